Context: an optimization exercise on an open-source flow, tuned for small area, a short achievable clock period and few clock cycles. The choices shown serve that exercise and are no tape-out recipe.
Where RTL was checked, it was by simulation tests only, not by an equivalence proof against the original.
Order is by start time. A run may have started before the one above it ended, and the first run may already hold edits.
Not every run is shown, and edits may drop behaviour that the tests do not exercise.
The RTL of runs 8 and 9 was laid out without a check of its function.
In runs 9 to 16 the design's own scripts or RTL, not TritonCTS, make the clock network.
The clock input has no modelled driver; a real chip could not lean on it and would need a root buffer or a full tree.

[config.mk]
export PLATFORM = sky130hd
export DESIGN_NAME = cache_top
export DESIGN_NICKNAME = cache_top
export VERILOG_FILES = /design/flow/design.v
export SDC_FILE = /design/flow/constraint.sdc
export NUM_CORES = 4
export LEC_CHECK = 0
export CAP_MARGIN = 20
export CORE_AREA = 3 3 61 61
export DIE_AREA = 0 0 64 64
export PLACE_DENSITY = 0.6
export SLEW_MARGIN = 20
[constraint.sdc]
create_clock -name core_clock -period 10.0 [get_ports {clk}]
set_input_delay 2.0000 -clock core_clock [delete_from_list [all_inputs] [get_ports {clk}]]
set_output_delay 2.0000 -clock core_clock [all_outputs]
set_load 0.01 [all_outputs]
[design.v]
module cache_controller (
    input clk,
    input rst,
    input cs_cpu,
    output reg rdy
);
reg [1:0] cs_counter;    
always @(posedge clk or posedge rst) begin
    if (rst) begin
        cs_counter <= 2'd0;
        rdy <= 1'b0;
    end else begin
        cs_counter <= cs_cpu ? cs_counter + 2'd1 : 2'd0;
        rdy <= cs_cpu && cs_counter == 2'd3;
    end
end
endmodule
module cache_top #(
    parameter ADDR_WIDTH = 16,
    parameter ADDR_WIDTH_SRAM = 8,
    parameter DATA_WIDTH = 8,
    parameter DEPTH = 2**ADDR_WIDTH_SRAM
)(
    input clk,
    input rst,
    input [ADDR_WIDTH-1:0] Address_cpu,
    input wr_rd_cpu,
    input cs_cpu,
    input [DATA_WIDTH-1:0] DOut_cpu,
    output wire [DATA_WIDTH-1:0] din_cpu,
    output wire rdy_cpu,
    input [DATA_WIDTH-1:0] DOut_sdram,
    output wire [ADDR_WIDTH-1:0] Address_sdram,
    output wire wr_rd_sdram,
    output wire mstrb_sdram,
    output wire [DATA_WIDTH-1:0] din_sdram
);
    wire rdy;
    cache_controller controller (
        .clk(clk),
        .rst(rst),
        .cs_cpu(cs_cpu),
        .rdy(rdy)
    );
    assign rdy_cpu       = rdy;
    assign mstrb_sdram   = rdy;
    assign Address_sdram = Address_cpu;
    assign wr_rd_sdram   = wr_rd_cpu;
    assign din_sdram     = DOut_cpu;
    assign din_cpu       = DOut_sdram;
endmodule
[run.sh]
#!/bin/bash
# synth_recipe.tcl (not shown) runs the flow's synth.tcl, then flattens the netlist and writes it again
# the make line also repeats each setting of config.mk as NAME=value (left out here)
make -C /OpenROAD-flow-scripts/flow DESIGN_CONFIG=/design/flow/config.mk WORK_HOME=/design/flow/orfs CLKGATE_MAP_FILE= SYNTH_SCRIPT=/design/flow/synth_recipe.tcl finish
==> results of run 1 <==
==> final cells by class <==
class	count	area share
flip-flops and latches	3	0.314
well taps	44	0.230
multi-input cells	4	0.162
repair buffers	4	0.168
inverters	1	0.0157
clock buffers	4	0.110
==> synthesized netlist by cell type <==
| cell type | instances |
|---|---|
| sky130_fd_sc_hd__buf_4 | 34 |
| sky130_fd_sc_hd__dfrtp_1 | 3 |
| sky130_fd_sc_hd__and2_1 | 2 |
| sky130_fd_sc_hd__ha_1 | 1 |
| sky130_fd_sc_hd__inv_1 | 1 |
| sky130_fd_sc_hd__nor2b_4 | 1 |
==> registers in the layout, summed over array words and instances (netlist names) <==
name,cells
controller.cs_counter,2
controller.rdy,1
==> metrics by stage <==
| step | instance area [um2] | setup WS (ns) | cells | hold WS, ns |
|---|---|---|---|---|
| 2_1_floorplan | 373 | 5.88 | 42 | 0.452 |
| 3_3_place_gp | 213 | 6.00 | 56 | 0.462 |
| 3_5_place_dp | 213 | 6.00 | 56 | 0.478 |
| 4_1_cts | 239 | 6.00 | 60 | 0.483 |
| 5_1_grt | 239 | 6.00 | 60 | 0.510 |
| 6_report | 239 | 6.00 | 60 | 0.481 |
==> cell families (layout without fill, tap and decap cells) <==
kind of cell | after synthesis | after routing | share of synthesized area
and+or+nand+nor | 3 | 3 | 0.0705
DFF | 3 | 3 | 0.201
adders and majority gates | 1 | 1 | 0.0336
buffers and inverters | 35 | 9 | 0.695
==> routing by layer <==
metal	wire, um	up-vias	track usage
met4	53	0	0.0620
li1	-	40	-
met5	0	-	0
met1	84	61	0.00953
met3	83	10	0.0264
met2	158	16	0.0232
==> worst paths after layout <==
path | startpoint | to | slack [ns] | depth (start not counted)
min in group asynchronous | rst | controller.rdy$_DFF_PP0_ | 1.94 | 2
hold / removal | controller.cs_counter[0]$_DFF_PP0_ | controller.cs_counter[0]$_DFF_PP0_ | 0.48 | 1
setup / recovery | Address_cpu[3] | Address_sdram[3] | 6.00 | 0
setup reg to reg | controller.cs_counter[0]$_DFF_PP0_ | controller.cs_counter[1]$_DFF_PP0_ | 9.04 | 2
max in group asynchronous | rst | controller.cs_counter[0]$_DFF_PP0_ | 7.93 | 2
hold reg to reg | controller.cs_counter[0]$_DFF_PP0_ | controller.cs_counter[0]$_DFF_PP0_ | 0.48 | 1
==> cell usage in the layout (no fill, tap or decap), drive strengths merged <==
cell type / Yosys / layout
dfrtp: 3 / 3
ha: 1 / 1
inv: 1 / 1
nor2b: 1 / 1
clkbuf: 0 / 4
clkdlybuf4s50: 0 / 4
and2: 2 / 2
==> summary.txt, run 1 <==
Floorplan:
- The total die area is 4100 um2.
- The die extent in x is 64 um.
- The number of placement rows is 20.
- Measured along the y axis, the die boundary spans 64 um.
- The starting density of the core is 0.119.
- In this run the standard cell core region covers 3130 um2.
- The number of I/O pins is 71.

STA:
- Setup repair after global routing left no endpoint under its margin.
- Timing would allow up to 250 MHz.
- In this run the tightest slew margin relative to its limit is 0.902.
- The worst clock skew is 0.00340 ns.
- Setup violations remaining at the end of the flow were counted as 0.
- Adding up every negative setup slack in the final design gives 0 ns.
- The max-slew violation count is 0.
- For the pin with the worst max-slew slack, the measured transition is 0.147 ns.
- Subtracting the final worst setup slack from the clock period gives 4.00 ns.
- The final count of hold timing violations is 0.
- Dividing the final minimum period by the clock period gives 0.400.

Clock network:
- At the later pin of the worst-skew pair, clock insertion delay measures 0.23 ns.
- The clock sink count is 3.
- The depth of the CTS H-tree is 1.
- Buffers added to address setup during post-CTS repair amount to 0.
- In this run the clock root is driven by a sky130_fd_sc_hd__clkbuf_4.
- In this run, post-CTS hold repair placed 0 buffers.
- TritonCTS built the clock tree.
- No sink is reached through more buffers than the 2 on the longest clock path.
- The number of clock buffers added by TritonCTS is 3.
- The number of gates resized after CTS is 0.
- Clock-pin slew was measured on the worst setup and hold paths at approximately 0.030 ns.

Route:
- For this block, the routed nets add up to 379 um of wire.
- The per-cell via count in the routed design is 2.12.
- The number of design-rule violations left by the first detailed-router iteration is 4.
- The residual DRC count is 0.
- The routed via count is 127.
- The length of the first detailed-routing pass in iterations is 2.
- The average wire length per cell after detail routing is 6.32 um.
- Once detail routing completed, the nets flagged for antenna violations numbered 0.

Final layout:
- The area growth from synthesis to final layout is -35.9%.
- The fraction of final layout cells sized beyond drive strength 1 is 0.250.
- The number of antenna cells inserted is 0.
- At the end of the flow the core is filled with cells to 0.0764.
- After the last flow step, the layout net total stands at 54.
- In the final layout, the multi-input gates occupy about 39 um2.
- The layout has 376 filler cells.
- Summing all flip-flop and latch instances after layout gives 75.1 um2.

GRT:
- The remaining global-route overflow is 0.
- The initial antenna violation count is 0.
- The wire length of the first global-routing pass is 634 um.
- For this run, the total global-route usage over all layers was measured as 0.0238.
- The maximum number of pins on one net before global-route repair is 4.
- The via count of the first global-routing pass is approximately 150.

Synthesis:
- After technology mapping, the gate count stands at 42.
- The post-synth design cell area is between 300 and 400 um2.
- The number of distinct library cells after synthesis is 6.
- The top-area cell type share of the netlist area is 0.685.
- The portion of the post-synthesis area used by sequential elements is 0.201.
- After synthesis, the mean cell area works out to 8.88 um2.
- For this run, the number of Yosys warnings is 1.
- In this run, synthesis produced a sequential element count of 3.
- Sorting the synthesized cells by area gives the leading types as sky130_fd_sc_hd__buf_4 68%, sky130_fd_sc_hd__dfrtp_1 20%, sky130_fd_sc_hd__nor2b_4 3.7%, sky130_fd_sc_hd__and2_1 3.4%, sky130_fd_sc_hd__ha_1 3.4%.
- Summed over all instances, the cell type with the most area after synthesis is sky130_fd_sc_hd__buf_4.
- Counting every net in the synthesized netlist gives between 70 and 80.

Setup path:
- The largest fanout on the critical path is 1.
- The critical path class is in -> out.
- The kind of start point of the critical path is an input port.
- The worst path arrival time is ~2.0 ns.
- The nature of the critical path endpoint is a primary output.
- For the worst setup path, the data required time is 8.00 ns.

Place:
- The global placement routability congestion is 0.533.
- The number of input and output port buffers inserted is 4.

Flow run:
- Max-cap violations in this run came to 0.

Min path:
- The type of the tightest min-delay check is reg -> reg.

Run status:
- The run finished with no timing, DRC or antenna violations.
Testbench counts, summed over its fixed seeds: cycles 16,000.
Power of run 1 is not shown: the default activity estimate is doubtful for this run.
==> run 2: changes to the inputs <==
--- a/design.v
+++ b/design.v
@@ -4,14 +4,15 @@
     input cs_cpu,
     output reg rdy
 );
-reg [1:0] cs_counter;    
+reg [1:0] cnt;
 always @(posedge clk or posedge rst) begin
     if (rst) begin
-        cs_counter <= 2'd0;
+        cnt <= 2'b00;
         rdy <= 1'b0;
     end else begin
-        cs_counter <= cs_cpu ? cs_counter + 2'd1 : 2'd0;
-        rdy <= cs_cpu && cs_counter == 2'd3;
+        cnt[0] <= cs_cpu && !cnt[1];
+        cnt[1] <= cnt[0];
+        rdy <= cnt[1] && !cnt[0];
     end
 end
 endmodule
==> run 2 against run 1 <==
  * Still clean on timing, DRC and antenna
  * Hold slack worse by 0.079 ns
  * Die area unchanged
  * First-iteration DRC count down 100%
  * Core utilization down 0.76 points
  * Global-route usage down 0.11 points
  * Setup slack about the same
  * Routed wire length up 13%
==> summary.txt, run 2 <==
STA:
- The worst hold margin is 0.402 ns (-0.0787 ns).
- The post-route fraction of the period consumed by the critical path is 0.400 (about the same).
- The final number of setup-violating endpoints was 0 (unchanged).
- Setup repair after global routing left no endpoint under its margin.
- The max-slew violation count is 0 (unchanged).
- The worst-case headroom to the max-slew limit is 0.920 (+0.0173).
- The top achievable clock speed was 250 MHz (about the same).
- The worst clock skew was 0.00232 ns (-0.00108 ns).
- The sum of negative setup slack is 0 ns (unchanged).
- The final count of hold timing violations is 0 (unchanged).
- The final critical path time including I/O delays and setup is 4.00 ns (+0.000330 ns).
- The actual transition at the worst max-transition pin is 0.120 ns (-0.0263 ns).
- The setup slack of the critical path after layout is 6.00 ns (-0.000330 ns).

Route:
- The number of design-rule violations left by the first detailed-router iteration is 0 (-4).
- The average wire length per cell after detail routing came to 7.38 um (+17%).
- The routed via count is 118 (-7.1%).
- The per-cell via count in the routed design came to 2.03 (-3.9%).
- The residual DRC count is 0 (unchanged).
- The final routed wirelength across all metal layers was 428 um (+13%).
- The length of the first detailed-routing pass in iterations is 1 (-1).
- The count of nets left with antenna violations after detail routing is 0 (unchanged).

Clock network:
- The clock transition time at the flip-flop clock pins of the worst setup and hold paths was 0.03 ns (about the same).
- The depth of the CTS H-tree was 1 (unchanged).
- Clock tree synthesis selected as its root buffer the cell sky130_fd_sc_hd__clkbuf_4.
- The clock sink count was 3 (unchanged).
- The post-cts hold buffer count was 0 (unchanged).
- The setup fix buffers added after clock tree synthesis is 0 (unchanged).
- The number of buffers on the longest clock path is 2 (unchanged).
- The later-pin clock latency in the skew report is 0.23 ns (about the same).
- The TritonCTS buffer count is 3 (unchanged).
- The number of gates resized after CTS is 0 (unchanged).
- TritonCTS built the clock tree.

Synthesis:
- The net count of the mapped netlist is 76 (-3.8%).
- The count of flip-flops with a built-in enable after synthesis is 0 (unchanged).
- The most used flip-flop cell after synthesis is sky130_fd_sc_hd__dfrtp_1.
- The synthesized design spends more area on one cell type than any other, namely sky130_fd_sc_hd__buf_4.
- The share of flip-flops with an asynchronous set or reset after synthesis came to 1.00 (unchanged).
- The top-area cell type share of the netlist area is 0.731 (+0.0466).
- The portion of the post-synthesis area used by sequential elements came to 0.215 (+0.0137).
- The per-instance average area after synthesis came to 8.73 um2 (-1.7%).
- The number of warning messages in the yosys log is 1 (unchanged).
- The cell with the most instances after synthesis is sky130_fd_sc_hd__buf_4.
- The synthesized flop and latch total is 3 (unchanged).
- The post-synth design cell area is 349 um2 (-6.4%).
- By count the netlist is led by 34 x sky130_fd_sc_hd__buf_4, 3 x sky130_fd_sc_hd__dfrtp_1, 1 x sky130_fd_sc_hd__inv_1, 1 x sky130_fd_sc_hd__nor2b_1, 1 x sky130_fd_sc_hd__nor2b_2.
- By area the synthesized netlist is led by sky130_fd_sc_hd__buf_4 73%, sky130_fd_sc_hd__dfrtp_1 22%, sky130_fd_sc_hd__nor2b_2 2.5%, sky130_fd_sc_hd__nor2b_1 1.8%, sky130_fd_sc_hd__inv_1 1.1%.
- The number of distinct library cells after synthesis is 5 (-1).
- The gate count of the mapped netlist was 40 (-4.8%).

Min path:
- The tightest min-delay check is of the reg -> reg type.

Floorplan:
- The number of I/O pins is 71 (unchanged).
- The area inside the core boundary is 3130 um2 (unchanged).
- The starting density of the core was 0.112 (-0.00760).
- The chip height was 64 um (unchanged).
- The number of placement rows is 20 (unchanged).
- The total die area came to 4100 um2 (unchanged).
- The die extent in x is 64 um (unchanged).

Place:
- The global placement routability congestion is 0.551 (+3.3%).
- The post-placement worst setup slack was 6.00 ns (-0.000330 ns).
- The number of input and output port buffers inserted came to 4 (unchanged).
- The cell area reported after detailed placement was 189 um2 (-11%).

GRT:
- The global routing usage summed across all routing layers is 0.0227 (-0.00110).
- The remaining global-route overflow came to 0 (unchanged).
- The maximum number of pins on one net before global-route repair is 4 (unchanged).
- The initial antenna violation count is 0 (unchanged).
- The wire length of the first global-routing pass is 621 um (-2.1%).
- The via count of the first global-routing pass is 152 (-1.3%).

Final layout:
- The number of fill cells in the layout is 365 (-2.9%).
- The number of antenna cells inserted came to 0 (unchanged).
- The register with the most flip-flops in the final layout is controller.cnt.
- The summed area of non-filler cells in the final layout is 215 um2 (-9.9%).
- The library cell used most frequently in the layout, excluding fill and tap cells, is sky130_fd_sc_hd__clkdlybuf4s50_1.
- The area of the multi-input gates is 15.0 um2 (-61%).
- The top cell types in the final layout, fill and taps aside, are 4 x sky130_fd_sc_hd__clkdlybuf4s50_1, 3 x sky130_fd_sc_hd__clkbuf_4, 3 x sky130_fd_sc_hd__dfrtp_1.
- The number of nets at the end of the flow is 51 (-5.6%).
- The number of flip-flops in the largest register is 2 (unchanged).
- The area of all sequential standard cells is 75.1 um2 (unchanged).
- In the final layout, the registers with the most flip-flops are controller.cnt x2, controller.rdy x1.
- Compared with the post-synthesis result, the final layout area differs by -38.4%.
- The fraction of final layout cells sized beyond drive strength 1 is 0.286 (+0.0357).

Setup path:
- The worst setup path is launched from an input port.
- The largest fanout on the critical path came to 1 (unchanged).
- The critical path class is in -> out.
- The worst path arrival time came to 2.00 ns (about the same).
- The required time reported for the critical path endpoint is 8.00 ns (about the same).
- The nature of the critical path endpoint is a primary output.

Flow run:
- The max-cap check violation count came to 0 (unchanged).

Run status:
- The run finished with no timing, DRC or antenna violations.
-- run 2: layout make-up --
type | instances | share of cell area
repair buffers | 4 | 0.186
well taps | 44 | 0.256
multi-input cells | 2 | 0.0698
inverters | 1 | 0.0174
clock buffers | 4 | 0.122
flip-flops and latches | 3 | 0.349
-- run 2: worst paths after layout --
| kind | from | to | slack (ns) | cells after the start |
|---|---|---|---|---|
| setup / recovery | DOut_sdram[4] | din_cpu[4] | 6.00 | 0 |
| hold / removal | controller.cnt[0]$_DFF_PP0_ | controller.cnt[1]$_DFF_PP0_ | 0.40 | 0 |
| setup reg to reg | controller.cnt[1]$_DFF_PP0_ | controller.rdy$_DFF_PP0_ | 9.38 | 1 |
| hold reg to reg | controller.cnt[0]$_DFF_PP0_ | controller.cnt[1]$_DFF_PP0_ | 0.40 | 0 |
| max in group asynchronous | rst | controller.cnt[1]$_DFF_PP0_ | 7.93 | 2 |
| min in group asynchronous | rst | controller.rdy$_DFF_PP0_ | 1.94 | 2 |
-- run 2: routing by layer --
layer	GRT usage	share of wire
met1	0.00636	0.15
met2	0.0219	0.43
met3	0.0211	0.26
met4	0.0728	0.15
met5	0	0
-- run 2: kinds of logic after synthesis --
| kind of cell | synth area share |
|---|---|
| buf+inv | 0.742 |
| flops | 0.215 |
| simple gates | 0.0430 |
-- run 2: metrics by stage --
step	cells	util
floorplan	40	-
global placement	54	0.0604
detailed placement	54	0.0604
CTS	58	0.0688
global route	58	0.0688
finish	58	0.0688
Testbench counts for the RTL of run 2, summed over its fixed seeds: cycles 16,000.
Power of run 2 is not shown: the default activity estimate is doubtful for this run.
==> run 3: changes to the inputs <==
--- a/config.mk
+++ b/config.mk
@@ -7,6 +7,7 @@
 export LEC_CHECK = 0
 export CAP_MARGIN = 20
 export CORE_AREA = 3 3 61 61
+export CTS_BUF_LIST = sky130_fd_sc_hd__clkbuf_1
 export DIE_AREA = 0 0 64 64
 export PLACE_DENSITY = 0.6
 export SLEW_MARGIN = 20
==> run 3 against run 2 <==
  * Count of clock-buffer cells in the layout is the same
  * Routed wire length grew 1.9%
  * Via count rose by 3.4%
  * Largest cell class unchanged
  * Critical endpoint unchanged
  * Sequential share of layout area is 1.9 points higher
  * Die area unchanged
  * Critical path depth unchanged
  * Core utilization decreased by 0.36 points
  * Fmax unchanged
  * Non-clock buffer count stayed put
  * First-iteration DRC count stayed put
  * Hold slack gained 0.0033 ns
  * Area after synthesis stayed put
==> summary.txt, run 3 <==
Synthesis:
- The cell with the most instances after synthesis is sky130_fd_sc_hd__buf_4.
- By area the synthesized netlist is led by sky130_fd_sc_hd__buf_4 73%, sky130_fd_sc_hd__dfrtp_1 22%, sky130_fd_sc_hd__nor2b_2 2.5%, sky130_fd_sc_hd__nor2b_1 1.8%, sky130_fd_sc_hd__inv_1 1.1%.
- The top-area cell type share of the netlist area is 0.731 (unchanged).
- The portion of the post-synthesis area used by sequential elements was 0.215 (unchanged).
- The synthesized flop and latch total is 3 (unchanged).
- The per-instance average area after synthesis is 8.73 um2 (unchanged).
- The net count of the mapped netlist was 76 (unchanged).
- The number of distinct library cells after synthesis is 5 (unchanged).
- The dominant synthesized flop cell is sky130_fd_sc_hd__dfrtp_1.
- The biggest area contributor in the post-synthesis netlist is sky130_fd_sc_hd__buf_4.
- The number of warning messages in the yosys log is 1 (unchanged).
- Sorting the synthesized cells by how often they occur yields 34 x sky130_fd_sc_hd__buf_4, 3 x sky130_fd_sc_hd__dfrtp_1, 1 x sky130_fd_sc_hd__inv_1, 1 x sky130_fd_sc_hd__nor2b_1, 1 x sky130_fd_sc_hd__nor2b_2.
- The share of flip-flops with an asynchronous set or reset after synthesis was 1.00 (unchanged).
- The count of flip-flops with a built-in enable after synthesis is 0 (unchanged).
- The gate count of the mapped netlist came to 40 (unchanged).
- The post-synth design cell area is 349 um2 (unchanged).

STA:
- The sum of negative setup slack is 0 ns (unchanged).
- The worst-case headroom to the max-slew limit is 0.920 (unchanged).
- The post-route fraction of the period consumed by the critical path is 0.400 (unchanged).
- The max-slew violation count was 0 (unchanged).
- The final number of setup-violating endpoints came to 0 (unchanged).
- The final critical path time including I/O delays and setup came to 4.00 ns (unchanged).
- Setup repair after global routing left no endpoint under its margin.
- The actual transition at the worst max-transition pin was 0.120 ns (unchanged).
- The worst clock skew is 0.00464 ns (+0.00232 ns).
- The final count of hold timing violations is 0 (unchanged).
- The top achievable clock speed is 250 MHz (unchanged).

Floorplan:
- The total die area is 4100 um2 (unchanged).
- The area inside the core boundary is 3130 um2 (unchanged).
- The starting density of the core was 0.112 (unchanged).
- The die extent in x was 64 um (unchanged).
- The chip height is 64 um (unchanged).
- The number of placement rows is 20 (unchanged).
- The number of I/O pins is 71 (unchanged).

Route:
- The final routed wirelength across all metal layers was 436 um (+1.9%).
- The count of nets left with antenna violations after detail routing is 0 (unchanged).
- The average wire length per cell after detail routing came to 7.52 um (+1.9%).
- The per-cell via count in the routed design is 2.10 (+3.4%).
- The length of the first detailed-routing pass in iterations is 1 (unchanged).
- The residual DRC count is 0 (unchanged).
- The routed via count was 122 (+3.4%).
- The number of design-rule violations left by the first detailed-router iteration is 0 (unchanged).

Setup path:
- The critical path class is in -> out.
- The instance count on the critical path is 0 (unchanged).
- STA classifies the critical path endpoint as a primary output.
- The required time reported for the critical path endpoint is 8.00 ns (about the same).
- The depth of the most critical reg-to-reg path was 1 (unchanged).
- The largest fanout on the critical path came to 1 (unchanged).
- The worst path arrival time is 2.00 ns (about the same).
- The worst setup path is launched from an input port.

Final layout:
- The summed area of non-filler cells in the final layout is 204 um2 (-5.2%).
- The fraction of final layout cells sized beyond drive strength 1 came to 0.0714 (-0.214).
- The post-layout utilization of the core is 0.0652 (-0.00360).
- In the layout the commonest cells are 4 x sky130_fd_sc_hd__clkbuf_1, 4 x sky130_fd_sc_hd__clkdlybuf4s50_1, 3 x sky130_fd_sc_hd__dfrtp_1.
- The number of antenna cells inserted was 0 (unchanged).
- The number of fill cells in the layout is 364 (-0.27%).
- The number of flip-flops in the largest register is 2 (unchanged).
- Relative to the synthesized area, the layout overhead comes to -41.6%.
- In the final layout, the registers with the most flip-flops are controller.cnt x2, controller.rdy x1.
- The most flop-heavy register is controller.cnt.
- The number of nets at the end of the flow is 51 (unchanged).

Clock network:
- The later-pin clock latency in the skew report is 0.23 ns (about the same).
- The cell chosen for the clock root is sky130_fd_sc_hd__clkbuf_1.
- The post-cts hold buffer count came to 0 (unchanged).
- The setup fix buffers added after clock tree synthesis is 0 (unchanged).
- The number of buffers on the longest clock path was 2 (unchanged).
- The TritonCTS buffer count came to 3 (unchanged).
- The clock sink count was 3 (unchanged).
- TritonCTS built the clock tree.
- The number of gates resized after CTS was 0 (unchanged).
- The clock transition time at the flip-flop clock pins of the worst setup and hold paths is 0.07 ns (+0.04 ns).
- The depth of the CTS H-tree is 1 (unchanged).

Place:
- The number of input and output port buffers inserted is 4 (unchanged).
- The cell area reported after detailed placement came to 189 um2 (unchanged).
- The global placement routability congestion came to 0.551 (unchanged).

GRT:
- The remaining global-route overflow is 0 (unchanged).
- The via count of the first global-routing pass is 153 (+0.66%).
- The wire length of the first global-routing pass is 648 um (+4.3%).
- The maximum number of pins on one net before global-route repair is 4 (unchanged).
- The initial antenna violation count was 0 (unchanged).
- The global routing usage summed across all routing layers was 0.0245 (+0.00183).

Run status:
- The run finished with no timing, DRC or antenna violations.

Min path:
- The cell count of the worst hold path is 0 (unchanged).
- The type of the tightest min-delay check is reg -> reg.

Flow run:
- The max-cap check violation count is 0 (unchanged).
==> run 3: cell types whose count changed in the layout (fill, tap and decap cells not counted) <==
cell	delta
sky130_fd_sc_hd__clkbuf_1	+3
sky130_fd_sc_hd__clkbuf_4	-3
==> run 3: area by class of cell <==
| cell class | count | area, um2 | share of cell area |
|---|---|---|---|
| sequential | 3 | 75.1 | 0.368 |
| tap | 44 | 55.1 | 0.270 |
| timing repair buffer | 4 | 40.0 | 0.196 |
| multi-input combinational | 2 | 15.0 | 0.0736 |
| clock buffer | 4 | 15.0 | 0.0736 |
| inverter | 1 | 3.75 | 0.0184 |
==> run 3: routing by layer <==
metal  global-route usage  routed length, um  up-vias
li1                     -                  -       32
met1              0.00742                 60       51
met2               0.0232                179       23
met3               0.0211                112       16
met4               0.0809                 83        0
met5                    0                  0        -
==> run 3: metrics by stage <==
stage	hold slack, ns	worst slack (ns)	instances
after global placement	0.382	6.00	54
after detailed placement	0.394	6.00	54
after floorplan	0.372	5.88	40
final	0.405	6.00	58
after global routing	0.419	6.00	58
after CTS	0.411	6.00	58
==> run 3: cells by family after synthesis <==
logic type             after synthesis  synth area share
AND/OR/NAND/NOR                      2            0.0430
flip-flops                           3             0.215
buffers and inverters               35             0.742
==> run 3: worst paths after layout <==
check	from	endpoint	slack, ns
max in group asynchronous	rst	controller.cnt[1]$_DFF_PP0_	7.94
min in group asynchronous	rst	controller.rdy$_DFF_PP0_	1.93
worst min register to register	controller.cnt[0]$_DFF_PP0_	controller.cnt[1]$_DFF_PP0_	0.41
worst min-delay path	controller.cnt[0]$_DFF_PP0_	controller.cnt[1]$_DFF_PP0_	0.41
worst max-delay path	DOut_sdram[4]	din_cpu[4]	6.00
worst max register to register	controller.cnt[1]$_DFF_PP0_	controller.rdy$_DFF_PP0_	9.38
Power of run 3 is not shown: the default activity estimate is doubtful for this run.
==> run 4: changes to the inputs <==
==> flow/run.sh (new file) <==
#!/bin/bash
# The standard layout (standard.sh: ORFS synthesis to finish), with
# two changes: the port buffers are the platform's smallest buffer (buf_1)
# instead of the resizer's default pick, and the clock tree uses clkbuf_1
# with no dummy loads. Make's full output goes to standard_make.log; each
# ORFS step keeps its own log under orfs/logs/.
set -euo pipefail
bash standard.sh \
  "BUFFER_PORTS_ARGS=-buffer_cell sky130_fd_sc_hd__buf_1" \
  "CTS_ARGS=-sink_clustering_enable -repair_clock_nets -buf_list sky130_fd_sc_hd__clkbuf_1 -root_buf sky130_fd_sc_hd__clkbuf_1 -dont_use_dummy_load" \
  finish > standard_make.log 2>&1
==> standard.sh (new file) <==
#!/bin/bash
# synth_recipe.tcl (not shown) runs the flow's synth.tcl, then flattens the netlist and writes it again
# the make line also repeats each setting of config.mk as NAME=value (left out here)
make -C /OpenROAD-flow-scripts/flow DESIGN_CONFIG=/design/flow/config.mk WORK_HOME=/design/flow/orfs CLKGATE_MAP_FILE= SYNTH_SCRIPT=/design/flow/synth_recipe.tcl "${@:-finish}"
removed: run.sh
==> run 4 against run 3 <==
  * Still clean
  * Core utilization decreased by 0.92 points
  * Clock skew is 0.012 ns higher
  * Non-clock buffer count unchanged
  * Register-to-register slack worse by 0.03 ns
  * Fmax is the same
  * Sequential share of layout area up 6.0 points
  * Routed wire length rose by 2.8%
  * Final area is 14% lower
  * Area after synthesis unchanged
  * Setup slack unchanged
  * Count of clock-buffer cells in the layout down 1
  * Highest routed layer unchanged
==> summary.txt, run 4 <==
Synthesis:
- The share of flip-flops with an asynchronous set or reset after synthesis is 1.00 (unchanged).
- The share of synthesized area spent on multiplexers was 0 (unchanged).
- The net count of the mapped netlist came to 76 (unchanged).
- The per-instance average area after synthesis came to 8.73 um2 (unchanged).
- The largest area contributor in the netlist is sky130_fd_sc_hd__buf_4.
- The number of distinct library cells after synthesis is 5 (unchanged).
- The simple-gate area share of the yosys netlist is 0.0430 (unchanged).
- The top-area cell type share of the netlist area is 0.731 (unchanged).
- Ranked by total cell area, the synthesized netlist is headed by sky130_fd_sc_hd__buf_4 73%, sky130_fd_sc_hd__dfrtp_1 22%, sky130_fd_sc_hd__nor2b_2 2.5%, sky130_fd_sc_hd__nor2b_1 1.8%, sky130_fd_sc_hd__inv_1 1.1%.
- Yosys instantiated no cell more often than sky130_fd_sc_hd__buf_4.
- The dominant synthesized flop cell is sky130_fd_sc_hd__dfrtp_1.
- The share of the synthesized area in compound gates (AO/OA/AOI/OAI) is 0 (unchanged).
- The gate count of the mapped netlist came to 40 (unchanged).
- The number of warning messages in the yosys log is 1 (unchanged).
- The synthesized flop and latch total is 3 (unchanged).
- The post-synth design cell area is 349 um2 (unchanged).
- The count of flip-flops with a built-in enable after synthesis is 0 (unchanged).
- The portion of the post-synthesis area used by sequential elements was 0.215 (unchanged).
- By area, the combinational part of the netlist is dominated by buffers and inverters.
- Ranked by instance count, the synthesized netlist is headed by 34 x sky130_fd_sc_hd__buf_4, 3 x sky130_fd_sc_hd__dfrtp_1, 1 x sky130_fd_sc_hd__inv_1, 1 x sky130_fd_sc_hd__nor2b_1, 1 x sky130_fd_sc_hd__nor2b_2.
- The arithmetic-cell share of the synthesized area counting full adders, half adders and majority gates is 0 (unchanged).
- The xor-xnor portion of the synthesized cell area is 0 (unchanged).

Flow run:
- The max-cap check violation count came to 0 (unchanged).

Final layout:
- The area of the multi-input gates is 15.0 um2 (unchanged).
- The area of all sequential standard cells is 75.1 um2 (unchanged).
- The library cells used most frequently in the layout, excluding fill and tap cells, are 4 x sky130_fd_sc_hd__buf_1, 3 x sky130_fd_sc_hd__clkbuf_1, 3 x sky130_fd_sc_hd__dfrtp_1.
- The largest registers in the layout are controller.cnt x2, controller.rdy x1.
- The number of flip-flops in the largest register came to 2 (unchanged).
- Compared with the post-synthesis result, the final layout area differs by -49.8%.
- The number of fill cells in the layout is 367 (+0.82%).
- The fraction of final layout cells sized beyond drive strength 1 is 0.0769 (+0.00549).
- Leaving out fill and tap cells, the most frequent cell in the layout is sky130_fd_sc_hd__buf_1.
- The most flop-heavy register is controller.cnt.
- The number of nets at the end of the flow is 51 (unchanged).
- The number of antenna cells inserted is 0 (unchanged).

Clock network:
- The setup fix buffers added after clock tree synthesis was 0 (unchanged).
- The cell sitting at the root of the clock tree is a sky130_fd_sc_hd__clkbuf_1.
- The post-cts hold buffer count is 0 (unchanged).
- The clock transition time at the flip-flop clock pins of the worst setup and hold paths came to 0.07 ns (about the same).
- The depth of the CTS H-tree is 1 (unchanged).
- The number of buffers on the longest clock path is 2 (unchanged).
- TritonCTS built the clock tree.
- The number of gates resized after CTS is 0 (unchanged).
- The later-pin clock latency in the skew report came to 0.22 ns (about the same).
- The TritonCTS buffer count is 3 (unchanged).
- The clock sink count was 3 (unchanged).

Route:
- The length of the first detailed-routing pass in iterations was 1 (unchanged).
- The residual DRC count is 0 (unchanged).
- The per-cell via count in the routed design came to 2.04 (-3.2%).
- The final routed wirelength across all metal layers was 448 um (+2.8%).
- The routed via count is 116 (-4.9%).
- The average wire length per cell after detail routing is 7.86 um (+4.6%).
- The count of nets left with antenna violations after detail routing was 0 (unchanged).
- The number of design-rule violations left by the first detailed-router iteration is 0 (unchanged).

STA:
- The worst clock skew came to 0.0162 ns (+0.0116 ns).
- The sum of negative setup slack is 0 ns (unchanged).
- The actual transition at the worst max-transition pin is 0.137 ns (+0.0165 ns).
- The setup slack of the critical path after layout is 6.00 ns (unchanged).
- The worst-case headroom to the max-slew limit came to 0.909 (-0.0104).
- Setup repair after global routing left no endpoint under its margin.
- The max-slew violation count is 0 (unchanged).
- The final number of setup-violating endpoints is 0 (unchanged).
- The post-route fraction of the period consumed by the critical path is 0.400 (unchanged).
- The final count of hold timing violations is 0 (unchanged).
- The top achievable clock speed came to 250 MHz (unchanged).
- The final critical path time including I/O delays and setup is 4.00 ns (unchanged).

Setup path:
- The required time reported for the critical path endpoint is 8.00 ns (about the same).
- The largest fanout on the critical path is 1 (unchanged).
- The critical path in this run is classified as in -> out.
- STA classifies the critical path startpoint as an input port.
- The worst path arrival time is 2.00 ns (about the same).
- The nature of the critical path endpoint is a primary output.

Floorplan:
- The number of placement rows is 20 (unchanged).
- The number of I/O pins is 71 (unchanged).
- The starting density of the core is 0.112 (unchanged).
- The die extent in x is 64 um (unchanged).
- The chip height is 64 um (unchanged).
- The area inside the core boundary is 3130 um2 (unchanged).
- The total die area came to 4100 um2 (unchanged).

Place:
- The number of input and output port buffers inserted is 4 (unchanged).
- The post-placement worst setup slack was 6.00 ns (unchanged).
- The global placement routability congestion is 0.575 (+4.4%).

GRT:
- The via count of the first global-routing pass is 150 (-2.0%).
- The maximum number of pins on one net before global-route repair is 4 (unchanged).
- The remaining global-route overflow is 0 (unchanged).
- The initial antenna violation count is 0 (unchanged).
- The global routing usage summed across all routing layers is 0.0253 (+0.000732).
- The wire length of the first global-routing pass was 634 um (-2.2%).

Min path:
- The tightest min-delay check is of the reg -> reg type.

Run status:
- The run finished with no timing, DRC or antenna violations.
[run 4: cell types whose count changed in the layout (fill, tap and decap cells not counted), sizes merged]
| cell | delta |
|---|---|
| buf | +4 |
| clkbuf | -1 |
| clkdlybuf4s50 | -4 |
[run 4: per-layer routing]
layer / vias up / GRT usage / routed length, um
li1: 31 / - / -
met1: 50 / 0.00318 / 55
met2: 21 / 0.0271 / 213
met3: 14 / 0.0264 / 111
met4: 0 / 0.0809 / 69
met5: - / 0 / 0
[run 4: kinds of logic after synthesis]
| logic type | Yosys count |
|---|---|
| buffers and inverters | 35 |
| and+or+nand+nor | 2 |
| DFF | 3 |
[run 4: worst paths after layout]
check                                                  from                           to  slack [ns]  cells after the start
max in group asynchronous                               rst     controller.rdy$_DFF_PP0_        8.25                      2
worst min-delay path            controller.cnt[0]$_DFF_PP0_  controller.cnt[1]$_DFF_PP0_        0.40                      0
worst max-delay path                          DOut_sdram[4]                   din_cpu[4]        6.00                      0
worst min register to register  controller.cnt[0]$_DFF_PP0_  controller.cnt[1]$_DFF_PP0_        0.40                      0
worst max register to register  controller.cnt[1]$_DFF_PP0_     controller.rdy$_DFF_PP0_        9.35                      1
min in group asynchronous                               rst  controller.cnt[1]$_DFF_PP0_        1.60                      2
[run 4: layout make-up]
cell class                      count  share of cell area
Clock buffer                        3              0.0643
Timing Repair Buffer                4              0.0857
Tap cell                           44               0.314
Inverter                            1              0.0214
Sequential cell                     3               0.429
Multi-Input combinational cell      2              0.0857
[run 4: metrics by stage]
stage | instance area [um2] | utilization | hold WS [ns] | instances
after global placement | 164 | 0.0524 | 0.382 | 54
after CTS | 175 | 0.0560 | 0.411 | 57
after floorplan | 349 | - | 0.372 | 40
after global routing | 175 | 0.0560 | 0.426 | 57
after detailed placement | 164 | 0.0524 | 0.393 | 54
final | 175 | 0.0560 | 0.402 | 57
Power of run 4 is not shown: the default activity estimate is doubtful for this run.
==> run 5: changes to the inputs <==
--- a/flow/run.sh
+++ b/flow/run.sh
@@ -7,5 +7,5 @@
 set -euo pipefail
 bash standard.sh \
   "BUFFER_PORTS_ARGS=-buffer_cell sky130_fd_sc_hd__buf_1" \
-  "CTS_ARGS=-sink_clustering_enable -repair_clock_nets -buf_list sky130_fd_sc_hd__clkbuf_1 -root_buf sky130_fd_sc_hd__clkbuf_1 -dont_use_dummy_load" \
+  "CTS_ARGS=-repair_clock_nets -buf_list sky130_fd_sc_hd__clkbuf_1 -root_buf sky130_fd_sc_hd__clkbuf_1 -dont_use_dummy_load" \
   finish > standard_make.log 2>&1
==> run 5 against run 4 <==
  * Sequential share of layout area stayed put
  * Clock skew stayed put
  * First-iteration DRC count stayed put
  * Critical endpoint unchanged
  * Highest routed layer unchanged
==> summary.txt, run 5 <==
Final layout:
- In the layout the commonest cells are 4 x sky130_fd_sc_hd__buf_1, 3 x sky130_fd_sc_hd__clkbuf_1, 3 x sky130_fd_sc_hd__dfrtp_1.
- The area growth from synthesis to final layout was -49.8% (unchanged).
- The post-layout utilization of the core is 0.0560 (unchanged).
- The number of antenna cells inserted is 0 (unchanged).
- The fraction of final layout cells sized beyond drive strength 1 is 0.0769 (unchanged).
- More flip-flops sit in one register than any other, and that register is controller.cnt.
- The number of nets at the end of the flow is 51 (unchanged).
- The most frequent standard cell in the layout excluding fill and tap cells is sky130_fd_sc_hd__buf_1.
- The number of flip-flops in the largest register came to 2 (unchanged).
- The number of fill cells in the layout came to 367 (unchanged).
- The largest registers in the layout are controller.cnt x2, controller.rdy x1.

STA:
- The post-route fraction of the period consumed by the critical path came to 0.400 (unchanged).
- The final count of hold timing violations is 0 (unchanged).
- The top achievable clock speed is 250 MHz (unchanged).
- The worst-case headroom to the max-slew limit is 0.909 (unchanged).
- The worst clock skew was 0.0162 ns (unchanged).
- The final number of setup-violating endpoints came to 0 (unchanged).
- The max-slew violation count came to 0 (unchanged).
- The actual transition at the worst max-transition pin is 0.137 ns (unchanged).
- The sum of negative setup slack was 0 ns (unchanged).
- Setup repair after global routing left no endpoint under its margin.
- The final critical path time including I/O delays and setup is 4.00 ns (unchanged).
- The worst hold margin is 0.402 ns (unchanged).

Synthesis:
- The post-synth design cell area is 349 um2 (unchanged).
- The largest area contributor in the netlist is sky130_fd_sc_hd__buf_4.
- For this run, the leading register cell type out of synthesis is sky130_fd_sc_hd__dfrtp_1.
- The net count of the mapped netlist is 76 (unchanged).
- The gate count of the mapped netlist is 40 (unchanged).
- The count of flip-flops with a built-in enable after synthesis was 0 (unchanged).
- The per-instance average area after synthesis is 8.73 um2 (unchanged).
- The portion of the post-synthesis area used by sequential elements came to 0.215 (unchanged).
- The number of distinct library cells after synthesis is 5 (unchanged).
- The top-area cell type share of the netlist area is 0.731 (unchanged).
- The share of flip-flops with an asynchronous set or reset after synthesis was 1.00 (unchanged).
- The synthesized flop and latch total came to 3 (unchanged).
- The cell with the most instances after synthesis is sky130_fd_sc_hd__buf_4.
- Counting instances in the post-synthesis netlist gives the leading cell types as 34 x sky130_fd_sc_hd__buf_4, 3 x sky130_fd_sc_hd__dfrtp_1, 1 x sky130_fd_sc_hd__inv_1, 1 x sky130_fd_sc_hd__nor2b_1, 1 x sky130_fd_sc_hd__nor2b_2.
- By area the synthesized netlist is led by sky130_fd_sc_hd__buf_4 73%, sky130_fd_sc_hd__dfrtp_1 22%, sky130_fd_sc_hd__nor2b_2 2.5%, sky130_fd_sc_hd__nor2b_1 1.8%, sky130_fd_sc_hd__inv_1 1.1%.
- The number of warning messages in the yosys log is 1 (unchanged).

Clock network:
- The depth of the CTS H-tree is 1 (unchanged).
- The number of gates resized after CTS is 0 (unchanged).
- TritonCTS built the clock tree.
- The number of buffers on the longest clock path is 2 (unchanged).
- CTS placed an instance of sky130_fd_sc_hd__clkbuf_1 at the clock tree root.
- The later-pin clock latency in the skew report came to 0.22 ns (about the same).
- The post-cts hold buffer count is 0 (unchanged).
- The clock sink count was 3 (unchanged).
- The setup fix buffers added after clock tree synthesis came to 0 (unchanged).
- The TritonCTS buffer count was 3 (unchanged).
- The clock transition time at the flip-flop clock pins of the worst setup and hold paths is 0.07 ns (about the same).

GRT:
- The initial antenna violation count came to 0 (unchanged).
- The met3 track utilization from global routing was 0.0264 (unchanged).
- The global routing usage summed across all routing layers is 0.0253 (unchanged).
- The met1 usage in global routing was 0.00318 (unchanged).
- The wire length of the first global-routing pass is 634 um (unchanged).
- The maximum number of pins on one net before global-route repair is 4 (unchanged).
- The global-route met2 utilization is 0.0271 (unchanged).
- The via count of the first global-routing pass came to 150 (unchanged).
- The layer carrying the most global-route usage is met4.
- The remaining global-route overflow is 0 (unchanged).

Setup path:
- The required time reported for the critical path endpoint is 8.00 ns (about the same).
- Following the worst setup path forward leads to its endpoint at din_cpu[4].
- The worst path arrival time was 2.00 ns (about the same).
- The critical path class is in -> out.
- Tracing the worst setup path back leads to its startpoint at DOut_sdram[4].
- The register-to-register setup slack is 9.35 ns (about the same).
- The largest fanout on the critical path is 1 (unchanged).
- The kind of start point of the critical path is an input port.
- The instance count on the critical path is 0 (unchanged).
- The depth of the most critical reg-to-reg path came to 1 (unchanged).
- In this run the critical register-to-register path is launched from controller.cnt[1]$_DFF_PP0_.
- The nature of the critical path endpoint is a primary output.
- The endpoint identified for the worst register-to-register timing path is controller.rdy$_DFF_PP0_.

Route:
- The per-cell via count in the routed design is 2.04 (unchanged).
- The number of design-rule violations left by the first detailed-router iteration is 0 (unchanged).
- The final routed wirelength across all metal layers came to 448 um (unchanged).
- The residual DRC count was 0 (unchanged).
- The average wire length per cell after detail routing is 7.86 um (unchanged).
- The count of nets left with antenna violations after detail routing was 0 (unchanged).
- The routed via count was 116 (unchanged).
- The length of the first detailed-routing pass in iterations came to 1 (unchanged).

Place:
- The number of input and output port buffers inserted was 4 (unchanged).
- The global placement routability congestion is 0.575 (unchanged).

Min path:
- The min-delay analysis places its worst path in the category reg -> reg.

Floorplan:
- The starting density of the core is 0.112 (unchanged).
- The number of I/O pins is 71 (unchanged).
- The number of placement rows is 20 (unchanged).
- The total die area is 4100 um2 (unchanged).
- The area inside the core boundary came to 3130 um2 (unchanged).
- The die extent in x is 64 um (unchanged).
- The chip height is 64 um (unchanged).

Run status:
- The run finished with no timing, DRC or antenna violations.

Flow run:
- The max-cap check violation count was 0 (unchanged).
-- run 5: metrics by stage --
step                cell area (um2)  worst slack, ns  instances
floorplan                       349             5.88         40
global placement                164             6.00         54
detailed placement              164             6.00         54
CTS                             175             6.00         57
global route                    175             6.00         57
finish                          175             6.00         57
-- run 5: worst min path at each step --
| stage | startpoint | end | slack [ns] | cells past startpoint |
|---|---|---|---|---|
| floorplan | controller.cnt[0]$_DFF_PP0_ | controller.cnt[1]$_DFF_PP0_ | 0.37 | 0 |
| global placement | controller.cnt[0]$_DFF_PP0_ | controller.cnt[1]$_DFF_PP0_ | 0.38 | 0 |
| detailed placement | controller.cnt[0]$_DFF_PP0_ | controller.cnt[1]$_DFF_PP0_ | 0.39 | 0 |
| CTS | controller.cnt[0]$_DFF_PP0_ | controller.cnt[1]$_DFF_PP0_ | 0.41 | 0 |
| global route | controller.cnt[0]$_DFF_PP0_ | controller.cnt[1]$_DFF_PP0_ | 0.43 | 0 |
| finish | controller.cnt[0]$_DFF_PP0_ | controller.cnt[1]$_DFF_PP0_ | 0.40 | 0 |
-- run 5: routing by layer --
layer,vias to the layer above,part of all wire
li1,31,-
met1,50,0.12
met2,21,0.48
met3,14,0.25
met4,0,0.15
met5,-,0
-- run 5: layout make-up --
| class | instances | area [um2] | area share |
|---|---|---|---|
| repair buffers | 4 | 15.0 | 0.0857 |
| multi-input cells | 2 | 15.0 | 0.0857 |
| well taps | 44 | 55.1 | 0.314 |
| inverters | 1 | 3.75 | 0.0214 |
| flip-flops and latches | 3 | 75.1 | 0.429 |
| clock buffers | 3 | 11.3 | 0.0643 |
-- run 5: cells by family (layout without fill, tap and decap cells) --
family	count (synthesis)	count (layout)	synth area share
buffers and inverters	35	8	0.742
DFF	3	3	0.215
and+or+nand+nor	2	2	0.0430
Power of run 5 is not shown: the default activity estimate is doubtful for this run.
==> run 6: changes to the inputs <==
--- a/flow/run.sh
+++ b/flow/run.sh
@@ -7,5 +7,5 @@
 set -euo pipefail
 bash standard.sh \
   "BUFFER_PORTS_ARGS=-buffer_cell sky130_fd_sc_hd__buf_1" \
-  "CTS_ARGS=-repair_clock_nets -buf_list sky130_fd_sc_hd__clkbuf_1 -root_buf sky130_fd_sc_hd__clkbuf_1 -dont_use_dummy_load" \
+  "CTS_ARGS=-sink_clustering_enable -sink_clustering_size 4 -sink_clustering_max_diameter 500 -sink_clustering_levels 0 -repair_clock_nets -buf_list sky130_fd_sc_hd__clkbuf_1 -root_buf sky130_fd_sc_hd__clkbuf_1 -dont_use_dummy_load" \
   finish > standard_make.log 2>&1
==> run 6 against run 5 <==
  * Flip-flop and latch count unchanged
  * Register-to-register slack about the same
  * Sequential share of layout area unchanged
  * Still clean on timing, DRC and antenna
  * Hold slack unchanged
  * Largest cell class unchanged
==> summary.txt, run 6 <==
STA:
- Setup repair after global routing left no endpoint under its margin.
- The max-slew violation count came to 0 (unchanged).
- The post-route fraction of the period consumed by the critical path came to 0.400 (unchanged).
- The actual transition at the worst max-transition pin is 0.137 ns (unchanged).
- The final number of setup-violating endpoints is 0 (unchanged).
- The worst clock skew is 0.0162 ns (unchanged).
- The top achievable clock speed came to 250 MHz (unchanged).
- The final critical path time including I/O delays and setup is 4.00 ns (unchanged).
- The worst-case headroom to the max-slew limit is 0.909 (unchanged).
- The sum of negative setup slack is 0 ns (unchanged).
- The final count of hold timing violations is 0 (unchanged).

Clock network:
- The setup fix buffers added after clock tree synthesis came to 0 (unchanged).
- The depth of the CTS H-tree is 1 (unchanged).
- TritonCTS built the clock tree.
- The post-cts hold buffer count is 0 (unchanged).
- The clock transition time at the flip-flop clock pins of the worst setup and hold paths was 0.07 ns (about the same).
- The clock sink count was 3 (unchanged).
- The number of buffers on the longest clock path is 2 (unchanged).
- The number of gates resized after CTS is 0 (unchanged).
- The TritonCTS buffer count is 3 (unchanged).
- The later-pin clock latency in the skew report is 0.22 ns (about the same).
- The cell chosen for the clock root is sky130_fd_sc_hd__clkbuf_1.

Flow run:
- The max-cap check violation count was 0 (unchanged).

Final layout:
- The number of antenna cells inserted is 0 (unchanged).
- The number of nets at the end of the flow is 51 (unchanged).
- The area growth from synthesis to final layout is -49.8% (unchanged).
- The number of flip-flops in the largest register was 2 (unchanged).
- The most flop-heavy register is controller.cnt.
- The most frequent standard cell in the layout excluding fill and tap cells is sky130_fd_sc_hd__buf_1.
- The number of fill cells in the layout is 367 (unchanged).
- The fraction of final layout cells sized beyond drive strength 1 was 0.0769 (unchanged).
- The largest registers in the layout are controller.cnt x2, controller.rdy x1.
- In the layout the commonest cells are 4 x sky130_fd_sc_hd__buf_1, 3 x sky130_fd_sc_hd__clkbuf_1, 3 x sky130_fd_sc_hd__dfrtp_1.

GRT:
- The maximum number of pins on one net before global-route repair is 4 (unchanged).
- The global routing usage summed across all routing layers is 0.0253 (unchanged).
- The via count of the first global-routing pass is 150 (unchanged).
- The initial antenna violation count was 0 (unchanged).
- The wire length of the first global-routing pass is 634 um (unchanged).
- The remaining global-route overflow is 0 (unchanged).

Route:
- The per-cell via count in the routed design is 2.04 (unchanged).
- The average wire length per cell after detail routing came to 7.86 um (unchanged).
- The length of the first detailed-routing pass in iterations is 1 (unchanged).
- The routed via count was 116 (unchanged).
- The final routed wirelength across all metal layers is 448 um (unchanged).
- The count of nets left with antenna violations after detail routing came to 0 (unchanged).
- The residual DRC count is 0 (unchanged).
- The number of design-rule violations left by the first detailed-router iteration was 0 (unchanged).

Floorplan:
- The total die area is 4100 um2 (unchanged).
- The die extent in x is 64 um (unchanged).
- The starting density of the core is 0.112 (unchanged).
- The area inside the core boundary was 3130 um2 (unchanged).
- The number of I/O pins came to 71 (unchanged).
- The number of placement rows is 20 (unchanged).
- The chip height came to 64 um (unchanged).

Synthesis:
- The number of distinct library cells after synthesis came to 5 (unchanged).
- The portion of the post-synthesis area used by sequential elements came to 0.215 (unchanged).
- The cell with the most instances after synthesis is sky130_fd_sc_hd__buf_4.
- The count of flip-flops with a built-in enable after synthesis is 0 (unchanged).
- By area the synthesized netlist is led by sky130_fd_sc_hd__buf_4 73%, sky130_fd_sc_hd__dfrtp_1 22%, sky130_fd_sc_hd__nor2b_2 2.5%, sky130_fd_sc_hd__nor2b_1 1.8%, sky130_fd_sc_hd__inv_1 1.1%.
- The biggest area contributor in the post-synthesis netlist is sky130_fd_sc_hd__buf_4.
- The per-instance average area after synthesis is 8.73 um2 (unchanged).
- The dominant synthesized flop cell is sky130_fd_sc_hd__dfrtp_1.
- The post-synth design cell area was 349 um2 (unchanged).
- The gate count of the mapped netlist is 40 (unchanged).
- The share of flip-flops with an asynchronous set or reset after synthesis came to 1.00 (unchanged).
- The top-area cell type share of the netlist area is 0.731 (unchanged).
- The net count of the mapped netlist came to 76 (unchanged).
- After synthesis, the most frequently instantiated cells are 34 x sky130_fd_sc_hd__buf_4, 3 x sky130_fd_sc_hd__dfrtp_1, 1 x sky130_fd_sc_hd__inv_1, 1 x sky130_fd_sc_hd__nor2b_1, 1 x sky130_fd_sc_hd__nor2b_2.
- The synthesized flop and latch total is 3 (unchanged).
- The number of warning messages in the yosys log is 1 (unchanged).

Setup path:
- The worst setup path is of the in -> out kind.
- The register-to-register setup slack is 9.35 ns (about the same).
- The launch point of the worst reg-to-reg path is controller.cnt[1]$_DFF_PP0_.
- The largest fanout on the critical path is 1 (unchanged).
- The worst register-to-register path ends at controller.rdy$_DFF_PP0_.
- The required time reported for the critical path endpoint is 8.00 ns (about the same).
- The depth of the most critical reg-to-reg path is 1 (unchanged).
- The worst path arrival time is 2.00 ns (about the same).
- The nature of the critical path endpoint is a primary output.
- The worst setup path is launched from an input port.

Min path:
- The type of the tightest min-delay check is reg -> reg.
- The worst hold endpoint is controller.cnt[1]$_DFF_PP0_.
- The cell count of the worst hold path is 0 (unchanged).
- The worst min-delay path startpoint is controller.cnt[0]$_DFF_PP0_.

Run status:
- The run finished with no timing, DRC or antenna violations.

Place:
- The number of input and output port buffers inserted is 4 (unchanged).
- The global placement routability congestion came to 0.575 (unchanged).
run 6: cell counts after synthesis:
Identical to the previous run, type by type.
run 6: metrics by stage:
| stage | util | std cells | area [um2] | setup slack (ns) | hold slack, ns |
|---|---|---|---|---|---|
| 3_5_place_dp | 0.0524 | 54 | 164 | 6.00 | 0.393 |
| 5_1_grt | 0.0560 | 57 | 175 | 6.00 | 0.426 |
| 2_1_floorplan | - | 40 | 349 | 5.88 | 0.372 |
| 6_report | 0.0560 | 57 | 175 | 6.00 | 0.402 |
| 4_1_cts | 0.0560 | 57 | 175 | 6.00 | 0.411 |
| 3_3_place_gp | 0.0524 | 54 | 164 | 6.00 | 0.382 |
run 6: logic make-up (layout without fill, tap and decap cells):
logic type | after synthesis | count (layout) | share of synthesized area
AND/OR/NAND/NOR | 2 | 2 | 0.0430
flip-flops | 3 | 3 | 0.215
buffers and inverters | 35 | 8 | 0.742
run 6: cell type report:
type | count | area [um2] | area share
Inverter | 1 | 3.75 | 0.0214
Timing Repair Buffer | 4 | 15.0 | 0.0857
Sequential cell | 3 | 75.1 | 0.429
Multi-Input combinational cell | 2 | 15.0 | 0.0857
Tap cell | 44 | 55.1 | 0.314
Clock buffer | 3 | 11.3 | 0.0643
run 6: worst max path at each step:
stage / startpoint / depth (start not counted) / endpoint
floorplan: Address_cpu[0] / 1 / Address_sdram[0]
global placement: DOut_sdram[4] / 0 / din_cpu[4]
detailed placement: DOut_sdram[4] / 0 / din_cpu[4]
CTS: DOut_sdram[4] / 0 / din_cpu[4]
global route: DOut_sdram[4] / 0 / din_cpu[4]
finish: DOut_sdram[4] / 0 / din_cpu[4]
run 6: routing by layer:
layer,track usage,wire [um],share of wire,up-vias
li1,-,-,-,31
met3,0.0264,111,0.25,14
met5,0,0,0,-
met2,0.0271,213,0.48,21
met1,0.00318,55,0.12,50
met4,0.0809,69,0.15,0
Power of run 6 is not shown: the default activity estimate is doubtful for this run.
==> run 7: changes to the inputs <==
--- a/flow/run.sh
+++ b/flow/run.sh
@@ -7,5 +7,5 @@
 set -euo pipefail
 bash standard.sh \
   "BUFFER_PORTS_ARGS=-buffer_cell sky130_fd_sc_hd__buf_1" \
-  "CTS_ARGS=-sink_clustering_enable -sink_clustering_size 4 -sink_clustering_max_diameter 500 -sink_clustering_levels 0 -repair_clock_nets -buf_list sky130_fd_sc_hd__clkbuf_1 -root_buf sky130_fd_sc_hd__clkbuf_1 -dont_use_dummy_load" \
+  "CTS_ARGS=-sink_clustering_enable -repair_clock_nets -buf_list sky130_fd_sc_hd__clkbuf_1 -root_buf sky130_fd_sc_hd__clkbuf_1 -dont_use_dummy_load -no_insertion_delay" \
   finish > standard_make.log 2>&1
==> run 7 against run 6 <==
  * Critical path depth stayed put
  * First-iteration DRC count stayed put
  * Final cell count stayed put
  * Register-to-register slack hardly changed
  * Synthesized cell count stayed put
  * Via count stayed put
==> summary.txt, run 7 <==
GRT:
- The initial antenna violation count is 0 (unchanged).
- The global routing usage summed across all routing layers came to 0.0253 (unchanged).
- The maximum number of pins on one net before global-route repair was 4 (unchanged).
- The wire length of the first global-routing pass was 634 um (unchanged).
- The via count of the first global-routing pass is 150 (unchanged).
- The remaining global-route overflow is 0 (unchanged).

Floorplan:
- The number of placement rows is 20 (unchanged).
- The starting density of the core is 0.112 (unchanged).
- The die extent in x is 64 um (unchanged).
- The chip height is 64 um (unchanged).
- The total die area was 4100 um2 (unchanged).
- The area inside the core boundary came to 3130 um2 (unchanged).
- The number of I/O pins is 71 (unchanged).

STA:
- Setup repair after global routing left no endpoint under its margin.
- The max-slew violation count came to 0 (unchanged).
- The final critical path time including I/O delays and setup came to 4.00 ns (unchanged).
- The top achievable clock speed is 250 MHz (unchanged).
- The worst-case headroom to the max-slew limit was 0.909 (unchanged).
- The setup slack of the critical path after layout is 6.00 ns (unchanged).
- The worst clock skew was 0.0162 ns (unchanged).
- The final number of setup-violating endpoints is 0 (unchanged).
- The sum of negative setup slack came to 0 ns (unchanged).
- The final count of hold timing violations is 0 (unchanged).
- The post-route fraction of the period consumed by the critical path is 0.400 (unchanged).
- The actual transition at the worst max-transition pin is 0.137 ns (unchanged).

Final layout:
- Leaving out fill and tap cells, the most frequent cells in the layout are 4 x sky130_fd_sc_hd__buf_1, 3 x sky130_fd_sc_hd__clkbuf_1, 3 x sky130_fd_sc_hd__dfrtp_1.
- The largest registers in the layout are controller.cnt x2, controller.rdy x1.
- The number of nets at the end of the flow is 51 (unchanged).
- The number of fill cells in the layout came to 367 (unchanged).
- The most frequent standard cell in the layout excluding fill and tap cells is sky130_fd_sc_hd__buf_1.
- The area growth from synthesis to final layout came to -49.8% (unchanged).
- The number of antenna cells inserted is 0 (unchanged).
- The most flop-heavy register is controller.cnt.
- The number of flip-flops in the largest register was 2 (unchanged).
- The fraction of final layout cells sized beyond drive strength 1 is 0.0769 (unchanged).

Synthesis:
- The portion of the post-synthesis area used by sequential elements is 0.215 (unchanged).
- The share of flip-flops with an asynchronous set or reset after synthesis came to 1.00 (unchanged).
- The top-area cell type share of the netlist area is 0.731 (unchanged).
- The cell with the most instances after synthesis is sky130_fd_sc_hd__buf_4.
- Of all cell types, the one taking the most synthesized area is sky130_fd_sc_hd__buf_4.
- Ranked by total cell area, the synthesized netlist is headed by sky130_fd_sc_hd__buf_4 73%, sky130_fd_sc_hd__dfrtp_1 22%, sky130_fd_sc_hd__nor2b_2 2.5%, sky130_fd_sc_hd__nor2b_1 1.8%, sky130_fd_sc_hd__inv_1 1.1%.
- The post-synth design cell area is 349 um2 (unchanged).
- In the synthesized netlist the dominant register cell turns out to be sky130_fd_sc_hd__dfrtp_1.
- The count of flip-flops with a built-in enable after synthesis was 0 (unchanged).
- The synthesized flop and latch total is 3 (unchanged).
- The net count of the mapped netlist was 76 (unchanged).
- In the synthesized netlist, the cells that appear most often are 34 x sky130_fd_sc_hd__buf_4, 3 x sky130_fd_sc_hd__dfrtp_1, 1 x sky130_fd_sc_hd__inv_1, 1 x sky130_fd_sc_hd__nor2b_1, 1 x sky130_fd_sc_hd__nor2b_2.
- The gate count of the mapped netlist was 40 (unchanged).
- The number of distinct library cells after synthesis was 5 (unchanged).
- The number of warning messages in the yosys log is 1 (unchanged).
- The per-instance average area after synthesis is 8.73 um2 (unchanged).

Min path:
- The cell count of the worst hold path is 0 (unchanged).
- The worst hold path terminates at controller.cnt[1]$_DFF_PP0_.
- The type of the tightest min-delay check is reg -> reg.
- The worst hold path begins at controller.cnt[0]$_DFF_PP0_.

Clock network:
- The later-pin clock latency in the skew report is 0.22 ns (about the same).
- The number of buffers on the longest clock path came to 2 (unchanged).
- The clock sink count was 3 (unchanged).
- The post-cts hold buffer count was 0 (unchanged).
- The cell chosen for the clock root is sky130_fd_sc_hd__clkbuf_1.
- TritonCTS built the clock tree.
- The setup fix buffers added after clock tree synthesis came to 0 (unchanged).
- The TritonCTS buffer count is 3 (unchanged).
- The depth of the CTS H-tree is 1 (unchanged).
- The clock transition time at the flip-flop clock pins of the worst setup and hold paths is 0.07 ns (about the same).
- The number of gates resized after CTS came to 0 (unchanged).

Route:
- The per-cell via count in the routed design is 2.04 (unchanged).
- The count of nets left with antenna violations after detail routing is 0 (unchanged).
- The routed via count is 116 (unchanged).
- The residual DRC count is 0 (unchanged).
- The final routed wirelength across all metal layers was 448 um (unchanged).
- The length of the first detailed-routing pass in iterations is 1 (unchanged).
- The average wire length per cell after detail routing was 7.86 um (unchanged).
- The number of design-rule violations left by the first detailed-router iteration came to 0 (unchanged).

Setup path:
- The worst path arrival time is 2.00 ns (about the same).
- The required time reported for the critical path endpoint is 8.00 ns (about the same).
- The endpoint identified for the worst register-to-register timing path is controller.rdy$_DFF_PP0_.
- By startpoint and endpoint, the worst setup path is classified as in -> out.
- The register-to-register setup slack is 9.35 ns (about the same).
- The nature of the critical path endpoint is a primary output.
- The largest fanout on the critical path is 1 (unchanged).
- The depth of the most critical reg-to-reg path is 1 (unchanged).
- In this run the critical register-to-register path is launched from controller.cnt[1]$_DFF_PP0_.
- The worst setup path is launched from an input port.

Place:
- The post-placement worst setup slack was 6.00 ns (unchanged).
- The number of input and output port buffers inserted is 4 (unchanged).
- The global placement routability congestion is 0.575 (unchanged).

Flow run:
- The max-cap check violation count is 0 (unchanged).

Run status:
- The run finished with no timing, DRC or antenna violations.
[run 7: cell families after synthesis]
| group | synth area share |
|---|---|
| buffers and inverters | 0.742 |
| DFF | 0.215 |
| and+or+nand+nor | 0.0430 |
[run 7: worst max path at each step]
stage	start	end	slack, ns	depth (start not counted)
6_report	DOut_sdram[4]	din_cpu[4]	6.00	0
5_1_grt	DOut_sdram[4]	din_cpu[4]	6.00	0
4_1_cts	DOut_sdram[4]	din_cpu[4]	6.00	0
3_5_place_dp	DOut_sdram[4]	din_cpu[4]	6.00	0
3_3_place_gp	DOut_sdram[4]	din_cpu[4]	6.00	0
2_1_floorplan	Address_cpu[0]	Address_sdram[0]	5.88	1
[run 7: stage by stage]
step	cell area [um2]	util	hold slack (ns)	std cells
5_1_grt	175	0.0560	0.426	57
3_5_place_dp	164	0.0524	0.393	54
4_1_cts	175	0.0560	0.411	57
6_report	175	0.0560	0.402	57
3_3_place_gp	164	0.0524	0.382	54
2_1_floorplan	349	-	0.372	40
[run 7: layer usage]
metal / GRT usage / wire length (um) / vias to the layer above
met4: 0.0809 / 69 / 0
li1: - / - / 31
met3: 0.0264 / 111 / 14
met2: 0.0271 / 213 / 21
met1: 0.00318 / 55 / 50
met5: 0 / 0 / -
[run 7: final cells by class]
type	instances	area (um2)	area share
Tap cell	44	55.1	0.314
Multi-Input combinational cell	2	15.0	0.0857
Sequential cell	3	75.1	0.429
Timing Repair Buffer	4	15.0	0.0857
Clock buffer	3	11.3	0.0643
Inverter	1	3.75	0.0214
Power of run 7 is not shown: the default activity estimate is doubtful for this run.
==> run 8: changes to the inputs <==
--- a/design.v
+++ b/design.v
@@ -5,15 +5,15 @@
     output reg rdy
 );
 reg [1:0] cnt;
+always @(posedge clk) begin
+    cnt[0] <= cs_cpu && !cnt[1];
+    cnt[1] <= cnt[0];
+end
 always @(posedge clk or posedge rst) begin
-    if (rst) begin
-        cnt <= 2'b00;
+    if (rst)
         rdy <= 1'b0;
-    end else begin
-        cnt[0] <= cs_cpu && !cnt[1];
-        cnt[1] <= cnt[0];
-        rdy <= cnt[1] && !cnt[0];
-    end
+    else
+        rdy <= cs_cpu && cnt[1] && !cnt[0];
 end
 endmodule
 module cache_top #(
--- a/flow/run.sh
+++ b/flow/run.sh
@@ -7,5 +7,5 @@
 set -euo pipefail
 bash standard.sh \
   "BUFFER_PORTS_ARGS=-buffer_cell sky130_fd_sc_hd__buf_1" \
-  "CTS_ARGS=-sink_clustering_enable -repair_clock_nets -buf_list sky130_fd_sc_hd__clkbuf_1 -root_buf sky130_fd_sc_hd__clkbuf_1 -dont_use_dummy_load -no_insertion_delay" \
+  "CTS_ARGS=-sink_clustering_enable -repair_clock_nets -buf_list sky130_fd_sc_hd__clkbuf_1 -root_buf sky130_fd_sc_hd__clkbuf_1 -dont_use_dummy_load" \
   finish > standard_make.log 2>&1
--- a/config.mk
+++ b/config.mk
@@ -5,6 +5,7 @@
 export SDC_FILE = /design/flow/constraint.sdc
 export NUM_CORES = 4
 export LEC_CHECK = 0
+export ABC_AREA = 1
 export CAP_MARGIN = 20
 export CORE_AREA = 3 3 61 61
 export CTS_BUF_LIST = sky130_fd_sc_hd__clkbuf_1
==> run 8 against run 7 <==
  * Still clean on timing, DRC and antenna
  * Synthesized cell count rose by 5.0%
  * Final cell count increased by 3.5%
  * Global-route usage up 0.69 points
  * Fmax barely moved
  * Die area stayed put
  * Sequential share of layout area down 4.1 points
  * First-iteration DRC count increased by 3
  * Area after synthesis down 2.2%
  * Non-clock buffer count unchanged
  * Routed wire length up 35%
==> summary.txt, run 8 <==
Synthesis:
- The xor-xnor portion of the synthesized cell area is 0 (unchanged).
- The largest family of logic cells by synthesized area is buffers and inverters.
- By count the netlist is led by 34 x sky130_fd_sc_hd__buf_4, 2 x sky130_fd_sc_hd__dfxtp_1, 2 x sky130_fd_sc_hd__inv_1.
- The share of synthesized area spent on multiplexers is 0 (unchanged).
- The share of the synthesized area in compound gates (AO/OA/AOI/OAI) is 0 (unchanged).
- The cell with the most instances after synthesis is sky130_fd_sc_hd__buf_4.
- The simple-gate area share of the yosys netlist is 0.0403 (-0.00272).
- The top-area cell type share of the netlist area is 0.747 (+0.0161).
- Ranked by total cell area, the synthesized netlist is headed by sky130_fd_sc_hd__buf_4 75%, sky130_fd_sc_hd__dfxtp_1 12%, sky130_fd_sc_hd__dfrtp_1 7.3%, sky130_fd_sc_hd__inv_1 2.2%, sky130_fd_sc_hd__nor2_2 1.8%.
- The count of flip-flops with a built-in enable after synthesis is 0 (unchanged).
- The dominant synthesized flop cell is sky130_fd_sc_hd__dfxtp_1.
- The post-synth design cell area is 342 um2 (-2.2%).
- The number of distinct library cells after synthesis came to 7 (+2).
- The synthesized design spends more area on one cell type than any other, namely sky130_fd_sc_hd__buf_4.
- The number of warning messages in the yosys log is 1 (unchanged).
- The net count of the mapped netlist is 78 (+2.6%).
- The portion of the post-synthesis area used by sequential elements is 0.190 (-0.0246).
- The synthesized flop and latch total is 3 (unchanged).
- The gate count of the mapped netlist was 42 (+5.0%).
- The per-instance average area after synthesis is 8.13 um2 (-6.8%).
- The share of flip-flops with an asynchronous set or reset after synthesis is 0.333 (-0.667).
- The arithmetic-cell share of the synthesized area counting full adders, half adders and majority gates is 0 (unchanged).

STA:
- The worst-case headroom to the max-slew limit was 0.880 (-0.0288).
- The top achievable clock speed is 250 MHz (about the same).
- The max-slew violation count is 0 (unchanged).
- The post-route fraction of the period consumed by the critical path is 0.400 (about the same).
- The worst clock skew is 0.0339 ns (+0.0177 ns).
- The sum of negative setup slack is 0 ns (unchanged).
- The worst hold margin was 0.320 ns (-0.0814 ns).
- The final count of hold timing violations is 0 (unchanged).
- Setup repair after global routing left no endpoint under its margin.
- The setup slack of the critical path after layout is 6.00 ns (-0.000130 ns).
- The final number of setup-violating endpoints is 0 (unchanged).
- The final critical path time including I/O delays and setup is 4.00 ns (+0.000130 ns).
- The actual transition at the worst max-transition pin is 0.180 ns (+0.0434 ns).

Clock network:
- The post-cts hold buffer count came to 0 (unchanged).
- The setup fix buffers added after clock tree synthesis is 0 (unchanged).
- TritonCTS built the clock tree.
- In this run the clock root is driven by a sky130_fd_sc_hd__clkbuf_1.
- The later-pin clock latency in the skew report came to 0.23 ns (about the same).
- The clock transition time at the flip-flop clock pins of the worst setup and hold paths is 0.09 ns (+0.02 ns).
- The clock sink count came to 3 (unchanged).
- The number of gates resized after CTS is 0 (unchanged).
- The TritonCTS buffer count came to 3 (unchanged).
- The depth of the CTS H-tree was 1 (unchanged).
- The number of buffers on the longest clock path is 2 (unchanged).

Floorplan:
- The number of I/O pins came to 71 (unchanged).
- The area inside the core boundary came to 3130 um2 (unchanged).
- The chip height was 64 um (unchanged).
- The starting density of the core is 0.109 (-0.00240).
- The die extent in x is 64 um (unchanged).
- The total die area came to 4100 um2 (unchanged).
- The number of placement rows is 20 (unchanged).

Setup path:
- The required time reported for the critical path endpoint came to 8.00 ns (about the same).
- The critical path class is in -> out.
- The worst setup path is launched from an input port.
- The largest fanout on the critical path came to 1 (unchanged).
- The nature of the critical path endpoint is a primary output.
- The worst path arrival time was 2.00 ns (about the same).

Place:
- The global placement routability congestion is 0.488 (-15%).
- The post-placement worst setup slack was 6.00 ns (-0.0000400 ns).
- The number of input and output port buffers inserted is 4 (unchanged).

Min path:
- In this run the worst hold path is classified as reg -> reg.

Final layout:
- The fraction of final layout cells sized beyond drive strength 1 is 0.0667 (-0.0103).
- The number of nets at the end of the flow came to 53 (+3.9%).
- The number of flip-flops in the largest register is 2 (unchanged).
- Counting flops per register, the top entry is controller.cnt.
- Leaving out fill and tap cells, the most frequent cell in the layout is sky130_fd_sc_hd__buf_1.
- The area of the multi-input gates was 13.8 um2 (-8.3%).
- The area growth from synthesis to final layout is -50.9%.
- The number of antenna cells inserted came to 0 (unchanged).
- The number of fill cells in the layout is 371 (+1.1%).
- The library cells used most frequently in the layout, excluding fill and tap cells, are 4 x sky130_fd_sc_hd__buf_1, 3 x sky130_fd_sc_hd__clkbuf_1, 2 x sky130_fd_sc_hd__inv_1, 2 x sky130_fd_sc_hd__dfxtp_1.
- The largest registers in the layout are controller.cnt x2, controller.rdy x1.
- The area of all sequential standard cells was 65.1 um2 (-13%).

Route:
- The length of the first detailed-routing pass in iterations was 2 (+1).
- The number of design-rule violations left by the first detailed-router iteration was 3 (+3).
- The count of nets left with antenna violations after detail routing is 0 (unchanged).
- The final routed wirelength across all metal layers is 607 um (+35%).
- The residual DRC count is 0 (unchanged).
- The per-cell via count in the routed design is 2.00 (-1.7%).
- The routed via count is 118 (+1.7%).
- The average wire length per cell after detail routing is 10.3 um (+31%).

GRT:
- The initial antenna violation count came to 0 (unchanged).
- The wire length of the first global-routing pass is 828 um (+31%).
- The via count of the first global-routing pass came to 140 (-6.7%).
- The global routing usage summed across all routing layers is 0.0322 (+0.00690).
- The remaining global-route overflow came to 0 (unchanged).
- The maximum number of pins on one net before global-route repair is 3 (-1).

Run status:
- The flow ran to the end and the layout has no timing, DRC or antenna violations.

Flow run:
- The max-cap check violation count is 0 (unchanged).
==> run 8: kinds of logic after synthesis <==
logic type,Yosys count
flops,3
buf+inv,36
simple gates,3
==> run 8: worst paths after layout <==
check	from	end	slack, ns	cells past startpoint
min reg2reg	controller.cnt[0]$_DFF_P_	controller.cnt[1]$_DFF_P_	0.32	0
min	controller.cnt[0]$_DFF_P_	controller.cnt[1]$_DFF_P_	0.32	0
min in group asynchronous	rst	controller.rdy$_DFF_PP0_	1.56	2
max in group asynchronous	rst	controller.rdy$_DFF_PP0_	8.35	2
max reg2reg	controller.cnt[1]$_DFF_P_	controller.rdy$_DFF_PP0_	9.46	2
max	DOut_sdram[2]	din_cpu[2]	6.00	0
==> run 8: cell type report <==
cell class,count,area share
well taps,44,0.328
flip-flops and latches,3,0.388
clock buffers,3,0.0672
multi-input cells,3,0.0821
inverters,2,0.0448
repair buffers,4,0.0896
==> run 8: metrics by stage <==
stage | util | instances | area (um2)
finish | 0.0536 | 59 | 168
global route | 0.0536 | 59 | 168
CTS | 0.0536 | 59 | 168
detailed placement | 0.0500 | 56 | 156
global placement | 0.0500 | 56 | 156
floorplan | - | 42 | 342
==> run 8: per-layer routing <==
layer	part of all wire	global-route usage	routed length, um
met2	0.41	0.0348	250
met3	0.36	0.0633	216
met5	0	0	0
met1	0.18	0.00948	107
met4	0.054	0.0431	33
Power of run 8 is not shown: the default activity estimate is doubtful for this run.
==> run 9: changes to the inputs <==
==> flow/run.sh (replaced) <==
#!/bin/bash
# The standard layout (standard.sh: ORFS synthesis to finish), with
# two changes: the port buffers are the platform's smallest buffer (buf_1)
# instead of the resizer's default pick, and the clock tree is one clkbuf_1
# (flow/cts_one_buffer.tcl). Make's full output goes to standard_make.log;
# each ORFS step keeps its own log under orfs/logs/.
set -euo pipefail
bash standard.sh \
  "BUFFER_PORTS_ARGS=-buffer_cell sky130_fd_sc_hd__buf_1" \
  "PRE_CTS_TCL=$PWD/flow/cts_one_buffer.tcl" \
  finish > standard_make.log 2>&1
==> flow/cts_one_buffer.tcl (new file) <==
# PRE_CTS_TCL hook: for a design this small (three registers, placed close
# together) the clock tree is a single clkbuf_1 between the clock port and
# every register clock pin, placed at the registers' centre. It stands in
# for TritonCTS, whose H-tree here is a root buffer and two leaf buffers.
# The rest of cts.tcl (legalization, timing repair) runs as usual.
rename clock_tree_synthesis tritoncts_clock_tree_synthesis
proc clock_tree_synthesis {args} {
  set block [ord::get_db_block]
  set clk_net [[$block findBTerm clk] getNet]
  set sinks [$clk_net getITerms]
  if {[llength $sinks] == 0 || [llength $sinks] > 8} {
    # not the design this hook is for: leave it to TritonCTS
    return [tritoncts_clock_tree_synthesis {*}$args]
  }
  set sx 0; set sy 0
  foreach it $sinks {
    set bb [[$it getInst] getBBox]
    set sx [expr {$sx + ([$bb xMin] + [$bb xMax]) / 2}]
    set sy [expr {$sy + ([$bb yMin] + [$bb yMax]) / 2}]
  }
  set n [llength $sinks]
  set master [[ord::get_db] findMaster sky130_fd_sc_hd__clkbuf_1]
  set buf [odb::dbInst_create $block $master clkbuf_0_clk]
  set leaf [odb::dbNet_create $block clknet_0_clk]
  $leaf setSigType CLOCK
  $clk_net setSigType CLOCK
  foreach it $sinks {
    $it disconnect
    $it connect $leaf
  }
  [$buf findITerm A] connect $clk_net
  [$buf findITerm X] connect $leaf
  $buf setLocation [expr {$sx / $n}] [expr {$sy / $n}]
  $buf setPlacementStatus PLACED
  set_propagated_clock [all_clocks]
  puts "cts_one_buffer: clkbuf_1 drives $n register clock pins"
}
==> run 9 against run 8 <==
  * Critical path depth unchanged
  * Area after synthesis is the same
  * Final area shrank 4.5%
  * Flip-flop and latch count is the same
  * First-iteration DRC count unchanged
  * Critical path type unchanged
  * Critical endpoint unchanged
==> summary.txt, run 9 <==
Run status:
- The run finished with no timing, DRC or antenna violations.

Flow run:
- The max-cap check violation count came to 0 (unchanged).

Setup path:
- The required time reported for the critical path endpoint was 8.00 ns (about the same).
- The worst path arrival time is 2.00 ns (about the same).
- The critical path class is in -> out.
- The largest fanout on the critical path is 1 (unchanged).
- STA classifies the critical path startpoint as an input port.
- The worst setup path is captured at a primary output.

Synthesis:
- The share of flip-flops with an asynchronous set or reset after synthesis is 0.333 (unchanged).
- The share of the synthesized area in compound gates (AO/OA/AOI/OAI) is 0 (unchanged).
- The share of synthesized area spent on multiplexers was 0 (unchanged).
- The top-area cell type share of the netlist area was 0.747 (unchanged).
- The arithmetic-cell share of the synthesized area counting full adders, half adders and majority gates is 0 (unchanged).
- The synthesized flop and latch total is 3 (unchanged).
- The largest total area in the synthesized netlist belongs to sky130_fd_sc_hd__buf_4.
- Among all cell types in the netlist, the one instantiated most often is sky130_fd_sc_hd__buf_4.
- By area the synthesized netlist is led by sky130_fd_sc_hd__buf_4 75%, sky130_fd_sc_hd__dfxtp_1 12%, sky130_fd_sc_hd__dfrtp_1 7.3%, sky130_fd_sc_hd__inv_1 2.2%, sky130_fd_sc_hd__nor2_2 1.8%.
- The count of flip-flops with a built-in enable after synthesis is 0 (unchanged).
- By area, the combinational part of the netlist is dominated by buffers and inverters.
- The number of distinct library cells after synthesis is 7 (unchanged).
- The dominant synthesized flop cell is sky130_fd_sc_hd__dfxtp_1.
- The post-synth design cell area is 342 um2 (unchanged).
- The simple-gate area share of the yosys netlist is 0.0403 (unchanged).
- The per-instance average area after synthesis came to 8.13 um2 (unchanged).
- The portion of the post-synthesis area used by sequential elements is 0.190 (unchanged).
- The number of warning messages in the yosys log is 1 (unchanged).
- The gate count of the mapped netlist came to 42 (unchanged).
- The xor-xnor portion of the synthesized cell area is 0 (unchanged).
- The net count of the mapped netlist came to 78 (unchanged).
- By count the netlist is led by 34 x sky130_fd_sc_hd__buf_4, 2 x sky130_fd_sc_hd__dfxtp_1, 2 x sky130_fd_sc_hd__inv_1.

Floorplan:
- The number of placement rows is 20 (unchanged).
- The chip height was 64 um (unchanged).
- The total die area is 4100 um2 (unchanged).
- The number of I/O pins came to 71 (unchanged).
- The die extent in x is 64 um (unchanged).
- The starting density of the core was 0.109 (unchanged).
- The area inside the core boundary is 3130 um2 (unchanged).

GRT:
- The met1 usage in global routing is 0.00843 (-0.00105).
- The met3 track utilization from global routing is 0.0492 (-0.0141).
- The via count of the first global-routing pass came to 121 (-14%).
- The remaining global-route overflow is 0 (unchanged).
- The global-route met2 utilization is 0.0335 (-0.00129).
- The wire length of the first global-routing pass is 745 um (-10%).
- The maximum number of pins on one net before global-route repair came to 4 (+1).
- The global routing usage summed across all routing layers is 0.0245 (-0.00768).
- The initial antenna violation count was 0 (unchanged).
- The layer carrying the most global-route usage is met3.

Final layout:
- The largest registers in the layout are controller.cnt x2, controller.rdy x1.
- Leaving out fill and tap cells, the most frequent cells in the layout are 4 x sky130_fd_sc_hd__buf_1, 2 x sky130_fd_sc_hd__inv_1, 2 x sky130_fd_sc_hd__dfxtp_1.
- The area of the multi-input gates is 13.8 um2 (unchanged).
- The most frequent standard cell in the layout excluding fill and tap cells is sky130_fd_sc_hd__buf_1.
- The number of fill cells in the layout is 375 (+1.1%).
- The number of nets at the end of the flow was 51 (-3.8%).
- The number of antenna cells inserted is 0 (unchanged).
- The area of all sequential standard cells was 65.1 um2 (unchanged).
- The fraction of final layout cells sized beyond drive strength 1 is 0.0769 (+0.0103).
- The number of flip-flops in the largest register is 2 (unchanged).
- The area growth from synthesis to layout is -53.1%.
- The most flop-heavy register is controller.cnt.

Place:
- The number of input and output port buffers inserted was 4 (unchanged).
- The global placement routability congestion is 0.488 (unchanged).

Clock network:
- The clock transition time at the flip-flop clock pins of the worst setup and hold paths is 0.10 ns (about the same).
- The setup fix buffers added after clock tree synthesis came to 0 (unchanged).
- The number of gates resized after CTS is 0 (unchanged).
- The later-pin clock latency in the skew report came to 0.11 ns (-0.12 ns).
- The post-cts hold buffer count came to 0 (unchanged).

STA:
- The actual transition at the worst max-transition pin is 0.180 ns (+0.000000119 ns).
- The final count of hold timing violations is 0 (unchanged).
- The final critical path time including I/O delays and setup is 4.00 ns (unchanged).
- Setup repair after global routing left no endpoint under its margin.
- The sum of negative setup slack is 0 ns (unchanged).
- The post-route fraction of the period consumed by the critical path was 0.400 (unchanged).
- The final number of setup-violating endpoints was 0 (unchanged).
- The worst clock skew came to 0.0000409 ns (-0.0339 ns).
- The top achievable clock speed came to 250 MHz (unchanged).
- The worst-case headroom to the max-slew limit came to 0.880 (unchanged).
- The max-slew violation count is 0 (unchanged).

Route:
- The per-cell via count in the routed design is 1.88 (-6.1%).
- The average wire length per cell after detail routing is 9.95 um (-3.3%).
- The residual DRC count was 0 (unchanged).
- The count of nets left with antenna violations after detail routing is 0 (unchanged).
- The final routed wirelength across all metal layers is 567 um (-6.6%).
- The routed via count is 107 (-9.3%).
- The number of design-rule violations left by the first detailed-router iteration is 3 (unchanged).
- The length of the first detailed-routing pass in iterations was 2 (unchanged).

Min path:
- The min-delay analysis places its worst path in the category reg -> reg.
-- run 9: path summary, 6_finish.rpt --
| check | depth (start not counted) | endpoint | startpoint | slack, ns |
|---|---|---|---|---|
| max | 0 | din_cpu[2] | DOut_sdram[2] | 6.00 |
| min | 0 | controller.cnt[1]$_DFF_P_ | controller.cnt[0]$_DFF_P_ | 0.37 |
| max reg2reg | 2 | controller.rdy$_DFF_PP0_ | controller.cnt[1]$_DFF_P_ | 9.46 |
| min reg2reg | 0 | controller.cnt[1]$_DFF_P_ | controller.cnt[0]$_DFF_P_ | 0.37 |
| max in group asynchronous | 2 | controller.rdy$_DFF_PP0_ | rst | 8.24 |
| min in group asynchronous | 2 | controller.rdy$_DFF_PP0_ | rst | 1.67 |
-- run 9: per-stage QoR --
| step | util | worst slack (ns) | area, um2 | std cells | hold slack, ns |
|---|---|---|---|---|---|
| detailed placement | 0.0500 | 6.00 | 156 | 56 | 0.358 |
| floorplan | - | 5.88 | 342 | 42 | 0.350 |
| global route | 0.0512 | 6.00 | 160 | 57 | 0.388 |
| finish | 0.0512 | 6.00 | 160 | 57 | 0.375 |
| CTS | 0.0512 | 6.00 | 160 | 57 | 0.377 |
| global placement | 0.0500 | 6.00 | 156 | 56 | 0.355 |
-- run 9: cells by family (layout without fill, tap and decap cells) --
family	Yosys count	count (layout)
buf+inv	36	7
flops	3	3
simple gates	3	3
-- run 9: cell type report --
cell class | instances | share of cell area
Sequential cell | 3 | 0.406
Timing Repair Buffer | 4 | 0.0937
Buffer | 1 | 0.0234
Multi-Input combinational cell | 3 | 0.0859
Tap cell | 44 | 0.344
Inverter | 2 | 0.0469
-- run 9: metal layers --
metal / part of all wire / up-vias / wire (um)
li1: - / 33 / -
met1: 0.16 / 33 / 88
met2: 0.41 / 33 / 232
met3: 0.39 / 8 / 220
met4: 0.044 / 0 / 25
met5: 0 / - / 0
Power of run 9 is not shown: the default activity estimate is doubtful for this run.
==> run 10: changes to the inputs <==
--- a/design.v
+++ b/design.v
@@ -4,16 +4,16 @@
     input cs_cpu,
     output reg rdy
 );
-reg [1:0] cnt;
+reg [1:0] cnt_n;
 always @(posedge clk) begin
-    cnt[0] <= cs_cpu && !cnt[1];
-    cnt[1] <= cnt[0];
+    cnt_n[0] <= !(cs_cpu && cnt_n[1]);
+    cnt_n[1] <= cnt_n[0];
 end
 always @(posedge clk or posedge rst) begin
     if (rst)
         rdy <= 1'b0;
     else
-        rdy <= cs_cpu && cnt[1] && !cnt[0];
+        rdy <= cs_cpu && cnt_n[0] && !cnt_n[1];
 end
 endmodule
 module cache_top #(
==> run 10 against run 9 <==
  * Via count down 1.9%
  * Highest routed layer unchanged
  * Flip-flop and latch count unchanged
  * Still clean on timing, DRC and antenna
  * Critical endpoint is now Address_sdram[2]
  * Final cell count down 1.8%
  * Largest cell class unchanged
==> summary.txt, run 10 <==
Final layout:
- Leaving out fill and tap cells, the most frequent cells in the layout are 4 x sky130_fd_sc_hd__buf_1, 2 x sky130_fd_sc_hd__nand2_1, 2 x sky130_fd_sc_hd__dfxtp_1.
- The number of antenna cells inserted is 0 (unchanged).
- The most flop-heavy register is controller.cnt_n.
- The fraction of final layout cells sized beyond drive strength 1 came to 0.0833 (+0.00641).
- The number of nets at the end of the flow is 50 (-2.0%).
- The post-layout utilization of the core was 0.0500 (-0.00120).
- The number of flip-flops in the largest register is 2 (unchanged).
- Leaving out fill and tap cells, the most frequent cell in the layout is sky130_fd_sc_hd__buf_1.
- Relative to the synthesized area, the layout overhead comes to -53.7%.
- The largest registers in the layout are controller.cnt_n x2, controller.rdy x1.

Floorplan:
- The number of placement rows is 20 (unchanged).
- The total die area came to 4100 um2 (unchanged).
- The area inside the core boundary came to 3130 um2 (unchanged).
- The die extent in x was 64 um (unchanged).
- The starting density of the core is 0.108 (-0.00120).
- The number of I/O pins is 71 (unchanged).
- The chip height is 64 um (unchanged).

Place:
- The wire-length estimate of the detail-placed layout is 430 um.
- The number of input and output port buffers inserted is 4 (unchanged).
- The post-placement worst setup slack is 6.00 ns (-0.000160 ns).
- The global placement routability congestion is 0.541 (+11%).

GRT:
- The remaining global-route overflow is 0 (unchanged).
- The wire length of the first global-routing pass is 607 um (-19%).
- The global routing usage summed across all routing layers is 0.0205 (-0.00400).
- The maximum number of pins on one net before global-route repair is 4 (unchanged).
- The via count of the first global-routing pass is 97 (-20%).
- The initial antenna violation count is 0 (unchanged).

Synthesis:
- The largest total area in the synthesized netlist belongs to sky130_fd_sc_hd__buf_4.
- In the synthesized netlist the dominant register cell turns out to be sky130_fd_sc_hd__dfxtp_1.
- The number of distinct library cells after synthesis is 6 (-1).
- The number of warning messages in the yosys log is 1 (unchanged).
- The per-instance average area after synthesis is 8.24 um2 (+1.3%).
- After synthesis, the cell types taking the most area are sky130_fd_sc_hd__buf_4 76%, sky130_fd_sc_hd__dfxtp_1 12%, sky130_fd_sc_hd__dfrtp_1 7.4%, sky130_fd_sc_hd__nand2_1 2.2%, sky130_fd_sc_hd__nor2_2 1.9%.
- The cell with the most instances after synthesis is sky130_fd_sc_hd__buf_4.
- The net count of the mapped netlist is 77 (-1.3%).
- The post-synth design cell area is 338 um2 (-1.1%).
- The share of flip-flops with an asynchronous set or reset after synthesis came to 0.333 (unchanged).
- The portion of the post-synthesis area used by sequential elements is 0.193 (+0.00212).
- The top-area cell type share of the netlist area was 0.756 (+0.00830).
- The synthesized flop and latch total was 3 (unchanged).
- In the synthesized netlist, the cells that appear most often are 34 x sky130_fd_sc_hd__buf_4, 2 x sky130_fd_sc_hd__dfxtp_1, 2 x sky130_fd_sc_hd__nand2_1.
- The gate count of the mapped netlist came to 41 (-2.4%).
- The count of flip-flops with a built-in enable after synthesis was 0 (unchanged).

STA:
- The post-route fraction of the period consumed by the critical path is 0.400 (unchanged).
- The final count of hold timing violations is 0 (unchanged).
- The sum of negative setup slack is 0 ns (unchanged).
- The worst clock skew is 0.0000873 ns (+0.0000464 ns).
- The worst-case headroom to the max-slew limit is 0.912 (+0.0316).
- The actual transition at the worst max-transition pin is 0.132 ns (-0.0476 ns).
- The setup slack of the critical path after layout came to 6.00 ns (unchanged).
- The final number of setup-violating endpoints came to 0 (unchanged).
- The final critical path time including I/O delays and setup is 4.00 ns (unchanged).
- The top achievable clock speed is 250 MHz (unchanged).
- The max-slew violation count came to 0 (unchanged).
- Setup repair after global routing left no endpoint under its margin.

Clock network:
- The clock transition time at the flip-flop clock pins of the worst setup and hold paths came to 0.10 ns (about the same).
- The number of gates resized after CTS is 0 (unchanged).
- The later-pin clock latency in the skew report was 0.11 ns (about the same).
- The setup fix buffers added after clock tree synthesis was 0 (unchanged).
- The post-cts hold buffer count is 0 (unchanged).

Run status:
- The flow ran to the end and the layout has no timing, DRC or antenna violations.

Setup path:
- The required time reported for the critical path endpoint is 8.00 ns (about the same).
- The worst path arrival time is 2.00 ns (about the same).
- STA classifies the critical path startpoint as an input port.
- The critical path class is in -> out.
- The largest fanout on the critical path came to 1 (unchanged).
- The nature of the critical path endpoint is a primary output.

Route:
- The per-cell via count in the routed design was 1.88 (-0.12%).
- The residual DRC count is 0 (unchanged).
- The length of the first detailed-routing pass in iterations is 1 (-1).
- The number of design-rule violations left by the first detailed-router iteration is 0 (-3).
- The final routed wirelength across all metal layers is 493 um (-13%).
- The routed via count is 105 (-1.9%).
- The count of nets left with antenna violations after detail routing was 0 (unchanged).
- The average wire length per cell after detail routing was 8.80 um (-11%).

Flow run:
- The max-cap check violation count came to 0 (unchanged).

Min path:
- In this run the worst hold path is classified as reg -> reg.
[run 10: cell count changes after synthesis]
cell                      delta
sky130_fd_sc_hd__inv_1       -1
sky130_fd_sc_hd__nor2_1      -1
sky130_fd_sc_hd__nand2_1     +1
[run 10: worst paths after layout]
check	from	endpoint	slack [ns]	depth (start not counted)
max	Address_cpu[2]	Address_sdram[2]	6.00	0
min	controller.cnt_n[0]$_DFF_P_	controller.cnt_n[1]$_DFF_P_	0.36	0
max reg2reg	controller.cnt_n[0]$_DFF_P_	controller.rdy$_DFF_PP0_	9.46	2
min reg2reg	controller.cnt_n[0]$_DFF_P_	controller.cnt_n[1]$_DFF_P_	0.36	0
max in group asynchronous	rst	controller.rdy$_DFF_PP0_	8.24	2
min in group asynchronous	rst	controller.rdy$_DFF_PP0_	1.67	2
[run 10: cells by family (layout without fill, tap and decap cells)]
| kind of cell | after synthesis | count (layout) | share of synthesized area |
|---|---|---|---|
| flip-flops | 3 | 3 | 0.193 |
| buffers and inverters | 35 | 6 | 0.767 |
| AND/OR/NAND/NOR | 3 | 3 | 0.0408 |
[run 10: final cells by class]
class                      count  area [um2]
fill                         373        2970
sequential                     3        65.1
tap                           44        55.1
timing repair buffer           4        15.0
multi-input combinational      3        13.8
buffer                         1        3.75
inverter                       1        3.75
[run 10: routing by layer]
metal,global-route usage,vias up,part of all wire
li1,-,31,-
met1,0.0106,43,0.18
met2,0.0232,25,0.40
met3,0.0422,6,0.38
met4,0.0108,0,0.043
met5,0,-,0
[run 10: worst reg2reg max path, cell delays in order (launching register included)]
cell and delay [ns]:
sky130_fd_sc_hd__dfxtp_1 0.34, sky130_fd_sc_hd__nand2_1 0.06, sky130_fd_sc_hd__nor2_2 0.07
[run 10: stage by stage]
stage / hold slack [ns] / cells / cell area, um2
2_1_floorplan: 0.331 / 41 / 338
3_3_place_gp: 0.338 / 55 / 153
3_5_place_dp: 0.345 / 55 / 153
4_1_cts: 0.365 / 56 / 156
5_1_grt: 0.377 / 56 / 156
6_report: 0.363 / 56 / 156
Testbench counts for the RTL of run 10, summed over its fixed seeds: cycles 16,000.
Power of run 10 is not shown: the default activity estimate is doubtful for this run.
==> run 11: changes to the inputs <==
--- a/config.mk
+++ b/config.mk
@@ -6,6 +6,7 @@
 export NUM_CORES = 4
 export LEC_CHECK = 0
 export ABC_AREA = 1
+export ABC_CLOCK_PERIOD_IN_PS = 100000
 export CAP_MARGIN = 20
 export CORE_AREA = 3 3 61 61
 export CTS_BUF_LIST = sky130_fd_sc_hd__clkbuf_1
==> run 11 against run 10 <==
  * Final cell count unchanged
  * Critical path depth stayed put
  * Hold slack stayed put
  * Flip-flop and latch count unchanged
  * Register-to-register slack about the same
  * Synthesized cell count unchanged
  * Clock skew did not move
  * Critical path type unchanged
  * Core utilization unchanged
  * Routed wire length stayed put
  * Critical endpoint unchanged
  * Sequential share of layout area unchanged
  * First-iteration DRC count unchanged
==> summary.txt, run 11 <==
Run status:
- The flow ran to the end and the layout has no timing, DRC or antenna violations.

Final layout:
- The number of antenna cells inserted is 0 (unchanged).
- The number of flip-flops in the largest register is 2 (unchanged).
- The number of fill cells in the layout is 373 (unchanged).
- The non-filler instance count after layout is 56 (unchanged).
- The area growth from synthesis to final layout came to -53.7% (unchanged).
- The most frequent standard cell in the layout excluding fill and tap cells is sky130_fd_sc_hd__buf_1.
- The most flop-heavy register is controller.cnt_n.
- The area of all sequential standard cells is 65.1 um2 (unchanged).
- The number of nets at the end of the flow was 50 (unchanged).
- The fraction of final layout cells sized beyond drive strength 1 was 0.0833 (unchanged).
- The area of the multi-input gates was 13.8 um2 (unchanged).
- In the layout the commonest cells are 4 x sky130_fd_sc_hd__buf_1, 2 x sky130_fd_sc_hd__nand2_1, 2 x sky130_fd_sc_hd__dfxtp_1.
- In the final layout, the registers with the most flip-flops are controller.cnt_n x2, controller.rdy x1.

Synthesis:
- The number of warning messages in the yosys log is 1 (unchanged).
- The number of distinct library cells after synthesis is 6 (unchanged).
- The per-instance average area after synthesis came to 8.24 um2 (unchanged).
- The synthesized flop and latch total was 3 (unchanged).
- By count the netlist is led by 34 x sky130_fd_sc_hd__buf_4, 2 x sky130_fd_sc_hd__dfxtp_1, 2 x sky130_fd_sc_hd__nand2_1.
- The xor-xnor portion of the synthesized cell area was 0 (unchanged).
- The largest area contributor in the netlist is sky130_fd_sc_hd__buf_4.
- The share of flip-flops with an asynchronous set or reset after synthesis was 0.333 (unchanged).
- The share of the synthesized area in compound gates (AO/OA/AOI/OAI) is 0 (unchanged).
- The share of synthesized area spent on multiplexers was 0 (unchanged).
- The post-synth design cell area is 338 um2 (unchanged).
- The top-area cell type share of the netlist area was 0.756 (unchanged).
- The portion of the post-synthesis area used by sequential elements was 0.193 (unchanged).
- The gate count of the mapped netlist was 41 (unchanged).
- The arithmetic-cell share of the synthesized area counting full adders, half adders and majority gates is 0 (unchanged).
- The simple-gate area share of the yosys netlist is 0.0407 (unchanged).
- The cell with the most instances after synthesis is sky130_fd_sc_hd__buf_4.
- The net count of the mapped netlist came to 77 (unchanged).
- By area the synthesized netlist is led by sky130_fd_sc_hd__buf_4 76%, sky130_fd_sc_hd__dfxtp_1 12%, sky130_fd_sc_hd__dfrtp_1 7.4%, sky130_fd_sc_hd__nand2_1 2.2%, sky130_fd_sc_hd__nor2_2 1.9%.
- The largest family of logic cells by synthesized area is buffers and inverters.
- The most used flip-flop cell after synthesis is sky130_fd_sc_hd__dfxtp_1.
- The count of flip-flops with a built-in enable after synthesis was 0 (unchanged).

Floorplan:
- The starting density of the core came to 0.108 (unchanged).
- The chip height was 64 um (unchanged).
- The number of placement rows is 20 (unchanged).
- The area inside the core boundary came to 3130 um2 (unchanged).
- The total die area is 4100 um2 (unchanged).
- The die extent in x came to 64 um (unchanged).
- The number of I/O pins is 71 (unchanged).

STA:
- The final number of setup-violating endpoints is 0 (unchanged).
- The actual transition at the worst max-transition pin is 0.132 ns (unchanged).
- The max-slew violation count is 0 (unchanged).
- The worst-case headroom to the max-slew limit is 0.912 (unchanged).
- The sum of negative setup slack came to 0 ns (unchanged).
- The final count of hold timing violations came to 0 (unchanged).
- The post-route fraction of the period consumed by the critical path came to 0.400 (unchanged).
- The top achievable clock speed was 250 MHz (unchanged).
- The worst clock skew is 0.0000873 ns (unchanged).
- The final critical path time including I/O delays and setup is 4.00 ns (unchanged).
- Setup repair after global routing left no endpoint under its margin.

Clock network:
- The setup fix buffers added after clock tree synthesis came to 0 (unchanged).
- The number of gates resized after CTS is 0 (unchanged).
- The clock transition time at the flip-flop clock pins of the worst setup and hold paths came to 0.10 ns (about the same).
- The post-cts hold buffer count is 0 (unchanged).
- The later-pin clock latency in the skew report is 0.11 ns (about the same).

Setup path:
- The worst path arrival time came to 2.00 ns (about the same).
- The largest fanout on the critical path is 1 (unchanged).
- The required time reported for the critical path endpoint is 8.00 ns (about the same).
- The nature of the critical path endpoint is a primary output.
- The worst setup path is of the in -> out kind.
- The kind of start point of the critical path is an input port.

Route:
- The count of nets left with antenna violations after detail routing was 0 (unchanged).
- The average wire length per cell after detail routing is 8.80 um (unchanged).
- The routed via count was 105 (unchanged).
- The residual DRC count is 0 (unchanged).
- The final routed wirelength across all metal layers was 493 um (unchanged).
- The length of the first detailed-routing pass in iterations is 1 (unchanged).
- The number of design-rule violations left by the first detailed-router iteration is 0 (unchanged).
- The per-cell via count in the routed design was 1.88 (unchanged).

GRT:
- The remaining global-route overflow came to 0 (unchanged).
- The via count of the first global-routing pass is 97 (unchanged).
- The global routing usage summed across all routing layers was 0.0205 (unchanged).
- The initial antenna violation count came to 0 (unchanged).
- The maximum number of pins on one net before global-route repair is 4 (unchanged).
- The wire length of the first global-routing pass is 607 um (unchanged).

Flow run:
- The max-cap check violation count is 0 (unchanged).

Place:
- The global placement routability congestion is 0.541 (unchanged).
- The number of input and output port buffers inserted came to 4 (unchanged).
- The total half-perimeter wirelength after legalization and detailed placement is 430 um (unchanged).
- The cell total after placement was 55 (unchanged).

Min path:
- The type of the tightest min-delay check is reg -> reg.
run 11: kinds of logic after synthesis:
logic type,count (synthesis)
flip-flops,3
buffers and inverters,35
AND/OR/NAND/NOR,3
run 11: per-layer routing:
layer | share of wire | up-vias | track usage
li1 | - | 31 | -
met1 | 0.18 | 43 | 0.0106
met2 | 0.40 | 25 | 0.0232
met3 | 0.38 | 6 | 0.0422
met4 | 0.043 | 0 | 0.0108
met5 | 0 | - | 0
run 11: stage by stage:
step	area [um2]	util	setup WS, ns	hold slack (ns)
finish	156	0.0500	6.00	0.363
CTS	156	0.0500	6.00	0.365
global placement	153	0.0488	6.00	0.338
global route	156	0.0500	6.00	0.377
floorplan	338	-	5.88	0.331
detailed placement	153	0.0488	6.00	0.345
run 11: layout make-up:
type,count,share of cell area
well taps,44,0.352
inverters,1,0.0240
multi-input cells,3,0.0880
flip-flops and latches,3,0.416
plain buffers,1,0.0240
repair buffers,4,0.0960
run 11: final timing paths:
path                                                  start                     endpoint  slack (ns)  depth (start not counted)
worst min register to register  controller.cnt_n[0]$_DFF_P_  controller.cnt_n[1]$_DFF_P_        0.36                          0
worst min-delay path            controller.cnt_n[0]$_DFF_P_  controller.cnt_n[1]$_DFF_P_        0.36                          0
max in group asynchronous                               rst     controller.rdy$_DFF_PP0_        8.24                          2
worst max register to register  controller.cnt_n[0]$_DFF_P_     controller.rdy$_DFF_PP0_        9.46                          2
min in group asynchronous                               rst     controller.rdy$_DFF_PP0_        1.67                          2
worst max-delay path                         Address_cpu[2]             Address_sdram[2]        6.00                          0
Power of run 11 is not shown: the default activity estimate is doubtful for this run.
==> run 12: changes to the inputs <==
--- a/config.mk
+++ b/config.mk
@@ -5,8 +5,7 @@
 export SDC_FILE = /design/flow/constraint.sdc
 export NUM_CORES = 4
 export LEC_CHECK = 0
-export ABC_AREA = 1
-export ABC_CLOCK_PERIOD_IN_PS = 100000
+export ABC_AREA = 0
 export CAP_MARGIN = 20
 export CORE_AREA = 3 3 61 61
 export CTS_BUF_LIST = sky130_fd_sc_hd__clkbuf_1
==> run 12 against run 11 <==
  * Clock skew about the same
  * Routed wire length decreased by 24%
  * Hold slack improved by 0.0012 ns
  * Die area unchanged
  * Fmax about the same
  * Critical path type unchanged
  * Via count decreased by 3.8%
  * Flip-flop and latch count unchanged
  * Critical path depth unchanged
  * Synthesized cell count decreased by 2.4%
  * Area after synthesis decreased by 0.37%
  * Final cell count decreased by 1.8%
  * Core utilization about the same
==> summary.txt, run 12 <==
Final layout:
- In the layout the commonest cells are 4 x sky130_fd_sc_hd__buf_1, 2 x sky130_fd_sc_hd__dfxtp_1.
- The most flop-heavy register is controller.cnt_n.
- The largest registers in the layout are controller.cnt_n x2, controller.rdy x1.
- The number of nets at the end of the flow came to 49 (-2.0%).
- The number of flip-flops in the largest register is 2 (unchanged).
- The library cell used most frequently in the layout, excluding fill and tap cells, is sky130_fd_sc_hd__buf_1.
- The fraction of final layout cells sized beyond drive strength 1 was 0 (-0.0833).
- The post-layout utilization of the core came to 0.0496 (-0.000400).
- The number of antenna cells inserted came to 0 (unchanged).
- The area growth from synthesis to final layout is -53.9%.

Route:
- The routed via count was 101 (-3.8%).
- The length of the first detailed-routing pass in iterations was 1 (unchanged).
- The number of design-rule violations left by the first detailed-router iteration was 0 (unchanged).
- The count of nets left with antenna violations after detail routing is 0 (unchanged).
- The residual DRC count came to 0 (unchanged).
- The per-cell via count in the routed design is 1.84 (-2.1%).
- The average wire length per cell after detail routing is 6.80 um (-23%).
- The final routed wirelength across all metal layers is 374 um (-24%).

Floorplan:
- The area inside the core boundary was 3130 um2 (unchanged).
- The total die area is 4100 um2 (unchanged).
- The number of I/O pins is 71 (unchanged).
- The starting density of the core is 0.108 (-0.000400).
- The die extent in x is 64 um (unchanged).
- The chip height is 64 um (unchanged).
- The number of placement rows is 20 (unchanged).

Setup path:
- The instance count on the critical path came to 0 (unchanged).
- The largest fanout on the critical path came to 1 (unchanged).
- The launch point of the worst reg-to-reg path is controller.cnt_n[1]$_DFF_P_.
- STA classifies the critical path startpoint as an input port.
- The setup path with the least slack is of type in -> out.
- The nature of the critical path endpoint is a primary output.
- The depth of the most critical reg-to-reg path is 1 (-1).
- The register-to-register setup slack was 9.40 ns (-0.06 ns).
- The worst path arrival time was 2.00 ns (about the same).
- The required time reported for the critical path endpoint is 8.00 ns (about the same).
- The reg-to-reg critical path endpoint is controller.rdy$_DFF_PP0_.

GRT:
- The via count of the first global-routing pass is 94 (-3.1%).
- The wire length of the first global-routing pass came to 510 um (-16%).
- The global routing usage summed across all routing layers is 0.0154 (-0.00513).
- The maximum number of pins on one net before global-route repair is 4 (unchanged).
- The remaining global-route overflow came to 0 (unchanged).
- The initial antenna violation count was 0 (unchanged).

STA:
- The actual transition at the worst max-transition pin was 0.140 ns (+0.00724 ns).
- The worst-case headroom to the max-slew limit is 0.907 (-0.00481).
- The final critical path time including I/O delays and setup is 4.00 ns (-0.000170 ns).
- The final count of hold timing violations was 0 (unchanged).
- The top achievable clock speed is 250 MHz (about the same).
- The max-slew violation count is 0 (unchanged).
- The final number of setup-violating endpoints came to 0 (unchanged).
- The sum of negative setup slack was 0 ns (unchanged).
- The worst clock skew is 0.0000207 ns (-0.0000666 ns).
- The post-route fraction of the period consumed by the critical path is 0.400 (about the same).
- Setup repair after global routing left no endpoint under its margin.

Min path:
- The worst hold path belongs to the class reg -> reg.
- The path with the worst hold slack has its endpoint at controller.cnt_n[1]$_DFF_P_.
- The cell count of the worst hold path was 0 (unchanged).
- The worst min-delay path startpoint is controller.cnt_n[0]$_DFF_P_.

Clock network:
- The clock transition time at the flip-flop clock pins of the worst setup and hold paths came to 0.10 ns (about the same).
- The number of gates resized after CTS is 0 (unchanged).
- The post-cts hold buffer count is 0 (unchanged).
- The later-pin clock latency in the skew report is 0.11 ns (about the same).
- The setup fix buffers added after clock tree synthesis is 0 (unchanged).

Flow run:
- The max-cap check violation count came to 0 (unchanged).

Synthesis:
- The share of flip-flops with an asynchronous set or reset after synthesis came to 0.333 (unchanged).
- The cell with the most instances after synthesis is sky130_fd_sc_hd__buf_4.
- In the synthesized netlist the dominant register cell turns out to be sky130_fd_sc_hd__dfxtp_1.
- The synthesized flop and latch total came to 3 (unchanged).
- The portion of the post-synthesis area used by sequential elements is 0.193 (+0.000716).
- Ranked by total cell area, the synthesized netlist is headed by sky130_fd_sc_hd__buf_4 76%, sky130_fd_sc_hd__dfxtp_1 12%, sky130_fd_sc_hd__dfrtp_1 7.4%, sky130_fd_sc_hd__and3b_1 2.6%, sky130_fd_sc_hd__inv_1 1.1%.
- The post-synth design cell area is 337 um2 (-0.37%).
- The synthesized design spends more area on one cell type than any other, namely sky130_fd_sc_hd__buf_4.
- The net count of the mapped netlist is 76 (-1.3%).
- The per-instance average area after synthesis is 8.41 um2 (+2.1%).
- The number of distinct library cells after synthesis is 6 (unchanged).
- The count of flip-flops with a built-in enable after synthesis is 0 (unchanged).
- The top-area cell type share of the netlist area was 0.758 (+0.00281).
- The commonest cells after synthesis are 34 x sky130_fd_sc_hd__buf_4, 2 x sky130_fd_sc_hd__dfxtp_1.
- The number of warning messages in the yosys log came to 1 (unchanged).
- The gate count of the mapped netlist is 40 (-2.4%).

Place:
- The global placement routability congestion is 0.594 (+9.8%).
- The number of input and output port buffers inserted is 4 (unchanged).

Run status:
- The flow ran to the end and the layout has no timing, DRC or antenna violations.
run 12: changes by cell type after synthesis, sizes merged:
cell and delta:
and3b +1, nor2 -1, nand2 -1
run 12: routing by layer:
metal,vias to the layer above,part of all wire,global-route usage
met3,10,0.30,0.0246
met1,45,0.21,0.00844
li1,29,-,-
met5,-,0,0
met4,0,0.12,0.0189
met2,17,0.36,0.0168
run 12: cell type report:
| class | instances | area (um2) |
|---|---|---|
| timing repair buffer | 4 | 15.0 |
| fill | 367 | 2970 |
| tap | 44 | 55.1 |
| sequential | 3 | 65.1 |
| inverter | 1 | 3.75 |
| buffer | 1 | 3.75 |
| multi-input combinational | 2 | 12.5 |
run 12: worst max-delay path by stage:
stage / startpoint / to
after floorplan: Address_cpu[0] / Address_sdram[0]
after global placement: Address_cpu[4] / Address_sdram[4]
after detailed placement: Address_cpu[4] / Address_sdram[4]
after CTS: Address_cpu[4] / Address_sdram[4]
after global routing: Address_cpu[4] / Address_sdram[4]
final: Address_cpu[4] / Address_sdram[4]
run 12: logic make-up (layout without fill, tap and decap cells):
logic type / Yosys count / count (layout) / synth area share
buffers and inverters: 35 / 6 / 0.769
DFF: 3 / 3 / 0.193
and+or+nand+nor: 2 / 2 / 0.0372
run 12: through the flow:
step	worst slack [ns]	cells	hold slack, ns	area (um2)
floorplan	5.88	40	0.324	337
global placement	6.00	54	0.332	151
detailed placement	6.00	54	0.338	151
CTS	6.00	55	0.362	155
global route	6.00	55	0.373	155
finish	6.00	55	0.364	155
Power of run 12 is not shown: the default activity estimate is doubtful for this run.
==> run 13: changes to the inputs <==
==> flow/run.sh (replaced) <==
#!/bin/bash
# The standard layout (standard.sh: ORFS synthesis to finish), with
# three changes: the port buffers are the platform's smallest buffer (buf_1)
# instead of the resizer's default pick, and the clock tree is one clkbuf_1
# (flow/cts_one_buffer.tcl), and gates ABC mapped at drive strength 2 go
# back to strength 1 (flow/downsize.tcl). Make's full output goes to standard_make.log;
# each ORFS step keeps its own log under orfs/logs/.
set -euo pipefail
bash standard.sh \
  "BUFFER_PORTS_ARGS=-buffer_cell sky130_fd_sc_hd__buf_1" \
  "PRE_CTS_TCL=$PWD/flow/cts_one_buffer.tcl" \
  "POST_FLOORPLAN_TCL=$PWD/flow/downsize.tcl" \
  finish > standard_make.log 2>&1
==> flow/downsize.tcl (new file) <==
# POST_FLOORPLAN hook: area recovery on the synthesized netlist. ABC maps
# some logic gates at drive strength 2 where strength 1 does (every path in
# this design has several ns of slack); swap each such combinational gate
# for the strength-1 cell of the same function. Registers, buffers and
# clock cells are left alone; later repair steps may still upsize.
set n_swapped 0
foreach inst [[ord::get_db_block] getInsts] {
  set m [[$inst getMaster] getName]
  if {![regexp {^sky130_fd_sc_hd__((?:nand|nor|and|or|inv|xor|xnor|a|o)[0-9a-z_]*?)_([2-9]|1[0-9])$} $m -> base drive]} continue
  set small "sky130_fd_sc_hd__${base}_1"
  if {[[ord::get_db] findMaster $small] eq "NULL"} continue
  replace_cell [$inst getName] $small
  puts "downsize: [$inst getName] $m -> $small"
  incr n_swapped
}
puts "downsize: $n_swapped gates swapped"
--- a/config.mk
+++ b/config.mk
@@ -5,7 +5,7 @@
 export SDC_FILE = /design/flow/constraint.sdc
 export NUM_CORES = 4
 export LEC_CHECK = 0
-export ABC_AREA = 0
+export ABC_AREA = 1
 export CAP_MARGIN = 20
 export CORE_AREA = 3 3 61 61
 export CTS_BUF_LIST = sky130_fd_sc_hd__clkbuf_1
==> run 13 against run 12 <==
  * Still clean on timing, DRC and antenna
  * Die area unchanged
  * Core utilization about the same
  * Final area down 0.81%
  * Global-route usage up 0.073 points
  * Hold slack better by 0.0029 ns
  * Critical path type unchanged
==> summary.txt, run 13 <==
Route:
- The final routed wirelength across all metal layers is 431 um (+15%).
- The detailed-route wire length on metal 1 is 109 um (+36%).
- The routed length on met2 is 140 um (+3.7%).
- The average wire length per cell after detail routing is 7.70 um (+13%).
- The wire length on met3 came to 177 um (+58%).
- The length of the first detailed-routing pass in iterations is 3 (+2).
- The number of design-rule violations left by the first detailed-router iteration came to 1 (+1).
- The count of nets left with antenna violations after detail routing is 0 (unchanged).
- Routed signal wires occupy layers up through met4.
- The residual DRC count came to 0 (unchanged).
- The routed via count is 110 (+8.9%).
- The per-cell via count in the routed design is 1.96 (+7.0%).

Final layout:
- The number of antenna cells inserted came to 0 (unchanged).
- The most flop-heavy register is controller.cnt_n.
- Leaving out fill and tap cells, the most frequent cell in the layout is sky130_fd_sc_hd__buf_1.
- In the final layout, the registers with the most flip-flops are controller.cnt_n x2, controller.rdy x1.
- The number of flip-flops in the largest register is 2 (unchanged).
- The non-filler instance count after layout is 56 (+1.8%).
- The library cells used most frequently in the layout, excluding fill and tap cells, are 4 x sky130_fd_sc_hd__buf_1, 2 x sky130_fd_sc_hd__nand2_1, 2 x sky130_fd_sc_hd__dfxtp_1.
- The number of nets at the end of the flow is 50 (+2.0%).
- The area growth from synthesis to final layout is -54.4%.
- The number of fill cells in the layout was 371 (+1.1%).
- The fraction of final layout cells sized beyond drive strength 1 is 0 (unchanged).

GRT:
- The wire length of the first global-routing pass was 489 um (-4.1%).
- The via count of the first global-routing pass is 73 (-22%).
- The maximum number of pins on one net before global-route repair is 4 (unchanged).
- The global routing usage summed across all routing layers is 0.0161 (+0.000725).
- The initial antenna violation count came to 0 (unchanged).
- The remaining global-route overflow is 0 (unchanged).

Synthesis:
- The share of flip-flops with an asynchronous set or reset after synthesis is 0.333 (unchanged).
- The portion of the post-synthesis area used by sequential elements is 0.193 (-0.000716).
- The net count of the mapped netlist was 77 (+1.3%).
- The cell with the most instances after synthesis is sky130_fd_sc_hd__buf_4.
- The number of distinct library cells after synthesis is 6 (unchanged).
- The gate count of the mapped netlist is 41 (+2.5%).
- The count of flip-flops with a built-in enable after synthesis is 0 (unchanged).
- The top-area cell type share of the netlist area is 0.756 (-0.00281).
- The largest area contributor in the netlist is sky130_fd_sc_hd__buf_4.
- The synthesized flop and latch total is 3 (unchanged).
- The post-synth design cell area was 338 um2 (+0.37%).
- By count the netlist is led by 34 x sky130_fd_sc_hd__buf_4, 2 x sky130_fd_sc_hd__dfxtp_1, 2 x sky130_fd_sc_hd__nand2_1.
- The per-instance average area after synthesis is 8.24 um2 (-2.1%).
- The dominant synthesized flop cell is sky130_fd_sc_hd__dfxtp_1.
- Yosys attributes the largest share of cell area to sky130_fd_sc_hd__buf_4 76%, sky130_fd_sc_hd__dfxtp_1 12%, sky130_fd_sc_hd__dfrtp_1 7.4%, sky130_fd_sc_hd__nand2_1 2.2%, sky130_fd_sc_hd__nor2_2 1.9%.
- The number of warning messages in the yosys log is 1 (unchanged).

Clock network:
- The number of gates resized after CTS is 0 (unchanged).
- The post-cts hold buffer count came to 0 (unchanged).
- The setup fix buffers added after clock tree synthesis came to 0 (unchanged).
- The clock transition time at the flip-flop clock pins of the worst setup and hold paths is 0.11 ns (about the same).
- The later-pin clock latency in the skew report is 0.11 ns (about the same).

Setup path:
- The worst path arrival time came to 2.00 ns (about the same).
- The register-to-register setup slack is 9.47 ns (+0.07 ns).
- The depth of the most critical reg-to-reg path is 2 (+1).
- The kind of start point of the critical path is an input port.
- The largest fanout on the critical path is 1 (unchanged).
- The reg-to-reg critical path endpoint is controller.rdy$_DFF_PP0_.
- The required time reported for the critical path endpoint is 8.00 ns (about the same).
- The worst setup path is captured at a primary output.
- The worst setup path is of the in -> out kind.
- In this run the critical register-to-register path is launched from controller.cnt_n[0]$_DFF_P_.

Min path:
- For hold timing, the worst endpoint is controller.cnt_n[1]$_DFF_P_.
- The cell count of the worst hold path is 0 (unchanged).
- The type of the tightest min-delay check is reg -> reg.
- The startpoint identified for the worst hold timing path is controller.cnt_n[0]$_DFF_P_.

Run status:
- The flow ran to the end and the layout has no timing, DRC or antenna violations.

STA:
- Setup repair after global routing left no endpoint under its margin.
- The top achievable clock speed is 250 MHz (about the same).
- The worst-case headroom to the max-slew limit is 0.912 (+0.00499).
- The final critical path time including I/O delays and setup is 4.00 ns (+0.0000700 ns).
- The worst clock skew is 0.0000524 ns (+0.0000317 ns).
- The final count of hold timing violations is 0 (unchanged).
- The actual transition at the worst max-transition pin is 0.132 ns (-0.00752 ns).
- The sum of negative setup slack is 0 ns (unchanged).
- The post-route fraction of the period consumed by the critical path was 0.400 (about the same).
- The max-slew violation count was 0 (unchanged).
- The final number of setup-violating endpoints is 0 (unchanged).

Floorplan:
- The number of I/O pins is 71 (unchanged).
- The total die area is 4100 um2 (unchanged).
- The die extent in x is 64 um (unchanged).
- The chip height was 64 um (unchanged).
- The area inside the core boundary is 3130 um2 (unchanged).
- The starting density of the core is 0.108 (+0.000400).
- The number of placement rows is 20 (unchanged).

Place:
- The global placement routability congestion was 0.500 (-16%).
- The cell total after placement is 55 (+1.9%).
- The number of input and output port buffers inserted is 4 (unchanged).

Flow run:
- The max-cap check violation count is 0 (unchanged).
## run 13: cell count changes in the layout (fill, tap and decap cells not counted)
| cell | previous run | this run |
|---|---|---|
| sky130_fd_sc_hd__nor2_1 | 0 | 1 |
| sky130_fd_sc_hd__and3b_1 | 1 | 0 |
| sky130_fd_sc_hd__nand2_1 | 1 | 2 |
## run 13: layout make-up
cell class | count | area (um2) | share of cell area
tap | 44 | 55.1 | 0.358
inverter | 1 | 3.75 | 0.0244
timing repair buffer | 4 | 15.0 | 0.0976
buffer | 1 | 3.75 | 0.0244
multi-input combinational | 3 | 11.3 | 0.0732
sequential | 3 | 65.1 | 0.423
## run 13: through the flow
stage                     area [um2]  hold WS (ns)  utilization  setup slack (ns)
after floorplan                  338         0.331            -              5.88
after global placement           150         0.340       0.0480              6.00
after CTS                        154         0.367       0.0492              6.00
after global routing             154         0.387       0.0492              6.00
after detailed placement         150         0.351       0.0480              6.00
final                            154         0.367       0.0492              6.00
## run 13: worst max-delay path by stage
stage,end,slack [ns],from,depth (start not counted)
2_1_floorplan,Address_sdram[0],5.88,Address_cpu[0],1
3_3_place_gp,din_sdram[3],6.00,DOut_cpu[3],0
3_5_place_dp,din_sdram[3],6.00,DOut_cpu[3],0
4_1_cts,din_sdram[3],6.00,DOut_cpu[3],0
5_1_grt,Address_sdram[11],6.00,Address_cpu[11],0
6_report,din_sdram[3],6.00,DOut_cpu[3],0
## run 13: cells by family after synthesis
kind of cell           synth area share
buffers and inverters             0.767
flip-flops                        0.193
AND/OR/NAND/NOR                  0.0408
## run 13: routing by layer
metal | vias to the layer above | GRT usage
met1 | 48 | 0.0116
li1 | 30 | -
met2 | 30 | 0.0155
met4 | 0 | 0.00270
met5 | - | 0
met3 | 2 | 0.0351
Power of run 13 is not shown: the default activity estimate is doubtful for this run.
==> run 14: changes to the inputs <==
==> flow/run.sh (replaced) <==
#!/bin/bash
# The standard layout (standard.sh: ORFS synthesis to finish), with
# three changes: the port buffers are the platform's smallest buffer (buf_1)
# instead of the resizer's default pick; the clock tree is one clkbuf_1
# (flow/cts_one_buffer.tcl); and gates ABC mapped at drive strength 2 go
# back to strength 1 (flow/downsize.tcl). Make's full output goes to
# standard_make.log; each ORFS step keeps its own log under orfs/logs/.
set -euo pipefail
bash standard.sh \
  "BUFFER_PORTS_ARGS=-buffer_cell sky130_fd_sc_hd__buf_1" \
  "PRE_CTS_TCL=$PWD/flow/cts_one_buffer.tcl" \
  "POST_FLOORPLAN_TCL=$PWD/flow/downsize.tcl" \
  finish > standard_make.log 2>&1
==> run 14 against run 13 <==
  * Still clean on timing, DRC and antenna
  * First-iteration DRC count stayed put
  * Sequential share of layout area stayed put
  * Core utilization stayed put
  * Final cell count stayed put
  * Clock skew stayed put
  * Synthesized cell count stayed put
  * Critical path type unchanged
  * Highest routed layer unchanged
==> summary.txt, run 14 <==
Final layout:
- The non-filler instance count after layout is 56 (unchanged).
- The number of nets at the end of the flow is 50 (unchanged).
- Counting flops per register, the top entry is controller.cnt_n.
- The number of flip-flops in the largest register is 2 (unchanged).
- The summed area of non-filler cells in the final layout is 154 um2 (unchanged).
- The post-layout utilization of the core is 0.0492 (unchanged).
- In the final layout, the registers with the most flip-flops are controller.cnt_n x2, controller.rdy x1.
- The most frequent standard cell in the layout excluding fill and tap cells is sky130_fd_sc_hd__buf_1.
- The number of antenna cells inserted came to 0 (unchanged).
- The fraction of final layout cells sized beyond drive strength 1 is 0 (unchanged).
- The top cell types in the final layout, fill and taps aside, are 4 x sky130_fd_sc_hd__buf_1, 2 x sky130_fd_sc_hd__nand2_1, 2 x sky130_fd_sc_hd__dfxtp_1.
- The area growth from synthesis to final layout is -54.4% (unchanged).

GRT:
- The layer carrying the most global-route usage is met3.
- The met3 track utilization from global routing came to 0.0351 (unchanged).
- The met1 usage in global routing is 0.0116 (unchanged).
- The remaining global-route overflow was 0 (unchanged).
- The initial antenna violation count came to 0 (unchanged).
- The via count of the first global-routing pass came to 73 (unchanged).
- The global routing usage summed across all routing layers is 0.0161 (unchanged).
- The maximum number of pins on one net before global-route repair is 4 (unchanged).
- The global-route met2 utilization was 0.0155 (unchanged).
- The wire length of the first global-routing pass is 489 um (unchanged).

Place:
- The number of input and output port buffers inserted is 4 (unchanged).
- The cell total after placement is 55 (unchanged).
- The cell area reported after detailed placement is 150 um2 (unchanged).
- The global placement routability congestion is 0.500 (unchanged).

Route:
- The length of the first detailed-routing pass in iterations is 3 (unchanged).
- The final routed wirelength across all metal layers is 431 um (unchanged).
- The per-cell via count in the routed design is 1.96 (unchanged).
- The routed via count was 110 (unchanged).
- The count of nets left with antenna violations after detail routing is 0 (unchanged).
- The residual DRC count is 0 (unchanged).
- The average wire length per cell after detail routing is 7.70 um (unchanged).
- The number of design-rule violations left by the first detailed-router iteration came to 1 (unchanged).

Synthesis:
- The count of flip-flops with a built-in enable after synthesis is 0 (unchanged).
- The synthesized flop and latch total is 3 (unchanged).
- By count the netlist is led by 34 x sky130_fd_sc_hd__buf_4, 2 x sky130_fd_sc_hd__dfxtp_1, 2 x sky130_fd_sc_hd__nand2_1.
- The share of flip-flops with an asynchronous set or reset after synthesis is 0.333 (unchanged).
- The per-instance average area after synthesis was 8.24 um2 (unchanged).
- The number of warning messages in the yosys log is 1 (unchanged).
- The portion of the post-synthesis area used by sequential elements is 0.193 (unchanged).
- Among all flip-flop cells after synthesis, the most frequent one is sky130_fd_sc_hd__dfxtp_1.
- The number of distinct library cells after synthesis was 6 (unchanged).
- By area the synthesized netlist is led by sky130_fd_sc_hd__buf_4 76%, sky130_fd_sc_hd__dfxtp_1 12%, sky130_fd_sc_hd__dfrtp_1 7.4%, sky130_fd_sc_hd__nand2_1 2.2%, sky130_fd_sc_hd__nor2_2 1.9%.
- The net count of the mapped netlist is 77 (unchanged).
- The cell with the most instances after synthesis is sky130_fd_sc_hd__buf_4.
- The gate count of the mapped netlist was 41 (unchanged).
- The largest area contributor in the netlist is sky130_fd_sc_hd__buf_4.
- The top-area cell type share of the netlist area is 0.756 (unchanged).
- The post-synth design cell area was 338 um2 (unchanged).

Clock network:
- The later-pin clock latency in the skew report is 0.11 ns (about the same).
- The setup fix buffers added after clock tree synthesis is 0 (unchanged).
- The clock transition time at the flip-flop clock pins of the worst setup and hold paths is 0.11 ns (about the same).
- The post-cts hold buffer count is 0 (unchanged).
- The number of gates resized after CTS is 0 (unchanged).

Min path:
- The worst hold path belongs to the class reg -> reg.

Setup path:
- The nature of the critical path endpoint is a primary output.
- The worst path arrival time is 2.00 ns (about the same).
- The worst setup path is launched from an input port.
- The required time reported for the critical path endpoint came to 8.00 ns (about the same).
- The critical path class is in -> out.
- The largest fanout on the critical path was 1 (unchanged).

Run status:
- The flow ran to the end and the layout has no timing, DRC or antenna violations.

Floorplan:
- The starting density of the core was 0.108 (unchanged).
- The number of placement rows was 20 (unchanged).
- The area inside the core boundary came to 3130 um2 (unchanged).
- The number of I/O pins is 71 (unchanged).
- The die extent in x was 64 um (unchanged).
- The chip height was 64 um (unchanged).
- The total die area is 4100 um2 (unchanged).

Flow run:
- The max-cap check violation count is 0 (unchanged).

STA:
- The worst clock skew is 0.0000524 ns (unchanged).
- The sum of negative setup slack is 0 ns (unchanged).
- The actual transition at the worst max-transition pin is 0.132 ns (unchanged).
- The final number of setup-violating endpoints was 0 (unchanged).
- The top achievable clock speed is 250 MHz (unchanged).
- The max-slew violation count was 0 (unchanged).
- The final critical path time including I/O delays and setup came to 4.00 ns (unchanged).
- Setup repair after global routing left no endpoint under its margin.
- The final count of hold timing violations came to 0 (unchanged).
- The worst-case headroom to the max-slew limit came to 0.912 (unchanged).
- The post-route fraction of the period consumed by the critical path is 0.400 (unchanged).
[run 14: cell counts in the layout (fill, tap and decap cells not counted)]
Identical to the previous run, type by type.
[run 14: worst register-to-register path: stages (launching register included)]
cell and delay, ns:
sky130_fd_sc_hd__dfxtp_1 0.35, sky130_fd_sc_hd__nand2_1 0.05, sky130_fd_sc_hd__nor2_1 0.07
[run 14: layer usage]
layer	vias up	wire length (um)
met5	-	0
met4	0	4
met3	2	177
met2	30	140
met1	48	109
li1	30	-
[run 14: final cells by class]
class	count	area, um2
inverters	1	3.75
repair buffers	4	15.0
fillers	371	2970
multi-input cells	3	11.3
well taps	44	55.1
flip-flops and latches	3	65.1
plain buffers	1	3.75
[run 14: worst paths after layout]
check | start | endpoint | slack [ns] | cells past startpoint
max | DOut_cpu[3] | din_sdram[3] | 6.00 | 0
min | controller.cnt_n[0]$_DFF_P_ | controller.cnt_n[1]$_DFF_P_ | 0.37 | 0
max reg2reg | controller.cnt_n[0]$_DFF_P_ | controller.rdy$_DFF_PP0_ | 9.47 | 2
min reg2reg | controller.cnt_n[0]$_DFF_P_ | controller.cnt_n[1]$_DFF_P_ | 0.37 | 0
max in group asynchronous | rst | controller.rdy$_DFF_PP0_ | 8.24 | 2
min in group asynchronous | rst | controller.rdy$_DFF_PP0_ | 1.67 | 2
[run 14: through the flow]
step / hold WS (ns) / worst slack [ns]
after global placement: 0.340 / 6.00
final: 0.367 / 6.00
after global routing: 0.387 / 6.00
after floorplan: 0.331 / 5.88
after CTS: 0.367 / 6.00
after detailed placement: 0.351 / 6.00
[run 14: cells by family after synthesis]
logic type	after synthesis	synth area share
simple gates	3	0.0408
buf+inv	35	0.767
flops	3	0.193
Power of run 14 is not shown: the default activity estimate is doubtful for this run.
==> run 15: changes to the inputs <==
--- a/design.v
+++ b/design.v
@@ -4,16 +4,15 @@
     input cs_cpu,
     output reg rdy
 );
-reg [1:0] cnt_n;
-always @(posedge clk) begin
-    cnt_n[0] <= !(cs_cpu && cnt_n[1]);
-    cnt_n[1] <= cnt_n[0];
-end
+reg cs_q;    
 always @(posedge clk or posedge rst) begin
-    if (rst)
+    if (rst) begin
+        cs_q <= 1'b0;
         rdy <= 1'b0;
-    else
-        rdy <= cs_cpu && cnt_n[0] && !cnt_n[1];
+    end else begin
+        cs_q <= cs_cpu;
+        rdy <= cs_q && !cs_cpu;
+    end
 end
 endmodule
 module cache_top #(
==> run 15 against run 14 <==
  * Still clean on timing, DRC and antenna
  * Register-to-register slack lost 0.03 ns
  * Die area is the same
  * Clock skew is essentially flat
  * Routed wire length shrank 7.9%
  * Critical endpoint is now Address_sdram[2]
  * Highest routed layer is now met3
==> summary.txt, run 15 <==
Place:
- The number of input and output port buffers inserted is 4 (unchanged).
- The global placement routability congestion is 0.487 (-2.6%).
- The cell area reported after detailed placement is 131 um2 (-13%).

Min path:
- The tightest min-delay check is of the reg -> reg type.
- The worst min-delay path startpoint is controller.cs_q$_DFF_PP0_.

Route:
- The routed via count came to 91 (-17%).
- The per-cell via count in the routed design came to 1.69 (-14%).
- The average wire length per cell after detail routing is 7.35 um (-4.5%).
- The length of the first detailed-routing pass in iterations is 1 (-2).
- The count of nets left with antenna violations after detail routing is 0 (unchanged).
- The residual DRC count is 0 (unchanged).
- The final routed wirelength across all metal layers was 397 um (-7.9%).
- The number of design-rule violations left by the first detailed-router iteration is 0 (-1).

Setup path:
- The worst path arrival time was 2.00 ns (about the same).
- The kind of start point of the critical path is an input port.
- The register-to-register setup slack is 9.44 ns (-0.03 ns).
- The critical path in this run is classified as in -> out.
- The worst setup path endpoint is Address_sdram[2].
- The reg-to-reg critical path endpoint is controller.rdy$_DFF_PP0_.
- The required time reported for the critical path endpoint is 8.00 ns (about the same).
- The largest fanout on the critical path is 1 (unchanged).
- In this run the worst setup path begins at Address_cpu[2].
- The depth of the most critical reg-to-reg path is 2 (unchanged).
- The instance count on the critical path is 0 (unchanged).
- STA classifies the critical path endpoint as a primary output.
- The launch point of the worst reg-to-reg path is controller.cs_q$_DFF_PP0_.

Synthesis:
- The number of distinct library cells after synthesis is 4 (-2).
- By count the netlist is led by 34 x sky130_fd_sc_hd__buf_4, 2 x sky130_fd_sc_hd__dfrtp_1, 2 x sky130_fd_sc_hd__inv_1.
- The cell with the most instances after synthesis is sky130_fd_sc_hd__buf_4.
- Ranked by total cell area, the synthesized netlist is headed by sky130_fd_sc_hd__buf_4 80%, sky130_fd_sc_hd__dfrtp_1 16%, sky130_fd_sc_hd__inv_1 2.4%, sky130_fd_sc_hd__nor2_2 2.0%.
- The portion of the post-synthesis area used by sequential elements was 0.157 (-0.0357).
- The post-synth design cell area was 319 um2 (-5.6%).
- The net count of the mapped netlist is 75 (-2.6%).
- The gate count of the mapped netlist is 39 (-4.9%).
- The top-area cell type share of the netlist area is 0.800 (+0.0444).
- The number of warning messages in the yosys log is 1 (unchanged).
- The dominant synthesized flop cell is sky130_fd_sc_hd__dfrtp_1.
- The per-instance average area after synthesis is 8.18 um2 (-0.71%).
- The largest area contributor in the netlist is sky130_fd_sc_hd__buf_4.
- The count of flip-flops with a built-in enable after synthesis is 0 (unchanged).
- The share of flip-flops with an asynchronous set or reset after synthesis came to 1.00 (+0.667).
- The synthesized flop and latch total came to 2 (-1).

Final layout:
- The number of antenna cells inserted is 0 (unchanged).
- The most frequent standard cell in the layout excluding fill and tap cells is sky130_fd_sc_hd__buf_1.
- In the layout the commonest cells are 4 x sky130_fd_sc_hd__buf_1, 2 x sky130_fd_sc_hd__inv_1, 2 x sky130_fd_sc_hd__dfrtp_1.
- The largest registers in the layout are controller.cs_q x1, controller.rdy x1.
- The summed area of non-filler cells in the final layout came to 135 um2 (-12%).
- The fraction of final layout cells sized beyond drive strength 1 was 0 (unchanged).
- The area growth from synthesis to final layout is -57.6%.
- The number of nets at the end of the flow is 48 (-4.0%).

GRT:
- The via count of the first global-routing pass is 84 (+15%).
- The global-route met2 utilization is 0.0129 (-0.00258).
- The met3 track utilization from global routing is 0.0387 (+0.00351).
- The initial antenna violation count is 0 (unchanged).
- The layer carrying the most global-route usage is met3.
- The met1 usage in global routing is 0.00948 (-0.00211).
- The remaining global-route overflow is 0 (unchanged).
- The wire length of the first global-routing pass came to 503 um (+2.9%).
- The global routing usage summed across all routing layers is 0.0161 (unchanged).
- The maximum number of pins on one net before global-route repair is 3 (-1).

STA:
- The post-route fraction of the period consumed by the critical path was 0.400 (about the same).
- The actual transition at the worst max-transition pin came to 0.141 ns (+0.00837 ns).
- The sum of negative setup slack is 0 ns (unchanged).
- Setup repair after global routing left no endpoint under its margin.
- The worst clock skew came to 0.0000326 ns (-0.0000198 ns).
- The top achievable clock speed is 250 MHz (about the same).
- The final critical path time including I/O delays and setup was 4.00 ns (-0.0000600 ns).
- The max-slew violation count was 0 (unchanged).
- The final number of setup-violating endpoints came to 0 (unchanged).
- The worst-case headroom to the max-slew limit came to 0.907 (-0.00556).
- The final count of hold timing violations is 0 (unchanged).

Clock network:
- The post-cts hold buffer count is 0 (unchanged).
- The setup fix buffers added after clock tree synthesis is 0 (unchanged).
- The clock transition time at the flip-flop clock pins of the worst setup and hold paths was 0.07 ns (-0.04 ns).
- The later-pin clock latency in the skew report is 0.08 ns (-0.03 ns).
- The number of gates resized after CTS is 0 (unchanged).

Floorplan:
- The total die area is 4100 um2 (unchanged).
- The die extent in x is 64 um (unchanged).
- The starting density of the core is 0.102 (-0.00600).
- The number of I/O pins was 71 (unchanged).
- The area inside the core boundary is 3130 um2 (unchanged).
- The chip height is 64 um (unchanged).
- The number of placement rows is 20 (unchanged).

Run status:
- The run finished with no timing, DRC or antenna violations.

Flow run:
- The max-cap check violation count is 0 (unchanged).
-- run 15: cell types whose count changed after synthesis, sizes merged --
cell,delta
dfrtp,+1
dfxtp,-2
inv,+1
nand2,-2
-- run 15: worst min path at each step --
stage	endpoint	slack, ns	cells past startpoint
global route	controller.rdy$_DFF_PP0_	0.49	2
CTS	controller.rdy$_DFF_PP0_	0.48	2
floorplan	controller.rdy$_DFF_PP0_	0.43	2
detailed placement	controller.rdy$_DFF_PP0_	0.47	2
finish	controller.rdy$_DFF_PP0_	0.48	2
global placement	controller.rdy$_DFF_PP0_	0.45	2
-- run 15: logic make-up after synthesis --
logic type	count (synthesis)	synth area share
buffers and inverters	36	0.824
flip-flops	2	0.157
AND/OR/NAND/NOR	1	0.0196
-- run 15: area by class of cell --
cell class	count	area, um2
fillers	377	2990
well taps	44	55.1
flip-flops and latches	2	50.0
repair buffers	4	15.0
inverters	2	7.51
multi-input cells	1	3.75
plain buffers	1	3.75
-- run 15: metrics by stage --
stage,setup WS (ns),cells,hold WS [ns],util
finish,6.00,54,0.484,0.0432
global route,6.00,54,0.494,0.0432
CTS,6.00,54,0.482,0.0432
detailed placement,6.00,53,0.469,0.0420
global placement,6.00,53,0.446,0.0420
floorplan,5.88,39,0.433,-
-- run 15: routing by layer --
| metal | vias to the layer above | part of all wire |
|---|---|---|
| met5 | - | 0 |
| met2 | 26 | 0.35 |
| met1 | 41 | 0.22 |
| met3 | 0 | 0.44 |
| met4 | 0 | 0 |
| li1 | 24 | - |
-- run 15: worst register-to-register path: stages, from the launching register on --
cell,delay (ns)
sky130_fd_sc_hd__dfrtp_1,0.36
sky130_fd_sc_hd__inv_1,0.05
sky130_fd_sc_hd__nor2_1,0.04
Testbench counts for the RTL of run 15, summed over its fixed seeds: cycles 19,200.
Power of run 15 is not shown: the default activity estimate is doubtful for this run.
==> run 16: changes to the inputs <==
--- a/config.mk
+++ b/config.mk
@@ -5,7 +5,7 @@
 export SDC_FILE = /design/flow/constraint.sdc
 export NUM_CORES = 4
 export LEC_CHECK = 0
-export ABC_AREA = 1
+export ABC_AREA = 0
 export CAP_MARGIN = 20
 export CORE_AREA = 3 3 61 61
 export CTS_BUF_LIST = sky130_fd_sc_hd__clkbuf_1
==> run 16 against run 15 <==
  * Still clean on timing, DRC and antenna
  * Global-route usage fell by 0.11 points
  * Die area stayed put
  * Fmax is essentially flat
  * Sequential share of layout area grew 0.35 points
  * Final cell count is 1.9% lower
  * Core utilization about the same
  * First-iteration DRC count unchanged
  * Register-to-register slack got worse by 0.03 ns
  * Setup slack barely moved
  * Via count decreased by 2.2%
  * Area after synthesis grew 1.2%
  * Clock skew about the same
  * Critical endpoint is now din_sdram[3]
  * Largest cell class unchanged
==> summary.txt, run 16 <==
Floorplan:
- The area inside the core boundary is 3130 um2 (unchanged).
- The number of I/O pins is 71 (unchanged).
- The number of placement rows is 20 (unchanged).
- The die extent in x is 64 um (unchanged).
- The starting density of the core came to 0.103 (+0.00120).
- The total die area is 4100 um2 (unchanged).
- The chip height was 64 um (unchanged).

Final layout:
- The area of all sequential standard cells is 50.0 um2 (unchanged).
- The most frequent standard cell in the layout excluding fill and tap cells is sky130_fd_sc_hd__buf_1.
- The number of antenna cells inserted is 0 (unchanged).
- The number of fill cells in the layout is 374 (-0.80%).
- The fraction of final layout cells sized beyond drive strength 1 is 0 (unchanged).
- In the final layout, the registers with the most flip-flops are controller.cs_q x1, controller.rdy x1.
- The area growth from synthesis to final layout is -58.5%.
- The number of nets at the end of the flow is 47 (-2.1%).
- In the layout the commonest cells are 4 x sky130_fd_sc_hd__buf_1, 2 x sky130_fd_sc_hd__dfrtp_1, 1 x sky130_fd_sc_hd__inv_1, 1 x sky130_fd_sc_hd__nor2b_1, 1 x sky130_fd_sc_hd__clkbuf_1.
- The area of the multi-input gates is 6.26 um2 (+67%).

GRT:
- The global routing usage summed across all routing layers is 0.0150 (-0.00110).
- The maximum number of pins on one net before global-route repair is 3 (unchanged).
- The initial antenna violation count is 0 (unchanged).
- The remaining global-route overflow was 0 (unchanged).
- The wire length of the first global-routing pass is 489 um (-2.8%).
- The via count of the first global-routing pass was 89 (+6.0%).

Route:
- The number of design-rule violations left by the first detailed-router iteration is 0 (unchanged).
- The average wire length per cell after detail routing is 6.57 um (-11%).
- The residual DRC count was 0 (unchanged).
- The routed via count is 89 (-2.2%).
- The count of nets left with antenna violations after detail routing is 0 (unchanged).
- The final routed wirelength across all metal layers is 348 um (-12%).
- The length of the first detailed-routing pass in iterations is 1 (unchanged).
- The per-cell via count in the routed design was 1.68 (-0.35%).

STA:
- The final count of hold timing violations is 0 (unchanged).
- The final critical path time including I/O delays and setup is 4.00 ns (-0.0000600 ns).
- The post-route fraction of the period consumed by the critical path was 0.400 (about the same).
- The worst-case headroom to the max-slew limit came to 0.909 (+0.00224).
- The sum of negative setup slack is 0 ns (unchanged).
- The max-slew violation count is 0 (unchanged).
- The worst hold margin is 0.481 ns (-0.00312 ns).
- The worst clock skew is 0.0000139 ns (-0.0000187 ns).
- The actual transition at the worst max-transition pin is 0.137 ns (-0.00337 ns).
- The final number of setup-violating endpoints was 0 (unchanged).
- The top achievable clock speed is 250 MHz (about the same).
- Setup repair after global routing left no endpoint under its margin.

Synthesis:
- The number of warning messages in the yosys log is 1 (unchanged).
- The per-instance average area after synthesis is 8.50 um2 (+3.8%).
- By count the netlist is led by 34 x sky130_fd_sc_hd__buf_4, 2 x sky130_fd_sc_hd__dfrtp_1, 1 x sky130_fd_sc_hd__inv_1, 1 x sky130_fd_sc_hd__nor2b_4.
- The net count of the mapped netlist came to 74 (-1.3%).
- By area the synthesized netlist is led by sky130_fd_sc_hd__buf_4 79%, sky130_fd_sc_hd__dfrtp_1 16%, sky130_fd_sc_hd__nor2b_4 4.3%, sky130_fd_sc_hd__inv_1 1.2%.
- The post-synth design cell area was 323 um2 (+1.2%).
- The number of distinct library cells after synthesis is 4 (unchanged).
- The share of flip-flops with an asynchronous set or reset after synthesis is 1.00 (unchanged).
- The count of flip-flops with a built-in enable after synthesis is 0 (unchanged).
- The top-area cell type share of the netlist area is 0.791 (-0.00930).
- The synthesized flop and latch total came to 2 (unchanged).
- The portion of the post-synthesis area used by sequential elements is 0.155 (-0.00182).
- The dominant synthesized flop cell is sky130_fd_sc_hd__dfrtp_1.
- The gate count of the mapped netlist is 38 (-2.6%).
- The biggest area contributor in the post-synthesis netlist is sky130_fd_sc_hd__buf_4.
- The cell with the most instances after synthesis is sky130_fd_sc_hd__buf_4.

Clock network:
- The number of gates resized after CTS is 0 (unchanged).
- The post-cts hold buffer count was 0 (unchanged).
- The setup fix buffers added after clock tree synthesis is 0 (unchanged).
- The clock transition time at the flip-flop clock pins of the worst setup and hold paths is 0.07 ns (about the same).
- The later-pin clock latency in the skew report is 0.09 ns (about the same).

Setup path:
- STA classifies the critical path startpoint as an input port.
- The required time reported for the critical path endpoint is 8.00 ns (about the same).
- By startpoint and endpoint, the worst setup path is classified as in -> out.
- The worst path arrival time came to 2.00 ns (about the same).
- The worst setup path startpoint is DOut_cpu[3].
- The largest fanout on the critical path is 1 (unchanged).
- STA classifies the critical path endpoint as a primary output.
- The launch point of the worst reg-to-reg path is controller.cs_q$_DFF_PP0_.

Min path:
- The worst min-delay path startpoint is controller.cs_q$_DFF_PP0_.
- The tightest min-delay check is of the reg -> reg type.

Flow run:
- The max-cap check violation count is 0 (unchanged).

Place:
- The global placement routability congestion is 0.534 (+9.7%).
- The number of input and output port buffers inserted is 4 (unchanged).

Run status:
- The flow ran to the end and the layout has no timing, DRC or antenna violations.
run 16: cell type report:
type / count / area share
flip-flops and latches: 2 / 0.374
inverters: 1 / 0.0280
well taps: 44 / 0.411
multi-input cells: 1 / 0.0467
repair buffers: 4 / 0.112
plain buffers: 1 / 0.0280
run 16: per-layer routing:
| layer | GRT usage | wire [um] |
|---|---|---|
| met5 | 0 | 0 |
| met4 | 0.0216 | 29 |
| met3 | 0.0264 | 128 |
| met2 | 0.0181 | 134 |
| met1 | 0.00421 | 55 |
run 16: cell families (layout without fill, tap and decap cells):
logic type,Yosys count,after routing,share of synthesized area
flops,2,2,0.155
simple gates,1,1,0.0426
buf+inv,35,6,0.802
run 16: stage by stage:
stage               utilization  instance area (um2)  setup slack (ns)  instances
floorplan                     -                  323              5.88         38
global placement         0.0416                  130              6.00         52
detailed placement       0.0416                  130              6.00         52
CTS                      0.0428                  134              6.00         53
global route             0.0428                  134              6.00         53
finish                   0.0428                  134              6.00         53
run 16: worst paths after layout:
path | slack (ns) | endpoint | depth (start not counted)
setup / recovery | 6.00 | din_sdram[3] | 0
hold / removal | 0.48 | controller.rdy$_DFF_PP0_ | 1
setup reg to reg | 9.41 | controller.rdy$_DFF_PP0_ | 1
hold reg to reg | 0.48 | controller.rdy$_DFF_PP0_ | 1
max in group asynchronous | 8.18 | controller.cs_q$_DFF_PP0_ | 2
min in group asynchronous | 1.72 | controller.cs_q$_DFF_PP0_ | 2
Power of run 16 is not shown: the default activity estimate is doubtful for this run.

[separate check: timing with driven ports]
How much do the figures lean on ideal ports? The routed layouts below were timed once more, with nothing changed but the port constraints. Step 1: set_driving_cell puts a clkbuf_16 on clk and a buf_2 on each other input, an assumption about the parent block. Step 2 times the ports against the registers' clock, not the clock port: input delays grow and output delays shrink by t, the midpoint of the rising clock arrivals with the driver on. a / b / c = ideal / step 1 / step 2; a / b = the first two.
run | t, ns | setup slack, ns | worst setup path after step 2 | clock arrival spread, ns | worst data-port slew with drivers (ns)
run 1 | 0.246 | 6.000 / 5.951 / 5.951 | input to output | 0.003 / 0.003 | 0.07
run 2 | 0.244 | 6.000 / 5.943 / 5.943 | input to output | 0.002 / 0.002 | 0.08
run 3 | 0.242 | 6.000 / 5.943 / 5.943 | input to output | 0.005 / 0.005 | 0.08
run 4 | 0.228 | 6.000 / 5.943 / 5.943 | input to output | 0.016 / 0.016 | 0.08
run 5 | 0.228 | 6.000 / 5.943 / 5.943 | input to output | 0.016 / 0.016 | 0.08
run 6 | 0.228 | 6.000 / 5.943 / 5.943 | input to output | 0.016 / 0.016 | 0.08
run 7 | 0.228 | 6.000 / 5.943 / 5.943 | input to output | 0.016 / 0.016 | 0.08
run 8 | 0.226 | 5.999 / 5.930 / 5.930 | input to output | 0.034 / 0.034 | 0.10
run 9 | 0.121 | 5.999 / 5.930 / 5.930 | input to output | 0.000 / 0.000 | 0.10
run 10 | 0.124 | 5.999 / 5.928 / 5.928 | input to output | 0.001 / 0.000 | 0.10
run 11 | 0.124 | 5.999 / 5.928 / 5.928 | input to output | 0.001 / 0.000 | 0.10
run 12 | 0.124 | 6.000 / 5.940 / 5.940 | input to output | 0.001 / 0.000 | 0.08
run 13 | 0.124 | 6.000 / 5.935 / 5.935 | input to output | 0.000 / 0.000 | 0.09
run 14 | 0.124 | 6.000 / 5.935 / 5.935 | input to output | 0.000 / 0.000 | 0.09
run 15 | 0.104 | 6.000 / 5.942 / 5.942 | input to output | 0.000 / 0.000 | 0.08
run 16 | 0.104 | 6.000 / 5.942 / 5.942 | input to output | 0.000 / 0.000 | 0.08
After both steps setup and hold are still met in every run listed.
